Source: an optimization exercise on an open RTL-to-GDS flow (aim: small area). Production flows keep margins and buffers that such runs may drop. Only simulation tests tie the RTL to the original design; equivalence was not proved. The runs stand in the order in which they began. Some may have run side by side, so a run need not build on the results above it, and the first need not be the original design. Not every run is shown, and edits may drop behaviour that the tests do not exercise. Power figures rest on the tool's default switching activity, not on a simulated workload.

==> flow/design.v <==
module uart_core #(
    parameter OVERSAMPLE = 4
)(
    input wire clk,
    input wire rst_n,
    input wire rx,
    output reg tx,
    input wire [9:0] div_int,
    input wire [3:0] div_frac,
    input wire [7:0] tx_byte,
    output [7:0] rx_byte,
    input wire tx_valid,
    output wire rx_valid,
    output wire tx_done,
    input wire rxfifo_ren_ext,
    output wire rx_irq
);
wire rst_n_sync;
reset_sync #(
    .N_CYCLES (2)
) inst_reset_sync (
    .clk(clk),
    .rst_n_in(rst_n),
    .rst_n_out(rst_n_sync)
);
wire rx_sync;
sync_1bit inst_sync_rx(
    .clk(clk),
    .rst_n(rst_n_sync),
    .i(rx),
    .o(rx_sync)
);
localparam W_OVER = $clog2(OVERSAMPLE);
reg [W_OVER-1:0] tx_over_ctr;
reg [3:0] tx_state;
reg [7:0] tx_shifter;
localparam TX_IDLE = 0;
localparam TX_START = 1;
localparam TX_STOP = 10;
wire clk_en;
clkdiv_frac #(
    .W_DIV_FRAC(4),
    .W_DIV_INT(10)
) inst_clk_div (
    .clk(clk),
    .rst_n(rst_n_sync),
    .en(1'b1),
    .div_frac(div_frac),
    .div_int(div_int),
    .clk_en(clk_en)
);
wire tx_fifo_wen = tx_valid;
wire [7:0] tx_fifo_wdata = tx_byte;
wire tx_fifo_ren = ((!tx_fifo_empty) && clk_en && (tx_state == TX_IDLE || tx_state == TX_STOP)
                    && (!tx_over_ctr));
wire [7:0] tx_fifo_rdata;
wire [2:0] tx_fifo_lvl;
wire tx_fifo_full;
wire tx_fifo_empty;
sync_fifo #(
    .WIDTH (8),
    .DEPTH (5)
) inst_tx_fifo (
    .clk(clk),
    .rst_n(rst_n_sync),
    .w_en(tx_fifo_wen),
    .w_data(tx_fifo_wdata),
    .r_en(tx_fifo_ren),
    .r_data(tx_fifo_rdata),
    .full(tx_fifo_full),
    .empty(tx_fifo_empty),
    .level(tx_fifo_lvl)
);
wire tx_busy = (tx_state != TX_IDLE);
assign tx_done = (tx_state == TX_STOP - 1);
always @(posedge clk or negedge rst_n_sync) begin
    if(!rst_n_sync) begin
        tx <= 1'b1;
        tx_over_ctr <= {W_OVER{1'b0}};
        tx_state <= TX_IDLE;
        tx_shifter <= 8'h0;
    end else begin
        if(clk_en)
            tx_over_ctr <= tx_over_ctr + 1'b1;
        if(clk_en && !tx_over_ctr) begin
            tx_state <= tx_state + 1'b1;
            case(tx_state)
            TX_IDLE: begin
                if(!tx_fifo_empty) begin
                    tx_shifter <= tx_fifo_rdata;
                    tx <= 1'b0;
                end
                else begin
                    tx_over_ctr <= 8'b0;
                    tx_state <= TX_IDLE;
                end
            end
            TX_START: begin
                tx_shifter <= tx_shifter >> 1;
                tx <= tx_shifter[0];
            end
            TX_STOP: begin
                if(!tx_fifo_empty) begin
                    tx_shifter <= tx_fifo_rdata;
                    tx <= 1'b0;
                    tx_state <= TX_START;
                end else begin
                    tx_state <= TX_IDLE;
                    tx_over_ctr <= {W_OVER{1'b0}};
                end
            end
            default: begin
                tx_shifter <= tx_shifter >> 1;
                if(tx_state == TX_STOP - 1) begin
                    tx <= 1;
                end else begin
                    tx <= tx_shifter[0];
                end
            end
            endcase
        end
    end
end
reg [W_OVER-1:0] rx_over_ctr;
reg [3:0] rx_state;
reg [7:0] rx_shifter;
reg rxfifo_wen;
wire din = rx_sync;
assign rx_valid = (rx_state == (RX_STOP));
wire rx_fifo_full;
wire [2:0] rx_fifo_lvl;
wire rx_fifo_empty;
localparam RX_IDLE = 0;
localparam RX_START = 1;
localparam RX_STOP = 10;
sync_fifo #(
    .WIDTH (8),
    .DEPTH (5)
) inst_rx_fifo (
    .clk(clk),
    .rst_n(rst_n_sync),
    .w_en(rxfifo_wen),
    .w_data(rx_shifter),
    .r_en(rxfifo_ren_ext && !rx_fifo_empty),
    .r_data(rx_byte),
    .full(rx_fifo_full),
    .empty(rx_fifo_empty),
    .level(rx_fifo_lvl)
);
assign rx_irq = !rx_fifo_empty;
always @(posedge clk or negedge rst_n_sync) begin
    if(!rst_n_sync) begin
        rx_over_ctr <= {W_OVER{1'b0}};
        rx_state <= RX_IDLE;
        rx_shifter <= 8'h0;
        rxfifo_wen <= 1'b0;
    end else begin
        rxfifo_wen <= 1'b0;
        if(clk_en)
            rx_over_ctr <= rx_over_ctr + 1'b1;
        if(clk_en && !rx_over_ctr) begin
            rx_state <= rx_state + 1'b1;
            case(rx_state)
                RX_IDLE: begin
                    if(din) begin
                        rx_state <= RX_IDLE;
                        rx_over_ctr <= {W_OVER{1'b0}};
                    end
                end
                RX_START: begin
                    rx_over_ctr <= OVERSAMPLE / 2 + 1;
                end
                RX_STOP: begin
                    rxfifo_wen <= din;
                    rx_state <= RX_IDLE;
                    rx_over_ctr <= 0;
                end
                default: begin
                    rx_shifter <= (rx_shifter >> 1) | (din << 7);
                end
            endcase
        end
    end
end
endmodule
module reset_sync #(
    parameter N_CYCLES = 2  
) (
    input  wire clk,
    input  wire rst_n_in,
    output wire rst_n_out
);
(* keep = 1'b1 *) reg [N_CYCLES-1:0] delay;
always @ (posedge clk or negedge rst_n_in)
    if (!rst_n_in)
        delay <= {N_CYCLES{1'b0}};
    else
        delay <= {delay[N_CYCLES-2:0], 1'b1};
assign rst_n_out = delay[N_CYCLES-1];
endmodule
module sync_1bit #(
    parameter N_STAGES = 2  
) (
    input wire clk,
    input wire rst_n,
    input wire i,
    output wire o
);
(* keep = 1'b1 *) reg [N_STAGES-1:0] sync_flops;
always @ (posedge clk or negedge rst_n)
    if (!rst_n)
        sync_flops <= {N_STAGES{1'b1}};
    else
        sync_flops <= {sync_flops[N_STAGES-2:0], i};
assign o = sync_flops[N_STAGES-1];
endmodule
module clkdiv_frac #(
    parameter W_DIV_INT = 16,
    parameter W_DIV_FRAC = 8
) (
    input wire                  clk,
    input wire                  rst_n,
    input wire                  en,
    input wire [W_DIV_INT-1:0]  div_int,
    input wire [W_DIV_FRAC-1:0] div_frac,
    output reg                  clk_en
);
reg [W_DIV_INT-1:0]  ctr_int;
reg [W_DIV_FRAC-1:0] ctr_frac;
reg                  frac_carry;
always @ (posedge clk or negedge rst_n) begin
    if (!rst_n) begin
        clk_en <= 1'b0;
        ctr_int <= {W_DIV_INT{1'b0}} | 1'b1;
        ctr_frac <= {W_DIV_FRAC{1'b0}};
        frac_carry <= 1'b0;
    end else if (!en) begin
        clk_en <= 1'b0;
        ctr_int <= {W_DIV_INT{1'b0}} | 1'b1;
        ctr_frac <= {W_DIV_FRAC{1'b0}};
        frac_carry <= 1'b0;
    end else begin
        if (ctr_int == 1) begin
            {frac_carry, ctr_frac} <= ctr_frac + div_frac;
            ctr_int <= div_int + frac_carry;
            clk_en <= 1'b1;
        end else begin
            clk_en <= 1'b0;
            ctr_int <= ctr_int - 1'b1;
        end
    end
end
endmodule
module sync_fifo #(
    parameter DEPTH   = 2,
    parameter WIDTH   = 32,
    parameter W_LEVEL = $clog2(DEPTH + 1)
) (
    input wire clk,
    input wire rst_n,
    input  wire [WIDTH-1:0] w_data,
    input  wire             w_en,
    output wire [WIDTH-1:0] r_data,
    input  wire             r_en,
    output wire               full,
    output wire               empty,
    output reg  [W_LEVEL-1:0] level
);
    reg [WIDTH-1:0] mem[0:DEPTH];
    reg [DEPTH:0] valid;
    wire push = w_en && !full;
    wire pop = r_en && !empty;
    always @(posedge clk or negedge rst_n) begin
        if (!rst_n) begin
            valid <= {DEPTH + 1{1'b0}};
        end else if (w_en || r_en) begin
            valid <= (valid << push | {{DEPTH - 1{1'b0}}, push}) >> pop;
        end
    end
  always @(posedge clk) begin : shift_data
    integer i;
    for (i = 0; i < DEPTH; i = i + 1) begin : data_stage
      if (r_en || (w_en && !valid[i] && (i == DEPTH - 1 || !valid[i+1]))) begin
        mem[i] <= valid[i+1] ? mem[i+1] : w_data;
      end
    end
  end
  always @(*) mem[DEPTH] = w_data;
  assign r_data = mem[0];
  assign full   = valid[DEPTH-1];
  assign empty  = !valid[0];
  always @(posedge clk or negedge rst_n) begin
    if (!rst_n) begin
      level <= {W_LEVEL{1'b0}};
    end else begin
      level <= level + push - pop;
    end
  end
  always @(posedge clk) if (w_en && full) $display($time, ": WARNING %m: push on full");
  always @(posedge clk) if (r_en && empty) $display($time, ": WARNING %m: pop on empty");
endmodule
module uart_regs #(
    parameter W_REG = 32
)(
    input wire clk,
    input wire rst_n,
    input wire rx,
    output wire tx,
    input wire [9:0] div_int,
    input wire [3:0] div_frac,
    output wire [W_REG-1:0] Reg1,
    output wire [W_REG-1:0] Reg2,
    output wire [W_REG-1:0] Reg3,
    output wire [W_REG-1:0] Reg4,
    output wire [W_REG-1:0] Reg5,
    output wire [W_REG-1:0] Reg6,
    output wire [W_REG-1:0] Reg7,
    output wire [W_REG-1:0] Reg8
);
localparam REG_ADDR = $clog2(8);
reg [W_REG-1:0] mem [0:7];
reg [REG_ADDR-1:0] addr;
reg [3:0] state;
wire rst_n_sync;
localparam IDLE = 0;
localparam READ_REG = 1;
localparam WRITE_REG = 2;
localparam TX_BYTE = 3;
localparam RX_BYTE = 4;
localparam WRITE_COMPLETE = 5;
localparam READ_COMPLETE  = 6;
localparam RESOLVE = 7;
wire rx_irq;
reg rx_ren;
wire rx_valid;
wire tx_done;
reg [7:0] tx_byte;
wire [7:0] rx_byte;
reg tx_valid;
wire read_reg = !(rx_byte[7:5] == 3'b101);
reg [2:0] cnt_byte;
reg [31:0] temp_wdata;
uart_core #(
    .OVERSAMPLE(4)
) inst_uart (
    .clk(clk),
    .rst_n(rst_n),
    .tx(tx),
    .rx(rx),
    .div_int(div_int),
    .div_frac(div_frac),
    .tx_byte(tx_byte),
    .rx_byte(rx_byte),
    .tx_valid(tx_valid),
    .rx_valid(rx_valid),
    .tx_done(tx_done),
    .rxfifo_ren_ext(rx_ren),
    .rx_irq(rx_irq)
);
reset_sync #(
    .N_CYCLES (2)
) inst_reset_sync (
    .clk(clk),
    .rst_n_in(rst_n),
    .rst_n_out(rst_n_sync)
);
integer i;
always @(posedge clk or negedge rst_n_sync) begin
    if(!rst_n_sync) begin
        state <= IDLE;
        rx_ren <= 1'b0;
        tx_valid <= 1'b0;
        tx_byte <= 0;
        addr <= 0;
        cnt_byte <= 3'b0;
        temp_wdata <= 0;
        for(i = 0; i < 8; i = i + 1) begin
            mem[i] <= 32'h12345678;
        end
    end else begin
        case(state)
            IDLE: begin
                tx_valid <= 1'b0;
                if(rx_irq) begin
                    rx_ren <= 1'b1;
                    addr <= rx_byte[2:0];
                    if(read_reg) begin
                        state <= READ_REG;
                    end
                    else begin
                        state <= WRITE_REG;
                        temp_wdata <= 32'b0;
                    end
                end
                else begin
                    state <= IDLE;
                end
            end
            READ_REG: begin
                rx_ren <= 1'b0;
                cnt_byte <= cnt_byte + 1'b1;
                tx_valid <= 1'b1;
                case(cnt_byte)
                    0: tx_byte <= mem[addr][7:0];
                    1: tx_byte <= mem[addr][15:8];
                    2: tx_byte <= mem[addr][23:16];
                    3: tx_byte <= mem[addr][31:24];
                    default:
                        tx_byte <= tx_byte;
                endcase
                if(cnt_byte == 3'd3) begin
                    state <= IDLE;
                    cnt_byte <= 3'd0;
                end
                else begin
                    state <= READ_REG;
                end
            end
            WRITE_REG: begin
                if(cnt_byte != 3'd5) begin
                    if(rx_irq) begin
                        rx_ren <= 1'b1;
                        cnt_byte <= cnt_byte + 1;
                        if(cnt_byte != 3'd0)
                            temp_wdata <= temp_wdata | (rx_byte << ((cnt_byte - 1) << 3));
                    end else begin
                        rx_ren <= 1'b1;
                    end
                    state <= WRITE_REG;
                end else begin
                    rx_ren <= 1'b0;
                    temp_wdata <= 0;
                    cnt_byte <= 0;
                    state <= IDLE;
                    mem[addr] <= temp_wdata;
                end
            end
            default: begin
            end
        endcase
    end
end
assign Reg1 = mem[0];
assign Reg2 = mem[1];
assign Reg3 = mem[2];
assign Reg4 = mem[3];
assign Reg5 = mem[4];
assign Reg6 = mem[5];
assign Reg7 = mem[6];
assign Reg8 = mem[7];
endmodule
==> flow/run.sh <==
#!/bin/bash
# synth_recipe.tcl (not shown) runs the flow's synth.tcl, then flattens the netlist and writes it again
# the make line also repeats each setting of config.mk as NAME=value (left out here)
make -C /OpenROAD-flow-scripts/flow DESIGN_CONFIG=/design/flow/config.mk WORK_HOME=/design/flow/orfs CLKGATE_MAP_FILE= SYNTH_SCRIPT=/design/flow/synth_recipe.tcl finish
==> flow/config.mk <==
export PLATFORM = sky130hd
export DESIGN_NAME = uart_regs
export DESIGN_NICKNAME = uart_regs
export VERILOG_FILES = /design/flow/design.v
export SDC_FILE = /design/flow/constraint.sdc
export NUM_CORES = 4
export LEC_CHECK = 0
export CAP_MARGIN = 20
export CORE_MARGIN = 2
export CORE_UTILIZATION = 40
export SLEW_MARGIN = 20
==> flow/constraint.sdc <==
create_clock -name core_clock -period 10.0 [get_ports {clk}]
set_input_delay 2.0000 -clock core_clock [delete_from_list [all_inputs] [get_ports {clk}]]
set_output_delay 2.0000 -clock core_clock [all_outputs]
set_load 0.01 [all_outputs]
==> key figures, run 1 <==
STA
  • Final slew viol count: 0
  • FMAX: 0.259 GHz
  • Post-layout minimum cycle time: 3860 ps
  • Unrepaired setup endpoints after global routing: false
  • Setup violators final: 0
  • Hold slack final: 346 ps
  • Final worst path period share: 0.386
  • Fin Clk Skew: 37.9 ps
  • Worst-Margin Slew: 1170 ps
  • Hold Vio Cnt, Final: 0
  • Slew margin rel.: 0.214
  • Final worst slack: 6140 ps
  • Setup TNS Final: 0 ps

Cells and area
  • Share of layout cells above drive strength 1: 0.301
  • # diodes: 0
  • Layout area overhead: 24.0%
  • # nets final: 1,839
  • Multi-input gate area: 8120 µm²
  • Fill count: 4,403
  • Reg area: 11,800 µm²

Detailed routing
  • Routed Antenna Nets: 0
  • Drt wl/cell: 24.5 µm
  • Vias per cell: 5.68
  • Detailed-route wire length: 61.4 mm
  • Iter 0 DRT Violations: 1,156
  • Total number of vias: 14,219
  • # DRC: 0
  • Drt pass-1 iters: 5

Critical path
  • Reg2reg path depth: 5
  • CP cell instances: buf_4 > nand4_1 > nor3_2 > buf_4 > mux2_2
  • Crit path DAT: 4330 ps
  • CP max FO: 47
  • Most common cell on crit path: buf_4
  • Buffers plus inverters on the worst setup path: 2
  • Startpoint Class: flop
  • CP max stage cell: dfrtp_4
  • CP max stage delay: 740 ps
  • CP top delay family: simple AND/OR/NAND/NOR gates
  • Kind of critical path: flop to flop
  • Critical path depth in cells: 5
  • Worst Path Required: 10,470 ps
  • Crit path capture type: flop

Global routing
  • GRT overflow: 0
  • First-pass GRT wire length: 93.2 mm
  • Initial antenna violation count: 1
  • Pin count of the biggest net entering global routing: 164
  • GRT Resource Usage Total: 0.232
  • Vias in the first global route: 14,281

Synth
  • Cell area after synthesis: 20,400 µm²
  • Syn avg cell area: 13.3 µm²
  • Synth warn: 8
  • Cells after Synth: 1,533
  • Post-synth net total: 1,580

CTS
  • Root buffer cell: clkbuf_16
  • CTS tree: yes
  • Clk buf depth: 3
  • # clock sinks: 448
  • Post-CTS Setup Bufs: 0
  • Resize count post-CTS: 0
  • H-Tree Depth: 2
  • Clk Latency, worst-skew pair: 610 ps
  • Hold buffers post-CTS: 0
  • Clock transition at the registers of the reported paths: 60 ps
  • TritonCTS buffer count: 49

Floorplan
  • Initial Util: 0.406
  • Boundary pin count: 274
  • Die ar.: 52,800 µm²
  • Core ar.: 50,300 µm²
  • Die Y: 230 µm
  • Die W: 230 µm
  • FP Rows: 82

Power and ir drop
  • PwrDens: 146 nW/µm²
  • Peak VDD IR: 0.100 mV
  • Leakage: 10.2 nW

Placement
  • HPWL Detailed: 42.2 mm
  • IO buf count: 273
  • Post-Place Setup Slack: 6250 ps
  • Gpl congestion: 0.829

Min path
  • WHS Path Cells: 0
  • Hold Path Class: flop to flop

Flow run
  • Maxcap violations: 0

Run status
  • Outcome: complete, no violations
[through the flow]
step,total power (W),cells,utilization,cell area (µm²)
floorplan,0.00196,1533,-,20400
global placement,0.00199,2412,0.473,23800
detailed placement,0.00199,2412,0.473,23800
CTS,0.00373,2503,0.502,25300
global route,0.00381,2504,0.503,25300
finish,0.00369,2504,0.503,25300
[cells in the final DEF, fill, tap and decap left out, types with 5 or more instances in the layout]
cell	count
mux2_2	323
clkdlybuf4s50_1	273
dfrtp_1	256
dfstp_2	108
nand2_1	92
o21ai_0	83
edfxtp_1	80
clkbuf_16	49
a21oi_1	46
a22o_1	44
inv_1	41
nor2_1	41
mux2i_1	39
ha_1	29
clkbuf_1	23
nand3_1	19
o221ai_1	19
buf_4	18
a221oi_1	16
nand2b_1	15
xnor2_1	13
o22ai_1	13
nor2b_1	12
mux2_1	12
nor3_1	11
o21ai_1	11
mux4_2	10
o2bb2ai_1	9
xor2_1	8
a31oi_1	8
a211oi_1	8
a21o_1	7
o211ai_1	5
a22oi_1	5
clkinv_2	5
[sequential cells by signal, summed over array words and instances, names as in the netlist, 2 cells and up]
signal	flops
inst_uart.inst_clk_div.ctr_int	10
inst_uart.inst_tx_fifo.valid	6
cnt_byte	3
state	2
inst_uart.inst_clk_div.ctr_frac	4
inst_uart.tx_over_ctr	2
addr	3
temp_wdata	32
inst_uart.inst_rx_fifo.mem	40
inst_uart.tx_shifter	8
inst_uart.tx_state	4
mem	256
tx_byte	8
inst_uart.rx_state	4
inst_uart.inst_tx_fifo.mem	40
inst_uart.inst_sync_rx.sync_flops	2
inst_uart.inst_rx_fifo.valid	6
inst_uart.rx_over_ctr	2
inst_uart.rx_shifter	8
[final cells by class]
cell class / count / area share
clock buffer: 74 / 0.0530
clock inverter: 17 / 0.00648
inverter: 42 / 0.00624
multi-input combinational: 958 / 0.321
sequential: 448 / 0.465
tap: 672 / 0.0333
timing repair buffer: 293 / 0.115
[layer usage]
metal / track usage / up-vias / share of wire
met4: 0.0577 / 0 / 0.019
li1: - / 6211 / -
met1: 0.336 / 7399 / 0.45
met3: 0.0441 / 84 / 0.065
met5: 0 / - / 0
met2: 0.358 / 525 / 0.47
[worst paths after layout]
path,from,endpoint,slack [ps]
setup / recovery,addr[0]$_DFFE_PN0P_,mem[1][29]$_DFFE_PN0P_,6140
hold / removal,inst_uart.inst_reset_sync.delay[0]$_DFF_PN0_,inst_reset_sync.delay[1]$_DFF_PN0_,350
setup reg to reg,addr[0]$_DFFE_PN0P_,mem[1][29]$_DFFE_PN0P_,6140
hold reg to reg,inst_uart.inst_reset_sync.delay[0]$_DFF_PN0_,inst_reset_sync.delay[1]$_DFF_PN0_,350
max in group asynchronous,inst_reset_sync.delay[1]$_DFF_PN0_,addr[0]$_DFFE_PN0P_,8060
min in group asynchronous,inst_reset_sync.delay[1]$_DFF_PN0_,mem[2][23]$_DFFE_PN0P_,400
[power by group]
part | switching, W | total (W) | internal (W)
clock | 0.000748 | 0.00173 | 0.000980
sequential | 0.0000175 | 0.00189 | 0.00187
combinational | 0.0000463 | 0.0000723 | 0.0000260
total | 0.000812 | 0.00369 | 0.00288
==> run 2: changes to the inputs <==
==> flow/design.v (replaced) <==
module reset_sync (
    input  wire clk,
    input  wire rst_n_in,
    output wire rst_n_out
);
reg [1:0] delay;
always @(posedge clk or negedge rst_n_in)
    if (!rst_n_in)
        delay <= 2'b00;
    else
        delay <= {delay[0], 1'b1};
assign rst_n_out = delay[1];
endmodule
module clkdiv_frac (
    input  wire       clk,
    input  wire       rst_n,
    input  wire [9:0] div_int,
    input  wire [3:0] div_frac,
    output reg        clk_en
);
reg [9:0] ctr_int;
reg [3:0] ctr_frac;
reg       frac_carry;
reg       extra;
always @(posedge clk or negedge rst_n) begin
    if (!rst_n) begin
        clk_en <= 1'b0;
        ctr_int <= 10'd1;
        ctr_frac <= 4'd0;
        frac_carry <= 1'b0;
        extra <= 1'b0;
    end else if (ctr_int == 10'd1 && !extra) begin
        {frac_carry, ctr_frac} <= ctr_frac + div_frac;
        extra <= frac_carry;
        ctr_int <= div_int;
        clk_en <= 1'b1;
    end else begin
        clk_en <= 1'b0;
        if (ctr_int == 10'd1)
            extra <= 1'b0;
        else
            ctr_int <= ctr_int - 1'b1;
    end
end
endmodule
module uart_regs #(
    parameter W_REG = 32
)(
    input wire clk,
    input wire rst_n,
    input wire rx,
    output reg tx,
    input wire [9:0] div_int,
    input wire [3:0] div_frac,
    output wire [W_REG-1:0] Reg1,
    output wire [W_REG-1:0] Reg2,
    output wire [W_REG-1:0] Reg3,
    output wire [W_REG-1:0] Reg4,
    output wire [W_REG-1:0] Reg5,
    output wire [W_REG-1:0] Reg6,
    output wire [W_REG-1:0] Reg7,
    output wire [W_REG-1:0] Reg8
);
wire rst_s;
wire tick;
reset_sync inst_reset_sync (
    .clk(clk),
    .rst_n_in(rst_n),
    .rst_n_out(rst_s)
);
clkdiv_frac inst_clk_div (
    .clk(clk),
    .rst_n(rst_s),
    .div_int(div_int),
    .div_frac(div_frac),
    .clk_en(tick)
);
reg [1:0] rx_sync;
always @(posedge clk or negedge rst_s)
    if (!rst_s)
        rx_sync <= 2'b11;
    else
        rx_sync <= {rx_sync[0], rx};
wire din = rx_sync[1];
localparam RX_IDLE = 4'd0;
localparam RX_START = 4'd1;
localparam RX_STOP = 4'd10;
localparam RX_P1 = 4'd11;
localparam RX_P2 = 4'd12;
localparam RX_P3 = 4'd13;
localparam RX_P4 = 4'd14;
reg [1:0] rx_over;
reg [3:0] rx_state;
reg [31:0] sr;
wire rx_post = (rx_state == 4'd11) || (rx_state == 4'd12) || (rx_state == 4'd13);
wire rx_idle = (rx_state == RX_IDLE) || (rx_state == RX_P4);
wire rx_step = tick && (rx_over == 2'd0);
wire rx_shift = rx_step && !rx_post && !rx_idle && (rx_state != RX_START) && (rx_state != RX_STOP);
always @(posedge clk or negedge rst_s) begin
    if (!rst_s) begin
        rx_over <= 2'd0;
        rx_state <= RX_IDLE;
    end else begin
        if (tick)
            rx_over <= rx_over + 1'b1;
        if (rx_post) begin
            rx_state <= rx_state + 1'b1;
        end else if (rx_step) begin
            rx_state <= rx_state + 1'b1;
            if (rx_idle) begin
                if (din) begin
                    rx_state <= RX_IDLE;
                    rx_over <= 2'd0;
                end else begin
                    rx_state <= RX_START;
                end
            end else if (rx_state == RX_START) begin
                rx_over <= 2'd3;
            end else if (rx_state == RX_STOP) begin
                rx_state <= din ? RX_P1 : RX_IDLE;
                rx_over <= 2'd0;
            end
        end else if (rx_state == RX_P4) begin
            rx_state <= RX_IDLE;
        end
    end
end
always @(posedge clk)
    if (rx_shift)
        sr <= {din, sr[31:1]};
reg        wmode;
reg [1:0]  wcnt;
reg [2:0]  addr;
reg        rd_active;
reg [1:0]  bcnt;
reg [W_REG-1:0] mem [0:7];
wire is_write_cmd = (sr[31:29] == 3'b101);
wire do_write = (rx_state == RX_P3) && wmode && (wcnt == 2'd3);
wire pre_write = (rx_state == RX_P2) && wmode && (wcnt == 2'd3);
reg [7:0] keep;
integer i;
always @(posedge clk)
    for (i = 0; i < 8; i = i + 1)
        keep[i] <= !(pre_write && addr == i);
always @(posedge clk or negedge rst_s) begin
    if (!rst_s) begin
        for (i = 0; i < 8; i = i + 1)
            mem[i] <= 32'h12345678;
    end else begin
        for (i = 0; i < 8; i = i + 1)
            mem[i] <= (mem[i] & {32{keep[i]}}) | (sr & {32{do_write && addr == i}});
    end
end
localparam TX_IDLE = 4'd0;
localparam TX_START = 4'd1;
localparam TX_STOP = 4'd10;
reg [1:0] tx_over;
reg [3:0] tx_state;
wire tx_step = tick && (tx_over == 2'd0);
wire [2:0] bit_idx = tx_state[2:0] - 1'b1;
wire [31:0] rd_word = mem[addr];
wire tx_bit = rd_word[{bcnt, bit_idx}];
always @(posedge clk or negedge rst_s) begin
    if (!rst_s) begin
        wmode <= 1'b0;
        wcnt <= 2'd0;
        addr <= 3'd0;
        rd_active <= 1'b0;
        bcnt <= 2'd0;
        tx <= 1'b1;
        tx_over <= 2'd0;
        tx_state <= TX_IDLE;
    end else begin
        if (rx_state == RX_P4) begin
            if (wmode) begin
                wcnt <= wcnt + 1'b1;
                if (wcnt == 2'd3)
                    wmode <= 1'b0;
            end else begin
                addr <= sr[26:24];
                if (is_write_cmd)
                    wmode <= 1'b1;
                else
                    rd_active <= 1'b1;
            end
        end
        if (tick)
            tx_over <= tx_over + 1'b1;
        if (tx_step) begin
            tx_state <= tx_state + 1'b1;
            case (tx_state)
                TX_IDLE: begin
                    if (rd_active) begin
                        tx <= 1'b0;
                    end else begin
                        tx_over <= 2'd0;
                        tx_state <= TX_IDLE;
                    end
                end
                4'd9: begin
                    tx <= 1'b1;
                    bcnt <= bcnt + 1'b1;
                    if (bcnt == 2'd3)
                        rd_active <= 1'b0;
                end
                TX_STOP: begin
                    if (rd_active) begin
                        tx <= 1'b0;
                        tx_state <= TX_START;
                    end else begin
                        tx_state <= TX_IDLE;
                        tx_over <= 2'd0;
                    end
                end
                default: begin
                    tx <= tx_bit;
                end
            endcase
        end
    end
end
assign Reg1 = mem[0];
assign Reg2 = mem[1];
assign Reg3 = mem[2];
assign Reg4 = mem[3];
assign Reg5 = mem[4];
assign Reg6 = mem[5];
assign Reg7 = mem[6];
assign Reg8 = mem[7];
endmodule
--- a/flow/config.mk
+++ b/flow/config.mk
@@ -9,3 +9,3 @@
 export CORE_MARGIN = 2
-export CORE_UTILIZATION = 40
+export CORE_UTILIZATION = 70
 export SLEW_MARGIN = 20
==> run 2 against run 1 <==
Still clean. Combinational power increased by about 20%. Global-route usage increased by 25 points. First-iteration DRC count increased by 82%. Clock power decreased by 24%. Setup slack got worse by 81 ps. Area after synthesis decreased by 25%. Core utilization increased by 38 points. Final cell count decreased by 31%. Die area decreased by 56%. Largest cell class unchanged.
==> key figures, run 2 <==
Detailed routing
  • Met1 WL: 18.3 mm
  • Iter 0 DRT Violations: 2,101
  • Met2 routed WL: 24.5 mm
  • WL met3: 8.47 mm
  • Drt wl/cell: 31.5 µm
  • Top Metal Used: met4
  • Vias per cell: 7.74
  • # DRC: 0
  • Drt pass-1 iters: 7
  • Detailed-route wire length: 54.9 mm
  • Routed Antenna Nets: 0
  • Total number of vias: 13,464

Synth
  • Post-synth net total: 1,265
  • Number of synthesized flops with an enable pin: 32
  • Post-synthesis register bit count: 339
  • Syn avg cell area: 12.4 µm²
  • Synth top cells by count: a22o_1, dfrtp_1, dfstp_2, nand2_1, o21ai_0
  • Primary FF master, synth: dfrtp_1
  • Cell area after synthesis: 15,300 µm²
  • Post-synth top area cell: dfrtp_1
  • Post-synth ARST share: 0.882
  • Unique masters post-synth: 85
  • Cells after Synth: 1,229
  • Sequential fraction of the synthesis area: 0.573
  • Synth warn: 4
  • Synth top area share: 0.313
  • Synth area leaders: dfrtp_1, dfstp_2, a22o_1, edfxtp_1, mux4_2
  • Most numerous cell in the Yosys netlist: a22o_1

Power and ir drop
  • Peak VDD IR: 0.139 mV
  • Leakage: 7.71 nW
  • PwrDens: 149 nW/µm²

STA
  • Fin Clk Skew: 18.8 ps
  • Final worst path period share: 0.394
  • Hold Vio Cnt, Final: 0
  • Unrepaired setup endpoints after global routing: false
  • FMAX: 0.254 GHz
  • Slew margin rel.: 0.236
  • Post-layout minimum cycle time: 3940 ps
  • Final slew viol count: 0
  • Setup violators final: 0
  • Worst-Margin Slew: 1140 ps
  • Setup TNS Final: 0 ps

Critical path
  • Worst Setup SP: tx_state[0]$_DFFE_PN0P_
  • CP top delay family: compound AO/OA/AOI/OAI gates
  • CP cell instances: inv_1 > ha_1 > xor2_1 > o211ai_1 > a21o_1 > o221a_2 > o22ai_1 > o2111ai_1 > o211ai_1
  • Critical R2R Capture: tx$_DFFE_PN1P_
  • CP max stage cell: dfrtp_1
  • Crit path DAT: 4380 ps
  • Buffers plus inverters on the worst setup path: 1
  • Worst Path Required: 10,440 ps
  • Reg2reg path depth: 9
  • Worst reg2reg path startpoint: tx_state[0]$_DFFE_PN0P_
  • Most common cell on crit path: o211ai_1
  • CP max stage delay: 1020 ps
  • Startpoint Class: flop
  • CP max FO: 26
  • Crit path capture type: flop
  • R2R Setup Slk: 6060 ps
  • Critical path depth in cells: 9
  • Critical path endpoint: tx$_DFFE_PN1P_
  • Kind of critical path: flop to flop

CTS
  • Post-CTS Setup Bufs: 0
  • # clock sinks: 339
  • TritonCTS buffer count: 35
  • Resize count post-CTS: 0
  • Clk Latency, worst-skew pair: 520 ps
  • Hold buffers post-CTS: 0
  • Root buffer cell: clkbuf_16
  • CTS tree: yes
  • H-Tree Depth: 2
  • Clk buf depth: 3
  • Clock transition at the registers of the reported paths: 60 ps

Min path
  • Hold Path Class: flop to flop
  • Hold Crit Start: rx_sync[0]$_DFF_PN1_

Global routing
  • First-pass GRT wire length: 81.5 mm
  • GRT Resource Usage Total: 0.479
  • GRT overflow: 0
  • Vias in the first global route: 13,386
  • Initial antenna violation count: 0
  • Pin count of the biggest net entering global routing: 93

Cells and area
  • Non-Filler Instances: 1,740
  • Reg area: 8750 µm²
  • Fill count: 948
  • Layout area overhead: 25.2%
  • Max FFs per register: 256
  • Largest registers: mem (256), sr (32), inst_clk_div.ctr_int (10)
  • Most frequent cells in the layout: clkdlybuf4s50_1, a22o_1, dfrtp_1
  • # diodes: 0
  • # nets final: 1,470
  • Commonest non-fill, non-tap cell in the layout: clkdlybuf4s50_1
  • Share of layout cells above drive strength 1: 0.171
  • Multi-input gate area: 5840 µm²
  • Largest reg by FF count: mem

Floorplan
  • FP Rows: 54
  • Core ar.: 21,600 µm²
  • Die Y: 152 µm
  • Die ar.: 23,000 µm²
  • Die W: 152 µm
  • Boundary pin count: 274
  • Initial Util: 0.705

Placement
  • Gpl congestion: 0.984
  • Placed cells: 1,676
  • IO buf count: 273
  • HPWL Detailed: 34.2 mm

Flow run
  • Maxcap violations: 0

Run status
  • Outcome: complete, no violations
## run 2: layout make-up
type                       count  area share
inverter                      27     0.00531
timing repair buffer         294       0.152
tap                          280      0.0183
multi-input combinational    737       0.306
sequential                   339       0.458
clock inverter                14     0.00609
clock buffer                  49      0.0545
## run 2: how the worst min path moves through the flow
stage | end | depth (start not counted)
global placement | inst_reset_sync.delay[1]$_DFF_PN0_ | 0
detailed placement | inst_reset_sync.delay[1]$_DFF_PN0_ | 0
global route | rx_sync[1]$_DFF_PN1_ | 0
floorplan | inst_reset_sync.delay[1]$_DFF_PN0_ | 0
CTS | inst_reset_sync.delay[1]$_DFF_PN0_ | 0
finish | rx_sync[1]$_DFF_PN1_ | 0
## run 2: cells by family (layout without fill, tap and decap cells)
family	count (synthesis)	in the layout	synth area share
AOI/OAI and AO/OA	465	465	0.242
xor gates and xnor gates	10	10	0.00574
adders and majority gates	19	19	0.0161
buffers and inverters	153	384	0.0477
DFF	339	339	0.573
muxes	63	63	0.0558
other	1	1	0.000246
and+or+nand+nor	179	179	0.0596
## run 2: through the flow
step	worst slack (ps)	hold slack [ps]	power, W	utilization	cell area [µm²]
after floorplan	1240	331	0.00152	-	15300
after global placement	6440	338	0.00154	0.829	17900
after detailed placement	6420	340	0.00155	0.829	17900
after CTS	6330	358	0.00284	0.882	19100
after global routing	6090	369	0.00291	0.883	19100
final	6060	365	0.00285	0.883	19100
## run 2: routing by layer
metal / GRT usage / vias up
met5: 0 / -
met4: 0.278 / 0
met3: 0.147 / 349
met2: 0.706 / 1525
met1: 0.636 / 6472
li1: - / 5118
## run 2: worst reg2reg max path: stages, from the launching register on
cell	delay, ps
dfrtp_1	1020
inv_1	570
ha_1	440
xor2_1	700
o211ai_1	230
a21o_1	230
o221a_2	140
o22ai_1	200
o2111ai_1	160
o211ai_1	190
## run 2: where the power goes
group / internal (W) / switching [W] / total, W
Clock: 0.000759 / 0.000560 / 0.00132
Combinational: 0.0000334 / 0.0000537 / 0.0000871
Sequential: 0.00141 / 0.0000336 / 0.00144
==> run 3: changes to the inputs <==
==> flow/flow/run.sh (new file) <==
#!/bin/bash
# Standard layout, with small port buffers and no CTS dummy loads.
cp standard.sh standard_sh_copy.txt
export BUFFER_PORTS_ARGS="-buffer_cell sky130_fd_sc_hd__buf_1"
export CTS_ARGS="-sink_clustering_enable -repair_clock_nets -dont_use_dummy_load -buf_list {sky130_fd_sc_hd__clkbuf_4 sky130_fd_sc_hd__clkbuf_8}"
bash standard.sh > standard.log 2>&1
==> flow/standard.sh (new file) <==
#!/bin/bash
# synth_recipe.tcl (not shown) runs the flow's synth.tcl, then flattens the netlist and writes it again
# the make line also repeats each setting of config.mk as NAME=value (left out here)
make -C /OpenROAD-flow-scripts/flow DESIGN_CONFIG=/design/flow/config.mk WORK_HOME=/design/flow/orfs CLKGATE_MAP_FILE= SYNTH_SCRIPT=/design/flow/synth_recipe.tcl "${@:-finish}"
--- a/flow/config.mk
+++ b/flow/config.mk
@@ -10,2 +10,3 @@
 export CORE_UTILIZATION = 70
+export CTS_BUF_LIST = sky130_fd_sc_hd__clkbuf_4 sky130_fd_sc_hd__clkbuf_8
 export SLEW_MARGIN = 20
removed: flow/run.sh
==> run 3 against run 2 <==
Total power shrank 13%. Clock skew grew 22 ps. Maximum frequency grew 7.6%. Sequential cell count is the same. Area after synthesis is the same. Setup slack gained 280 ps. Critical path type unchanged.
==> key figures, run 3 <==
Floorplan
  • Initial Util: 0.705
  • Die Y: 152 µm
  • Boundary pin count: 274
  • FP Rows: 54
  • Die ar.: 23,000 µm²
  • Core ar.: 21,600 µm²
  • Die W: 152 µm

Power and ir drop
  • Total power: 0.00247 W
  • Clock power frac: 0.385
  • PwrDens: 146 nW/µm²
  • Switch share: 0.229
  • Leakage: 6.92 nW
  • Comb power frac: 0.033
  • Internal power: 0.00191 W
  • Peak VDD IR: 0.101 mV
  • Sequential power share: 0.583
  • Psw: 0.000567 W

Detailed routing
  • Routed Antenna Nets: 0
  • Vias per cell: 7.29
  • Detailed-route wire length: 48.5 mm
  • Drt wl/cell: 28.0 µm
  • Iter 0 DRT Violations: 1,529
  • # DRC: 0
  • Drt pass-1 iters: 6
  • Total number of vias: 12,641

CTS
  • Hold buffers post-CTS: 0
  • Root buffer cell: clkbuf_8
  • Resize count post-CTS: 0
  • # clock sinks: 339
  • TritonCTS buffer count: 53
  • H-Tree Depth: 2
  • Post-CTS Setup Bufs: 0
  • Clock transition at the registers of the reported paths: 60 ps
  • CTS tree: yes
  • Clk Latency, worst-skew pair: 590 ps
  • Clk buf depth: 3

Synth
  • Synth top area share: 0.313
  • Sequential fraction of the synthesis area: 0.573
  • Cells after Synth: 1,229
  • Post-synth net total: 1,265
  • Primary FF master, synth: dfrtp_1
  • Synth area leaders: dfrtp_1, dfstp_2, a22o_1, edfxtp_1, mux4_2
  • Post-synth ARST share: 0.882
  • Post-synth top area cell: dfrtp_1
  • Unique masters post-synth: 85
  • Syn avg cell area: 12.4 µm²
  • Most numerous cell in the Yosys netlist: a22o_1
  • Cell area after synthesis: 15,300 µm²
  • Post-synthesis register bit count: 339
  • Synth warn: 4
  • Number of synthesized flops with an enable pin: 32
  • Synth top cells by count: a22o_1, dfrtp_1, dfstp_2, nand2_1, o21ai_0

Cells and area
  • Fill count: 1,388
  • # nets final: 1,491
  • Largest reg by FF count: mem
  • Largest registers: mem (256), sr (32), inst_clk_div.ctr_int (10)
  • Max FFs per register: 256
  • Layout area overhead: 11.5%
  • Most frequent cells in the layout: buf_1, a22o_1, dfrtp_1
  • Share of layout cells above drive strength 1: 0.169
  • Commonest non-fill, non-tap cell in the layout: buf_1
  • # diodes: 0

Critical path
  • Startpoint Class: flop
  • Crit path DAT: 4170 ps
  • CP max stage delay: 990 ps
  • CP cell instances: inv_1 > ha_1 > xnor2_1 > o211ai_1 > a31oi_1 > a2111oi_2 > o22ai_1 > o2111ai_1 > o211ai_1
  • CP max FO: 26
  • Most common cell on crit path: o211ai_1
  • Crit path capture type: flop
  • CP max stage cell: dfrtp_1
  • Kind of critical path: flop to flop
  • Worst Path Required: 10,510 ps

STA
  • Setup violators final: 0
  • FMAX: 0.273 GHz
  • Fin Clk Skew: 41.0 ps
  • Final worst path period share: 0.366
  • Setup TNS Final: 0 ps
  • Hold Vio Cnt, Final: 0
  • Post-layout minimum cycle time: 3660 ps
  • Worst-Margin Slew: 1110 ps
  • Final slew viol count: 0
  • Unrepaired setup endpoints after global routing: false
  • Slew margin rel.: 0.260

Global routing
  • Pin count of the biggest net entering global routing: 200
  • First-pass GRT wire length: 71.6 mm
  • Initial antenna violation count: 0
  • GRT Resource Usage Total: 0.419
  • GRT overflow: 0
  • Vias in the first global route: 11,926

Min path
  • Hold Path Class: flop to async pin

Run status
  • Outcome: complete, no violations

Placement
  • IO buf count: 273
  • HPWL Detailed: 32.0 mm
  • Gpl congestion: 0.936

Flow run
  • Maxcap violations: 0
-- run 3: cell types whose count changed in the layout (fill, tap and decap cells not counted), moves of 5 or more --
cell and delta:
buf_1 +273, clkbuf_8 +46, clkbuf_16 -37, clkdlybuf4s50_1 -273, clkinv_2 -5, clkbuf_1 -5
-- run 3: worst max-delay path: cells and delay by family (launching register included) --
| kind | cells | cell delay [ps] |
|---|---|---|
| adder cells (fa/ha/maj) | 1 | 410 |
| AO/OA/AOI/OAI | 6 | 1020 |
| XOR/XNOR | 1 | 660 |
| buffers and inverters | 1 | 510 |
| flip-flops | 1 | 990 |
-- run 3: kinds of logic after synthesis --
logic type      Yosys count  share of synthesized area
compound gates          465                      0.242
flops                   339                      0.573
simple gates            179                     0.0596
buf+inv                 153                     0.0477
mux                      63                     0.0558
fa+ha+maj                19                     0.0161
xor+xnor                 10                    0.00574
other cells               1                   0.000246
-- run 3: metal layers --
layer | GRT usage | up-vias | wire [µm]
met5 | 0 | - | 0
met2 | 0.616 | 1087 | 21600
met4 | 0.196 | 0 | 2400
met1 | 0.601 | 6221 | 18200
li1 | - | 5144 | -
met3 | 0.0940 | 189 | 6250
-- run 3: worst paths after layout --
check | startpoint | endpoint | slack, ps | cells after the start
worst max-delay path | tx_state[0]$_DFFE_PN0P_ | tx$_DFFE_PN1P_ | 6340 | 9
min in group core_clock | inst_reset_sync.delay[0]$_DFF_PN0_ | inst_reset_sync.delay[1]$_DFF_PN0_ | 350 | 0
worst min register to register | inst_reset_sync.delay[1]$_DFF_PN0_ | mem[7][1]$_DFF_PN0_ | 320 | 0
worst min-delay path | inst_reset_sync.delay[1]$_DFF_PN0_ | mem[7][1]$_DFF_PN0_ | 320 | 0
worst max register to register | tx_state[0]$_DFFE_PN0P_ | tx$_DFFE_PN1P_ | 6340 | 9
max in group asynchronous | inst_reset_sync.delay[1]$_DFF_PN0_ | mem[0][1]$_DFF_PN0_ | 8210 | 2
-- run 3: final cells by class --
class	instances	area, µm²	share of cell area
flip-flops and latches	339	8750	0.514
multi-input cells	737	5840	0.343
repair buffers	297	1240	0.0728
clock buffers	53	729	0.0429
well taps	280	350	0.0206
inverters	27	101	0.00596
-- run 3: power by group through the flow --
| stage | Clock, W | Combinational [W] | Sequential (W) |
|---|---|---|---|
| floorplan | 0 | 0.0000506 | 0.00147 |
| global placement | 0 | 0.0000759 | 0.00146 |
| detailed placement | 0 | 0.0000801 | 0.00146 |
| CTS | 0.000958 | 0.0000799 | 0.00144 |
| global route | 0.00102 | 0.0000936 | 0.00145 |
| finish | 0.000952 | 0.0000805 | 0.00144 |
-- run 3: per-stage QoR --
stage / worst slack [ps] / std cells / utilization / area (µm²) / hold slack, ps
2_1_floorplan: 1240 / 1229 / - / 15300 / 331
3_3_place_gp: 6650 / 1679 / 0.751 / 16200 / 311
3_5_place_dp: 6530 / 1679 / 0.751 / 16200 / 319
4_1_cts: 6550 / 1732 / 0.785 / 17000 / 334
5_1_grt: 6170 / 1733 / 0.786 / 17000 / 349
6_report: 6340 / 1733 / 0.786 / 17000 / 321
==> run 4: changes to the inputs <==
--- a/flow/design.v
+++ b/flow/design.v
@@ -1,45 +1,30 @@
-module reset_sync (
-    input  wire clk,
-    input  wire rst_n_in,
-    output wire rst_n_out
-);
-reg [1:0] delay;
-always @(posedge clk or negedge rst_n_in)
-    if (!rst_n_in)
-        delay <= 2'b00;
-    else
-        delay <= {delay[0], 1'b1};
-assign rst_n_out = delay[1];
-endmodule
-module clkdiv_frac (
-    input  wire       clk,
-    input  wire       rst_n,
-    input  wire [9:0] div_int,
-    input  wire [3:0] div_frac,
-    output reg        clk_en
-);
-reg [9:0] ctr_int;
-reg [3:0] ctr_frac;
-reg       frac_carry;
-reg       extra;
-always @(posedge clk or negedge rst_n) begin
-    if (!rst_n) begin
-        clk_en <= 1'b0;
-        ctr_int <= 10'd1;
-        ctr_frac <= 4'd0;
-        frac_carry <= 1'b0;
-        extra <= 1'b0;
-    end else if (ctr_int == 10'd1 && !extra) begin
-        {frac_carry, ctr_frac} <= ctr_frac + div_frac;
-        extra <= frac_carry;
-        ctr_int <= div_int;
-        clk_en <= 1'b1;
-    end else begin
-        clk_en <= 1'b0;
-        if (ctr_int == 10'd1)
-            extra <= 1'b0;
-        else
-            ctr_int <= ctr_int - 1'b1;
-    end
-end
+module rb_ao22 (
+    input  wire a1,
+    input  wire a2,
+    input  wire b1,
+    input  wire b2,
+    output wire y
+);
+assign y = (a1 & a2) | (b1 & b2);
+endmodule
+module rb_aoi222 (
+    input  wire a1,
+    input  wire a2,
+    input  wire b1,
+    input  wire b2,
+    input  wire c1,
+    input  wire c2,
+    output wire y
+);
+assign y = ~((a1 & a2) | (b1 & b2) | (c1 & c2));
+endmodule
+module rb_a221o (
+    input  wire a1,
+    input  wire a2,
+    input  wire b1,
+    input  wire b2,
+    input  wire c1,
+    output wire y
+);
+assign y = (a1 & a2) | (b1 & b2) | c1;
 endmodule
@@ -63,16 +48,36 @@
 );
-wire rst_s;
-wire tick;
-reset_sync inst_reset_sync (
-    .clk(clk),
-    .rst_n_in(rst_n),
-    .rst_n_out(rst_s)
-);
-clkdiv_frac inst_clk_div (
-    .clk(clk),
-    .rst_n(rst_s),
-    .div_int(div_int),
-    .div_frac(div_frac),
-    .clk_en(tick)
-);
+integer i;
+genvar r, b;
+reg [1:0] rst_sync;
+always @(posedge clk or negedge rst_n)
+    if (!rst_n)
+        rst_sync <= 2'b00;
+    else
+        rst_sync <= {rst_sync[0], 1'b1};
+wire rst_s = rst_sync[1];
+reg [9:0] ctr_int;
+reg [3:0] ctr_frac;
+reg       frac_carry;
+reg       extra;
+reg       tick;
+always @(posedge clk or negedge rst_s) begin
+    if (!rst_s) begin
+        tick <= 1'b0;
+        ctr_int <= 10'd1;
+        ctr_frac <= 4'd0;
+        frac_carry <= 1'b0;
+        extra <= 1'b0;
+    end else if (ctr_int == 10'd1 && !extra) begin
+        {frac_carry, ctr_frac} <= ctr_frac + div_frac;
+        extra <= frac_carry;
+        ctr_int <= div_int;
+        tick <= 1'b1;
+    end else begin
+        tick <= 1'b0;
+        if (ctr_int == 10'd1)
+            extra <= 1'b0;
+        else
+            ctr_int <= ctr_int - 1'b1;
+    end
+end
 reg [1:0] rx_sync;
@@ -88,3 +93,2 @@
 localparam RX_P1 = 4'd11;
-localparam RX_P2 = 4'd12;
 localparam RX_P3 = 4'd13;
@@ -127,5 +131,16 @@
 end
+wire rx_hold = !rx_shift;
+wire [31:0] sr_d;
+wire [32:0] sr_in = {din, sr};
+generate
+for (b = 0; b < 32; b = b + 1) begin : g_sr
+    rb_ao22 u_sr (
+        .a1(rx_shift), .a2(sr_in[b+1]),
+        .b1(rx_hold), .b2(sr[b]),
+        .y(sr_d[b])
+    );
+end
+endgenerate
 always @(posedge clk)
-    if (rx_shift)
-        sr <= {din, sr[31:1]};
+    sr <= sr_d;
 reg        wmode;
@@ -135,11 +150,23 @@
 reg [1:0]  bcnt;
-reg [W_REG-1:0] mem [0:7];
 wire is_write_cmd = (sr[31:29] == 3'b101);
 wire do_write = (rx_state == RX_P3) && wmode && (wcnt == 2'd3);
-wire pre_write = (rx_state == RX_P2) && wmode && (wcnt == 2'd3);
-reg [7:0] keep;
-integer i;
-always @(posedge clk)
-    for (i = 0; i < 8; i = i + 1)
-        keep[i] <= !(pre_write && addr == i);
+reg  [W_REG-1:0] mem [0:7];
+wire [W_REG-1:0] mem_d [0:7];
+wire [7:0] we;
+wire [7:0] we_n;
+wire [7:0] asel;
+generate
+for (r = 0; r < 8; r = r + 1) begin : g_reg
+    assign we[r] = do_write && (addr == r);
+    assign we_n[r] = !we[r];
+    assign asel[r] = (addr == r);
+    for (b = 0; b < W_REG; b = b + 1) begin : g_bit
+        rb_ao22 u_upd (
+            .a1(we[r]), .a2(sr[b]),
+            .b1(we_n[r]), .b2(mem[r][b]),
+            .y(mem_d[r][b])
+        );
+    end
+end
+endgenerate
 always @(posedge clk or negedge rst_s) begin
@@ -150,8 +177,32 @@
         for (i = 0; i < 8; i = i + 1)
-            mem[i] <= (mem[i] & {32{keep[i]}}) | (sr & {32{do_write && addr == i}});
-    end
-end
-localparam TX_IDLE = 4'd0;
-localparam TX_START = 4'd1;
-localparam TX_STOP = 4'd10;
+            mem[i] <= mem_d[i];
+    end
+end
+wire [W_REG-1:0] rd_n0, rd_n1, rd_word;
+generate
+for (b = 0; b < W_REG; b = b + 1) begin : g_rd
+    rb_aoi222 u_rd0 (
+        .a1(asel[0]), .a2(mem[0][b]),
+        .b1(asel[1]), .b2(mem[1][b]),
+        .c1(asel[2]), .c2(mem[2][b]),
+        .y(rd_n0[b])
+    );
+    rb_aoi222 u_rd1 (
+        .a1(asel[3]), .a2(mem[3][b]),
+        .b1(asel[4]), .b2(mem[4][b]),
+        .c1(asel[5]), .c2(mem[5][b]),
+        .y(rd_n1[b])
+    );
+    rb_a221o u_rd2 (
+        .a1(asel[6]), .a2(mem[6][b]),
+        .b1(asel[7]), .b2(mem[7][b]),
+        .c1(!(rd_n0[b] && rd_n1[b])),
+        .y(rd_word[b])
+    );
+end
+endgenerate
+localparam TX_STOPBIT = 4'd0;
+localparam TX_END = 4'd1;
+localparam TX_IDLE = 4'd2;
+localparam TX_D0 = 4'd8;
 reg [1:0] tx_over;
@@ -159,5 +210,3 @@
 wire tx_step = tick && (tx_over == 2'd0);
-wire [2:0] bit_idx = tx_state[2:0] - 1'b1;
-wire [31:0] rd_word = mem[addr];
-wire tx_bit = rd_word[{bcnt, bit_idx}];
+wire tx_bit = rd_word[{bcnt, tx_state[2:0]}];
 always @(posedge clk or negedge rst_s) begin
@@ -194,2 +243,3 @@
                         tx <= 1'b0;
+                        tx_state <= TX_D0;
                     end else begin
@@ -199,3 +249,3 @@
                 end
-                4'd9: begin
+                TX_STOPBIT: begin
                     tx <= 1'b1;
@@ -205,6 +255,6 @@
                 end
-                TX_STOP: begin
+                TX_END: begin
                     if (rd_active) begin
                         tx <= 1'b0;
-                        tx_state <= TX_START;
+                        tx_state <= TX_D0;
                     end else begin
==> flow/flow/run.sh (replaced) <==
#!/bin/bash
# The standard layout with two changes: port buffers use the smallest
# buffer, and clock tree synthesis inserts no dummy loads.
export BUFFER_PORTS_ARGS="-buffer_cell sky130_fd_sc_hd__buf_1"
export CTS_ARGS="-sink_clustering_enable -repair_clock_nets -dont_use_dummy_load -buf_list sky130_fd_sc_hd__clkbuf_4"
bash standard.sh > standard.log 2>&1
--- a/flow/config.mk
+++ b/flow/config.mk
@@ -10,3 +10,4 @@
 export CORE_UTILIZATION = 70
-export CTS_BUF_LIST = sky130_fd_sc_hd__clkbuf_4 sky130_fd_sc_hd__clkbuf_8
+export CTS_BUF_LIST = sky130_fd_sc_hd__clkbuf_4
 export SLEW_MARGIN = 20
+export SYNTH_HIERARCHICAL = 1
==> run 4 against run 3 <==
Wire length fell by 9.7%. Sequential power is 3% lower. Global-route usage rose by 0.89 points. Synthesized cell count fell by 16%. Count of clock-buffer cells in the layout up 28. Sequential cell count shrank 8. Sequential share of layout area grew 0.68 points. Die area decreased by 9.9%. Register-to-register slack improved by 440 ps. Clock skew increased by 1.5 ps. Critical endpoint is now Reg8[9]. Largest cell class unchanged. Largest power group unchanged.
==> key figures, run 4 <==
Synth
  • Synth top cells by count: a22o_1, dfrtp_1, dfstp_2, nand2_1, a222oi_1
  • Unique masters post-synth: 57
  • Cell area after synthesis: 13,700 µm²
  • Primary FF master, synth: dfrtp_1
  • Number of synthesized flops with an enable pin: 0
  • Post-synth ARST share: 0.903
  • Most numerous cell in the Yosys netlist: a22o_1
  • Post-synthesis register bit count: 331
  • Sequential fraction of the synthesis area: 0.603
  • Post-synth top area cell: dfrtp_1
  • Syn avg cell area: 13.3 µm²
  • Synth top area share: 0.347
  • Synth area leaders: dfrtp_1, dfstp_2, a22o_1, a222oi_1, dfxtp_1
  • Synth warn: 9
  • Cells after Synth: 1,031
  • Post-synth net total: 1,067

Cells and area
  • Layout area overhead: 15.7%
  • Reg area: 8260 µm²
  • Post-layout util: 0.820
  • Largest reg by FF count: mem
  • Fill count: 1,207
  • Max FFs per register: 256
  • Multi-input gate area: 5340 µm²
  • # nets final: 1,433
  • Largest registers: mem (256), sr (32), ctr_int (10)
  • Share of layout cells above drive strength 1: 0.169
  • Most frequent cells in the layout: a22o_1, buf_1, dfrtp_1
  • Commonest non-fill, non-tap cell in the layout: a22o_1

Placement
  • IO buf count: 273
  • HPWL Detailed: 27.1 mm
  • Gpl congestion: 0.922

CTS
  • TritonCTS buffer count: 81
  • Clock transition at the registers of the reported paths: 60 ps
  • Clk Latency, worst-skew pair: 700 ps
  • # clock sinks: 331
  • Clk buf depth: 3
  • CTS tree: yes
  • Root buffer cell: clkbuf_4
  • H-Tree Depth: 3
  • Hold buffers post-CTS: 0
  • Post-CTS Setup Bufs: 0
  • Resize count post-CTS: 0

Flow run
  • Maxcap violations: 0

Detailed routing
  • Drt wl/cell: 26.3 µm
  • Vias per cell: 7.29
  • Drt pass-1 iters: 6
  • # DRC: 0
  • Detailed-route wire length: 43.8 mm
  • Iter 0 DRT Violations: 1,626
  • Routed Antenna Nets: 0
  • Total number of vias: 12,111

Critical path
  • Crit path DAT: 1460 ps
  • CP max stage cell: dfstp_2
  • CP cell instances: buf_1
  • Worst Path Required: 8000 ps
  • CP max FO: 3
  • CP max stage delay: 550 ps
  • Kind of critical path: flop to output port
  • Crit path capture type: output port
  • Startpoint Class: flop
  • CP top delay family: flip-flops
  • Buffers plus inverters on the worst setup path: 1

Global routing
  • Initial antenna violation count: 1
  • Vias in the first global route: 11,697
  • First-pass GRT wire length: 67.0 mm
  • GRT Resource Usage Total: 0.428
  • GRT overflow: 0
  • Pin count of the biggest net entering global routing: 190

Floorplan
  • Initial Util: 0.708
  • Boundary pin count: 274
  • Die Y: 144 µm
  • Die ar.: 20,700 µm²
  • Die W: 144 µm
  • FP Rows: 51
  • Core ar.: 19,300 µm²

Power and ir drop
  • Internal power: 0.00178 W
  • Comb power frac: 0.048
  • Total power: 0.00235 W
  • PwrDens: 148 nW/µm²
  • Psw: 0.000574 W
  • Clock power frac: 0.357
  • Sequential power share: 0.595
  • Peak VDD IR: 0.111 mV
  • Leakage: 6.86 nW
  • Switch share: 0.244

STA
  • Hold Vio Cnt, Final: 0
  • Final worst path period share: 0.346
  • Worst-Margin Slew: 1200 ps
  • Post-layout minimum cycle time: 3460 ps
  • Setup TNS Final: 0 ps
  • FMAX: 0.289 GHz
  • Unrepaired setup endpoints after global routing: false
  • Setup violators final: 0
  • Slew margin rel.: 0.200
  • Fin Clk Skew: 42.6 ps
  • Final slew viol count: 0
  • Hold slack final: 281 ps

Run status
  • Outcome: complete, no violations

Min path
  • Hold Path Class: flop to async pin
[run 4: kinds of logic (layout without fill, tap and decap cells)]
| kind of cell | count (synthesis) | after routing | share of synthesized area |
|---|---|---|---|
| buf+inv | 38 | 402 | 0.0116 |
| mux | 23 | 23 | 0.0173 |
| compound gates | 465 | 465 | 0.293 |
| xor+xnor | 9 | 9 | 0.00575 |
| other cells | 1 | 2 | 0.000274 |
| flops | 331 | 331 | 0.603 |
| fa+ha+maj | 19 | 19 | 0.0179 |
| simple gates | 145 | 145 | 0.0508 |
[run 4: area by class of cell]
| class | instances | area share |
|---|---|---|
| antenna | 1 | 0.000158 |
| clock buffer | 81 | 0.0384 |
| inverter | 26 | 0.00647 |
| multi-input combinational | 662 | 0.337 |
| sequential | 331 | 0.521 |
| tap | 265 | 0.0209 |
| timing repair buffer | 295 | 0.0759 |
[run 4: worst paths after layout]
check / startpoint / end / slack (ps) / depth (start not counted)
worst max register to register: rx_state[0]$_DFFE_PN0P_ / sr[15]$_DFF_P_ / 6780 / 8
worst min-delay path: rst_sync[1]$_DFF_PN0_ / mem[0][7]$_DFF_PN0_ / 280 / 0
max in group asynchronous: rst_sync[1]$_DFF_PN0_ / mem[2][24]$_DFF_PN0_ / 7470 / 2
worst min register to register: rst_sync[1]$_DFF_PN0_ / mem[0][7]$_DFF_PN0_ / 280 / 0
worst max-delay path: mem[7][9]$_DFF_PN1_ / Reg8[9] / 6540 / 1
min in group core_clock: rx_sync[0]$_DFF_PN1_ / rx_sync[1]$_DFF_PN1_ / 350 / 0
[run 4: power by group through the flow]
stage | Sequential, W | Combinational [W] | Clock, W
after global placement | 0.00142 | 0.000107 | 0
final | 0.00140 | 0.000113 | 0.000838
after floorplan | 0.00143 | 0.0000747 | 0
after global routing | 0.00140 | 0.000127 | 0.000915
after CTS | 0.00140 | 0.000112 | 0.000844
after detailed placement | 0.00142 | 0.000112 | 0
[run 4: routing by layer]
layer	wire length, µm	vias up	track usage
met2	20000	999	0.632
met3	5630	151	0.112
met5	0	-	0
met1	16400	5987	0.596
met4	1700	0	0.207
li1	-	4974	-
[run 4: stage by stage]
stage | cell area (µm²) | worst slack [ps] | std cells
floorplan | 13700 | 1240 | 1031
global placement | 15200 | 6910 | 1579
detailed placement | 15200 | 6880 | 1579
CTS | 15800 | 6540 | 1660
global route | 15900 | 6500 | 1661
finish | 15900 | 6540 | 1661
[run 4: modules after synthesis, one instance, submodules excluded]
module	flip-flops and latches	area [µm²]
uart_regs	331	10200
rb_a221o	0	10.0
rb_aoi222	0	10.0
rb_ao22	0	8.76
==> run 5: changes to the inputs <==
--- a/flow/config.mk
+++ b/flow/config.mk
@@ -9,3 +9,3 @@
 export CORE_MARGIN = 2
-export CORE_UTILIZATION = 70
+export CORE_UTILIZATION = 85
 export CTS_BUF_LIST = sky130_fd_sc_hd__clkbuf_4
==> run 5 against run 4 <==
The flow now stops in global placement. Area after synthesis did not move. Synthesized cell count stayed put.
==> key figures, run 5 <==
Synth
  • Syn avg cell area: 13.3 µm²
  • Synthesized-area fraction occupied by and/or/nand/nor cells: 0.0508
  • Synth warn: 9
  • Post-synthesis register bit count: 331
  • Synth area leaders: dfrtp_1, dfstp_2, a22o_1, a222oi_1, dfxtp_1
  • Post-synthesis mux area share: 0.0173
  • Post-synth top area cell: dfrtp_1
  • Cell area after synthesis: 13,700 µm²
  • Cells after Synth: 1,031
  • Post-Synth Adder-Cell Area: 0.0179
  • Post-synth ARST share: 0.903
  • Synth Area in Compound Gates: 0.293
  • Sequential fraction of the synthesis area: 0.603
  • Number of synthesized flops with an enable pin: 0
  • Post-synth net total: 1,067
  • Synth top area share: 0.347
  • Main combinational cell family by area after synthesis: compound AO/OA/AOI/OAI gates
  • Synth top cells by count: a22o_1, dfrtp_1, dfstp_2, nand2_1, a222oi_1
  • Most numerous cell in the Yosys netlist: a22o_1
  • Primary FF master, synth: dfrtp_1
  • XOR/XNOR Fraction of Synth Area: 0.00575
  • Unique masters post-synth: 57

Run status
  • Outcome: aborted with a tool error
  • Failed at: global placement
  • Stop Error: [ERROR GPL-0301] Utilization 102.226 % exceeds 100%.

Floorplan
  • Die Y: 131 µm
  • Die W: 131 µm
  • Initial Util: 0.865
  • Boundary pin count: 274
  • FP Rows: 46

Placement
  • IO buf count: 273
## run 5: logic make-up after synthesis
| family | Yosys count |
|---|---|
| AOI/OAI and AO/OA | 465 |
| xor gates and xnor gates | 9 |
| adders and majority gates | 19 |
| buffers and inverters | 38 |
| DFF | 331 |
| muxes | 23 |
| other | 1 |
| and+or+nand+nor | 145 |
## run 5: modules after synthesis, one instance, submodules excluded
| module | area, µm² | times used | flip-flops and latches | cells inside |
|---|---|---|---|---|
| rb_aoi222 | 10.0 | 64 | 0 | 1 |
| rb_a221o | 10.0 | 32 | 0 | 1 |
| rb_ao22 | 8.76 | 288 | 0 | 1 |
| uart_regs | 10200 | 1 | 331 | 647 |
==> run 6: changes to the inputs <==
--- a/flow/design.v
+++ b/flow/design.v
@@ -146,8 +146,7 @@
 reg        wmode;
-reg [1:0]  wcnt;
+reg [1:0]  cnt;
 reg [2:0]  addr;
 reg        rd_active;
-reg [1:0]  bcnt;
 wire is_write_cmd = (sr[31:29] == 3'b101);
-wire do_write = (rx_state == RX_P3) && wmode && (wcnt == 2'd3);
+wire do_write = (rx_state == RX_P3) && wmode && (cnt == 2'd3);
 reg  [W_REG-1:0] mem [0:7];
@@ -210,3 +209,3 @@
 wire tx_step = tick && (tx_over == 2'd0);
-wire tx_bit = rd_word[{bcnt, tx_state[2:0]}];
+wire tx_bit = rd_word[{cnt, tx_state[2:0]}];
 always @(posedge clk or negedge rst_s) begin
@@ -214,6 +213,5 @@
         wmode <= 1'b0;
-        wcnt <= 2'd0;
+        cnt <= 2'd0;
         addr <= 3'd0;
         rd_active <= 1'b0;
-        bcnt <= 2'd0;
         tx <= 1'b1;
@@ -224,4 +222,4 @@
             if (wmode) begin
-                wcnt <= wcnt + 1'b1;
-                if (wcnt == 2'd3)
+                cnt <= cnt + 1'b1;
+                if (cnt == 2'd3)
                     wmode <= 1'b0;
@@ -251,4 +249,4 @@
                     tx <= 1'b1;
-                    bcnt <= bcnt + 1'b1;
-                    if (bcnt == 2'd3)
+                    cnt <= cnt + 1'b1;
+                    if (cnt == 2'd3)
                         rd_active <= 1'b0;
==> flow/flow/run.sh (replaced) <==
#!/bin/bash
# The standard layout with two changes: port buffers use the smallest
# buffer, and clock tree synthesis builds larger sink clusters with no
# dummy loads.
export BUFFER_PORTS_ARGS="-buffer_cell sky130_fd_sc_hd__buf_1"
export CTS_ARGS="-sink_clustering_enable -repair_clock_nets -dont_use_dummy_load -buf_list sky130_fd_sc_hd__clkbuf_4 -sink_clustering_size 10 -sink_clustering_max_diameter 60"
bash standard.sh > standard.log 2>&1
--- a/flow/config.mk
+++ b/flow/config.mk
@@ -7,7 +7,7 @@
 export LEC_CHECK = 0
-export CAP_MARGIN = 20
+export CAP_MARGIN = 5
 export CORE_MARGIN = 2
-export CORE_UTILIZATION = 85
+export CORE_UTILIZATION = 72
 export CTS_BUF_LIST = sky130_fd_sc_hd__clkbuf_4
-export SLEW_MARGIN = 20
+export SLEW_MARGIN = 5
 export SYNTH_HIERARCHICAL = 1
==> run 6 against run 5 <==
Now clean on timing, DRC and antenna. Area after synthesis fell by 0.75%. Synthesized cell count fell by 1.4%.
==> key figures, run 6 <==
STA
  • Fin Clk Skew: 67.1 ps
  • FMAX: 0.282 GHz
  • Final worst path period share: 0.355
  • Final worst slack: 6450 ps
  • Post-layout minimum cycle time: 3550 ps
  • Hold Vio Cnt, Final: 0
  • Setup violators final: 0
  • Unrepaired setup endpoints after global routing: false
  • Worst-Margin Slew: 1200 ps
  • Setup TNS Final: 0 ps
  • Final slew viol count: 0
  • Slew margin rel.: 0.196

Critical path
  • CP max stage delay: 1180 ps
  • Crit path DAT: 4120 ps
  • Buffers plus inverters on the worst setup path: 1
  • CP max stage cell: inv_1
  • CP cell instances: ha_1 > and3_1 > nand3_1 > nor2_1 > nand3_2 > inv_1 > a22o_1
  • R2R Setup Slk: 6450 ps
  • Startpoint Class: flop
  • CP top delay family: simple AND/OR/NAND/NOR gates
  • Crit path capture type: flop
  • CP max FO: 33
  • Kind of critical path: flop to flop
  • Worst Path Required: 10,570 ps

Floorplan
  • Die Y: 141 µm
  • Die W: 141 µm
  • Initial Util: 0.729
  • Boundary pin count: 274
  • Core ar.: 18,600 µm²
  • Die ar.: 20,000 µm²
  • FP Rows: 50

Synth
  • Synth top area share: 0.346
  • Unique masters post-synth: 60
  • Synth area leaders: dfrtp_1, dfstp_2, a22o_1, a222oi_1, dfxtp_1
  • Most numerous cell in the Yosys netlist: a22o_1
  • Synth warn: 9
  • Primary FF master, synth: dfrtp_1
  • Post-synth ARST share: 0.903
  • Number of synthesized flops with an enable pin: 0
  • Post-synthesis register bit count: 329
  • Post-synth net total: 1,052
  • Cells after Synth: 1,017
  • Sequential fraction of the synthesis area: 0.604
  • Post-synth top area cell: dfrtp_1
  • Cell area after synthesis: 13,600 µm²
  • Syn avg cell area: 13.4 µm²
  • Synth top cells by count: a22o_1, dfrtp_1, dfstp_2, nand2_1, a222oi_1

Power and ir drop
  • Leakage: 6.63 nW
  • Peak VDD IR: 0.152 mV
  • PwrDens: 145 nW/µm²
  • Clock power frac: 0.263
  • Internal power: 0.00163 W
  • Sequential power share: 0.642
  • Switch share: 0.269
  • Psw: 0.000599 W
  • Total power: 0.00223 W
  • Comb power frac: 0.095

Cells and area
  • Max FFs per register: 256
  • Most frequent cells in the layout: a22o_1, buf_1, dfrtp_1
  • Commonest non-fill, non-tap cell in the layout: a22o_1
  • Multi-input gate area: 5310 µm²
  • Fill count: 1,133
  • # nets final: 1,374
  • Largest registers: mem (256), sr (32), ctr_int (10)
  • Share of layout cells above drive strength 1: 0.144
  • Reg area: 8210 µm²
  • Largest reg by FF count: mem
  • Layout area overhead: 13.1%

Global routing
  • Pin count of the biggest net entering global routing: 170
  • Initial antenna violation count: 1
  • GRT Resource Usage Total: 0.427
  • First-pass GRT wire length: 65.4 mm
  • Vias in the first global route: 11,489
  • GRT overflow: 0

Placement
  • Post-Place Setup Slack: 6610 ps
  • IO buf count: 273
  • HPWL Detailed: 26.3 mm
  • Gpl congestion: 0.904

Detailed routing
  • Total number of vias: 11,861
  • Detailed-route wire length: 43.1 mm
  • Drt wl/cell: 27.4 µm
  • # DRC: 0
  • Vias per cell: 7.55
  • Iter 0 DRT Violations: 1,600
  • Drt pass-1 iters: 6
  • Routed Antenna Nets: 0

Run status
  • Outcome: complete, no violations

CTS
  • H-Tree Depth: 2
  • TritonCTS buffer count: 38
  • Clock transition at the registers of the reported paths: 110 ps
  • Clk buf depth: 3
  • Clk Latency, worst-skew pair: 680 ps
  • Hold buffers post-CTS: 0
  • CTS tree: yes
  • Resize count post-CTS: 0
  • Root buffer cell: clkbuf_4
  • Post-CTS Setup Bufs: 0
  • # clock sinks: 329

Min path
  • Hold Path Class: flop to flop

Flow run
  • Maxcap violations: 0
## run 6: cell count changes after synthesis, sizes merged, moves of 3 or more
cell	before	now
nand2	71	66
nand2b	7	3
nor2	22	26
a21boi	3	0
nand4	4	1
o21ai	12	9
## run 6: per-layer routing
layer | vias to the layer above | part of all wire | GRT usage
li1 | 4833 | - | -
met1 | 5847 | 0.37 | 0.606
met2 | 1016 | 0.44 | 0.615
met3 | 165 | 0.14 | 0.112
met4 | 0 | 0.046 | 0.222
met5 | - | 0 | 0
## run 6: worst register-to-register path, delay by kind of cell (launching register included)
kind | cells | cell delay [ps]
adder cells (fa/ha/maj) | 1 | 240
AND/OR/NAND/NOR | 4 | 1260
AO/OA/AOI/OAI | 1 | 300
buffers and inverters | 1 | 1190
flip-flops | 1 | 470
## run 6: Yosys stat by module (local to each module, per instance)
| module | times used | cells | cell area [µm²] |
|---|---|---|---|
| rb_ao22 | 288 | 1 | 8.76 |
| rb_aoi222 | 64 | 1 | 10.0 |
| rb_a221o | 32 | 1 | 10.0 |
| uart_regs | 1 | 633 | 10100 |
## run 6: area by class of cell
cell class | count | share of cell area
clock buffer | 38 | 0.0185
multi-input combinational | 654 | 0.345
timing repair buffer | 293 | 0.0772
inverter | 23 | 0.00561
tap | 234 | 0.0190
sequential | 329 | 0.534
antenna | 1 | 0.000163
## run 6: kinds of logic (layout without fill, tap and decap cells)
| logic type | Yosys count | count (layout) | share of synthesized area |
|---|---|---|---|
| AO/OA/AOI/OAI | 462 | 462 | 0.292 |
| flip-flops | 329 | 329 | 0.604 |
| AND/OR/NAND/NOR | 140 | 140 | 0.0513 |
| buffers and inverters | 34 | 354 | 0.0108 |
| multiplexers | 26 | 26 | 0.0198 |
| adder cells (fa/ha/maj) | 18 | 18 | 0.0171 |
| XOR/XNOR | 7 | 7 | 0.00451 |
| other | 1 | 2 | 0.000276 |
## run 6: metrics by stage
step	cell area, µm²	util	hold WS, ps	std cells
4_1_cts	15400	0.825	362	1571
2_1_floorplan	13600	-	331	1017
5_1_grt	15400	0.825	367	1572
3_3_place_gp	15100	0.810	343	1533
3_5_place_dp	15100	0.810	340	1533
6_report	15400	0.825	362	1572
## run 6: final timing paths
kind                                       start                     to  cells past startpoint
setup / recovery                cnt[0]$_DFF_PN0_   mem[5][24]$_DFF_PN0_                      7
hold / removal             rst_sync[0]$_DFF_PN0_  rst_sync[1]$_DFF_PN0_                      0
setup reg to reg                cnt[0]$_DFF_PN0_   mem[5][24]$_DFF_PN0_                      7
hold reg to reg            rst_sync[0]$_DFF_PN0_  rst_sync[1]$_DFF_PN0_                      0
max in group asynchronous  rst_sync[1]$_DFF_PN0_   mem[1][15]$_DFF_PN0_                      1
min in group asynchronous  rst_sync[1]$_DFF_PN0_   mem[6][26]$_DFF_PN0_                      0
## run 6: power groups by stage
stage / clock network [W] / registers (W) / logic [W]
4_1_cts: 0.000587 / 0.00143 / 0.000210
6_report: 0.000588 / 0.00143 / 0.000211
5_1_grt: 0.000636 / 0.00144 / 0.000238
2_1_floorplan: 0 / 0.00145 / 0.000158
3_3_place_gp: 0 / 0.00145 / 0.000201
3_5_place_dp: 0 / 0.00146 / 0.000210
==> run 7: changes to the inputs <==
==> flow/flow/run.sh (replaced) <==
#!/bin/bash
# The standard layout with three changes:
#  - synthesis maps logic with an area-oriented ABC script (flow/abc_area.script)
#    instead of the delay-oriented default; everything else in synthesis,
#    including the flattening and renaming of synth_recipe.tcl, is unchanged;
#  - port buffers use the smallest buffer;
#  - clock tree synthesis builds larger sink clusters with no dummy loads.
set -euo pipefail
here=$(pwd)
abc_script="$here/flow/abc_area.script"
{
    cat <<EOT
# Use the area-oriented ABC script for every abc call.
proc abc {args} {
  set i [lsearch \$args -script]
  if {\$i >= 0} { lset args [expr {\$i + 1}] "$abc_script" }
  yosys abc {*}\$args
}
EOT
    cat synth_recipe.tcl
} > my_synth.tcl
sed "s#SYNTH_SCRIPT=[^ ]*synth_recipe.tcl#SYNTH_SCRIPT=$here/my_synth.tcl#" standard.sh > my_standard.sh
grep -q "SYNTH_SCRIPT=$here/my_synth.tcl" my_standard.sh
export BUFFER_PORTS_ARGS="-buffer_cell sky130_fd_sc_hd__buf_1"
export CTS_ARGS="-sink_clustering_enable -repair_clock_nets -dont_use_dummy_load -buf_list sky130_fd_sc_hd__clkbuf_4 -sink_clustering_size 10 -sink_clustering_max_diameter 40"
bash my_standard.sh > standard.log 2>&1
==> flow/flow/abc_area.script (new file) <==
strash
&get -n
&st
&syn3
&dch
&nf -a
&put
topo
==> run 7 against run 6 <==
Wire length down 1.1%. Final cell count down 2.2%. First-iteration DRC count up 0.75%. Die area down 2.0%. Sequential share of layout area up 0.74 points. Still clean on timing, DRC and antenna. Highest routed layer is now met5.
==> key figures, run 7 <==
Run status
  • Outcome: complete, no violations

Cells and area
  • # nets final: 1,345
  • Most frequent cells in the layout: a22o_1, buf_1, dfrtp_1
  • Largest reg by FF count: mem
  • Fill count: 1,049
  • Post-layout util: 0.842
  • Commonest non-fill, non-tap cell in the layout: a22o_1
  • Layout area overhead: 14.0%
  • Max FFs per register: 256
  • Share of layout cells above drive strength 1: 0.148
  • Largest registers: mem (256), sr (32), ctr_int (10)

Flow run
  • Maxcap violations: 0

Power and ir drop
  • Leakage: 6.54 nW
  • PwrDens: 141 nW/µm²
  • Peak VDD IR: 0.136 mV

Critical path
  • Critical R2R Capture: tx$_DFFE_PN1P_
  • Kind of critical path: flop to flop
  • Worst Path Required: 10,560 ps
  • Crit path DAT: 4180 ps
  • CP max FO: 21
  • Worst Setup SP: addr[1]$_DFFE_PN0P_
  • Worst reg2reg path startpoint: addr[1]$_DFFE_PN0P_
  • Critical path endpoint: tx$_DFFE_PN1P_
  • R2R Setup Slk: 6390 ps
  • Startpoint Class: flop
  • Crit path capture type: flop
  • Reg2reg path depth: 11
  • CP max stage delay: 860 ps
  • CP max stage cell: nor3_2
  • CP cell instances: clkinv_1 > nor3_2 > buf_4 > a222oi_1 > nand2_1 > a221o_1 > mux4_2 > mux4_2 > mux2_1 > nand2_1 > a31oi_1

CTS
  • TritonCTS buffer count: 43
  • # clock sinks: 329
  • Clock transition at the registers of the reported paths: 90 ps
  • CTS tree: yes
  • Hold buffers post-CTS: 0
  • H-Tree Depth: 2
  • Post-CTS Setup Bufs: 0
  • Resize count post-CTS: 0
  • Clk Latency, worst-skew pair: 660 ps
  • Clk buf depth: 3
  • Root buffer cell: clkbuf_4

Min path
  • Hold Path Class: flop to flop

Synth
  • Post-synth net total: 1,004
  • Syn avg cell area: 13.7 µm²
  • Number of synthesized flops with an enable pin: 0
  • Cell area after synthesis: 13,300 µm²
  • Post-synthesis register bit count: 329
  • Primary FF master, synth: dfrtp_1
  • Synth warn: 9
  • Most numerous cell in the Yosys netlist: a22o_1
  • Synth area leaders: dfrtp_1, dfstp_2, a22o_1, a222oi_1, dfxtp_1
  • Cells after Synth: 969
  • Post-synth ARST share: 0.903
  • Sequential fraction of the synthesis area: 0.617
  • Post-synth top area cell: dfrtp_1
  • Unique masters post-synth: 40
  • Synth top area share: 0.353
  • Synth top cells by count: a22o_1, dfrtp_1, dfstp_2, a222oi_1, nand2_1

Floorplan
  • Die ar.: 19,600 µm²
  • Die W: 140 µm
  • Core ar.: 18,000 µm²
  • Initial Util: 0.739
  • Boundary pin count: 274
  • FP Rows: 49
  • Die Y: 140 µm

Detailed routing
  • Vias per cell: 7.65
  • Detailed-route wire length: 42.7 mm
  • Drt pass-1 iters: 14
  • Drt wl/cell: 27.7 µm
  • # DRC: 0
  • Total number of vias: 11,761
  • Iter 0 DRT Violations: 1,612
  • Routed Antenna Nets: 0

STA
  • Final slew viol count: 0
  • Post-layout minimum cycle time: 3610 ps
  • Slew margin rel.: 0.149
  • FMAX: 0.277 GHz
  • Final worst path period share: 0.361
  • Fin Clk Skew: 75.0 ps
  • Unrepaired setup endpoints after global routing: false
  • Worst-Margin Slew: 1270 ps
  • Hold Vio Cnt, Final: 0
  • Setup TNS Final: 0 ps
  • Setup violators final: 0

Global routing
  • Initial antenna violation count: 2
  • Vias in the first global route: 11,392
  • GRT Resource Usage Total: 0.429
  • First-pass GRT wire length: 65.0 mm
  • Pin count of the biggest net entering global routing: 81
  • GRT overflow: 0

Placement
  • IO buf count: 273
  • HPWL Detailed: 26.5 mm
  • Gpl congestion: 0.866
-- run 7: cell count changes in the layout (fill, tap and decap cells not counted), sizes merged, moves of 4 or more --
cell    before  now
a31oi        7    3
xor2         1    5
nand2       66   59
nor2b        4    0
a21oi       32   15
nor2        26   35
mux4         0   10
clkbuf      38   43
nand3       10    6
clkinv       1   29
inv         22    0
mux2i       19    3
-- run 7: how the worst min path moves through the flow --
| stage | start | endpoint | slack (ps) | depth (start not counted) |
|---|---|---|---|---|
| 6_report | rst_sync[0]$_DFF_PN0_ | rst_sync[1]$_DFF_PN0_ | 360 | 0 |
| 5_1_grt | rx_sync[0]$_DFF_PN1_ | rx_sync[1]$_DFF_PN1_ | 370 | 0 |
| 4_1_cts | rst_sync[0]$_DFF_PN0_ | rst_sync[1]$_DFF_PN0_ | 370 | 0 |
| 3_5_place_dp | rst_sync[0]$_DFF_PN0_ | rst_sync[1]$_DFF_PN0_ | 340 | 0 |
| 3_3_place_gp | rst_sync[0]$_DFF_PN0_ | rst_sync[1]$_DFF_PN0_ | 340 | 0 |
| 2_1_floorplan | rst_sync[0]$_DFF_PN0_ | rst_sync[1]$_DFF_PN0_ | 330 | 0 |
-- run 7: logic make-up (layout without fill, tap and decap cells) --
kind of cell	after synthesis	after routing	synth area share
DFF	329	329	0.617
and+or+nand+nor	131	131	0.0429
muxes	17	17	0.0226
xor gates and xnor gates	8	8	0.00526
other	1	2	0.000282
adders and majority gates	18	18	0.0175
buffers and inverters	29	368	0.00818
AOI/OAI and AO/OA	436	436	0.287
-- run 7: per-stage QoR --
| stage | cell area (µm²) | std cells | worst slack, ps | hold WS, ps | total power, W |
|---|---|---|---|---|---|
| floorplan | 13300 | 969 | 1300 | 331 | 0.00151 |
| global placement | 14800 | 1494 | 6710 | 343 | 0.00154 |
| detailed placement | 14800 | 1494 | 6530 | 336 | 0.00154 |
| CTS | 15200 | 1537 | 6530 | 369 | 0.00213 |
| global route | 15200 | 1538 | 6290 | 371 | 0.00221 |
| finish | 15200 | 1538 | 6390 | 362 | 0.00213 |
-- run 7: area by class of cell --
class	instances	area [µm²]	area share
Inverter	29	109	0.00718
Tap cell	229	287	0.0189
Antenna cell	1	2.50	0.000165
Clock buffer	43	323	0.0213
Sequential cell	329	8210	0.541
Multi-Input combinational cell	611	5040	0.332
Timing Repair Buffer	296	1200	0.0789
-- run 7: modules after synthesis (local to each module, per instance) --
module / cell area [µm²] / cells inside / copies in the design
rb_aoi222: 10.0 / 1 / 64
rb_ao22: 8.76 / 1 / 288
uart_regs: 9830 / 585 / 1
rb_a221o: 10.0 / 1 / 32
-- run 7: power by group --
part | switching [W] | total (W) | internal (W)
sequential | 0.0000469 | 0.00141 | 0.00136
clock | 0.000414 | 0.000612 | 0.000198
combinational | 0.0000650 | 0.000113 | 0.0000477
total | 0.000526 | 0.00213 | 0.00161
-- run 7: critical path, delay by kind of cell (launching register included) --
kind,cells,cell delay (ps)
and+or+nand+nor,3,1060
muxes,3,670
AOI/OAI and AO/OA,3,480
buffers and inverters,2,750
DFF,1,560
-- run 7: metal layers --
| layer | GRT usage | vias up | share of wire |
|---|---|---|---|
| met5 | 0 | - | 0.00030 |
| met3 | 0.120 | 198 | 0.14 |
| li1 | - | 4704 | - |
| met1 | 0.597 | 5781 | 0.36 |
| met4 | 0.216 | 2 | 0.050 |
| met2 | 0.632 | 1076 | 0.45 |
==> run 8: changes to the inputs <==
--- a/flow/design.v
+++ b/flow/design.v
@@ -19,12 +19,2 @@
 assign y = ~((a1 & a2) | (b1 & b2) | (c1 & c2));
-endmodule
-module rb_a221o (
-    input  wire a1,
-    input  wire a2,
-    input  wire b1,
-    input  wire b2,
-    input  wire c1,
-    output wire y
-);
-assign y = (a1 & a2) | (b1 & b2) | c1;
 endmodule
@@ -83,7 +73,4 @@
 reg [1:0] rx_sync;
-always @(posedge clk or negedge rst_s)
-    if (!rst_s)
-        rx_sync <= 2'b11;
-    else
-        rx_sync <= {rx_sync[0], rx};
+always @(posedge clk)
+    rx_sync <= {rx_sync[0], rx};
 wire din = rx_sync[1];
@@ -131,16 +118,2 @@
 end
-wire rx_hold = !rx_shift;
-wire [31:0] sr_d;
-wire [32:0] sr_in = {din, sr};
-generate
-for (b = 0; b < 32; b = b + 1) begin : g_sr
-    rb_ao22 u_sr (
-        .a1(rx_shift), .a2(sr_in[b+1]),
-        .b1(rx_hold), .b2(sr[b]),
-        .y(sr_d[b])
-    );
-end
-endgenerate
-always @(posedge clk)
-    sr <= sr_d;
 reg        wmode;
@@ -151,2 +124,3 @@
 wire do_write = (rx_state == RX_P3) && wmode && (cnt == 2'd3);
+wire rd_load = (rx_state == RX_P4) && !wmode && !is_write_cmd;
 reg  [W_REG-1:0] mem [0:7];
@@ -160,3 +134,3 @@
     assign we_n[r] = !we[r];
-    assign asel[r] = (addr == r);
+    assign asel[r] = rd_load && (sr[26:24] == r);
     for (b = 0; b < W_REG; b = b + 1) begin : g_bit
@@ -179,25 +153,5 @@
 end
-wire [W_REG-1:0] rd_n0, rd_n1, rd_word;
-generate
-for (b = 0; b < W_REG; b = b + 1) begin : g_rd
-    rb_aoi222 u_rd0 (
-        .a1(asel[0]), .a2(mem[0][b]),
-        .b1(asel[1]), .b2(mem[1][b]),
-        .c1(asel[2]), .c2(mem[2][b]),
-        .y(rd_n0[b])
-    );
-    rb_aoi222 u_rd1 (
-        .a1(asel[3]), .a2(mem[3][b]),
-        .b1(asel[4]), .b2(mem[4][b]),
-        .c1(asel[5]), .c2(mem[5][b]),
-        .y(rd_n1[b])
-    );
-    rb_a221o u_rd2 (
-        .a1(asel[6]), .a2(mem[6][b]),
-        .b1(asel[7]), .b2(mem[7][b]),
-        .c1(!(rd_n0[b] && rd_n1[b])),
-        .y(rd_word[b])
-    );
-end
-endgenerate
+always @(posedge clk)
+    if (rx_state == RX_P4 && !wmode)
+        addr <= sr[26:24];
 localparam TX_STOPBIT = 4'd0;
@@ -209,3 +163,33 @@
 wire tx_step = tick && (tx_over == 2'd0);
-wire tx_bit = rd_word[{cnt, tx_state[2:0]}];
+wire tx_shift = tx_step && tx_state[3];
+wire sr_shift = rx_shift || tx_shift;
+wire sr_hold = !(sr_shift || rd_load);
+wire [31:0] sr_d;
+wire [31:0] sr_n0, sr_n1, sr_n2;
+wire [32:0] sr_in = {din, sr};
+generate
+for (b = 0; b < 32; b = b + 1) begin : g_sr
+    rb_aoi222 u_n0 (
+        .a1(asel[0]), .a2(mem[0][b]),
+        .b1(asel[1]), .b2(mem[1][b]),
+        .c1(asel[2]), .c2(mem[2][b]),
+        .y(sr_n0[b])
+    );
+    rb_aoi222 u_n1 (
+        .a1(asel[3]), .a2(mem[3][b]),
+        .b1(asel[4]), .b2(mem[4][b]),
+        .c1(asel[5]), .c2(mem[5][b]),
+        .y(sr_n1[b])
+    );
+    rb_aoi222 u_n2 (
+        .a1(asel[6]), .a2(mem[6][b]),
+        .b1(asel[7]), .b2(mem[7][b]),
+        .c1(sr_shift), .c2(sr_in[b+1]),
+        .y(sr_n2[b])
+    );
+    assign sr_d[b] = !(sr_n0[b] && sr_n1[b] && sr_n2[b] && !(sr_hold && sr[b]));
+end
+endgenerate
+always @(posedge clk)
+    sr <= sr_d;
 always @(posedge clk or negedge rst_s) begin
@@ -214,3 +198,2 @@
         cnt <= 2'd0;
-        addr <= 3'd0;
         rd_active <= 1'b0;
@@ -226,3 +209,2 @@
             end else begin
-                addr <= sr[26:24];
                 if (is_write_cmd)
@@ -263,3 +245,3 @@
                 default: begin
-                    tx <= tx_bit;
+                    tx <= sr[0];
                 end
--- a/flow/flow/run.sh
+++ b/flow/flow/run.sh
@@ -3,4 +3,6 @@
 #  - synthesis maps logic with an area-oriented ABC script (flow/abc_area.script)
-#    instead of the delay-oriented default; everything else in synthesis,
-#    including the flattening and renaming of synth_recipe.tcl, is unchanged;
+#    instead of the delay-oriented default, and leaves adders to ABC instead
+#    of extracting half and full adder cells first; everything else in
+#    synthesis, including the flattening and renaming of synth_recipe.tcl, is
+#    unchanged;
 #  - port buffers use the smallest buffer;
@@ -12,2 +14,4 @@
     cat <<EOT
+# No adder cell extraction before ABC.
+set ::env(ADDER_MAP_FILE) ""
 # Use the area-oriented ABC script for every abc call.
@@ -24,3 +28,3 @@
 export BUFFER_PORTS_ARGS="-buffer_cell sky130_fd_sc_hd__buf_1"
-export CTS_ARGS="-sink_clustering_enable -repair_clock_nets -dont_use_dummy_load -buf_list sky130_fd_sc_hd__clkbuf_4 -sink_clustering_size 10 -sink_clustering_max_diameter 40"
+export CTS_ARGS="-sink_clustering_enable -repair_clock_nets -dont_use_dummy_load -buf_list sky130_fd_sc_hd__clkbuf_4 -sink_clustering_size 9 -sink_clustering_max_diameter 40"
 bash my_standard.sh > standard.log 2>&1
==> flow/flow/abc_area.script (replaced) <==
strash
&get -n
&st
&syn4
&dch -f
&nf -a -R 1000
&put
topo
--- a/flow/config.mk
+++ b/flow/config.mk
@@ -7,3 +7,3 @@
 export LEC_CHECK = 0
-export CAP_MARGIN = 5
+export CAP_MARGIN = 20
 export CORE_MARGIN = 2
@@ -11,3 +11,3 @@
 export CTS_BUF_LIST = sky130_fd_sc_hd__clkbuf_4
-export SLEW_MARGIN = 5
+export SLEW_MARGIN = 20
 export SYNTH_HIERARCHICAL = 1
==> run 8 against run 7 <==
Still clean on timing, DRC and antenna. Core utilization rose by 0.22 points. Total power fell by 5.2%. Sequential cell count did not move. Global-route usage rose by 2.1 points. Sequential power fell by 4%. Count of clock-buffer cells in the layout rose by 1. Sequential share of layout area rose by 2.1 points. Via count fell by 3.3%. Non-clock buffer count rose by 7. Largest power group unchanged.
==> key figures, run 8 <==
Placement
  • IO buf count: 273
  • HPWL Detailed: 25.6 mm
  • Placed cells: 1,461
  • Gpl congestion: 0.922

Synth
  • Cell area after synthesis: 12,700 µm²
  • Number of synthesized flops with an enable pin: 3
  • Sequential fraction of the synthesis area: 0.647
  • Synthesized-area fraction occupied by and/or/nand/nor cells: 0.0678
  • Synth Area in Compound Gates: 0.273
  • XOR/XNOR Fraction of Synth Area: 0.00897
  • Most numerous cell in the Yosys netlist: a22o_1
  • Syn avg cell area: 13.6 µm²
  • Post-synth top area cell: dfrtp_1
  • Synth area leaders: dfrtp_1, dfstp_2, a22o_1, a222oi_1, dfxtp_1
  • Synth warn: 9
  • Post-synthesis register bit count: 329
  • Unique masters post-synth: 37
  • Main combinational cell family by area after synthesis: compound AO/OA/AOI/OAI gates
  • Cells after Synth: 933
  • Post-synthesis mux area share: 0
  • Post-Synth Adder-Cell Area: 0
  • Synth top cells by count: a22o_1, dfrtp_1, dfstp_2, a222oi_1, nand2_1
  • Post-synth net total: 950
  • Synth top area share: 0.365
  • Post-synth ARST share: 0.888
  • Primary FF master, synth: dfrtp_1

STA
  • Unrepaired setup endpoints after global routing: false
  • Setup violators final: 0
  • Hold Vio Cnt, Final: 0
  • Worst-Margin Slew: 1060 ps
  • FMAX: 0.289 GHz
  • Slew margin rel.: 0.290
  • Fin Clk Skew: 54.0 ps
  • Post-layout minimum cycle time: 3460 ps
  • Final worst path period share: 0.346
  • Setup TNS Final: 0 ps
  • Final slew viol count: 0

Floorplan
  • Boundary pin count: 274
  • Initial Util: 0.734
  • Die Y: 137 µm
  • Die ar.: 18,700 µm²
  • Die W: 137 µm
  • Core ar.: 17,300 µm²
  • FP Rows: 48

Flow run
  • Maxcap violations: 0

Cells and area
  • Layout area overhead: 15.0%
  • Max FFs per register: 256
  • Largest registers: mem (256), sr (32), ctr_int (10)
  • Fill count: 1,014
  • Non-Filler Instances: 1,506
  • Most frequent cells in the layout: buf_1, a22o_1, dfrtp_1
  • Commonest non-fill, non-tap cell in the layout: buf_1
  • Share of layout cells above drive strength 1: 0.149
  • Multi-input gate area: 4470 µm²
  • Reg area: 8220 µm²
  • Largest reg by FF count: mem
  • # nets final: 1,299

CTS
  • Resize count post-CTS: 0
  • # clock sinks: 329
  • Root buffer cell: clkbuf_4
  • Hold buffers post-CTS: 0
  • Clk Latency, worst-skew pair: 680 ps
  • Clk buf depth: 3
  • TritonCTS buffer count: 44
  • Post-CTS Setup Bufs: 0
  • H-Tree Depth: 2
  • CTS tree: yes
  • Clock transition at the registers of the reported paths: 100 ps

Critical path
  • Startpoint Class: flop
  • Crit path capture type: output port
  • Buffers plus inverters on the worst setup path: 1
  • CP max stage delay: 560 ps
  • Worst Path Required: 8000 ps
  • CP cell instances: buf_1
  • CP top delay family: flip-flops
  • Crit path DAT: 1460 ps
  • CP max stage cell: dfstp_2
  • Kind of critical path: flop to output port
  • CP max FO: 3

Global routing
  • First-pass GRT wire length: 63.5 mm
  • Pin count of the biggest net entering global routing: 86
  • GRT overflow: 0
  • Initial antenna violation count: 1
  • GRT Resource Usage Total: 0.450
  • Vias in the first global route: 11,202

Detailed routing
  • Met2 routed WL: 19.1 mm
  • # DRC: 0
  • Vias per cell: 7.55
  • WL met3: 6.37 mm
  • Iter 0 DRT Violations: 1,767
  • Top Metal Used: met4
  • Total number of vias: 11,375
  • Met1 WL: 14.7 mm
  • Detailed-route wire length: 42.1 mm
  • Drt wl/cell: 28.0 µm
  • Routed Antenna Nets: 0
  • Drt pass-1 iters: 9

Power and ir drop
  • Peak VDD IR: 0.116 mV
  • Leakage: 6.03 nW
  • PwrDens: 139 nW/µm²

Run status
  • Outcome: complete, no violations

Min path
  • Hold Path Class: flop to flop
run 8: changes by cell type in the layout (fill, tap and decap cells not counted), moves of 6 or more:
cell	before	now
a211oi_1	9	1
a221o_1	32	0
a222oi_1	64	96
a22o_1	289	256
buf_4	23	29
clkinv_1	29	12
ha_1	17	0
mux4_2	10	0
nand2_1	59	76
nand4_1	2	33
nor2_1	29	22
o21ai_0	8	17
run 8: through the flow:
stage	cell area (µm²)	hold WS (ps)	utilization	total power, W	setup WS [ps]
4_1_cts	14600	348	0.844	0.00202	6550
6_report	14600	344	0.844	0.00202	6540
3_3_place_gp	14300	318	0.824	0.00142	6800
3_5_place_dp	14300	319	0.824	0.00143	6670
2_1_floorplan	12700	310	-	0.00141	1450
5_1_grt	14600	356	0.844	0.00209	6350
run 8: logic make-up after synthesis:
kind of cell | Yosys count
simple gates | 181
other cells | 1
buf+inv | 12
flops | 329
compound gates | 397
xor+xnor | 13
run 8: area by class of cell:
type                    count  share of cell area
flip-flops and latches    329               0.563
multi-input cells         592               0.306
repair buffers            303              0.0859
clock buffers              44              0.0226
well taps                 225              0.0193
inverters                  12             0.00309
diodes                      1            0.000171
run 8: power by group:
group          leakage, nW  internal, W  switching (W)  total [W]
Combinational         1.87    0.0000127      0.0000286  0.0000412
Sequential            3.96      0.00135      0.0000167    0.00136
Clock                0.202     0.000202       0.000418   0.000620
Total                 6.03      0.00156       0.000463    0.00202
run 8: worst paths after layout:
| path | from | end | slack (ps) | cells past startpoint |
|---|---|---|---|---|
| min in group asynchronous | rst_sync[1]$_DFF_PN0_ | mem[0][8]$_DFF_PN0_ | 370 | 0 |
| worst max-delay path | mem[3][18]$_DFF_PN1_ | Reg4[18] | 6540 | 1 |
| worst min-delay path | rx_sync[0]$_DFF_P_ | rx_sync[1]$_DFF_P_ | 340 | 0 |
| max in group asynchronous | rst_sync[1]$_DFF_PN0_ | mem[3][30]$_DFF_PN0_ | 7320 | 2 |
| worst max register to register | rx_state[0]$_DFFE_PN0P_ | sr[23]$_DFF_P_ | 6570 | 8 |
| worst min register to register | rx_sync[0]$_DFF_P_ | rx_sync[1]$_DFF_P_ | 340 | 0 |
run 8: worst reg2reg max path, cell delays in order (launching register included):
cell and delay, ps:
dfrtp_1 510, nand2b_1 240, or2_0 290, nor3_1 490, nand2_1 280, nor2_2 810
buf_4 420, a222oi_1 190, nand4_1 120
run 8: metal layers:
metal,vias to the layer above,GRT usage
met1,5585,0.599
li1,4598,-
met2,1005,0.680
met3,187,0.146
met5,-,0
met4,0,0.207
run 8: per-module statistics from Yosys (local to each module, per instance):
module,area [µm²],cells inside,flops+latches,times used
rb_aoi222,10.0,1,0,96
rb_ao22,8.76,1,0,256
uart_regs,9490,581,329,1
==> run 9: changes to the inputs <==
--- a/flow/config.mk
+++ b/flow/config.mk
@@ -9,4 +9,5 @@
 export CORE_MARGIN = 2
-export CORE_UTILIZATION = 72
+export CORE_UTILIZATION = 76
 export CTS_BUF_LIST = sky130_fd_sc_hd__clkbuf_4
+export GPL_TIMING_DRIVEN = 0
 export SLEW_MARGIN = 20
==> run 9 against run 8 <==
Final area up 2.8%. Total power rose by 0.35%. Final cell count fell by 0.60%. Non-clock buffer count fell by 3. Setup slack worse by 370 ps. Critical endpoint is now sr[18]$_DFF_P_. Maximum frequency down 9.7%. Combinational power rose by 17%. Still clean on timing, DRC and antenna. Sequential cell count unchanged.
==> key figures, run 9 <==
Power and ir drop
  • PwrDens: 135 nW/µm²
  • Total power: 0.00203 W
  • Leakage: 6.21 nW
  • Internal power: 0.00156 W
  • Switch share: 0.231
  • Sequential power share: 0.670
  • Comb power frac: 0.024
  • Clock power frac: 0.306
  • Peak VDD IR: 0.119 mV
  • Psw: 0.000470 W

CTS
  • CTS tree: yes
  • Root buffer cell: clkbuf_4
  • TritonCTS buffer count: 43
  • Hold buffers post-CTS: 0
  • Clk buf depth: 3
  • Clock transition at the registers of the reported paths: 100 ps
  • Resize count post-CTS: 0
  • # clock sinks: 329
  • Clk Latency, worst-skew pair: 680 ps
  • Post-CTS Setup Bufs: 0
  • H-Tree Depth: 2

Synth
  • Synth warn: 9
  • Unique masters post-synth: 37
  • Cells after Synth: 933
  • Synth area leaders: dfrtp_1, dfstp_2, a22o_1, a222oi_1, dfxtp_1
  • Primary FF master, synth: dfrtp_1
  • Syn avg cell area: 13.6 µm²
  • Number of synthesized flops with an enable pin: 3
  • Post-synth ARST share: 0.888
  • Cell area after synthesis: 12,700 µm²
  • Synth top area share: 0.365
  • Most numerous cell in the Yosys netlist: a22o_1
  • Synth top cells by count: a22o_1, dfrtp_1, dfstp_2, a222oi_1, nand2_1
  • Post-synth top area cell: dfrtp_1
  • Sequential fraction of the synthesis area: 0.647
  • Post-synthesis register bit count: 329
  • Post-synth net total: 950

Detailed routing
  • Met2 routed WL: 20.0 mm
  • Top Metal Used: met4
  • WL met3: 7.68 mm
  • # DRC: 0
  • Detailed-route wire length: 45.3 mm
  • Iter 0 DRT Violations: 2,208
  • Drt wl/cell: 30.2 µm
  • Total number of vias: 12,024
  • Met1 WL: 14.7 mm
  • Drt pass-1 iters: 12
  • Vias per cell: 8.03
  • Routed Antenna Nets: 0

Floorplan
  • Initial Util: 0.771
  • Die ar.: 17,800 µm²
  • Boundary pin count: 274
  • Die W: 133 µm
  • Core ar.: 16,500 µm²
  • FP Rows: 47
  • Die Y: 133 µm

STA
  • Unrepaired setup endpoints after global routing: false
  • Fin Clk Skew: 62.6 ps
  • Slew margin rel.: 0.385
  • Hold slack final: 327 ps
  • Hold Vio Cnt, Final: 0
  • Final worst slack: 6170 ps
  • FMAX: 0.261 GHz
  • Worst-Margin Slew: 920 ps
  • Post-layout minimum cycle time: 3830 ps
  • Final slew viol count: 0
  • Final worst path period share: 0.383
  • Setup violators final: 0

Global routing
  • GRT overflow: 0
  • Pin count of the biggest net entering global routing: 62
  • Vias in the first global route: 11,949
  • Initial antenna violation count: 1
  • GRT Resource Usage Total: 0.508
  • First-pass GRT wire length: 68.5 mm

Cells and area
  • Fill count: 641
  • Share of layout cells above drive strength 1: 0.160
  • Commonest non-fill, non-tap cell in the layout: buf_1
  • Max FFs per register: 256
  • Post-layout util: 0.911
  • Largest registers: mem (256), sr (32), ctr_int (10)
  • Non-Filler Instances: 1,497
  • Largest reg by FF count: mem
  • Layout area overhead: 18.2%
  • Most frequent cells in the layout: buf_1, a22o_1, dfrtp_1
  • # nets final: 1,295

Critical path
  • Crit path DAT: 4420 ps
  • Kind of critical path: flop to flop
  • CP cell instances: nand2b_1 > or2_0 > nor3_1 > nand2b_1 > nor3_2 > buf_6 > buf_4 > a222oi_1 > nand4_1
  • Most common cell on crit path: nand2b_1
  • Buffers plus inverters on the worst setup path: 2
  • CP max FO: 12
  • Worst Path Required: 10,590 ps
  • CP max stage delay: 710 ps
  • Crit path capture type: flop
  • Startpoint Class: flop
  • CP top delay family: simple AND/OR/NAND/NOR gates
  • CP max stage cell: nor3_2

Placement
  • Placed cells: 1,453
  • IO buf count: 273
  • Post-Place Setup Slack: 6570 ps
  • Gpl congestion: 0.892
  • HPWL Detailed: 27.8 mm

Min path
  • Hold Path Class: flop to async pin

Flow run
  • Maxcap violations: 0

Run status
  • Outcome: complete, no violations
-- run 9: per-layer routing --
layer	GRT usage	vias up
met3	0.197	314
met2	0.751	1373
met5	0	-
met1	0.647	5731
met4	0.299	0
li1	-	4606
-- run 9: power by group through the flow --
| stage | logic (W) | clock network, W | registers [W] |
|---|---|---|---|
| after floorplan | 0.0000172 | 0 | 0.00139 |
| after global placement | 0.0000212 | 0 | 0.00140 |
| after detailed placement | 0.0000491 | 0 | 0.00138 |
| after CTS | 0.0000489 | 0.000614 | 0.00136 |
| after global routing | 0.0000550 | 0.000663 | 0.00136 |
| final | 0.0000481 | 0.000622 | 0.00136 |
-- run 9: cells by family (layout without fill, tap and decap cells) --
family                    Yosys count  after routing  share of synthesized area
AOI/OAI and AO/OA                 397            397                      0.273
DFF                               329            329                      0.647
and+or+nand+nor                   181            181                     0.0678
xor gates and xnor gates           13             13                    0.00897
buffers and inverters              12            355                    0.00355
other                               1              2                   0.000295
-- run 9: metrics by stage --
stage / instance area [µm²] / setup TNS [ps]
floorplan: 12700 / 0
detailed placement: 14700 / 0
CTS: 15000 / 0
global route: 15000 / 0
finish: 15000 / 0
global placement: 14000 / -213780
-- run 9: path summary, 6_finish.rpt --
path / start / slack [ps] / depth (start not counted) / to
max reg2reg: rx_state[0]$_DFFE_PN0P_ / 6170 / 9 / sr[18]$_DFF_P_
min in group core_clock: rx_sync[0]$_DFF_P_ / 350 / 0 / rx_sync[1]$_DFF_P_
min reg2reg: rst_sync[1]$_DFF_PN0_ / 330 / 0 / mem[0][13]$_DFF_PN0_
max: rx_state[0]$_DFFE_PN0P_ / 6170 / 9 / sr[18]$_DFF_P_
min: rst_sync[1]$_DFF_PN0_ / 330 / 0 / mem[0][13]$_DFF_PN0_
max in group asynchronous: rst_sync[1]$_DFF_PN0_ / 8340 / 3 / mem[3][21]$_DFF_PN1_
-- run 9: final cells by class --
cell class | instances | area [µm²] | area share
timing repair buffer | 300 | 1600 | 0.107
multi-input combinational | 592 | 4530 | 0.302
clock buffer | 43 | 323 | 0.0215
tap | 220 | 275 | 0.0183
antenna | 1 | 2.50 | 0.000167
inverter | 12 | 55.1 | 0.00367
sequential | 329 | 8220 | 0.547
-- run 9: Yosys stat by module, one instance, submodules excluded --
module,times used,area (µm²)
uart_regs,1,9490
rb_ao22,256,8.76
rb_aoi222,96,10.0
==> run 10: changes to the inputs <==
==> flow/design.v (replaced) <==
module rb_ao22 (
    input  wire a1,
    input  wire a2,
    input  wire b1,
    input  wire b2,
    output wire y
);
assign y = (a1 & a2) | (b1 & b2);
endmodule
module rb_aoi222 (
    input  wire a1,
    input  wire a2,
    input  wire b1,
    input  wire b2,
    input  wire c1,
    input  wire c2,
    output wire y
);
assign y = ~((a1 & a2) | (b1 & b2) | (c1 & c2));
endmodule
module uart_regs #(
    parameter W_REG = 32
)(
    input wire clk,
    input wire rst_n,
    input wire rx,
    output reg tx,
    input wire [9:0] div_int,
    input wire [3:0] div_frac,
    output wire [W_REG-1:0] Reg1,
    output wire [W_REG-1:0] Reg2,
    output wire [W_REG-1:0] Reg3,
    output wire [W_REG-1:0] Reg4,
    output wire [W_REG-1:0] Reg5,
    output wire [W_REG-1:0] Reg6,
    output wire [W_REG-1:0] Reg7,
    output wire [W_REG-1:0] Reg8
);
integer i;
genvar r, b;
reg [1:0] rst_sync;
always @(posedge clk or negedge rst_n)
    if (!rst_n)
        rst_sync <= 2'b00;
    else
        rst_sync <= {rst_sync[0], 1'b1};
wire rst_s = rst_sync[1];
reg [9:0] ctr_int;
reg [3:0] ctr_frac;
reg       frac_carry;
reg       extra;
reg       tick;
always @(posedge clk or negedge rst_s) begin
    if (!rst_s) begin
        tick <= 1'b0;
        ctr_int <= 10'd1;
        ctr_frac <= 4'd0;
        frac_carry <= 1'b0;
        extra <= 1'b0;
    end else if (ctr_int == 10'd1 && !extra) begin
        {frac_carry, ctr_frac} <= ctr_frac + div_frac;
        extra <= frac_carry;
        ctr_int <= div_int;
        tick <= 1'b1;
    end else begin
        tick <= 1'b0;
        if (ctr_int == 10'd1)
            extra <= 1'b0;
        else
            ctr_int <= ctr_int - 1'b1;
    end
end
reg [1:0] rx_sync;
always @(posedge clk)
    rx_sync <= {rx_sync[0], rx};
wire din = rx_sync[1];
localparam ST_IDLE = 4'd0;
localparam ST_START = 4'd1;
localparam ST_STOPBIT = 4'd9;
localparam ST_STOP = 4'd10;
localparam ST_P1 = 4'd11;
localparam ST_P3 = 4'd13;
localparam ST_P4 = 4'd14;
reg [1:0] over;
reg [3:0] state;
reg [31:0] sr;
reg        wmode;
reg [1:0]  cnt;
reg [2:0]  addr;
reg        rd_active;
wire post = (state == 4'd11) || (state == 4'd12) || (state == 4'd13);
wire idle = (state == ST_IDLE) || (state == ST_P4);
wire step = tick && (over == 2'd0);
wire rx_shift = step && !rd_active && (state >= 4'd2) && (state <= 4'd9);
wire tx_shift = step && rd_active && (state >= 4'd1) && (state <= 4'd8);
wire is_write_cmd = (sr[31:29] == 3'b101);
wire do_write = (state == ST_P3) && wmode && (cnt == 2'd3);
wire rd_load = (state == ST_P4) && !wmode && !is_write_cmd;
always @(posedge clk or negedge rst_s) begin
    if (!rst_s) begin
        over <= 2'd0;
        state <= ST_IDLE;
        wmode <= 1'b0;
        cnt <= 2'd0;
        rd_active <= 1'b0;
        tx <= 1'b1;
    end else begin
        if (tick)
            over <= over + 1'b1;
        if (post) begin
            state <= state + 1'b1;
        end else if (step) begin
            state <= state + 1'b1;
            if (!rd_active) begin
                if (idle) begin
                    if (din) begin
                        state <= ST_IDLE;
                        over <= 2'd0;
                    end else begin
                        state <= ST_START;
                    end
                end else if (state == ST_START) begin
                    over <= 2'd3;
                end else if (state == ST_STOP) begin
                    state <= din ? ST_P1 : ST_IDLE;
                    over <= 2'd0;
                end
            end else begin
                if (state == ST_IDLE) begin
                    tx <= 1'b0;
                end else if (state == ST_STOPBIT) begin
                    tx <= 1'b1;
                    cnt <= cnt + 1'b1;
                    if (cnt == 2'd3) begin
                        rd_active <= 1'b0;
                        state <= ST_IDLE;
                        over <= 2'd0;
                    end
                end else if (state == ST_STOP) begin
                    tx <= 1'b0;
                    state <= ST_START;
                end else begin
                    tx <= sr[0];
                end
            end
        end else if (state == ST_P4) begin
            state <= ST_IDLE;
        end
        if (state == ST_P4) begin
            if (wmode) begin
                cnt <= cnt + 1'b1;
                if (cnt == 2'd3)
                    wmode <= 1'b0;
            end else begin
                if (is_write_cmd)
                    wmode <= 1'b1;
                else
                    rd_active <= 1'b1;
            end
        end
    end
end
reg  [W_REG-1:0] mem [0:7];
wire [W_REG-1:0] mem_d [0:7];
wire [7:0] we;
wire [7:0] we_n;
wire [7:0] asel;
generate
for (r = 0; r < 8; r = r + 1) begin : g_reg
    assign we[r] = do_write && (addr == r);
    assign we_n[r] = !we[r];
    assign asel[r] = rd_load && (sr[26:24] == r);
    for (b = 0; b < W_REG; b = b + 1) begin : g_bit
        rb_ao22 u_upd (
            .a1(we[r]), .a2(sr[b]),
            .b1(we_n[r]), .b2(mem[r][b]),
            .y(mem_d[r][b])
        );
    end
end
endgenerate
always @(posedge clk or negedge rst_s) begin
    if (!rst_s) begin
        for (i = 0; i < 8; i = i + 1)
            mem[i] <= 32'h12345678;
    end else begin
        for (i = 0; i < 8; i = i + 1)
            mem[i] <= mem_d[i];
    end
end
always @(posedge clk)
    if (state == ST_P4 && !wmode)
        addr <= sr[26:24];
wire sr_shift = rx_shift || tx_shift;
wire sr_hold = !(sr_shift || rd_load);
wire [31:0] sr_d;
wire [31:0] sr_n0, sr_n1, sr_n2;
wire [32:0] sr_in = {din, sr};
generate
for (b = 0; b < 32; b = b + 1) begin : g_sr
    rb_aoi222 u_n0 (
        .a1(asel[0]), .a2(mem[0][b]),
        .b1(asel[1]), .b2(mem[1][b]),
        .c1(asel[2]), .c2(mem[2][b]),
        .y(sr_n0[b])
    );
    rb_aoi222 u_n1 (
        .a1(asel[3]), .a2(mem[3][b]),
        .b1(asel[4]), .b2(mem[4][b]),
        .c1(asel[5]), .c2(mem[5][b]),
        .y(sr_n1[b])
    );
    rb_aoi222 u_n2 (
        .a1(asel[6]), .a2(mem[6][b]),
        .b1(asel[7]), .b2(mem[7][b]),
        .c1(sr_shift), .c2(sr_in[b+1]),
        .y(sr_n2[b])
    );
    assign sr_d[b] = !(sr_n0[b] && sr_n1[b] && sr_n2[b] && !(sr_hold && sr[b]));
end
endgenerate
always @(posedge clk)
    sr <= sr_d;
assign Reg1 = mem[0];
assign Reg2 = mem[1];
assign Reg3 = mem[2];
assign Reg4 = mem[3];
assign Reg5 = mem[4];
assign Reg6 = mem[5];
assign Reg7 = mem[6];
assign Reg8 = mem[7];
endmodule
--- a/flow/config.mk
+++ b/flow/config.mk
@@ -9,5 +9,4 @@
 export CORE_MARGIN = 2
-export CORE_UTILIZATION = 76
+export CORE_UTILIZATION = 72
 export CTS_BUF_LIST = sky130_fd_sc_hd__clkbuf_4
-export GPL_TIMING_DRIVEN = 0
 export SLEW_MARGIN = 20
==> run 10 against run 9 <==
Register-to-register slack gained 20 ps. Clock power decreased by 2%. Largest power group unchanged. Non-clock buffer count decreased by 15. First-iteration DRC count decreased by 2.1%. Critical path depth grew 1. Area after synthesis decreased by 1.1%. Maximum frequency grew 0.54%. Wire length fell by 6.2%. Sequential cell count down 6. Synthesized cell count is 0.64% lower. Combinational power down 5.4%.
==> key figures, run 10 <==
Cells and area
  • Max FFs per register: 256
  • # nets final: 1,274
  • Most frequent cells in the layout: buf_1, a22o_1, dfrtp_1
  • Layout area overhead: 14.6%
  • Largest registers: mem (256), sr (32), ctr_int (10)
  • Share of layout cells above drive strength 1: 0.145
  • Largest reg by FF count: mem
  • Commonest non-fill, non-tap cell in the layout: buf_1
  • Fill count: 1,010

STA
  • Fin Clk Skew: 89.1 ps
  • Post-layout minimum cycle time: 3810 ps
  • Final worst path period share: 0.381
  • Hold slack final: 329 ps
  • Setup TNS Final: 0 ps
  • Slew margin rel.: 0.142
  • Hold Vio Cnt, Final: 0
  • Worst-Margin Slew: 1280 ps
  • Setup violators final: 0
  • Final slew viol count: 0
  • Unrepaired setup endpoints after global routing: false
  • FMAX: 0.263 GHz

Detailed routing
  • # DRC: 0
  • Routed Antenna Nets: 0
  • Vias per cell: 7.83
  • Drt pass-1 iters: 6
  • Detailed-route wire length: 42.5 mm
  • Total number of vias: 11,589
  • Iter 0 DRT Violations: 2,161
  • Drt wl/cell: 28.7 µm

Power and ir drop
  • PwrDens: 139 nW/µm²
  • Peak VDD IR: 0.134 mV
  • Leakage: 5.90 nW

Global routing
  • Initial antenna violation count: 1
  • First-pass GRT wire length: 63.5 mm
  • GRT Resource Usage Total: 0.455
  • Pin count of the biggest net entering global routing: 166
  • GRT overflow: 0
  • Vias in the first global route: 11,118
  • M2 GR Usage: 0.647
  • Met1 Resource Use GR: 0.625
  • Grt met3 use: 0.150
  • Busiest metal layer after global routing: met2

Critical path
  • R2R Setup Slk: 6190 ps
  • Startpoint Class: flop
  • Kind of critical path: flop to flop
  • CP max FO: 23
  • Crit path capture type: flop
  • Critical R2R Capture: sr[7]$_DFF_P_
  • Worst Path Required: 10,590 ps
  • Reg2reg path depth: 10
  • Worst reg2reg path startpoint: state[3]$_DFFE_PN0P_
  • Crit path DAT: 4400 ps

Synth
  • Synth top cells by count: a22o_1, dfrtp_1, dfstp_2, a222oi_1, nand2_1
  • Cells after Synth: 927
  • Primary FF master, synth: dfrtp_1
  • Number of synthesized flops with an enable pin: 3
  • Syn avg cell area: 13.5 µm²
  • Post-synth ARST share: 0.885
  • Synth area leaders: dfrtp_1, dfstp_2, a22o_1, a222oi_1, dfxtp_1
  • Post-synth net total: 944
  • Sequential fraction of the synthesis area: 0.642
  • Synth top area share: 0.359
  • Unique masters post-synth: 37
  • Post-synthesis register bit count: 323
  • Post-synth top area cell: dfrtp_1
  • Cell area after synthesis: 12,600 µm²
  • Most numerous cell in the Yosys netlist: a22o_1
  • Synth warn: 9

Floorplan
  • Core ar.: 17,200 µm²
  • Boundary pin count: 274
  • Die ar.: 18,500 µm²
  • Initial Util: 0.731
  • FP Rows: 48
  • Die Y: 136 µm
  • Die W: 136 µm

CTS
  • Resize count post-CTS: 0
  • Root buffer cell: clkbuf_4
  • TritonCTS buffer count: 43
  • Clock transition at the registers of the reported paths: 90 ps
  • Hold buffers post-CTS: 0
  • Post-CTS Setup Bufs: 0
  • CTS tree: yes
  • # clock sinks: 323
  • Clk Latency, worst-skew pair: 670 ps
  • Clk buf depth: 3
  • H-Tree Depth: 2

Min path
  • Hold Path Class: flop to flop
  • WHS Path Cells: 0
  • Hold Crit Start: rx_sync[0]$_DFF_P_
  • Endpoint of the worst hold path: rx_sync[1]$_DFF_P_

Run status
  • Outcome: complete, no violations

Placement
  • IO buf count: 273
  • HPWL Detailed: 25.1 mm
  • Gpl congestion: 0.925

Flow run
  • Maxcap violations: 0
run 10: changes by cell type after synthesis, sizes merged, moves of 5 or more:
cell / delta
nor2: +5
nand2: -6
o21ai: -7
dfrtp: -5
run 10: through the flow:
step / area [µm²] / setup WS (ps) / total power [W] / util / instances
after floorplan: 12600 / 1620 / 0.00139 / - / 927
after global placement: 14100 / 6410 / 0.00141 / 0.819 / 1437
after detailed placement: 14100 / 6280 / 0.00141 / 0.819 / 1437
after CTS: 14400 / 6290 / 0.00199 / 0.838 / 1480
after global routing: 14400 / 6060 / 0.00205 / 0.838 / 1481
final: 14400 / 6190 / 0.00199 / 0.838 / 1481
run 10: worst max path at each step:
| stage | to | start | slack (ps) |
|---|---|---|---|
| final | sr[7]$_DFF_P_ | state[3]$_DFFE_PN0P_ | 6190 |
| after floorplan | cnt[0]$_DFF_PN0_ | rst_sync[1]$_DFF_PN0_ | 1620 |
| after detailed placement | mem[6][2]$_DFF_PN0_ | state[3]$_DFFE_PN0P_ | 6280 |
| after CTS | mem[6][29]$_DFF_PN0_ | state[3]$_DFFE_PN0P_ | 6290 |
| after global placement | mem[6][7]$_DFF_PN0_ | state[3]$_DFFE_PN0P_ | 6410 |
| after global routing | sr[19]$_DFF_P_ | state[3]$_DFFE_PN0P_ | 6060 |
run 10: critical path, cell delays in order (launching register included):
cell and delay, ps:
dfrtp_1 600, nand2_1 210, nor2_1 210, nand2_1 140, nor2_1 290, and2_0 360
nand2b_1 280, nor3_2 820, buf_4 500, a222oi_1 210, nand4_1 180
run 10: cell families after synthesis:
group,after synthesis,synth area share
simple gates,183,0.0691
flops,323,0.642
other cells,1,0.000299
xor+xnor,11,0.00767
buf+inv,11,0.00329
compound gates,398,0.278
run 10: per-layer routing:
layer	vias up	wire (µm)
li1	4563	-
met1	5612	14800
met2	1188	18500
met3	226	6830
met4	0	2370
met5	-	0
run 10: where the power goes:
part	switching, W	internal, W
Clock	0.000410	0.000198
Sequential	0.0000173	0.00132
Combinational	0.0000302	0.0000153
run 10: area by class of cell:
class / instances / area, µm² / share of cell area
Antenna cell: 1 / 2.50 / 0.000174
Clock buffer: 43 / 323 / 0.0224
Inverter: 11 / 42.5 / 0.00296
Multi-Input combinational cell: 593 / 4550 / 0.316
Sequential cell: 323 / 8060 / 0.560
Tap cell: 225 / 282 / 0.0196
Timing Repair Buffer: 285 / 1130 / 0.0783
run 10: per-module statistics from Yosys (local to each module, per instance):
module	flip-flops and latches	copies in the design	cell area, µm²	cells
rb_ao22	0	256	8.76	1
rb_aoi222	0	96	10.0	1
uart_regs	323	1	9350	575
==> run 11: changes to the inputs <==
--- a/flow/design.v
+++ b/flow/design.v
@@ -51,6 +51,5 @@
 reg       extra;
-reg       tick;
+wire      tick = (ctr_int == 10'd1) && !extra;
 always @(posedge clk or negedge rst_s) begin
     if (!rst_s) begin
-        tick <= 1'b0;
         ctr_int <= 10'd1;
@@ -59,3 +58,3 @@
         extra <= 1'b0;
-    end else if (ctr_int == 10'd1 && !extra) begin
+    end else if (tick) begin
         {frac_carry, ctr_frac} <= ctr_frac + div_frac;
@@ -63,5 +62,3 @@
         ctr_int <= div_int;
-        tick <= 1'b1;
     end else begin
-        tick <= 1'b0;
         if (ctr_int == 10'd1)
@@ -72,6 +69,6 @@
 end
-reg [1:0] rx_sync;
+reg rx_sync;
 always @(posedge clk)
-    rx_sync <= {rx_sync[0], rx};
-wire din = rx_sync[1];
+    rx_sync <= rx;
+wire din = rx_sync;
 localparam ST_IDLE = 4'd0;
@@ -81,3 +78,2 @@
 localparam ST_P1 = 4'd11;
-localparam ST_P3 = 4'd13;
 localparam ST_P4 = 4'd14;
@@ -93,6 +89,6 @@
 wire step = tick && (over == 2'd0);
-wire rx_shift = step && !rd_active && (state >= 4'd2) && (state <= 4'd9);
-wire tx_shift = step && rd_active && (state >= 4'd1) && (state <= 4'd8);
+wire data_bit = (state >= 4'd2) && (state <= 4'd9);
+wire sr_shift = step && data_bit;
 wire is_write_cmd = (sr[31:29] == 3'b101);
-wire do_write = (state == ST_P3) && wmode && (cnt == 2'd3);
+wire do_write = (state == ST_P4) && wmode && (cnt == 2'd3);
 wire rd_load = (state == ST_P4) && !wmode && !is_write_cmd;
@@ -107,2 +103,3 @@
     end else begin
+        tx <= !rd_active || ((state != ST_START) && (!data_bit || sr[0]));
         if (tick)
@@ -128,6 +125,3 @@
             end else begin
-                if (state == ST_IDLE) begin
-                    tx <= 1'b0;
-                end else if (state == ST_STOPBIT) begin
-                    tx <= 1'b1;
+                if (state == ST_STOPBIT) begin
                     cnt <= cnt + 1'b1;
@@ -139,6 +133,3 @@
                 end else if (state == ST_STOP) begin
-                    tx <= 1'b0;
                     state <= ST_START;
-                end else begin
-                    tx <= sr[0];
                 end
@@ -193,3 +184,2 @@
         addr <= sr[26:24];
-wire sr_shift = rx_shift || tx_shift;
 wire sr_hold = !(sr_shift || rd_load);
==> run 11 against run 10 <==
Still clean. Maximum frequency down 3.7%. Largest cell class unchanged. Synthesized cell count down 1.1%. Sequential power about the same. Final area down 0.48%.
==> key figures, run 11 <==
Run status
  • Outcome: complete, no violations

STA
  • Final worst path period share: 0.395
  • FMAX: 0.253 GHz
  • Unrepaired setup endpoints after global routing: false
  • Slew margin rel.: 0.180
  • Setup TNS Final: 0 ps
  • Fin Clk Skew: 69.2 ps
  • Post-layout minimum cycle time: 3950 ps
  • Final slew viol count: 0
  • Setup violators final: 0
  • Worst-Margin Slew: 1230 ps
  • Hold Vio Cnt, Final: 0

Cells and area
  • Max FFs per register: 256
  • Layout area overhead: 14.8%
  • # nets final: 1,262
  • Largest registers: mem (256), sr (32), ctr_int (10)
  • Largest reg by FF count: mem
  • Most frequent cells in the layout: buf_1, a22o_1, dfrtp_1
  • Post-layout util: 0.837
  • Share of layout cells above drive strength 1: 0.146
  • Fill count: 976
  • Commonest non-fill, non-tap cell in the layout: buf_1

Detailed routing
  • Drt pass-1 iters: 9
  • Total number of vias: 11,544
  • Drt wl/cell: 29.2 µm
  • Vias per cell: 7.86
  • Routed Antenna Nets: 0
  • # DRC: 0
  • Iter 0 DRT Violations: 2,104
  • Detailed-route wire length: 42.8 mm

Synth
  • Most numerous cell in the Yosys netlist: a22o_1
  • Synth top area share: 0.359
  • Post-synthesis register bit count: 321
  • Post-synth ARST share: 0.888
  • Cell area after synthesis: 12,500 µm²
  • Synth area leaders: dfrtp_1, dfstp_2, a22o_1, a222oi_1, dfxtp_1
  • Number of synthesized flops with an enable pin: 3
  • Post-synth net total: 934
  • Synth warn: 9
  • Cells after Synth: 917
  • Unique masters post-synth: 36
  • Sequential fraction of the synthesis area: 0.643
  • Primary FF master, synth: dfrtp_1
  • Syn avg cell area: 13.6 µm²
  • Post-synth top area cell: dfrtp_1
  • Synth top cells by count: a22o_1, dfrtp_1, dfstp_2, a222oi_1, nand2_1

Placement
  • IO buf count: 273
  • Gpl congestion: 0.867
  • HPWL Detailed: 24.5 mm

Global routing
  • GRT overflow: 0
  • Vias in the first global route: 11,143
  • First-pass GRT wire length: 63.8 mm
  • Initial antenna violation count: 1
  • GRT Resource Usage Total: 0.457
  • Pin count of the biggest net entering global routing: 206

Power and ir drop
  • Peak VDD IR: 0.134 mV
  • Leakage: 6.01 nW
  • PwrDens: 138 nW/µm²

Critical path
  • Startpoint Class: flop
  • Crit path capture type: flop
  • Worst Path Required: 10,490 ps
  • Crit path DAT: 4450 ps
  • CP max FO: 33
  • Kind of critical path: flop to flop

Floorplan
  • Die W: 136 µm
  • Core ar.: 17,100 µm²
  • Initial Util: 0.729
  • FP Rows: 48
  • Die Y: 136 µm
  • Die ar.: 18,400 µm²
  • Boundary pin count: 274

CTS
  • TritonCTS buffer count: 42
  • Hold buffers post-CTS: 0
  • Post-CTS Setup Bufs: 0
  • # clock sinks: 321
  • Resize count post-CTS: 0
  • CTS tree: yes
  • Clk Latency, worst-skew pair: 680 ps
  • Clk buf depth: 3
  • H-Tree Depth: 2
  • Clock transition at the registers of the reported paths: 100 ps
  • Root buffer cell: clkbuf_4

Flow run
  • Maxcap violations: 0

Min path
  • Hold Path Class: flop to flop
run 11: cell types whose count changed after synthesis, sizes merged, moves of 3 or more:
cell and change:
nand2 -4, and3 +3, o21ai +4, nor3 +6, nor2 -8, o22ai -3
a21oi +4
run 11: layer usage:
layer / part of all wire / vias up / GRT usage
li1: - / 4534 / -
met1: 0.34 / 5555 / 0.626
met2: 0.45 / 1200 / 0.663
met3: 0.15 / 255 / 0.139
met4: 0.057 / 0 / 0.247
met5: 0 / - / 0
run 11: Yosys stat by module (local to each module, per instance):
module,cells,copies in the design
rb_ao22,1,256
rb_aoi222,1,96
uart_regs,565,1
run 11: final cells by class:
class	count	area [µm²]	share of cell area
Multi-Input combinational cell	587	4510	0.315
Sequential cell	321	8020	0.560
Antenna cell	1	2.50	0.000175
Timing Repair Buffer	284	1150	0.0805
Tap cell	225	282	0.0197
Clock buffer	42	315	0.0220
Inverter	9	35.0	0.00245
run 11: path summary, 6_finish.rpt:
check | startpoint | to | slack, ps | cells past startpoint
min | rst_sync[0]$_DFF_PN0_ | rst_sync[1]$_DFF_PN0_ | 370 | 0
min reg2reg | rst_sync[0]$_DFF_PN0_ | rst_sync[1]$_DFF_PN0_ | 370 | 0
max reg2reg | ctr_int[7]$_DFFE_PN0P_ | sr[14]$_DFF_P_ | 6050 | 8
max in group asynchronous | rst_sync[1]$_DFF_PN0_ | ctr_int[8]$_DFFE_PN0P_ | 7900 | 2
max | ctr_int[7]$_DFFE_PN0P_ | sr[14]$_DFF_P_ | 6050 | 8
min in group asynchronous | rst_sync[1]$_DFF_PN0_ | mem[0][16]$_DFF_PN0_ | 480 | 0
run 11: cell families after synthesis:
logic type,after synthesis,share of synthesized area
adder cells (fa/ha/maj),1,0.000803
other,1,0.000301
buffers and inverters,9,0.00271
XOR/XNOR,9,0.00632
AND/OR/NAND/NOR,175,0.0676
AO/OA/AOI/OAI,401,0.280
flip-flops,321,0.643
run 11: metrics by stage:
| stage | instances | worst slack [ps] | hold slack (ps) | total power, W | cell area [µm²] |
|---|---|---|---|---|---|
| after floorplan | 917 | 1650 | 331 | 0.00138 | 12500 |
| after global placement | 1424 | 6360 | 343 | 0.00140 | 14000 |
| after detailed placement | 1424 | 6190 | 341 | 0.00140 | 14000 |
| after CTS | 1466 | 6150 | 371 | 0.00197 | 14300 |
| after global routing | 1469 | 5920 | 375 | 0.00205 | 14300 |
| final | 1469 | 6050 | 366 | 0.00198 | 14300 |
run 11: report_power, final:
group	total, W	internal [W]	switching [W]
Combinational	0.0000444	0.0000148	0.0000295
Sequential	0.00134	0.00131	0.0000213
Clock	0.000603	0.000194	0.000409
Total	0.00198	0.00152	0.000460
run 11: worst max-delay path: stages (launching register included):
cell and delay [ps]:
dfrtp_1 420, nor4_1 420, nand4_1 220, or2_0 490, or3_1 490, nor2_4 940
nor2_4 450, nand2_1 210, nand4_1 130
==> run 12: changes to the inputs <==
--- a/flow/config.mk
+++ b/flow/config.mk
@@ -9,3 +9,3 @@
 export CORE_MARGIN = 2
-export CORE_UTILIZATION = 72
+export CORE_UTILIZATION = 66
 export CTS_BUF_LIST = sky130_fd_sc_hd__clkbuf_4
==> run 12 against run 11 <==
Still clean. Critical path depth up 1. Global-route usage down 4.7 points. Count of clock-buffer cells in the layout up 2. Final area up 0.15%. Synthesized cell count unchanged. Sequential cell count unchanged. First-iteration DRC count down 12%. Maximum frequency down 0.72%. Combinational power down 4%. Sequential power about the same.
==> key figures, run 12 <==
Placement
  • Placed cells: 1,440
  • HPWL Detailed: 24.3 mm
  • IO buf count: 273
  • Gpl congestion: 0.874
  • Placed Instance Area: 14,000 µm²

Flow run
  • Maxcap violations: 0

Floorplan
  • Die ar.: 20,000 µm²
  • FP Rows: 50
  • Die W: 141 µm
  • Core ar.: 18,600 µm²
  • Boundary pin count: 274
  • Die Y: 141 µm
  • Initial Util: 0.669

Synth
  • Post-synth top area cell: dfrtp_1
  • Sequential fraction of the synthesis area: 0.643
  • Primary FF master, synth: dfrtp_1
  • Unique masters post-synth: 36
  • Post-synth net total: 934
  • Synthesized-area fraction occupied by and/or/nand/nor cells: 0.0676
  • XOR/XNOR Fraction of Synth Area: 0.00632
  • Synth warn: 9
  • Post-synthesis mux area share: 0
  • Cell area after synthesis: 12,500 µm²
  • Syn avg cell area: 13.6 µm²
  • Main combinational cell family by area after synthesis: compound AO/OA/AOI/OAI gates
  • Synth area leaders: dfrtp_1, dfstp_2, a22o_1, a222oi_1, dfxtp_1
  • Cells after Synth: 917
  • Synth Area in Compound Gates: 0.280
  • Post-Synth Adder-Cell Area: 0.000803
  • Synth top area share: 0.359
  • Synth top cells by count: a22o_1, dfrtp_1, dfstp_2, a222oi_1, nand2_1
  • Post-synth ARST share: 0.888
  • Most numerous cell in the Yosys netlist: a22o_1
  • Number of synthesized flops with an enable pin: 3
  • Post-synthesis register bit count: 321

Critical path
  • CP max stage cell: nand3_2
  • Startpoint Class: flop
  • Kind of critical path: flop to flop
  • Crit path capture type: flop
  • Crit path DAT: 4520 ps
  • CP max stage delay: 840 ps
  • CP cell instances: nand2_1 > nor2_1 > nand2_1 > nor2_1 > and2_0 > nand3_2 > clkinv_1 > buf_4 > a22o_1
  • CP max FO: 33
  • Worst Path Required: 10,540 ps

Global routing
  • GRT Resource Usage Total: 0.410
  • GRT overflow: 0
  • Vias in the first global route: 10,864
  • First-pass GRT wire length: 62.8 mm
  • Pin count of the biggest net entering global routing: 83
  • Initial antenna violation count: 0

STA
  • Post-layout minimum cycle time: 3980 ps
  • Hold Vio Cnt, Final: 0
  • Slew margin rel.: 0.235
  • Worst-Margin Slew: 1140 ps
  • Setup TNS Final: 0 ps
  • Final worst path period share: 0.398
  • Unrepaired setup endpoints after global routing: false
  • Fin Clk Skew: 102 ps
  • Setup violators final: 0
  • Final slew viol count: 0
  • FMAX: 0.251 GHz

CTS
  • CTS tree: yes
  • H-Tree Depth: 2
  • Post-CTS Setup Bufs: 0
  • Clk buf depth: 3
  • Resize count post-CTS: 0
  • # clock sinks: 321
  • Hold buffers post-CTS: 0
  • Clk Latency, worst-skew pair: 690 ps
  • Clock transition at the registers of the reported paths: 90 ps
  • TritonCTS buffer count: 44
  • Root buffer cell: clkbuf_4

Run status
  • Outcome: complete, no violations

Detailed routing
  • Total number of vias: 11,011
  • Routed Antenna Nets: 0
  • Drt wl/cell: 28.0 µm
  • Drt pass-1 iters: 7
  • # DRC: 0
  • Vias per cell: 7.42
  • Detailed-route wire length: 41.5 mm
  • Iter 0 DRT Violations: 1,845

Power and ir drop
  • Leakage: 6.04 nW
  • PwrDens: 139 nW/µm²
  • Peak VDD IR: 0.0996 mV

Cells and area
  • Non-Filler Instances: 1,484
  • Largest registers: mem (256), sr (32), ctr_int (10)
  • Non-Filler Cell Area, Final: 14,300 µm²
  • # diodes: 0
  • Share of layout cells above drive strength 1: 0.148
  • Most frequent cells in the layout: buf_1, a22o_1, dfrtp_1
  • Layout area overhead: 15.0%
  • Commonest non-fill, non-tap cell in the layout: buf_1
  • Largest reg by FF count: mem
  • Max FFs per register: 256
  • # nets final: 1,269

Min path
  • Hold Path Class: flop to flop
run 12: cell families (layout without fill, tap and decap cells):
logic type | after synthesis | after routing
compound gates | 401 | 401
xor+xnor | 9 | 9
fa+ha+maj | 1 | 1
buf+inv | 9 | 342
flops | 321 | 321
other cells | 1 | 1
simple gates | 175 | 175
run 12: layout make-up:
| cell class | count | area (µm²) |
|---|---|---|
| repair buffers | 289 | 1140 |
| inverters | 9 | 33.8 |
| well taps | 234 | 293 |
| clock buffers | 44 | 330 |
| fillers | 1278 | 4300 |
| flip-flops and latches | 321 | 8020 |
| multi-input cells | 587 | 4520 |
run 12: worst max-delay path: cells and delay by family, from the launching register on:
kind	cells	cell delay, ps
flip-flops	1	580
buffers and inverters	2	1180
AND/OR/NAND/NOR	6	1850
AO/OA/AOI/OAI	1	210
run 12: path summary, 6_finish.rpt:
kind / startpoint / end / slack, ps / cells past startpoint
max: state[2]$_DFFE_PN0P_ / mem[7][24]$_DFF_PN0_ / 6020 / 9
min: rst_sync[0]$_DFF_PN0_ / rst_sync[1]$_DFF_PN0_ / 360 / 0
max reg2reg: state[2]$_DFFE_PN0P_ / mem[7][24]$_DFF_PN0_ / 6020 / 9
min reg2reg: rst_sync[0]$_DFF_PN0_ / rst_sync[1]$_DFF_PN0_ / 360 / 0
max in group asynchronous: rst_sync[1]$_DFF_PN0_ / mem[3][7]$_DFF_PN0_ / 8000 / 1
min in group asynchronous: rst_sync[1]$_DFF_PN0_ / mem[0][15]$_DFF_PN0_ / 430 / 0
run 12: stage by stage:
stage	util	power [W]	setup WS (ps)	hold slack (ps)
floorplan	-	0.00138	1650	331
global placement	0.751	0.00140	6240	341
detailed placement	0.752	0.00140	6290	346
CTS	0.769	0.00199	6230	367
global route	0.769	0.00206	5870	376
finish	0.769	0.00199	6020	364
run 12: per-layer routing:
layer / wire length (µm) / vias to the layer above / GRT usage
met1: 15200 / 5395 / 0.553
met2: 18900 / 921 / 0.615
met3: 5580 / 151 / 0.120
met5: 0 / - / 0
li1: - / 4544 / -
met4: 1890 / 0 / 0.204
run 12: Yosys stat by module (local to each module, per instance):
module     times used  flops+latches
rb_aoi222          96              0
rb_ao22           256              0
uart_regs           1            321
run 12: report_power, final:
group | internal (W) | switching [W]
logic | 0.0000136 | 0.0000289
clock network | 0.000202 | 0.000408
registers | 0.00131 | 0.0000195
==> run 13: changes to the inputs <==
--- a/flow/flow/run.sh
+++ b/flow/flow/run.sh
@@ -28,3 +28,3 @@
 export BUFFER_PORTS_ARGS="-buffer_cell sky130_fd_sc_hd__buf_1"
-export CTS_ARGS="-sink_clustering_enable -repair_clock_nets -dont_use_dummy_load -buf_list sky130_fd_sc_hd__clkbuf_4 -sink_clustering_size 9 -sink_clustering_max_diameter 40"
+export CTS_ARGS="-sink_clustering_enable -repair_clock_nets -dont_use_dummy_load -buf_list sky130_fd_sc_hd__clkbuf_4 -sink_clustering_size 10 -sink_clustering_max_diameter 40"
 bash my_standard.sh > standard.log 2>&1
--- a/flow/config.mk
+++ b/flow/config.mk
@@ -7,3 +7,3 @@
 export LEC_CHECK = 0
-export CAP_MARGIN = 20
+export CAP_MARGIN = 12
 export CORE_MARGIN = 2
@@ -11,3 +11,3 @@
 export CTS_BUF_LIST = sky130_fd_sc_hd__clkbuf_4
-export SLEW_MARGIN = 20
+export SLEW_MARGIN = 12
 export SYNTH_HIERARCHICAL = 1
==> run 13 against run 12 <==
Count of clock-buffer cells in the layout decreased by 3. Area after synthesis unchanged. Wire length shrank 1.0%. Core utilization is 0.081 points lower. Sequential share of layout area is 0.059 points higher. Global-route usage decreased by 0.21 points. Via count is 0.29% higher. Sequential cell count unchanged. Final cell count about the same. Hold slack better by 2.7 ps. Critical path depth stayed put. Largest cell class unchanged.
==> key figures, run 13 <==
Floorplan
  • Core ar.: 18,600 µm²
  • Initial Util: 0.669
  • FP Rows: 50
  • Die Y: 141 µm
  • Die ar.: 20,000 µm²
  • Die W: 141 µm
  • Boundary pin count: 274

CTS
  • Clk Latency, worst-skew pair: 670 ps
  • Clk buf depth: 3
  • # clock sinks: 321
  • Hold buffers post-CTS: 0
  • Post-CTS Setup Bufs: 0
  • TritonCTS buffer count: 41
  • Clock transition at the registers of the reported paths: 90 ps
  • CTS tree: yes
  • H-Tree Depth: 2
  • Root buffer cell: clkbuf_4
  • Resize count post-CTS: 0

STA
  • Unrepaired setup endpoints after global routing: false
  • Fin Clk Skew: 89.6 ps
  • Post-layout minimum cycle time: 3850 ps
  • Final worst path period share: 0.385
  • Final slew viol count: 0
  • Setup violators final: 0
  • Hold Vio Cnt, Final: 0
  • Slew margin rel.: 0.194
  • Setup TNS Final: 0 ps
  • Worst-Margin Slew: 1210 ps
  • FMAX: 0.260 GHz

Power and ir drop
  • Leakage: 6.01 nW
  • PwrDens: 137 nW/µm²
  • Peak VDD IR: 0.0996 mV

Synth
  • Primary FF master, synth: dfrtp_1
  • XOR/XNOR Fraction of Synth Area: 0.00632
  • Post-synth net total: 934
  • Main combinational cell family by area after synthesis: compound AO/OA/AOI/OAI gates
  • Synth Area in Compound Gates: 0.280
  • Sequential fraction of the synthesis area: 0.643
  • Cell area after synthesis: 12,500 µm²
  • Synth warn: 9
  • Synth top cells by count: a22o_1, dfrtp_1, dfstp_2, a222oi_1, nand2_1
  • Cells after Synth: 917
  • Post-synthesis mux area share: 0
  • Post-synth top area cell: dfrtp_1
  • Synthesized-area fraction occupied by and/or/nand/nor cells: 0.0676
  • Post-Synth Adder-Cell Area: 0.000803
  • Syn avg cell area: 13.6 µm²
  • Synth top area share: 0.359
  • Post-synthesis register bit count: 321
  • Number of synthesized flops with an enable pin: 3
  • Post-synth ARST share: 0.888
  • Synth area leaders: dfrtp_1, dfstp_2, a22o_1, a222oi_1, dfxtp_1
  • Most numerous cell in the Yosys netlist: a22o_1
  • Unique masters post-synth: 36

Global routing
  • GRT Resource Usage Total: 0.408
  • GRT overflow: 0
  • Pin count of the biggest net entering global routing: 83
  • First-pass GRT wire length: 62.3 mm
  • Initial antenna violation count: 1
  • Vias in the first global route: 10,732

Critical path
  • CP max FO: 33
  • CP cell instances: nand2_1 > nor2_1 > nand2_1 > nor2_1 > and2_0 > nand3_2 > clkinv_1 > buf_4 > a22o_1
  • CP max stage delay: 830 ps
  • Startpoint Class: flop
  • Kind of critical path: flop to flop
  • CP max stage cell: nand3_2
  • Worst Path Required: 10,520 ps
  • Crit path capture type: flop
  • Crit path DAT: 4370 ps

Placement
  • IO buf count: 273
  • Placed Instance Area: 14,000 µm²
  • Gpl congestion: 0.874
  • HPWL Detailed: 24.3 mm

Cells and area
  • Commonest non-fill, non-tap cell in the layout: buf_1
  • Largest registers: mem (256), sr (32), ctr_int (10)
  • Largest reg by FF count: mem
  • # nets final: 1,267
  • Share of layout cells above drive strength 1: 0.147
  • Non-Filler Cell Area, Final: 14,300 µm²
  • Max FFs per register: 256
  • Most frequent cells in the layout: buf_1, a22o_1, dfrtp_1
  • Layout area overhead: 14.9%

Detailed routing
  • Drt pass-1 iters: 8
  • Drt wl/cell: 27.7 µm
  • Detailed-route wire length: 41.1 mm
  • Iter 0 DRT Violations: 1,818
  • Vias per cell: 7.45
  • Total number of vias: 11,043
  • Routed Antenna Nets: 0
  • # DRC: 0

Flow run
  • Maxcap violations: 0

Min path
  • Hold Path Class: flop to flop

Run status
  • Outcome: complete, no violations
[run 13: final cells by class]
class | count | area, µm²
Antenna cell | 1 | 2.50
Clock buffer | 41 | 308
Fill cell | 1276 | 4320
Inverter | 9 | 33.8
Multi-Input combinational cell | 587 | 4510
Sequential cell | 321 | 8020
Tap cell | 234 | 293
Timing Repair Buffer | 290 | 1160
[run 13: logic make-up (layout without fill, tap and decap cells)]
| group | Yosys count | in the layout |
|---|---|---|
| compound gates | 401 | 401 |
| flops | 321 | 321 |
| simple gates | 175 | 175 |
| xor+xnor | 9 | 9 |
| buf+inv | 9 | 340 |
| fa+ha+maj | 1 | 1 |
| other cells | 1 | 2 |
[run 13: final timing paths]
check	from	endpoint	slack, ps	cells after the start
min in group asynchronous	rst_sync[1]$_DFF_PN0_	mem[0][15]$_DFF_PN0_	430	0
worst min register to register	rst_sync[0]$_DFF_PN0_	rst_sync[1]$_DFF_PN0_	370	0
worst max-delay path	state[2]$_DFFE_PN0P_	mem[7][24]$_DFF_PN0_	6150	9
worst max register to register	state[2]$_DFFE_PN0P_	mem[7][24]$_DFF_PN0_	6150	9
max in group asynchronous	rst_sync[1]$_DFF_PN0_	mem[3][19]$_DFF_PN0_	8040	1
worst min-delay path	rst_sync[0]$_DFF_PN0_	rst_sync[1]$_DFF_PN0_	370	0
[run 13: modules after synthesis, one instance, submodules excluded]
module / cells / copies in the design
uart_regs: 565 / 1
rb_aoi222: 1 / 96
rb_ao22: 1 / 256
[run 13: layer usage]
metal / vias up / part of all wire / track usage
li1: 4544 / - / -
met1: 5427 / 0.37 / 0.566
met2: 899 / 0.45 / 0.613
met3: 173 / 0.13 / 0.0985
met4: 0 / 0.050 / 0.199
met5: - / 0 / 0
[run 13: report_power, final]
group          internal [W]  total [W]  switching (W)  leakage [nW]
combinational     0.0000137  0.0000422      0.0000286          1.97
clock              0.000189   0.000590       0.000401         0.189
sequential          0.00131    0.00133      0.0000193          3.85
[run 13: per-stage QoR]
stage / power, W / hold WS (ps) / std cells / worst slack (ps) / utilization
after floorplan: 0.00138 / 331 / 917 / 1650 / -
after global placement: 0.00140 / 341 / 1440 / 6240 / 0.751
after detailed placement: 0.00140 / 346 / 1441 / 6340 / 0.752
after CTS: 0.00197 / 367 / 1482 / 6300 / 0.768
after global routing: 0.00203 / 376 / 1483 / 5960 / 0.768
final: 0.00197 / 366 / 1483 / 6150 / 0.768
[run 13: worst max-delay path, delay by kind of cell, from the launching register on]
family	cells	cell delay, ps
and+or+nand+nor	6	1820
DFF	1	560
buffers and inverters	2	1190
AOI/OAI and AO/OA	1	210

port drivers added, routing unchanged:
Ports are ideal in the flow. The routed layouts listed here were re-timed in OpenROAD.
Step 1 (the two cells are an assumption about what drives the block):
set clk [get_ports {clk}]
set_driving_cell -lib_cell sky130_fd_sc_hd__clkbuf_16 $clk
set_driving_cell -lib_cell sky130_fd_sc_hd__buf_2 [delete_from_list [all_inputs] $clk]
Step 2 moves the port delays by t, midway between the first and last clock arrival at a register: inputs arrive t later, outputs are due t later. That takes back most of the time a late clock gives input paths.
Slacks: ideal ports / drivers / drivers and shift; pairs: ideal ports / drivers.
| run | t (ns) | slack for setup (ns) | worst hold slack (ns) | worst setup path after step 2 | worst slew at a driven data input, ns |
|---|---|---|---|---|---|
| run 1 | 0.647 | 6.141 / 6.141 / 6.141 | 0.346 / 0.346 / 0.346 | register to register | 0.06 |
| run 2 | 0.569 | 6.059 / 6.059 / 6.059 | 0.365 / 0.365 / 0.365 | register to register | 0.04 |
| run 3 | 0.619 | 6.337 / 6.337 / 6.337 | 0.321 / 0.321 / 0.321 | register to register | 0.03 |
| run 4 | 0.719 | 6.545 / 6.497 / 6.783 | 0.281 / 0.281 / 0.281 | register to register | 0.04 |
| run 6 | 0.694 | 6.448 / 6.448 / 6.448 | 0.362 / 0.362 / 0.362 | register to register | 0.03 |
| run 7 | 0.679 | 6.389 / 6.389 / 6.389 | 0.362 / 0.362 / 0.362 | register to register | 0.04 |
| run 8 | 0.697 | 6.542 / 6.499 / 6.573 | 0.344 / 0.344 / 0.344 | register to register | 0.04 |
| run 9 | 0.696 | 6.172 / 6.172 / 6.172 | 0.327 / 0.327 / 0.327 | register to register | 0.04 |
| run 10 | 0.671 | 6.193 / 6.193 / 6.193 | 0.329 / 0.329 / 0.329 | register to register | 0.04 |
| run 11 | 0.694 | 6.046 / 6.046 / 6.046 | 0.366 / 0.366 / 0.366 | register to register | 0.04 |
| run 12 | 0.677 | 6.018 / 6.018 / 6.018 | 0.364 / 0.364 / 0.364 | register to register | 0.03 |
| run 13 | 0.671 | 6.151 / 6.151 / 6.151 | 0.366 / 0.366 / 0.366 | register to register | 0.04 |
After both steps setup and hold are still met in every run listed.
